Source: an optimization exercise on an open RTL-to-GDS flow (aim: small area). Production flows keep margins and buffers that such runs may drop. Where RTL was checked, it was by simulation tests only, not by an equivalence proof against the original. The runs stand in the order in which they began. Some may have run side by side, so a run need not build on the results above it, and the first need not be the original design. Not every run is shown, and edits may drop behaviour that the tests do not exercise. For runs 11 and 12, only the layout was checked, not whether the RTL still works. The clock port is modelled as an ideal driver; clocking choices that lean on that would not hold on a real chip.

### run.sh
#!/bin/bash
# synth_recipe.tcl (not shown) runs the flow's synth.tcl, then flattens the netlist and writes it again
# the make line also repeats each setting of config.mk as NAME=value (left out here)
make -C /OpenROAD-flow-scripts/flow DESIGN_CONFIG=/design/flow/config.mk WORK_HOME=/design/flow/orfs CLKGATE_MAP_FILE= SYNTH_SCRIPT=/design/flow/synth_recipe.tcl finish
### config.mk
export PLATFORM = sky130hd
export DESIGN_NAME = rpm_basys2_top
export DESIGN_NICKNAME = rpm_basys2_top
export VERILOG_FILES = /design/flow/design.v
export SDC_FILE = /design/flow/constraint.sdc
export NUM_CORES = 4
export LEC_CHECK = 0
export CAP_MARGIN = 20
export CORE_MARGIN = 2
export CORE_UTILIZATION = 40
export SLEW_MARGIN = 20
### constraint.sdc
create_clock -name core_clock -period 20.0 [get_ports {mclk}]
set_input_delay 4.0000 -clock core_clock [delete_from_list [all_inputs] [get_ports {mclk}]]
set_output_delay 4.0000 -clock core_clock [all_outputs]
set_load 0.01 [all_outputs]
### design.v
module adc(
    input clk,
    input rst,
    output reg adc_clk,
    output reg adc_cs,
    input      adc_data,
    output reg [11:0] adc_value,
    output reg value_change
);
    localparam ADC_CLK_DIV = 13;
    localparam ADC_IDLE    = 0;
    localparam ADC_START   = 1;
    localparam ADC_CONVERT = 2;
    localparam ADC_FINISH  = 4;
    reg [11:0] adc_reg;
    reg [4:0] adc_ctrl_state;
    reg [4:0] adc_bit;
    reg [6:0] adc_delay;
    reg [4:0] adc_clk_div;
    wire adc_tick = (adc_clk_div == ADC_CLK_DIV) && !adc_clk;
    always @(posedge clk) begin
        if(rst) begin
            adc_clk_div <= 0;
            adc_clk     <= 0;
        end else if(adc_clk_div == ADC_CLK_DIV) begin
            adc_clk_div <= 0;
            adc_clk     <= ~adc_clk;
        end else begin
            adc_clk_div <= adc_clk_div + 1;
        end
    end
    always @(posedge clk) begin
        if(rst) begin
            value_change   <= 0;
            adc_cs         <= 1;
            adc_ctrl_state <= ADC_IDLE;
            adc_delay      <= 0;
            adc_reg        <= 0;
            adc_value      <= 0;
        end else if(adc_tick) begin
            case(adc_ctrl_state)
                ADC_IDLE: begin
                    adc_bit <= 15;
                    adc_cs  <= 1;
                    if(adc_delay == 0) begin
                        adc_ctrl_state <= ADC_START;
                    end else begin
                        adc_delay <= adc_delay - 1;
                    end
                end
                ADC_START: begin
                    adc_cs  <= 0;
                    adc_bit <= 14;
                    adc_ctrl_state <= ADC_CONVERT;
                end
                ADC_CONVERT: begin
                    if(adc_bit != 0) begin
                        adc_bit <= adc_bit - 1;
                        if(adc_bit < 12)
                            adc_reg[adc_bit] <= adc_data;
                    end else begin
                        adc_ctrl_state <= ADC_FINISH;
                    end
                end
                ADC_FINISH: begin
                    adc_value      <= adc_reg;
                    value_change   <= ~value_change;
                    adc_delay <= 16;
                    adc_ctrl_state <= ADC_IDLE;
                end
                default: ;
            endcase
        end
    end
endmodule
module threshold(
    input clk,
    input rst,
    input [11:0] adc_value,
    input adc_value_change,
    output reg [15:0] adc_average,
    output reg pulse
);
    localparam ADC_WIDTH    = 12;
    localparam NPOINT_AVG_2 = 4;
    localparam NPOINT_AVG   = 16;
    localparam ADC_AVERAGE_INTERVAL = 5099;
    reg adc_value_changed;
    reg [ADC_WIDTH - 1:0] threshold;
    reg [ADC_WIDTH - 3:0] hysteresis;
    reg [NPOINT_AVG_2 - 1:0] adc_average_index;
    reg [ADC_WIDTH - 1:0] adc_average_buffer[NPOINT_AVG - 1:0];
    reg [ADC_WIDTH - 1:0] adc_min;
    reg [ADC_WIDTH - 1:0] adc_max;
    reg [19:0] adc_average_interval;
    integer i;
    always @(posedge clk) begin
        if(rst) begin
            adc_average_interval <= 0;
            adc_average_index    <= 0;
            for(i = 0; i < NPOINT_AVG; i = i + 1) begin
                adc_average_buffer[i] <= 0;
            end
            adc_min <= 0;
            adc_max <= 0;
            threshold <= (1 << (ADC_WIDTH - 1));
            hysteresis <= (1 << (ADC_WIDTH - 9));
        end else if(adc_average_interval == ADC_AVERAGE_INTERVAL) begin
            adc_average_buffer[adc_average_index] <= adc_value;
            adc_average_index <= adc_average_index + 1;
            adc_average_interval <= 0;
            adc_average = 0;
            for(i = 0; i < NPOINT_AVG; i = i + 1) begin
                adc_average = adc_average + adc_average_buffer[i];
                if(adc_average_buffer[i] > adc_max)
                    adc_max <= adc_average_buffer[i];
                if(adc_average_buffer[i] < adc_max)
                    adc_min <= adc_average_buffer[i];
            end
            adc_average = adc_average/NPOINT_AVG;
            if(adc_max - 8 < adc_min)
                hysteresis <= 8;
            else
                hysteresis <= (adc_max - adc_min)/4;
            threshold <= adc_average[ADC_WIDTH - 1:0];
        end else begin
            adc_average_interval <= adc_average_interval + 1;
        end
    end
    always @(posedge clk) begin
        if(rst) begin
            adc_value_changed <= 0;
            pulse <= 0;
        end else if(adc_value_changed != adc_value_change) begin
            adc_value_changed <= adc_value_change;
            if(pulse) begin
                if(adc_value <= threshold - hysteresis)
                    pulse <= 0;
            end else begin
                if(adc_value >= threshold + hysteresis)
                    pulse <= 1;
            end
        end
    end
endmodule
module pulse_counter(
    input clk,
    input rst,
    input pulse,
    output reg [15:0] pulse_rate,
    output reg pulse_rate_change
);
    localparam CLK_RATE = 32'd500000;
    reg [31:0] second_clk_div;
    reg [15:0] pulse_count;
    reg pulse_active;
    always @(posedge clk) begin
        if(rst) begin
            second_clk_div    <= 0;
            pulse_rate        <= 0;
            pulse_rate_change <= 0;
            pulse_count       <= 0;
            pulse_active      <= 0;
        end else if(second_clk_div == CLK_RATE) begin
            second_clk_div <= 0;
            pulse_rate <= pulse_count;
            pulse_rate_change <= ~pulse_rate_change;
            pulse_count <= 0;
        end else begin
            second_clk_div <= second_clk_div + 1;
            if(pulse & ~pulse_active) begin
                pulse_active <= 1;
                pulse_count <= pulse_count + 1;
            end else if(~pulse) begin
                pulse_active <= 0;
            end
        end
    end
endmodule
module bcd(
    input clk,
    input rst,
    input [15:0] rpm,
    input [4:0] rpm_order,
    input rpm_change,
    output reg [3:0] dec0,
    output reg [3:0] dec1,
    output reg [3:0] dec2,
    output reg [3:0] dec3,
    output reg [3:0] dp,
    output reg [7:0] led
);
    localparam RPM_WIDTH   = 16;
    localparam RPM_WIDTH_2 = 4;
    reg rpm_changed;
    reg [4:0] order;
    reg [RPM_WIDTH_2:0] shift_count;
    reg [15:0] dec;
    reg [RPM_WIDTH - 1:0] p;
    localparam BCD_IDLE = 0;
    localparam BCD_RUN  = 1;
    reg state;
    always @(posedge clk) begin
        if(rst) begin
            shift_count = 0;
            rpm_changed <= 0;
            state <= BCD_IDLE;
            dec = 0;
            dec0 <= 0;
            dec1 <= 0;
            dec2 <= 0;
            dec3 <= 0;
            dp  <= 0;
            led <= 0;
        end else begin
            case(state)
                BCD_IDLE: begin
                    if(rpm_change != rpm_changed) begin
                        rpm_changed <= rpm_change;
                        state <= BCD_RUN;
                        p   = rpm;
                        order <= rpm_order;
                        dec = 0;
                        shift_count = 0;
                    end
                end
                BCD_RUN: begin
                    if(shift_count < RPM_WIDTH) begin
                        shift_count = shift_count + 1;
                        if(dec[3:0] >= 5)
                            dec[3:0] = dec[3:0] + 3;
                        if(dec[7:4] >= 5)
                            dec[7:4] = dec[7:4] + 3;
                        if(dec[11:8] >= 5)
                            dec[11:8] = dec[11:8] + 3;
                        if(dec[15:12] >= 5)
                            dec[15:12] = dec[15:12] + 3;
                        {dec, p} = {dec, p} << 1;
                    end else begin
                        dec0 <= dec[3:0];
                        dec1 <= dec[7:4];
                        dec2 <= dec[11:8];
                        dec3 <= dec[15:12];
                        state <= BCD_IDLE;
                    end
                end
            endcase
        end
    end
endmodule
module decode_seg(
    input clk,
    input [3:0] dec,
    input dp_i,
    output reg dp,
	output reg [6:0] seg  
);
    wire a, b, c, d;
    assign {a,b,c,d} = dec;
    always @(posedge clk) begin
	    seg[0] <=   a |   c | (b & d) | (~b & ~d);
	    seg[1] <=  ~b | (~c & ~d) | (c & d);
	    seg[2] <=   b | ~c  | d;
	    seg[3] <= (~b & ~d) | (c & ~d) | (b & ~c & d) | (~b & c) | a;
	    seg[4] <= (~b & ~d) | (c & ~d);
	    seg[5] <=   a | (~c & ~d) | (b & ~c) | (b & ~d);
	    seg[6] <=   a | ( b & ~c) | (~b & c) | (c & ~d);
        dp <= dp_i;
    end
endmodule
module seg_mux(
    input  clk,
    input  rst,
	input  [7:0] seg_a,
	input  [7:0] seg_b,
	input  [7:0] seg_c,
	input  [7:0] seg_d,
    input  [3:0] dp_k,
    output [3:0] dp,
	output [7:0] seg,
    output [3:0] an
);
    localparam SEG_CLK_DIV = 1166;
    reg [31:0] clk_div;
    reg [3:0] anode;
	reg [7:0] seg_a_r;
	reg [7:0] seg_b_r;
	reg [7:0] seg_c_r;
	reg [7:0] seg_d_r;
    assign an  = ~anode;
    assign dp  = anode[0] ? {3'b0, ~dp_k[0]}
               : anode[1] ? {3'b0, ~dp_k[1]}
               : anode[2] ? {3'b0, ~dp_k[2]}
               : anode[3] ? {3'b0, ~dp_k[3]}
               : 4'b0;
    assign seg = anode[0] ? ~seg_a_r
               : anode[1] ? ~seg_b_r
               : anode[2] ? ~seg_c_r
               : anode[3] ? ~seg_d_r
               : 8'b0;
    always @(posedge clk) begin
        if(rst) begin
            clk_div <= 0;
            anode   <= 0;
        end else if(clk_div == SEG_CLK_DIV) begin
            clk_div <= 0;
            seg_a_r <= seg_a;
            seg_b_r <= seg_b;
            seg_c_r <= seg_c;
            seg_d_r <= seg_d;
            anode <= anode[0] ? 4'b0010
                   : anode[1] ? 4'b0100
                   : anode[2] ? 4'b1000
                   : anode[3] ? 4'b0001
                   : 4'b0001;
        end else begin
            clk_div <= clk_div + 1;
        end
    end
endmodule
module rpm_basys2_top(
    input mclk,
    input rst,
    output [6:0] seg,
    output       dp,
    output [3:0] an,
    input [3:0] btn,
    input  [7:0] sw,
    output [7:0] led,
    output adc_cs,
    input  adc_d0,
    input  adc_d1,
    output adc_clk
);
    wire [11:0] adc_value;
    wire adc_change;
    adc adc_dut(mclk, rst, adc_clk, adc_cs, adc_d0, adc_value, adc_change);
    wire pulse;
    assign led = {7'b0, pulse};
    wire [15:0] avg;
    threshold threshold_dut(mclk, rst, adc_value, adc_change, avg, pulse);
    wire [15:0] pulse_rate;
    wire pulse_rate_change;
    pulse_counter pt(mclk, rst, pulse, pulse_rate, pulse_rate_change);
    wire [4:0] rpm_order = 5'd0;
    wire [3:0] dec0;
    wire [3:0] dec1;
    wire [3:0] dec2;
    wire [3:0] dec3;
    wire [3:0] dp_i;
    wire [7:0] led_i;
    wire [31:0] rpm60 = 60 * pulse_rate;
    bcd bcd_dut(mclk, rst, rpm60[15:0], rpm_order, pulse_rate_change, dec0, dec1, dec2, dec3, dp_i, led_i);
    wire [3:0] dp_j;
    wire [6:0] seg0;
    wire [6:0] seg1;
    wire [6:0] seg2;
    wire [6:0] seg3;
    decode_seg decode_seg0(mclk, dec0, dp_i[0], dp_j[0], seg0);
    decode_seg decode_seg1(mclk, dec1, dp_i[1], dp_j[1], seg1);
    decode_seg decode_seg2(mclk, dec2, dp_i[2], dp_j[2], seg2);
    decode_seg decode_seg3(mclk, dec3, dp_i[3], dp_j[3], seg3);
    wire [3:0] dp_w;
    wire [7:0] seg_w;
    seg_mux sm(mclk, rst,
               {1'b0, seg0}, {1'b0, seg1}, {1'b0, seg2}, {1'b0, seg3},
               dp_j,
               dp_w, seg_w, an);
    assign dp  = dp_w[0];
    assign seg = seg_w[6:0];
endmodule
==> results of run 1 <==
## layout make-up
class	instances	share of cell area [%]
multi-input combinational	2799	53.9
sequential	518	32.4
clock buffer	85	4.51
tap	1165	3.70
inverter	335	3.19
timing repair buffer	69	1.42
clock inverter	25	0.766
antenna	4	0.0254
## worst reg2reg max path: cells and delay by family (launching register included)
family / cells / cell delay, ns
XOR/XNOR: 2 / 0.76
AND/OR/NAND/NOR: 4 / 0.85
buffers and inverters: 5 / 0.32
flip-flops: 1 / 0.42
AO/OA/AOI/OAI: 11 / 1.75
adder cells (fa/ha/maj): 9 / 3.93
## cell usage after synthesis, types with 9 or more instances
master,count
a21boi_0,10
xor2_1,98
a22oi_1,33
nor2_1,322
fa_1,176
nand2b_1,35
inv_1,333
a221oi_1,30
o21a_1,16
o221ai_1,26
nand3_1,87
edfxtp_1,239
nor4_1,22
or3_1,34
a211oi_1,24
dfxtp_1,279
and3_1,38
buf_1,9
o31ai_1,17
o22ai_1,46
xnor2_1,85
ha_1,329
o21bai_1,13
a21oi_1,218
o21ai_0,143
o211ai_1,33
nor3_1,81
or2_2,30
nand2_1,315
a21o_1,44
clkbuf_1,133
a221o_1,15
a211o_1,21
nor2b_1,18
mux2i_1,46
nand4_1,54
and4_1,18
and2_1,191
a31oi_1,13
## worst paths after layout
path	start	endpoint	slack, ns	cells past startpoint
worst max register to register	threshold_dut.adc_average_buffer[1][0]	threshold_dut.threshold[11]	11.87	31
worst min-delay path	decode_seg2.seg[1]	sm.seg_c_r[1]	0.40	0
worst max-delay path	threshold_dut.adc_average_buffer[1][0]	threshold_dut.threshold[11]	11.87	31
worst min register to register	decode_seg2.seg[1]	sm.seg_c_r[1]	0.40	0
## per-layer routing
layer | share of wire (%) | vias up | routed length (um) | global-route usage [%]
li1 | - | 13300 | - | -
met1 | 43 | 13800 | 52300 | 36.1
met2 | 43 | 1198 | 52300 | 40.2
met3 | 9.0 | 295 | 10900 | 5.93
met4 | 4.7 | 4 | 5680 | 11.0
met5 | 0.022 | - | 27 | 0
## cells by family after synthesis
group | after synthesis | share of synthesized area, %
fa+ha+maj | 505 | 21.3
buf+inv | 490 | 5.25
other cells | 1 | 0.0105
compound gates | 774 | 14.3
simple gates | 1276 | 17.6
flops | 518 | 35.6
xor+xnor | 183 | 4.47
mux | 54 | 1.54
## metrics by stage
| step | hold slack [ns] | util [%] | setup WS (ns) | cells | cell area (um2) |
|---|---|---|---|---|---|
| floorplan | 0.386 | - | 13.07 | 3807 | 35900 |
| global placement | 0.386 | 42.0 | 12.07 | 4883 | 37300 |
| detailed placement | 0.389 | 42.0 | 12.07 | 4886 | 37300 |
| CTS | 0.401 | 44.4 | 12.05 | 4996 | 39400 |
| global route | 0.406 | 44.4 | 11.42 | 4996 | 39400 |
| finish | 0.401 | 44.4 | 11.87 | 5000 | 39400 |
==> results.sh, run 1 <==
export IMPL_fin_tns_setup_ns=0
export IMPL_antenna_found_initial=4
export IMPL_grt_overflow=0
export IMPL_clk_pin_slew_ns=0.06
export IMPL_cp_end_kind="flop"
export IMPL_path_delay_family="adder cells"
export IMPL_syn_avg_cell_area_um2=9.43
export IMPL_grt_max_degree=61
export IMPL_synth_edf_count=239
export IMPL_layout_common_cells="inv_1 (332), ha_1 (329), nor2_1 (321)"
export IMPL_post_route_period_util_pct=40.7
export IMPL_setup_viol=0
export IMPL_worstMarginPinSlew_ns=1.19
export IMPL_cp_slowest_stage_delay_ns=0.55
export IMPL_critPathArrivalTime_ns=8.64
export IMPL_largest_reg_flops=192
export IMPL_io_buffers=17
export IMPL_numCtsBuffers=59
export IMPL_path_class="reg2reg"
export IMPL_area_delta_synth_final_pct=9.85
export IMPL_vias=28700
export IMPL_clock_sinks=518
export IMPL_finalMaxSlewViolations=0
export IMPL_max_cap_violations=0
export IMPL_grt_total_usage_pct=26.3
export IMPL_ys_seq_area_share_pct=35.6
export IMPL_crit_path_top_delay_cell="fa_1"
export IMPL_final_layout_size_suffix_gt1_share_pct=5.69
export IMPL_clock_skew_ns=0.0390
export IMPL_wl_per_cell_um=24.2
export IMPL_clock_latency_ns=0.66
export IMPL_slew_limit_headroom_pct=18.8
export IMPL_hpwl_mm=90.3
export IMPL_cts_hold_buf=0
export IMPL_drc=0
export IMPL_crit_fanout=4
export IMPL_grt_pass1_wl_mm=179
export IMPL_max_freq_ghz=0.123
export IMPL_die_w_um=303
export IMPL_reg_largest_list="threshold_dut.adc_average_buffer (192), pt.second_clk_div (32), sm.clk_div (32)"
export IMPL_layout_nets=4303
export IMPL_io_pins=38
export IMPL_register_area_um2=12800
export IMPL_critPathLaunchType="flop"
export IMPL_cts_setup_buffers=0
export IMPL_outcome="finished clean"
export IMPL_hp_class="reg2reg"
export IMPL_grt_pass1_vias=27300
export IMPL_synthCells=3801
export IMPL_route_antenna_remaining_nets=0
export IMPL_place_gp_congestion=1.06
export IMPL_critPathMostFrequentCell="fa_1"
export IMPL_regMostFlops="threshold_dut.adc_average_buffer"
export IMPL_synth_area_leaders="edfxtp_1 (20%), dfxtp_1 (16%), ha_1 (11%)"
export IMPL_synth_area_um2=35800
export IMPL_yosysTopAreaCellShare_pct=20.0
export IMPL_cts_resized=0
export IMPL_fill_cells=8584
export IMPL_drtIter0Drc=2886
export IMPL_yosysWarningCount=6
export IMPL_finalCriticalPeriod_ns=8.13
export IMPL_hold_viol_final=0
export IMPL_core_area_um2=88600
export IMPL_dr_pass1_iters=6
export IMPL_die_area_um2=92000
export IMPL_final_common_cell="inv_1"
export IMPL_critPathBufInv=5
export IMPL_grt_setup_unrepaired="false"
export IMPL_die_h_um=303
export IMPL_synth_cell_types=84
export IMPL_clock_path_buffers=3
export IMPL_synth_async_reset_ratio_pct=0
export IMPL_ys_ff_latch=518
export IMPL_cts_tree="done"
export IMPL_routed_wl_mm=121
export IMPL_h_tree_depth=2
export IMPL_viasPerCell=5.73
export IMPL_num_rows=109
export IMPL_multi_input_area_um2=21200
export IMPL_ys_flop_type="dfxtp_1"
export IMPL_synth_largest_area_cell="edfxtp_1"
export IMPL_initial_core_util_pct=40.4
export IMPL_crit_required_ns=20.51
export IMPL_cts_root_buf="clkbuf_16"
Power of run 1 is not shown: the default activity estimate is doubtful for this run.
==> run 2, diff against run 1 <==
==> design.v (replaced) <==
module rpm_basys2_top(
    input mclk,
    input rst,
    output [6:0] seg,
    output       dp,
    output [3:0] an,
    input [3:0] btn,
    input  [7:0] sw,
    output [7:0] led,
    output adc_cs,
    input  adc_d0,
    input  adc_d1,
    output adc_clk
);
    reg [3:0] c14;           
    reg       aclk;
    reg       sh;            
    reg [4:0] su;            
    wire c13  = c14[3] & c14[2] & c14[0];
    wire tick = c13 & ~aclk;
    always @(posedge mclk) begin
        if (rst) begin
            c14  <= 0;
            aclk <= 0;
        end else if (c13) begin
            c14  <= 0;
            aclk <= ~aclk;
        end else begin
            c14 <= c14 + 4'd1;
        end
    end
    always @(posedge mclk) begin
        if (rst) begin
            sh <= 0;
            su <= 5'd15;
        end else if (tick) begin
            if (su[4]) begin
                su <= 0;
                sh <= ~sh;
            end else begin
                su <= su + 5'd1;
            end
        end
    end
    assign adc_cs  = ~sh;
    assign adc_clk = aclk;
    reg [10:0] sr;           
    reg [10:0] av;           
    wire u14 = su[3:0] == 4'd14;
    wire u15 = su[3:0] == 4'd15;
    always @(posedge mclk) begin
        if (tick & ~u14)
            sr <= {sr[9:0], adc_d0};
        if (tick & sh & u15)
            av <= sr;
    end
    wire ns = (c14 == 4'd0) & aclk & sh & su[4];
    reg  [12:0] ic;          
    wire icw = ic[12] & ic[9] & ic[8] & ic[7] & ic[6] & ic[5] & ic[3] & ic[1] & ic[0];
    always @(posedge mclk) begin
        if (rst)
            ic <= 13'd53;
        else if (icw)
            ic <= 0;
        else
            ic <= ic + 13'd1;
    end
    reg [3:0] ph;            
    always @(posedge mclk) begin
        if (rst)
            ph <= 0;
        else
            ph <= ph + 4'd1;
    end
    wire ph0  = ph == 4'd0;
    wire ph15 = ph == 4'd15;
    reg [10:0] ring [0:15];
    wire [10:0] head = ring[15];
    reg       pulse;
    reg [1:0] st;            
    reg [3:0] nidx;          
    reg       clr;
    reg       done;
    reg [14:0] acc;          
    reg [9:0]  hyst;
    reg [10:0] mx, mn;
    wire wr = (st == 2'd3) & (ph == nidx);
    wire [10:0] rin = wr ? av : (clr ? 11'd0 : head);
    integer i;
    always @(posedge mclk) begin
        ring[0] <= rin;
        for (i = 1; i < 16; i = i + 1)
            ring[i] <= ring[i-1];
    end
    wire hlt = head < mx;
    wire hgt = head > mx;
    wire dn  = ph0 ? 1'b0 : done;
    wire [10:0] dd   = mx - mn;
    wire        hcnd = (dd[10:2] == 0) & (|mx[10:2]);
    wire [9:0]  hn   = hcnd ? 10'd8 : dd[10:1];
    always @(posedge mclk) begin
        if (rst) begin
            st   <= 0;
            nidx <= 4'd15;
            clr  <= 1;
            acc  <= 15'h4000;
            hyst <= 10'd8;
            mx   <= 0;
            mn   <= 0;
        end else begin
            if (ph15)
                clr <= 0;
            if (icw) begin
                st   <= 2'd1;
                hyst <= hn;
            end else if (ph15 & (st != 0)) begin
                st <= st + 2'd1;
                if (st == 2'd3)
                    nidx <= nidx - 4'd1;
            end
            if (st == 2'd2) begin
                acc  <= (ph0 ? 15'd0 : acc) + {4'd0, head};
                if (~dn & hlt)
                    mn <= head;
                done <= dn | hlt;
            end
            if (st == 2'd3) begin
                if (~dn & hgt)
                    mx <= head;
                done <= dn | hgt;
            end
        end
    end
    wire [11:0] thr = acc[14:3];
    wire [11:0] hx  = {2'b0, hyst};
    wire [11:0] ylim = pulse ? thr - hx : thr + hx;
    wire [11:0] smp = {av, 1'b0};
    always @(posedge mclk) begin
        if (rst)
            pulse <= 0;
        else if (ns) begin
            if (pulse) begin
                if (smp <= ylim)
                    pulse <= 0;
            end else begin
                if (smp >= ylim)
                    pulse <= 1;
            end
        end
    end
    assign led = {7'b0, pulse};
    reg  [18:0] wc;          
    wire wwrap = wc[18] & wc[17] & wc[16] & wc[15] & wc[13] & wc[8] & wc[5];
    wire wev   = wc == 19'd499981;
    always @(posedge mclk) begin
        if (rst)
            wc <= 19'd499982;
        else if (wwrap)
            wc <= 0;
        else
            wc <= wc + 19'd1;
    end
    reg  [10:0] mc;
    wire mtick = mc[10] & mc[7] & mc[3] & mc[2] & mc[1];    
    always @(posedge mclk) begin
        if (rst)
            mc <= 0;
        else if (mtick)
            mc <= 0;
        else
            mc <= mc + 11'd1;
    end
    reg pa, frz, rdy, pend;
    reg [2:0] t2;            
    reg [3:0] hh, kk;        
    reg [2:0] m1;
    reg [3:0] m2, m3;
    wire edg = pulse & ~pa & ~wev;
    wire upd = mtick & rdy;
    always @(posedge mclk) begin
        if (rst) begin
            pa   <= 0;
            frz  <= 1;
            rdy  <= 1;
            pend <= 0;
            t2   <= 0;
            hh   <= 0;
            kk   <= 0;
        end else begin
            if (~wev)
                pa <= pulse;
            if (wev)
                frz <= 1;
            if (wwrap)
                rdy <= 1;
            if (upd) begin
                m1   <= t2;
                m2   <= hh;
                m3   <= kk;
                t2   <= (pend | edg) ? 3'd3 : 3'd0;
                hh   <= 0;
                kk   <= 0;
                pend <= 0;
                frz  <= 0;
                rdy  <= 0;
            end else if (edg) begin
                if (frz)
                    pend <= 1;
                else if (t2 >= 3'd2) begin
                    t2 <= t2 - 3'd2;
                    if (hh == 4'd9) begin
                        hh <= 0;
                        kk <= (kk == 4'd9) ? 4'd0 : kk + 4'd1;
                    end else begin
                        hh <= hh + 4'd1;
                    end
                end else begin
                    t2 <= t2 + 3'd3;
                end
            end
        end
    end
    reg [3:0] anode;
    always @(posedge mclk) begin
        if (rst)
            anode <= 0;
        else if (mtick)
            anode <= {anode[2:0], anode[3] | (anode == 4'd0)};
    end
    wire act = |anode;
    wire [3:0] dig = anode[1] ? {m1, 1'b0} : anode[2] ? m2 : anode[3] ? m3 : 4'd0;
    reg  [6:0] pat;          
    always @(*) begin
        case (dig)
            4'd0: pat = 7'b1000000;
            4'd1: pat = 7'b1111001;
            4'd2: pat = 7'b0100100;
            4'd3: pat = 7'b0110000;
            4'd4: pat = 7'b0011001;
            4'd5: pat = 7'b0010010;
            4'd6: pat = 7'b0000010;
            4'd7: pat = 7'b1111000;
            4'd8: pat = 7'b0000000;
            4'd9: pat = 7'b0010000;
            default: pat = 7'bxxxxxxx;
        endcase
    end
    assign an  = ~anode;
    assign seg = act ? pat : 7'd0;
    assign dp  = act;
endmodule
==> run 2 against run 1 <==
Effect of this change: sequential cell count is 176 lower; first-iteration DRC count fell by 88%; cell area decreased by 63%; largest cell class is now flip-flops and latches; clock skew fell by 0.024 ns; maximum frequency up 16%; critical endpoint is now seg[3]; register-to-register slack improved by 4.0 ns.
==> results.sh, run 2 <==
export IMPL_critPathLaunchType="flop"
export IMPL_regMostFlops="ring"
export IMPL_clock_path_buffers=3
export IMPL_synth_async_reset_ratio_pct=0
export IMPL_routed_wl_mm=22.8
export IMPL_die_w_um=182
export IMPL_cts_setup_buffers=0
export IMPL_initial_core_util_pct=40.4
export IMPL_reg_largest_list="ring (176), wc (19), acc (15)"
export IMPL_fin_tns_setup_ns=0
export IMPL_synth_largest_area_cell="dfxtp_1"
export IMPL_syn_avg_cell_area_um2=10.4
export IMPL_clock_skew_ns=0.0152
export IMPL_drc=0
export IMPL_crit_fanout=4
export IMPL_ys_ff_latch=342
export IMPL_finalMaxSlewViolations=0
export IMPL_crit_required_ns=16.00
export IMPL_cp_end_kind="output port"
export IMPL_final_util_pct=46.2
export IMPL_hp_class="reg2reg"
export IMPL_design_area_um2=14500
export IMPL_area_delta_synth_final_pct=14.3
export IMPL_h_tree_depth=2
export IMPL_grt_pass1_wl_mm=38.4
export IMPL_cts_resized=0
export IMPL_ys_seq_area_share_pct=56.7
export IMPL_num_rows=65
export IMPL_die_area_um2=33200
export IMPL_io_pins=38
export IMPL_dr_pass1_iters=7
export IMPL_yosysTopAreaCellShare_pct=48.6
export IMPL_core_area_um2=31400
export IMPL_io_buffers=17
export IMPL_grt_overflow=0
export IMPL_drtIter0Drc=344
export IMPL_clock_sinks=342
export IMPL_synth_area_um2=12700
export IMPL_largest_reg_flops=176
export IMPL_place_gp_congestion=0.811
export IMPL_place_area_um2=13300
export IMPL_hold_viol_final=0
export IMPL_wl_per_cell_um=13.6
export IMPL_post_route_period_util_pct=35.0
export IMPL_synth_edf_count=34
export IMPL_layout_nets=1346
export IMPL_finalCriticalPeriod_ns=7.00
export IMPL_vias=8262
export IMPL_max_freq_ghz=0.143
export IMPL_cts_hold_buf=0
export IMPL_grt_pass1_vias=8002
export IMPL_setup_viol=0
export IMPL_grt_total_usage_pct=14.1
export IMPL_layout_common_cells="dfxtp_1 (308), nor2_1 (132), nand2_1 (92)"
export IMPL_antennaDiodeCount=0
export IMPL_numCtsBuffers=37
export IMPL_path_class="reg2out"
export IMPL_synth_area_leaders="dfxtp_1 (49%), edfxtp_1 (8.0%), ha_1 (7.5%)"
export IMPL_hpwl_mm=15.6
export IMPL_final_common_cell="dfxtp_1"
export IMPL_slew_limit_headroom_pct=35.2
export IMPL_critPathArrivalTime_ns=3.00
export IMPL_grt_setup_unrepaired="false"
export IMPL_cts_tree="done"
export IMPL_clk_pin_slew_ns=0.06
export IMPL_outcome="finished clean"
export IMPL_worstMarginPinSlew_ns=0.970
export IMPL_antenna_found_initial=0
export IMPL_viasPerCell=4.91
export IMPL_ys_flop_type="dfxtp_1"
export IMPL_synth_cell_types=60
export IMPL_grt_max_degree=70
export IMPL_max_cap_violations=0
export IMPL_yosysWarningCount=2
export IMPL_yosysMostFrequentCell="dfxtp_1"
export IMPL_synthCells=1218
export IMPL_synth_top_cells_by_count="dfxtp_1 (308), nor2_1 (132), nand2_1 (92), ha_1 (76), inv_1 (65)"
export IMPL_die_h_um=182
export IMPL_cts_root_buf="clkbuf_16"
export IMPL_route_antenna_remaining_nets=0
export IMPL_clock_latency_ns=0.52
export IMPL_final_layout_size_suffix_gt1_share_pct=6.57
==> run 2: changes by cell type after synthesis, sizes merged, moves of 101 or more <==
| cell | change |
|---|---|
| o21ai | -101 |
| a21oi | -163 |
| ha | -253 |
| edfxtp | -205 |
| nor2 | -191 |
| clkbuf | -108 |
| and2 | -181 |
| inv | -268 |
| fa | -173 |
| nand2 | -223 |
==> run 2: critical path, stage by stage (launching register included) <==
cell and delay (ns):
dfxtp_1 0.38, inv_1 0.07, nor2_1 0.24, a22oi_1 0.10, o21ai_0 0.39, inv_1 0.16
ha_1 0.33, nor2_1 0.10, a21oi_1 0.06, nor2_1 0.11, clkdlybuf4s50_1 0.54
==> run 2: area by class of cell <==
type	instances	area (um2)
clock buffer	49	1040
clock inverter	18	186
fill	2885	16900
inverter	65	244
multi-input combinational	782	5130
sequential	342	7190
tap	402	503
timing repair buffer	23	210
==> run 2: through the flow <==
| step | worst slack (ns) | instances | hold WS [ns] |
|---|---|---|---|
| final | 13.00 | 1681 | 0.321 |
| after global routing | 12.66 | 1681 | 0.327 |
| after CTS | 12.97 | 1681 | 0.321 |
| after detailed placement | 13.53 | 1614 | 0.312 |
| after global placement | 13.55 | 1614 | 0.310 |
| after floorplan | 14.20 | 1224 | 0.310 |
==> run 2: path summary, 6_finish.rpt <==
path	startpoint	to	slack (ns)	depth (start not counted)
max reg2reg	pulse	pulse	15.87	15
min	ring[5][10]	ring[6][10]	0.32	0
min reg2reg	ring[5][10]	ring[6][10]	0.32	0
max	anode[3]	seg[3]	13.00	10
==> run 2: metal layers <==
layer | track usage (%) | up-vias | share of wire, %
met2 | 23.4 | 121 | 45
met3 | 2.43 | 51 | 3.6
met5 | 0 | - | 0
li1 | - | 4225 | -
met4 | 5.68 | 0 | 3.2
met1 | 18.3 | 3865 | 48
==> run 2: cells by family after synthesis <==
group | Yosys count | synth area share (%)
AOI/OAI and AO/OA | 186 | 9.24
adders and majority gates | 79 | 7.97
other | 1 | 0.0296
and+or+nand+nor | 396 | 14.7
DFF | 342 | 56.7
xor gates and xnor gates | 84 | 5.80
muxes | 30 | 2.37
buffers and inverters | 100 | 3.20
Power of run 2 is not shown: the default activity estimate is doubtful for this run.
==> run 3, diff against run 2 <==
==> design.v (replaced) <==
module rpm_basys2_top(
    input mclk,
    input rst,
    output [6:0] seg,
    output       dp,
    output [3:0] an,
    input [3:0] btn,
    input  [7:0] sw,
    output [7:0] led,
    output adc_cs,
    input  adc_d0,
    input  adc_d1,
    output adc_clk
);
    wire [10:0] av;
    wire        ns;
    adc_if u_adc(
        .clk(mclk), .rst(rst), .adc_d0(adc_d0),
        .adc_clk(adc_clk), .adc_cs(adc_cs), .av(av), .ns(ns));
    wire pulse;
    thresh u_thr(.clk(mclk), .rst(rst), .av(av), .ns(ns), .pulse(pulse));
    assign led = {7'b0, pulse};
    wire        mtick;
    wire [2:0]  m1;
    wire [3:0]  m2, m3;
    counter u_cnt(
        .clk(mclk), .rst(rst), .pulse(pulse), .mtick(mtick),
        .m1(m1), .m2(m2), .m3(m3));
    display u_disp(
        .clk(mclk), .rst(rst), .m1(m1), .m2(m2), .m3(m3),
        .mtick(mtick), .seg(seg), .dp(dp), .an(an));
endmodule
module adc_if(
    input             clk,
    input             rst,
    input             adc_d0,
    output reg        adc_clk,
    output            adc_cs,
    output reg [10:0] av,    
    output            ns     
);
    reg [3:0] c14;           
    reg       sh;            
    reg [4:0] su;            
    reg [10:0] sr;
    wire c13  = c14[3] & c14[2] & c14[0];
    wire tick = c13 & ~adc_clk;
    always @(posedge clk) begin
        if (rst) begin
            c14     <= 0;
            adc_clk <= 0;
        end else if (c13) begin
            c14     <= 0;
            adc_clk <= ~adc_clk;
        end else begin
            c14 <= c14 + 4'd1;
        end
    end
    always @(posedge clk) begin
        if (rst) begin
            sh <= 0;
            su <= 5'd15;
        end else if (tick) begin
            if (su[4]) begin
                su <= 0;
                sh <= ~sh;
            end else begin
                su <= su + 5'd1;
            end
        end
    end
    assign adc_cs = ~sh;
    wire u14 = su[3:0] == 4'd14;
    wire u15 = su[3:0] == 4'd15;
    always @(posedge clk) begin
        if (tick & ~u14)
            sr <= {sr[9:0], adc_d0};
        if (tick & sh & u15)
            av <= sr;
    end
    assign ns = (c14 == 4'd0) & adc_clk & sh & su[4];
endmodule
module thresh(
    input        clk,
    input        rst,
    input [10:0] av,
    input        ns,
    output reg   pulse
);
    reg  [12:0] ic;
    wire icw = ic == 13'd7441;                        
    always @(posedge clk) begin
        if (rst)
            ic <= 13'd6755;                           
        else if (icw)
            ic <= 13'd1;                              
        else
            ic <= {ic[11:0], ic[12] ^ ic[3] ^ ic[2] ^ ic[0]};
    end
    reg [3:0] ph;            
    always @(posedge clk)
        ph <= ph + 4'd1;
    wire ph0  = ph == 4'd0;
    wire ph15 = ph == 4'd15;
    reg [175:0] ring;        
    wire [10:0] head = ring[175:165];
    reg [1:0]  st;           
    reg [3:0]  nidx;         
    reg        clr;
    reg        done;
    reg [14:0] acc;          
    reg [9:0]  hyst;
    reg [10:0] mx, mn;
    wire wr = (st == 2'd3) & (ph == nidx);
    wire [10:0] rin = wr ? av : (clr ? 11'd0 : head);
    always @(posedge clk)
        ring <= {ring[164:0], rin};
    genvar g;
    wire [11:0] gc;
    assign gc[0] = 1'b1;
    generate for (g = 0; g < 11; g = g + 1) begin : g_ge
        assign gc[g+1] = (head[g] ^ ~mx[g]) ? gc[g] : head[g];
    end endgenerate
    wire hge = gc[11];
    wire hlt = ~hge;
    wire dn  = ~ph0 & done;
    wire [10:0] dd;
    wire [11:0] dc;
    assign dc[0] = 1'b1;
    generate for (g = 0; g < 11; g = g + 1) begin : g_dd
        wire x = mx[g] ^ ~mn[g];
        assign dd[g]   = x ^ dc[g];
        assign dc[g+1] = x ? dc[g] : mx[g];
    end endgenerate
    wire        hcnd = (dd[10:2] == 0) & (|mx[10:2]);
    wire [9:0]  hn   = hcnd ? 10'd8 : dd[10:1];
    always @(posedge clk) begin
        if (rst) begin
            st   <= 0;
            nidx <= 4'd15;
            clr  <= 1;
            hyst <= 10'd8;
            mx   <= 0;
            mn   <= 0;
        end else begin
            if (icw) begin
                st   <= 2'd1;
                hyst <= hn;
                clr  <= 0;
            end else if (ph15 & (st != 0)) begin
                st <= st + 2'd1;
                if (st == 2'd3)
                    nidx <= nidx - 4'd1;
            end
            if (st == 2'd2) begin
                if (~dn & hlt)
                    mn <= head;
                done <= dn | hlt;
            end
            if ((st == 2'd3) & hge)
                mx <= head;
        end
    end
    wire [14:0] aa = acc & {15{~ph0}};
    wire [14:0] as;
    wire [15:0] ac;
    assign ac[0] = 1'b0;
    generate for (g = 0; g < 15; g = g + 1) begin : g_acc
        if (g < 11) begin : full
            wire x = aa[g] ^ head[g];
            assign as[g]   = x ^ ac[g];
            assign ac[g+1] = x ? ac[g] : aa[g];
        end else begin : half
            assign as[g]   = aa[g] ^ ac[g];
            assign ac[g+1] = aa[g] & ac[g];
        end
    end endgenerate
    always @(posedge clk) begin
        if (rst)
            acc[14:3] <= 12'h800;
        else if (st == 2'd2)
            acc <= as;
    end
    wire [11:0] thr = acc[14:3];
    wire [11:0] hb  = {2'b0, hyst} ^ {12{pulse}};
    wire [11:0] ylim;
    wire [12:0] yc;
    wire [12:0] pc;
    wire [11:0] smp = {av, 1'b0};
    assign yc[0] = pulse;
    assign pc[0] = ~pulse;
    generate for (g = 0; g < 12; g = g + 1) begin : g_lim
        wire x = thr[g] ^ hb[g];
        wire z = smp[g] ^ ~ylim[g];
        assign ylim[g] = x ^ yc[g];
        assign yc[g+1] = x ? yc[g] : thr[g];
        assign pc[g+1] = z ? pc[g] : smp[g];
    end endgenerate
    always @(posedge clk) begin
        if (rst)
            pulse <= 0;
        else if (ns)
            pulse <= pc[12];
    end
endmodule
module counter(
    input            clk,
    input            rst,
    input            pulse,
    input            mtick,
    output reg [2:0] m1,     
    output reg [3:0] m2,     
    output reg [3:0] m3      
);
    reg  [18:0] wc;
    wire wev  = wc == 19'd186189;                     
    wire w18  = wc == 19'd446282;                     
    always @(posedge clk) begin
        if (rst | wev)
            wc <= 19'd1;                              
        else
            wc <= {wc[17:0], wc[18] ^ wc[5] ^ wc[1] ^ wc[0]};
    end
    reg pa, frz, rdy, pend;
    reg [2:0] t2;
    reg [3:0] hh, kk;
    wire edg = pulse & ~pa & ~wev;
    wire upd = mtick & rdy;
    always @(posedge clk)
        if (~wev)
            pa <= pulse;
    always @(posedge clk) begin
        if (rst) begin
            frz  <= 1;
            rdy  <= 1;
            pend <= 0;
            t2   <= 0;
            hh   <= 0;
            kk   <= 0;
        end else begin
            if (wev)
                frz <= 1;
            if (w18)
                rdy <= 1;
            if (upd) begin
                m1   <= t2;
                m2   <= hh;
                m3   <= kk;
                t2   <= (pend | edg) ? 3'd3 : 3'd0;
                hh   <= 0;
                kk   <= 0;
                pend <= 0;
                frz  <= 0;
                rdy  <= 0;
            end else if (edg) begin
                if (frz)
                    pend <= 1;
                else if (t2 >= 3'd2) begin
                    t2 <= t2 - 3'd2;
                    if (hh == 4'd9) begin
                        hh <= 0;
                        kk <= (kk == 4'd9) ? 4'd0 : kk + 4'd1;
                    end else begin
                        hh <= hh + 4'd1;
                    end
                end else begin
                    t2 <= t2 + 3'd3;
                end
            end
        end
    end
endmodule
module display(
    input        clk,
    input        rst,
    input  [2:0] m1,
    input  [3:0] m2,
    input  [3:0] m3,
    output       mtick,
    output [6:0] seg,
    output       dp,
    output [3:0] an
);
    reg  [10:0] mc;
    assign mtick = mc == 11'd1482;                    
    always @(posedge clk) begin
        if (rst | mtick)
            mc <= 11'd1;                              
        else
            mc <= {mc[9:0], mc[10] ^ mc[8]};
    end
    reg [3:0] anode;
    always @(posedge clk) begin
        if (rst)
            anode <= 0;
        else if (mtick)
            anode <= {anode[2:0], anode[3] | (anode == 4'd0)};
    end
    wire act = |anode;
    wire [3:0] dig = anode[1] ? {m1, 1'b0} : anode[2] ? m2 : anode[3] ? m3 : 4'd0;
    reg  [6:0] pat;          
    always @(*) begin
        case (dig)
            4'd0: pat = 7'b1000000;
            4'd1: pat = 7'b1111001;
            4'd2: pat = 7'b0100100;
            4'd3: pat = 7'b0110000;
            4'd4: pat = 7'b0011001;
            4'd5: pat = 7'b0010010;
            4'd6: pat = 7'b0000010;
            4'd7: pat = 7'b1111000;
            4'd8: pat = 7'b0000000;
            4'd9: pat = 7'b0010000;
            default: pat = 7'bxxxxxxx;
        endcase
    end
    assign an  = ~anode;
    assign seg = act ? pat : 7'd0;
    assign dp  = act;
endmodule
==> run 3 against run 2 <==
Effect of this change: setup slack improved by 0.18 ns; synthesized cell count decreased by 2.2%; maximum frequency increased by 2.6%; clock skew increased by 0.0072 ns; die area decreased by 1.7%; global-route usage decreased by 0.18 points; sequential cell count unchanged; critical endpoint is now seg[6].
==> results.sh, run 3 <==
export IMPL_finalMaxSlewViolations=0
export IMPL_slew_limit_headroom_pct=40.8
export IMPL_cp_slowest_stage_delay_ns=0.58
export IMPL_die_w_um=181
export IMPL_grt_pass1_wl_mm=38.0
export IMPL_hp_class="reg2reg"
export IMPL_max_freq_ghz=0.147
export IMPL_finalCriticalPeriod_ns=6.82
export IMPL_synth_xor_area_share_pct=4.92
export IMPL_yosysTopAreaCellShare_pct=48.8
export IMPL_cts_hold_buf=0
export IMPL_synth_top_cells_by_count="dfxtp_1 (304), nor2_1 (92), nand2_1 (90), inv_1 (59), a21oi_1 (47)"
export IMPL_largest_reg_flops=176
export IMPL_place_gp_congestion=0.783
export IMPL_highest_layer="met4"
export IMPL_path_class="reg2out"
export IMPL_routed_wl_mm=22.0
export IMPL_drtIter0Drc=415
export IMPL_syn_avg_cell_area_um2=10.5
export IMPL_wl_met1_mm=11.0
export IMPL_path_delay_family="compound AO/OA/AOI/OAI gates"
export IMPL_wl_per_cell_um=13.5
export IMPL_clock_sinks=342
export IMPL_ys_seq_area_share_pct=58.0
export IMPL_fin_tns_setup_ns=0
export IMPL_grt_pass1_vias=7779
export IMPL_ys_ff_latch=342
export IMPL_grt_total_usage_pct=13.9
export IMPL_layout_common_cells="dfxtp_1 (304), nor2_1 (92), nand2_1 (90)"
export IMPL_met2WireLength_mm=9.77
export IMPL_ys_flop_type="dfxtp_1"
export IMPL_synth_top_family_by_area="simple AND/OR/NAND/NOR gates"
export IMPL_synth_compound_area_share_pct=10.4
export IMPL_reg_largest_list="u_thr.ring (176), u_cnt.wc (19), u_thr.acc (15)"
export IMPL_final_layout_size_suffix_gt1_share_pct=8.21
export IMPL_cts_tree="done"
export IMPL_synth_mux_area_share_pct=3.09
export IMPL_crit_fanout=9
export IMPL_layout_nets=1241
export IMPL_area_delta_synth_final_pct=14.0
export IMPL_die_area_um2=32600
export IMPL_post_route_period_util_pct=34.1
export IMPL_regMostFlops="u_thr.ring"
export IMPL_initial_core_util_pct=40.6
export IMPL_clock_latency_ns=0.51
export IMPL_critPathMostFrequentCell="nor2_1"
export IMPL_critPathBufInv=1
export IMPL_hold_viol_final=0
export IMPL_antennaDiodeCount=0
export IMPL_hpwl_mm=14.5
export IMPL_viasPerCell=4.95
export IMPL_yosys_area_share_simple_pct=16.2
export IMPL_grt_setup_unrepaired="false"
export IMPL_cp_end_kind="output port"
export IMPL_core_area_um2=30700
export IMPL_clk_pin_slew_ns=0.06
export IMPL_final_common_cell="dfxtp_1"
export IMPL_wl_met3_um=865
export IMPL_grt_overflow=0
export IMPL_route_antenna_remaining_nets=0
export IMPL_h_tree_depth=2
export IMPL_crit_path_top_delay_cell="clkdlybuf4s50_1"
export IMPL_max_cap_violations=0
export IMPL_cts_root_buf="clkbuf_16"
export IMPL_synth_largest_area_cell="dfxtp_1"
export IMPL_clock_skew_ns=0.0223
export IMPL_cts_setup_buffers=0
export IMPL_io_buffers=17
export IMPL_crit_chain="nor2_1 -> a22oi_1 -> nor2_1 -> a21oi_1 -> nor2_1 -> a211oi_1 -> clkdlybuf4s50_1"
export IMPL_yosysWarningCount=4
export IMPL_setup_viol=0
export IMPL_vias=8052
export IMPL_die_h_um=181
export IMPL_clock_path_buffers=3
export IMPL_synthCells=1191
export IMPL_num_rows=64
export IMPL_dr_pass1_iters=5
export IMPL_critPathLaunchType="flop"
export IMPL_io_pins=38
export IMPL_synth_area_um2=12500
export IMPL_grt_max_degree=69
export IMPL_yosys_area_share_adder_pct=3.17
export IMPL_numCtsBuffers=36
export IMPL_synth_cell_types=87
export IMPL_yosysMostFrequentCell="dfxtp_1"
export IMPL_antenna_found_initial=0
export IMPL_synth_area_leaders="dfxtp_1 (49%), edfxtp_1 (9.2%), xnor2_1 (3.2%)"
export IMPL_cts_resized=0
export IMPL_crit_required_ns=16.00
export IMPL_synth_edf_count=38
export IMPL_synth_async_reset_ratio_pct=0
export IMPL_critPathArrivalTime_ns=2.82
export IMPL_worstMarginPinSlew_ns=0.885
export IMPL_drc=0
export IMPL_outcome="finished clean"
[run 3: worst register-to-register path, stage by stage, from the launching register on]
cell and delay [ns]:
dfxtp_1 0.38, inv_1 0.07, ha_1 0.20, or3b_1 0.16, buf_4 0.24, and2_1 0.18, ha_1 0.19, a31oi_1 0.19
o211ai_1 0.31, a31oi_1 0.13, a211oi_1 0.66, o21ai_0 0.29, a31oi_1 0.37, o31ai_1 0.14, a21oi_1 0.27, a21oi_1 0.11
nor3_1 0.28, ha_1 0.22, ha_1 0.15, ha_1 0.18, nand3_1 0.07, o21ai_0 0.08, a21o_1 0.13, nand2_1 0.05
[run 3: metal layers]
metal  GRT usage, %  vias to the layer above
met2           22.4                      116
met4           3.97                        0
li1               -                     4115
met1           19.1                     3792
met3           2.59                       29
met5              0                        -
[run 3: logic make-up after synthesis]
| family | Yosys count |
|---|---|
| mux | 38 |
| fa+ha+maj | 33 |
| other cells | 1 |
| buf+inv | 121 |
| compound gates | 196 |
| simple gates | 390 |
| flops | 342 |
| xor+xnor | 70 |
[run 3: area by class of cell]
type | count | area [um2]
multi-input cells | 734 | 4750
clock buffers | 55 | 1110
repair buffers | 28 | 248
fillers | 2844 | 16500
clock inverters | 11 | 149
inverters | 60 | 225
well taps | 396 | 495
flip-flops and latches | 342 | 7230
[run 3: worst paths after layout]
| check | start | to | slack [ns] | depth (start not counted) |
|---|---|---|---|---|
| hold reg to reg | u_thr.ring[21] | u_thr.ring[32] | 0.32 | 0 |
| setup / recovery | u_disp.anode[2] | seg[6] | 13.18 | 7 |
| hold / removal | u_thr.ring[21] | u_thr.ring[32] | 0.32 | 0 |
| setup reg to reg | u_thr.ph[0] | u_thr.acc[14] | 14.83 | 23 |
[run 3: per-stage QoR]
step	hold WS (ns)	setup slack (ns)	instance area, um2	cells	utilization [%]
2_1_floorplan	0.310	14.27	12500	1197	-
3_3_place_gp	0.310	13.74	12900	1560	42.2
3_5_place_dp	0.312	13.69	12900	1560	42.2
4_1_cts	0.322	13.14	14200	1626	46.3
5_1_grt	0.328	12.99	14200	1626	46.3
6_report	0.320	13.18	14200	1626	46.3
Power of run 3 is not shown: the default activity estimate is doubtful for this run.
==> run 4, diff against run 3 <==
--- a/config.mk
+++ b/config.mk
@@ -5,7 +5,11 @@
 export SDC_FILE = /design/flow/constraint.sdc
 export NUM_CORES = 4
 export LEC_CHECK = 0
+export ABC_AREA = 1
 export CAP_MARGIN = 20
 export CORE_MARGIN = 2
 export CORE_UTILIZATION = 40
+export CTS_BUF_LIST = sky130_fd_sc_hd__clkbuf_16
+export CTS_CLUSTER_DIAMETER = 100
+export CTS_CLUSTER_SIZE = 30
 export SLEW_MARGIN = 20
==> run 4 against run 3 <==
Effect of this change: count of clock-buffer cells in the layout decreased by 40; still clean on timing, DRC and antenna; global-route usage decreased by 0.79 points; largest cell class unchanged; wire length decreased by 11%; via count decreased by 7.5%; critical path depth unchanged; synthesized cell count increased by 2.6%.
==> results.sh, run 4 <==
export IMPL_fin_tns_setup_ns=0
export IMPL_io_pins=38
export IMPL_grt_setup_unrepaired="false"
export IMPL_finalCriticalPeriod_ns=6.79
export IMPL_wl_per_cell_um=12.0
export IMPL_core_area_um2=28700
export IMPL_clock_sinks=342
export IMPL_synth_area_um2=11700
export IMPL_ys_ff_latch=342
export IMPL_synth_cell_types=52
export IMPL_clock_path_buffers=3
export IMPL_grt_total_usage_pct=13.1
export IMPL_ys_flop_type="dfxtp_1"
export IMPL_synth_area_leaders="dfxtp_1 (52%), edfxtp_1 (9.8%), nand2_1 (6.3%)"
export IMPL_crit_required_ns=16.00
export IMPL_synth_async_reset_ratio_pct=0
export IMPL_grt_max_degree=46
export IMPL_clock_latency_ns=0.52
export IMPL_dr_pass1_iters=5
export IMPL_cts_hold_buf=0
export IMPL_area_delta_synth_final_pct=8.56
export IMPL_viasPerCell=4.57
export IMPL_hold_viol_final=0
export IMPL_cts_root_buf="clkbuf_16"
export IMPL_place_gp_congestion=0.842
export IMPL_regMostFlops="u_thr.ring"
export IMPL_crit_fanout=7
export IMPL_drc=0
export IMPL_grt_overflow=0
export IMPL_cp_end_kind="output port"
export IMPL_synth_largest_area_cell="dfxtp_1"
export IMPL_largest_reg_flops=176
export IMPL_drtIter0Drc=382
export IMPL_vias=7451
export IMPL_post_route_period_util_pct=34.0
export IMPL_cts_tree="done"
export IMPL_setup_viol=0
export IMPL_grt_pass1_wl_mm=33.6
export IMPL_synth_top_cells_by_count="dfxtp_1 (304), nand2_1 (196), inv_1 (171), nor2_1 (103), o21ai_0 (71)"
export IMPL_outcome="finished clean"
export IMPL_ys_seq_area_share_pct=61.9
export IMPL_yosysWarningCount=4
export IMPL_max_cap_violations=0
export IMPL_hp_class="reg2reg"
export IMPL_critPathArrivalTime_ns=2.79
export IMPL_antennaDiodeCount=0
export IMPL_cts_resized=0
export IMPL_die_area_um2=30600
export IMPL_route_antenna_remaining_nets=0
export IMPL_initial_core_util_pct=40.7
export IMPL_die_h_um=175
export IMPL_io_buffers=17
export IMPL_worstMarginPinSlew_ns=0.913
export IMPL_clock_skew_ns=0.0206
export IMPL_yosysMostFrequentCell="dfxtp_1"
export IMPL_final_common_cell="dfxtp_1"
export IMPL_max_freq_ghz=0.147
export IMPL_hpwl_mm=13.9
export IMPL_numCtsBuffers=15
export IMPL_slew_limit_headroom_pct=38.9
export IMPL_syn_avg_cell_area_um2=9.56
export IMPL_layout_nets=1278
export IMPL_synthCells=1222
export IMPL_final_layout_size_suffix_gt1_share_pct=4.89
export IMPL_cts_setup_buffers=0
export IMPL_die_w_um=175
export IMPL_critPathLaunchType="flop"
export IMPL_reg_largest_list="u_thr.ring (176), u_cnt.wc (19), u_thr.acc (15)"
export IMPL_h_tree_depth=1
export IMPL_layout_common_cells="dfxtp_1 (304), nand2_1 (196), inv_1 (179)"
export IMPL_antenna_found_initial=0
export IMPL_routed_wl_mm=19.6
export IMPL_path_class="reg2out"
export IMPL_synth_edf_count=38
export IMPL_yosysTopAreaCellShare_pct=52.1
export IMPL_clk_pin_slew_ns=0.11
export IMPL_finalMaxSlewViolations=0
export IMPL_num_rows=62
export IMPL_grt_pass1_vias=7021
[run 4: cell count changes in the layout (fill, tap and decap cells not counted), moves of 28 or more]
cell,before,now
inv_1,59,179
nand3_1,20,68
o21ai_0,42,71
nor2b_1,30,0
mux2i_1,34,0
nand2_1,90,196
and2_1,28,0
[run 4: final cells by class]
type | count | area (um2)
flip-flops and latches | 342 | 7230
fillers | 2817 | 16000
repair buffers | 23 | 215
multi-input cells | 676 | 3640
clock buffers | 15 | 375
clock inverters | 10 | 58.8
well taps | 384 | 480
inverters | 181 | 679
[run 4: logic make-up after synthesis]
family | Yosys count | synth area share (%)
AOI/OAI and AO/OA | 165 | 8.00
and+or+nand+nor | 433 | 16.5
other | 1 | 0.0321
adders and majority gates | 24 | 2.56
xor gates and xnor gates | 47 | 3.81
buffers and inverters | 210 | 7.18
DFF | 342 | 61.9
[run 4: layer usage]
metal,GRT usage (%),up-vias,share of wire [%]
met4,3.26,0,2.1
met5,0,-,0
met2,21.2,71,44
met3,1.63,21,2.6
li1,-,3910,-
met1,18.7,3449,51
[run 4: worst paths after layout]
kind / start / to / slack (ns) / cells after the start
worst max-delay path: u_disp.anode[2] / seg[1] / 13.21 / 7
worst min-delay path: u_thr.ring[157] / u_thr.ring[168] / 0.33 / 0
worst max register to register: u_thr.ph[0] / u_thr.acc[13] / 15.92 / 29
worst min register to register: u_thr.ring[157] / u_thr.ring[168] / 0.33 / 0
[run 4: critical path, cell delays in order (launching register included)]
cell             delay [ns]
dfxtp_1                0.38
inv_1                  0.16
nand3_1                0.09
a22oi_1                0.40
inv_1                  0.16
ha_1                   0.33
nor3_1                 0.19
clkdlybuf4s50_1        0.56
[run 4: metrics by stage]
stage          setup slack (ns)  utilization [%]  cell area, um2  cells  hold WS (ns)
5_1_grt                   13.01             44.2           12700   1631         0.339
3_3_place_gp              13.82             42.6           12200   1606         0.310
3_5_place_dp              13.78             42.7           12200   1606         0.312
6_report                  13.21             44.2           12700   1631         0.332
2_1_floorplan             14.36                -           11700   1228         0.310
4_1_cts                   13.19             44.2           12700   1631         0.328
Power of run 4 is not shown: the default activity estimate is doubtful for this run.
==> run 5, diff against run 4 <==
--- a/config.mk
+++ b/config.mk
@@ -9,7 +9,7 @@
 export CAP_MARGIN = 20
 export CORE_MARGIN = 2
 export CORE_UTILIZATION = 40
-export CTS_BUF_LIST = sky130_fd_sc_hd__clkbuf_16
-export CTS_CLUSTER_DIAMETER = 100
-export CTS_CLUSTER_SIZE = 30
+export CTS_BUF_LIST = sky130_fd_sc_hd__clkbuf_8
+export CTS_CLUSTER_DIAMETER = 60
+export CTS_CLUSTER_SIZE = 16
 export SLEW_MARGIN = 20
==> run 5 against run 4 <==
Effect of this change: via count is 1.6% higher; register-to-register slack worse by 0.02 ns; still clean; non-clock buffer count stayed put; worst hold slack worse by 0.010 ns; maximum frequency is 1.1% lower; core utilization is 0.52 points higher.
==> results.sh, run 5 <==
export IMPL_synthCells=1222
export IMPL_num_rows=62
export IMPL_synth_area_um2=11700
export IMPL_synth_top_cells_by_count="dfxtp_1 (304), nand2_1 (196), inv_1 (171), nor2_1 (103), o21ai_0 (71)"
export IMPL_area_delta_synth_final_pct=9.84
export IMPL_synth_largest_area_cell="dfxtp_1"
export IMPL_synth_cell_types=52
export IMPL_drtIter0Drc=377
export IMPL_largest_reg_flops=176
export IMPL_crit_chain="inv_1 -> nand3_1 -> a22oi_1 -> inv_1 -> ha_1 -> nor3_1 -> clkdlybuf4s50_1"
export IMPL_regMostFlops="u_thr.ring"
export IMPL_fin_tns_setup_ns=0
export IMPL_initial_core_util_pct=40.7
export IMPL_crit_fanout=7
export IMPL_path_delay_family="buffers and inverters"
export IMPL_wl_per_cell_um=11.9
export IMPL_critPathLaunchType="flop"
export IMPL_numCtsBuffers=29
export IMPL_clk_pin_slew_ns=0.09
export IMPL_final_util_pct=44.7
export IMPL_yosysWarningCount=4
export IMPL_cts_tree="done"
export IMPL_vias=7569
export IMPL_fill_cells=2809
export IMPL_core_area_um2=28700
export IMPL_max_cap_violations=0
export IMPL_syn_avg_cell_area_um2=9.56
export IMPL_hold_viol_final=0
export IMPL_grt_total_usage_pct=13.2
export IMPL_ys_flop_type="dfxtp_1"
export IMPL_cp_slowest_stage_delay_ns=0.56
export IMPL_route_antenna_remaining_nets=0
export IMPL_grt_pass1_vias=7158
export IMPL_die_area_um2=30600
export IMPL_slew_limit_headroom_pct=37.6
export IMPL_grt_pass1_wl_mm=33.9
export IMPL_drc=0
export IMPL_routed_wl_mm=19.8
export IMPL_post_route_period_util_pct=34.3
export IMPL_crit_required_ns=16.00
export IMPL_die_h_um=175
export IMPL_clock_latency_ns=0.59
export IMPL_cts_setup_buffers=0
export IMPL_critPathBufInv=3
export IMPL_yosysMostFrequentCell="dfxtp_1"
export IMPL_clock_path_buffers=3
export IMPL_final_common_cell="dfxtp_1"
export IMPL_antennaDiodeCount=0
export IMPL_hpwl_mm=13.9
export IMPL_antenna_found_initial=0
export IMPL_path_class="reg2out"
export IMPL_cts_resized=0
export IMPL_synth_async_reset_ratio_pct=0
export IMPL_outcome="finished clean"
export IMPL_yosysTopAreaCellShare_pct=52.1
export IMPL_ys_seq_area_share_pct=61.9
export IMPL_grt_overflow=0
export IMPL_design_area_um2=12800
export IMPL_viasPerCell=4.57
export IMPL_dr_pass1_iters=5
export IMPL_clock_sinks=342
export IMPL_synth_edf_count=38
export IMPL_cp_end_kind="output port"
export IMPL_hold_ws_ns=0.322
export IMPL_crit_path_top_delay_cell="clkdlybuf4s50_1"
export IMPL_clock_skew_ns=0.0298
export IMPL_critPathArrivalTime_ns=2.87
export IMPL_place_area_um2=12200
export IMPL_grt_setup_unrepaired="false"
export IMPL_layout_common_cells="dfxtp_1 (304), nand2_1 (196), inv_1 (177)"
export IMPL_hp_class="reg2reg"
export IMPL_synth_area_leaders="dfxtp_1 (52%), edfxtp_1 (9.8%), nand2_1 (6.3%)"
export IMPL_grt_max_degree=46
export IMPL_finalMaxSlewViolations=0
export IMPL_h_tree_depth=1
export IMPL_io_pins=38
export IMPL_setup_viol=0
export IMPL_layout_nets=1292
export IMPL_cts_hold_buf=0
export IMPL_io_buffers=17
export IMPL_ys_ff_latch=342
export IMPL_cts_root_buf="clkbuf_8"
export IMPL_place_gp_congestion=0.842
export IMPL_worstMarginPinSlew_ns=0.932
export IMPL_final_layout_size_suffix_gt1_share_pct=6.85
export IMPL_reg_largest_list="u_thr.ring (176), u_cnt.wc (19), u_thr.acc (15)"
export IMPL_finalCriticalPeriod_ns=6.87
export IMPL_max_freq_ghz=0.146
export IMPL_die_w_um=175
export IMPL_critPathMostFrequentCell="inv_1"
-- run 5: final cells by class --
cell class              instances  area (um2)  share of cell area, %
clock buffers                  31         427                   3.33
repair buffers                 23         215                   1.68
well taps                     384         480                   3.74
multi-input cells             676        3640                   28.4
inverters                     181         679                   5.29
flip-flops and latches        342        7230                   56.3
clock inverters                18         158                   1.23
-- run 5: final timing paths --
kind | from | end | slack (ns) | depth (start not counted)
max | u_disp.anode[2] | seg[1] | 13.13 | 7
min | u_thr.ring[13] | u_thr.ring[24] | 0.32 | 0
max reg2reg | u_thr.ph[0] | u_thr.acc[13] | 15.90 | 29
min reg2reg | u_thr.ring[13] | u_thr.ring[24] | 0.32 | 0
-- run 5: logic make-up after synthesis --
kind of cell	synth area share, %
xor gates and xnor gates	3.81
adders and majority gates	2.56
and+or+nand+nor	16.5
buffers and inverters	7.18
other	0.0321
DFF	61.9
AOI/OAI and AO/OA	8.00
-- run 5: metrics by stage --
step / cells / worst slack (ns)
after global routing: 1655 / 12.93
final: 1655 / 13.13
after floorplan: 1228 / 14.36
after global placement: 1606 / 13.82
after CTS: 1655 / 13.10
after detailed placement: 1606 / 13.78
-- run 5: per-layer routing --
layer / GRT usage, % / routed length, um / vias up
met5: 0 / 0 / -
met4: 3.78 / 465 / 0
met2: 21.2 / 8610 / 100
met3: 2.09 / 715 / 35
met1: 18.6 / 9980 / 3485
li1: - / - / 3949
Power of run 5 is not shown: the default activity estimate is doubtful for this run.
==> run 6, diff against run 5 <==
--- a/design.v
+++ b/design.v
@@ -140,8 +140,6 @@
             nidx <= 4'd15;
             clr  <= 1;
             hyst <= 10'd8;
-            mx   <= 0;
-            mn   <= 0;
         end else begin
             if (icw) begin
                 st   <= 2'd1;
@@ -152,16 +150,17 @@
                 if (st == 2'd3)
                     nidx <= nidx - 4'd1;
             end
-            if (st == 2'd2) begin
-                if (~dn & hlt)
-                    mn <= head;
+            if (st == 2'd2)
                 done <= dn | hlt;
-            end
-            if ((st == 2'd3) & hge)
-                mx <= head;
         end
     end
-    wire [14:0] aa = acc & {15{~ph0}};
+    always @(posedge clk) begin
+        if (clr | ((st == 2'd2) & ~dn & hlt))
+            mn <= head;
+        if (clr | ((st == 2'd3) & hge))
+            mx <= head;
+    end
+    wire [14:0] aa = acc;
     wire [14:0] as;
     wire [15:0] ac;
     assign ac[0] = 1'b0;
@@ -175,9 +174,12 @@
             assign ac[g+1] = aa[g] & ac[g];
         end
     end endgenerate
+    wire aclr = (st == 2'd1) & ph15;
     always @(posedge clk) begin
         if (rst)
-            acc[14:3] <= 12'h800;
+            acc <= 15'h4000;
+        else if (aclr)
+            acc <= 0;
         else if (st == 2'd2)
             acc <= as;
     end
@@ -298,22 +300,15 @@
     end
     wire act = |anode;
     wire [3:0] dig = anode[1] ? {m1, 1'b0} : anode[2] ? m2 : anode[3] ? m3 : 4'd0;
-    reg  [6:0] pat;          
-    always @(*) begin
-        case (dig)
-            4'd0: pat = 7'b1000000;
-            4'd1: pat = 7'b1111001;
-            4'd2: pat = 7'b0100100;
-            4'd3: pat = 7'b0110000;
-            4'd4: pat = 7'b0011001;
-            4'd5: pat = 7'b0010010;
-            4'd6: pat = 7'b0000010;
-            4'd7: pat = 7'b1111000;
-            4'd8: pat = 7'b0000000;
-            4'd9: pat = 7'b0010000;
-            default: pat = 7'bxxxxxxx;
-        endcase
-    end
+    wire [3:0] d = dig;
+    wire [6:0] pat;
+    assign pat[0] = (~d[3] & ~d[2] & ~d[1] & d[0]) | (d[2] & ~d[1] & ~d[0]);
+    assign pat[1] = (d[2] & ~d[1] & d[0]) | (d[2] & d[1] & ~d[0]);
+    assign pat[2] = ~d[2] & d[1] & ~d[0];
+    assign pat[3] = (~d[3] & ~d[2] & ~d[1] & d[0]) | (d[2] & ~d[1] & ~d[0]) | (d[2] & d[1] & d[0]);
+    assign pat[4] = (d[2] & ~d[1]) | d[0];
+    assign pat[5] = (~d[3] & ~d[2] & d[0]) | (~d[2] & d[1]) | (d[1] & d[0]);
+    assign pat[6] = (~d[3] & ~d[2] & ~d[1]) | (d[2] & d[1] & d[0]);
     assign an  = ~anode;
     assign seg = act ? pat : 7'd0;
     assign dp  = act;
--- a/config.mk
+++ b/config.mk
@@ -9,7 +9,7 @@
 export CAP_MARGIN = 20
 export CORE_MARGIN = 2
 export CORE_UTILIZATION = 40
-export CTS_BUF_LIST = sky130_fd_sc_hd__clkbuf_8
-export CTS_CLUSTER_DIAMETER = 60
-export CTS_CLUSTER_SIZE = 16
+export CTS_BUF_LIST = sky130_fd_sc_hd__clkbuf_16
+export CTS_CLUSTER_DIAMETER = 100
+export CTS_CLUSTER_SIZE = 30
 export SLEW_MARGIN = 20
==> run 6 against run 5 <==
Effect of this change: core utilization fell by 0.10 points; area after synthesis fell by 2.1%; synthesized cell count fell by 7.1%; highest routed layer unchanged; sequential cell count did not move; worst hold slack barely moved; register-to-register slack improved by 0.46 ns; wire length fell by 4.5%; largest cell class unchanged.
==> results.sh, run 6 <==
export IMPL_vias=7052
export IMPL_clock_latency_ns=0.50
export IMPL_ys_flop_type="dfxtp_1"
export IMPL_dp_cells=1518
export IMPL_viasPerCell=4.57
export IMPL_dp_slack_ns=13.68
export IMPL_io_pins=38
export IMPL_cp_slowest_stage_delay_ns=0.53
export IMPL_yosysMostFrequentCell="dfxtp_1"
export IMPL_setup_viol=0
export IMPL_die_area_um2=30000
export IMPL_grt_pass1_wl_mm=31.3
export IMPL_grt_overflow=0
export IMPL_antennaDiodeCount=0
export IMPL_max_cap_violations=0
export IMPL_ys_ff_latch=342
export IMPL_finalCriticalPeriod_ns=6.60
export IMPL_clk_pin_slew_ns=0.12
export IMPL_crit_chain="inv_1 -> o22ai_1 -> inv_1 -> a211oi_1 -> nand2_1 -> nand2_1 -> nand2_1 -> nand2_1 -> clkdlybuf4s50_1"
export IMPL_reg_largest_list="u_thr.ring (176), u_cnt.wc (19), u_thr.acc (15)"
export IMPL_die_h_um=173
export IMPL_wl_per_cell_um=12.2
export IMPL_dr_pass1_iters=7
export IMPL_synth_area_leaders="dfxtp_1 (50%), edfxtp_1 (15%), nand2_1 (6.2%)"
export IMPL_setup_slack_ns=13.40
export IMPL_core_area_um2=27900
export IMPL_h_tree_depth=1
export IMPL_critPathMostFrequentCell="nand2_1"
export IMPL_worstMarginPinSlew_ns=0.929
export IMPL_hpwl_mm=13.3
export IMPL_critPathLaunchType="flop"
export IMPL_synth_top_cells_by_count="dfxtp_1 (285), nand2_1 (190), inv_1 (166), nor2_1 (90), nand3_1 (63)"
export IMPL_design_area_um2=12500
export IMPL_synth_largest_area_cell="dfxtp_1"
export IMPL_num_rows=61
export IMPL_numCtsBuffers=15
export IMPL_path_delay_family="buffers and inverters"
export IMPL_yosysWarningCount=4
export IMPL_die_w_um=173
export IMPL_layout_nets=1190
export IMPL_synth_edf_count=57
export IMPL_place_gp_congestion=0.793
export IMPL_rrSetupSlack_ns=16.36
export IMPL_synth_area_um2=11400
export IMPL_cp_end_kind="output port"
export IMPL_crit_path_top_delay_cell="clkdlybuf4s50_1"
export IMPL_clock_path_buffers=3
export IMPL_grt_pass1_vias=6519
export IMPL_regMostFlops="u_thr.ring"
export IMPL_max_freq_ghz=0.151
export IMPL_yosysTopAreaCellShare_pct=49.9
export IMPL_crit_required_ns=16.00
export IMPL_finalMaxSlewViolations=0
export IMPL_clock_sinks=342
export IMPL_cts_setup_buffers=0
export IMPL_layout_common_cells="dfxtp_1 (285), nand2_1 (190), inv_1 (174)"
export IMPL_hp_class="reg2reg"
export IMPL_antenna_found_initial=0
export IMPL_slew_limit_headroom_pct=37.5
export IMPL_ys_seq_area_share_pct=64.9
export IMPL_clock_skew_ns=0.0247
export IMPL_crit_fanout=7
export IMPL_fin_tns_setup_ns=0
export IMPL_cts_hold_buf=0
export IMPL_hold_viol_final=0
export IMPL_critPathBufInv=3
export IMPL_synth_cell_types=46
export IMPL_cts_tree="done"
export IMPL_final_layout_size_suffix_gt1_share_pct=4.98
export IMPL_syn_avg_cell_area_um2=10.1
export IMPL_grt_setup_unrepaired="false"
export IMPL_final_cells=1543
export IMPL_grt_max_degree=32
export IMPL_post_route_period_util_pct=33.0
export IMPL_place_area_um2=12000
export IMPL_synth_async_reset_ratio_pct=0
export IMPL_initial_core_util_pct=40.9
export IMPL_cts_resized=0
export IMPL_largest_reg_flops=176
export IMPL_path_class="reg2out"
export IMPL_area_delta_synth_final_pct=8.95
export IMPL_route_antenna_remaining_nets=0
export IMPL_io_buffers=17
export IMPL_final_common_cell="dfxtp_1"
export IMPL_routed_wl_mm=18.9
export IMPL_grt_total_usage_pct=12.5
export IMPL_outcome="finished clean"
export IMPL_synthCells=1135
export IMPL_drtIter0Drc=434
export IMPL_cts_root_buf="clkbuf_16"
export IMPL_critPathArrivalTime_ns=2.60
export IMPL_drc=0
[run 6: cell types whose count changed in the layout (fill, tap and decap cells not counted), sizes merged, moves of 7 or more]
| cell | delta |
|---|---|
| a21oi | -16 |
| edfxtp | +19 |
| clkinv | -8 |
| dfxtp | -19 |
| nor2 | -13 |
| nand3 | -7 |
| o21ai | -32 |
| clkbuf | -16 |
| inv | -8 |
[run 6: path summary, 6_finish.rpt]
path	start	end	cells after the start
max reg2reg	u_thr.ring[166]	u_thr.acc[13]	26
min	u_thr.ring[39]	u_thr.ring[50]	0
min reg2reg	u_thr.ring[39]	u_thr.ring[50]	0
max	u_disp.anode[1]	seg[3]	9
[run 6: final cells by class]
class	instances	area, um2
clock buffer	15	375
clock inverter	10	76.3
fill	2659	15500
inverter	171	642
multi-input combinational	605	3270
sequential	342	7420
tap	378	473
timing repair buffer	22	208
[run 6: cells by family after synthesis]
logic type / Yosys count / synth area share (%)
other cells: 1 / 0.0328
compound gates: 127 / 6.75
xor+xnor: 46 / 3.59
simple gates: 407 / 16.0
fa+ha+maj: 18 / 1.95
flops: 342 / 64.9
buf+inv: 194 / 6.84
[run 6: worst reg2reg max path, cell delays in order, from the launching register on]
cell and delay, ns:
dfxtp_1 0.56, nor2_1 0.10, nor2_1 0.11, nand2_1 0.07
o21ai_0 0.10, nand2_1 0.10, o21ai_0 0.13, nand2_1 0.11
o21ai_0 0.13, nand2_1 0.11, nand2_1 0.10, nand3_1 0.09
nand2_1 0.13, nand3_1 0.12, nand2_1 0.10, nand2_1 0.07
nand2_1 0.09, nand3_1 0.10, nand2_1 0.10, nand3_1 0.09
nand2_1 0.13, a21oi_1 0.08, ha_1 0.19, ha_1 0.19
ha_1 0.28, a21oi_1 0.14, nor2_1 0.05
[run 6: stage by stage]
step / hold WS, ns / utilization [%]
floorplan: 0.310 / -
CTS: 0.334 / 44.6
finish: 0.322 / 44.6
detailed placement: 0.312 / 43.0
global placement: 0.309 / 43.0
global route: 0.329 / 44.6
[run 6: metal layers]
metal  vias to the layer above  share of wire, %  global-route usage (%)
li1                       3672                 -                       -
met2                        67                44                    20.4
met5                         -                 0                       0
met1                      3290                51                    17.8
met3                        23               2.6                    1.74
met4                         0               1.8                    2.75
Power of run 6 is not shown: the default activity estimate is doubtful for this run.
==> run 7, diff against run 6 <==
==> flow/run.sh (new file) <==
#!/bin/bash
# Layout flow: the standard flow, with the synthesis step using
# flow/own_synth.tcl (the standard flow's synthesis script with a different ABC script
# and no adder extraction). Each step's output goes to its own log here.
set -euo pipefail
work=$(pwd)
export FLOW_SYNTH_TCL="$work/synth_recipe.tcl"
bash standard.sh SYNTH_SCRIPT="$work/flow/own_synth.tcl" synth > "$work/own_synth.log" 2>&1
bash standard.sh SYNTH_SCRIPT="$work/flow/own_synth.tcl" finish > "$work/own_finish.log" 2>&1
test -f "$work/out/final.def"
==> flow/own_synth.tcl (new file) <==
# Synthesis script for this flow: the standard flow's own synthesis script (which makes
# every synth call skip the fsm and share passes, then flattens and renames),
# with two commands replaced before it runs:
#  - extract_fa does nothing, so adders stay plain logic for ABC;
#  - abc runs Yosys's default area script on the same liberty and don't-use
#    list, without ORFS's speed script, delay target and buffering.
# Neither touches a register.
proc extract_fa {args} { }
proc abc {args} {
  set keep {}
  set skip 0
  foreach a $args {
    if {$skip} { set skip 0; continue }
    if {$a eq "-script" || $a eq "-constr" || $a eq "-D"} { set skip 1; continue }
    lappend keep $a
  }
  yosys abc {*}$keep
}
source $::env(FLOW_SYNTH_TCL)
==> standard.sh (new file) <==
#!/bin/bash
# synth_recipe.tcl (not shown) runs the flow's synth.tcl, then flattens the netlist and writes it again
# the make line also repeats each setting of config.mk as NAME=value (left out here)
make -C /OpenROAD-flow-scripts/flow DESIGN_CONFIG=/design/flow/config.mk WORK_HOME=/design/flow/orfs CLKGATE_MAP_FILE= SYNTH_SCRIPT=/design/flow/synth_recipe.tcl "${@:-finish}"
--- a/config.mk
+++ b/config.mk
@@ -5,7 +5,6 @@
 export SDC_FILE = /design/flow/constraint.sdc
 export NUM_CORES = 4
 export LEC_CHECK = 0
-export ABC_AREA = 1
 export CAP_MARGIN = 20
 export CORE_MARGIN = 2
 export CORE_UTILIZATION = 40
removed: run.sh
==> run 7 against run 6 <==
Effect of this change: area after synthesis down 5.6%; non-clock buffer count up 3; sequential share of layout area up 3.1 points; maximum frequency down 3.2%; wire length down 14%; final cell count down 18%; critical path type unchanged; critical endpoint is now seg[6].
==> results.sh, run 7 <==
export IMPL_final_layout_size_suffix_gt1_share_pct=2.92
export IMPL_dp_slack_ns=13.70
export IMPL_hpwl_mm=11.0
export IMPL_place_gp_congestion=0.735
export IMPL_drc=0
export IMPL_layout_common_cells="dfxtp_1 (285), nor2_1 (79), edfxtp_1 (57)"
export IMPL_yosysMostFrequentCell="dfxtp_1"
export IMPL_grt_total_usage_pct=11.6
export IMPL_critPathLaunchType="flop"
export IMPL_cts_hold_buf=0
export IMPL_finalMaxSlewViolations=0
export IMPL_setup_slack_ns=13.18
export IMPL_cp_end_kind="output port"
export IMPL_area_delta_synth_final_pct=9.67
export IMPL_route_antenna_remaining_nets=0
export IMPL_synth_top_cells_by_count="dfxtp_1 (285), nor2_1 (79), edfxtp_1 (57), xnor2_1 (44), a21oi_1 (39)"
export IMPL_core_area_um2=26700
export IMPL_drtIter0Drc=230
export IMPL_max_freq_ghz=0.147
export IMPL_ys_ff_latch=342
export IMPL_syn_avg_cell_area_um2=12.3
export IMPL_clk_pin_slew_ns=0.11
export IMPL_largest_reg_flops=176
export IMPL_die_area_um2=28300
export IMPL_synth_area_leaders="dfxtp_1 (53%), edfxtp_1 (16%), xnor2_1 (3.6%)"
export IMPL_synth_largest_area_cell="dfxtp_1"
export IMPL_clock_sinks=342
export IMPL_die_w_um=168
export IMPL_ys_seq_area_share_pct=68.7
export IMPL_synth_edf_count=57
export IMPL_slew_limit_headroom_pct=35.0
export IMPL_grt_pass1_vias=5648
export IMPL_max_cap_violations=0
export IMPL_synthCells=877
export IMPL_antennaDiodeCount=0
export IMPL_grt_overflow=0
export IMPL_yosysTopAreaCellShare_pct=52.9
export IMPL_cts_root_buf="clkbuf_16"
export IMPL_critPathArrivalTime_ns=2.82
export IMPL_io_pins=38
export IMPL_fin_tns_setup_ns=0
export IMPL_initial_core_util_pct=40.4
export IMPL_wl_per_cell_um=12.9
export IMPL_die_h_um=168
export IMPL_outcome="finished clean"
export IMPL_viasPerCell=4.68
export IMPL_post_route_period_util_pct=34.1
export IMPL_grt_setup_unrepaired="false"
export IMPL_grt_pass1_wl_mm=27.4
export IMPL_finalCriticalPeriod_ns=6.82
export IMPL_path_class="reg2out"
export IMPL_cts_resized=0
export IMPL_clock_skew_ns=0.0238
export IMPL_final_util_pct=44.3
export IMPL_clock_path_buffers=3
export IMPL_hp_class="reg2reg"
export IMPL_cts_setup_buffers=0
export IMPL_grt_max_degree=48
export IMPL_final_common_cell="dfxtp_1"
export IMPL_synth_area_um2=10800
export IMPL_cts_tree="done"
export IMPL_ys_flop_type="dfxtp_1"
export IMPL_synth_async_reset_ratio_pct=0
export IMPL_yosysWarningCount=4
export IMPL_dr_pass1_iters=4
export IMPL_num_rows=60
export IMPL_io_buffers=17
export IMPL_layout_nets=933
export IMPL_numCtsBuffers=15
export IMPL_setup_viol=0
export IMPL_crit_required_ns=16.00
export IMPL_routed_wl_mm=16.3
export IMPL_synth_cell_types=51
export IMPL_h_tree_depth=1
export IMPL_worstMarginPinSlew_ns=0.971
export IMPL_hold_viol_final=0
export IMPL_vias=5923
export IMPL_crit_fanout=6
export IMPL_reg_largest_list="u_thr.ring (176), u_cnt.wc (19), u_thr.acc (15)"
export IMPL_clock_latency_ns=0.51
export IMPL_antenna_found_initial=0
export IMPL_regMostFlops="u_thr.ring"
run 7: stage by stage:
step	cells	cell area, um2	hold slack, ns
floorplan	883	10800	0.310
global placement	1241	11400	0.310
CTS	1266	11800	0.322
finish	1266	11800	0.317
global route	1266	11800	0.328
detailed placement	1241	11400	0.312
run 7: final timing paths:
check                  start              to  slack [ns]  cells after the start
max          u_disp.anode[3]          seg[6]       13.18                      8
min            u_thr.ring[7]  u_thr.ring[18]        0.32                      0
max reg2reg    u_thr.hyst[0]     u_thr.pulse       14.29                     15
min reg2reg    u_thr.ring[7]  u_thr.ring[18]        0.32                      0
run 7: logic make-up after synthesis:
logic type | share of synthesized area, %
muxes | 0.209
DFF | 68.7
buffers and inverters | 1.57
AOI/OAI and AO/OA | 7.74
xor gates and xnor gates | 6.70
adders and majority gates | 2.97
other | 0.0347
and+or+nand+nor | 12.1
run 7: cell type report:
| type | count | area (um2) |
|---|---|---|
| repair buffers | 25 | 225 |
| clock inverters | 10 | 51.3 |
| multi-input cells | 504 | 3230 |
| clock buffers | 15 | 375 |
| fillers | 2480 | 14900 |
| well taps | 341 | 427 |
| inverters | 29 | 109 |
| flip-flops and latches | 342 | 7420 |
run 7: metal layers:
metal  vias up  GRT usage [%]  part of all wire [%]
met2        59           18.3                    42
met1      2780           16.7                    52
met4         0           2.74                   1.4
met3        18           2.19                   4.3
li1       3066              -                     -
met5         -              0                     0
run 7: critical path: stages, from the launching register on:
cell	delay [ns]
dfxtp_1	0.37
clkinv_1	0.11
nor2_1	0.25
a22oi_1	0.10
o21ai_0	0.46
and2_0	0.27
a21oi_1	0.11
nor2_1	0.11
clkdlybuf4s50_1	0.54
Power of run 7 is not shown: the default activity estimate is doubtful for this run.
==> run 8, diff against run 7 <==
==> flow/run.sh (replaced) <==
#!/bin/bash
# Layout flow: the standard flow (standard.sh), with
#  - synthesis through flow/own_synth.tcl: the standard flow's synthesis script with a
#    different ABC script and no adder extraction;
#  - port buffers of the smallest buffer cell;
#  - clock tree synthesis without dummy loads.
# Each step's output goes to its own log file here.
set -euo pipefail
work=$(pwd)
export FLOW_SYNTH_TCL="$work/synth_recipe.tcl"
args=(
  "SYNTH_SCRIPT=$work/flow/own_synth.tcl"
  "BUFFER_PORTS_ARGS=-buffer_cell sky130_fd_sc_hd__buf_1"
  "CTS_ARGS=-sink_clustering_enable -repair_clock_nets -sink_clustering_size 30 -sink_clustering_max_diameter 100 -buf_list sky130_fd_sc_hd__clkbuf_16 -dont_use_dummy_load"
)
bash standard.sh "${args[@]}" synth > "$work/own_synth.log" 2>&1
bash standard.sh "${args[@]}" finish > "$work/own_finish.log" 2>&1
test -f "$work/out/final.def"
==> run 8 against run 7 <==
Effect of this change: global-route usage grew 0.058 points; via count shrank 0.66%; cell area shrank 1.2%; clock skew grew 0.024 ns; non-clock buffer count grew 1; core utilization shrank 0.53 points; register-to-register slack lost 0.02 ns; sequential cell count is the same; setup slack gained 0.35 ns; wire length grew 1.0%; die area is the same; sequential share of layout area grew 0.76 points; critical endpoint is now seg[3].
==> results.sh, run 8 <==
export IMPL_cp_slowest_stage_delay_ns=0.47
export IMPL_clock_sinks=342
export IMPL_grt_pass1_wl_mm=27.5
export IMPL_path_class="reg2out"
export IMPL_io_buffers=17
export IMPL_max_cap_violations=0
export IMPL_die_h_um=168
export IMPL_yosysTopAreaCellShare_pct=52.9
export IMPL_cts_tree="done"
export IMPL_crit_fanout=6
export IMPL_crit_required_ns=16.00
export IMPL_final_common_cell="dfxtp_1"
export IMPL_h_tree_depth=1
export IMPL_synthCells=877
export IMPL_slew_limit_headroom_pct=35.9
export IMPL_worstMarginPinSlew_ns=0.958
export IMPL_register_area_um2=7420
export IMPL_design_area_um2=11700
export IMPL_worstRegToRegCells=15
export IMPL_place_gp_congestion=0.752
export IMPL_finalMaxSlewViolations=0
export IMPL_rr_startpoint="u_thr.hyst[0]"
export IMPL_vias=5884
export IMPL_ys_ff_latch=342
export IMPL_setup_slack_ns=13.53
export IMPL_clock_skew_ns=0.0478
export IMPL_reg_largest_list="u_thr.ring (176), u_cnt.wc (19), u_thr.acc (15)"
export IMPL_hp_class="reg2reg"
export IMPL_viasPerCell=4.68
export IMPL_worstReg2RegEnd="u_thr.pulse"
export IMPL_ys_seq_area_share_pct=68.7
export IMPL_yosysWarningCount=4
export IMPL_crit_chain="clkinv_1 -> nor2_1 -> a22oi_1 -> o21ai_0 -> nor2b_1 -> o31a_1 -> a21o_1 -> buf_1"
export IMPL_cts_resized=0
export IMPL_finalCriticalPeriod_ns=6.47
export IMPL_dr_pass1_iters=4
export IMPL_crit_path_top_delay_cell="o21ai_0"
export IMPL_layout_common_cells="dfxtp_1 (285), nor2_1 (79), edfxtp_1 (57)"
export IMPL_grt_setup_unrepaired="false"
export IMPL_setup_viol=0
export IMPL_synth_edf_count=57
export IMPL_num_rows=60
export IMPL_min_path_cells=0
export IMPL_largest_reg_flops=176
export IMPL_fill_cells=2467
export IMPL_grt_total_usage_pct=11.7
export IMPL_path_delay_family="compound AO/OA/AOI/OAI gates"
export IMPL_grt_pass1_vias=5527
export IMPL_dp_slack_ns=14.04
export IMPL_cp_end_kind="output port"
export IMPL_yosysMostFrequentCell="dfxtp_1"
export IMPL_outcome="finished clean"
export IMPL_cts_setup_buffers=0
export IMPL_cts_hold_buf=0
export IMPL_routed_wl_mm=16.4
export IMPL_antenna_found_initial=0
export IMPL_final_layout_size_suffix_gt1_share_pct=2.84
export IMPL_place_area_um2=11300
export IMPL_synth_area_leaders="dfxtp_1 (53%), edfxtp_1 (16%), xnor2_1 (3.6%)"
export IMPL_numCtsBuffers=15
export IMPL_clk_pin_slew_ns=0.11
export IMPL_grt_max_degree=48
export IMPL_cts_root_buf="clkbuf_16"
export IMPL_critPathArrivalTime_ns=2.47
export IMPL_area_delta_synth_final_pct=8.36
export IMPL_grt_overflow=0
export IMPL_route_antenna_remaining_nets=0
export IMPL_initial_core_util_pct=40.4
export IMPL_synth_cell_types=51
export IMPL_hold_viol_final=0
export IMPL_hpwl_mm=11.0
export IMPL_synth_area_um2=10800
export IMPL_synth_largest_area_cell="dfxtp_1"
export IMPL_die_area_um2=28300
export IMPL_synth_async_reset_ratio_pct=0
export IMPL_antennaDiodeCount=0
export IMPL_hold_path_end="u_thr.ring[149]"
export IMPL_max_freq_ghz=0.155
export IMPL_rrSetupSlack_ns=14.27
export IMPL_core_area_um2=26700
export IMPL_drc=0
export IMPL_post_route_period_util_pct=32.4
export IMPL_io_pins=38
export IMPL_synth_top_cells_by_count="dfxtp_1 (285), nor2_1 (79), edfxtp_1 (57), xnor2_1 (44), a21oi_1 (39)"
export IMPL_regMostFlops="u_thr.ring"
export IMPL_multi_input_area_um2=3230
export IMPL_die_w_um=168
export IMPL_syn_avg_cell_area_um2=12.3
export IMPL_critPathLaunchType="flop"
export IMPL_drtIter0Drc=193
export IMPL_layout_nets=934
export IMPL_clock_latency_ns=0.51
export IMPL_clock_path_buffers=3
export IMPL_hold_start="u_thr.ring[138]"
export IMPL_fin_tns_setup_ns=0
export IMPL_ys_flop_type="dfxtp_1"
export IMPL_wl_per_cell_um=13.1
export IMPL_critPathBufInv=2
## run 8: per-stage QoR
step                      hold WS, ns  util, %  std cells
after detailed placement        0.312     42.3       1242
final                           0.296     43.8       1257
after global placement          0.310     42.3       1242
after CTS                       0.292     43.7       1257
after global routing            0.303     43.8       1257
after floorplan                 0.310        -        883
## run 8: worst register-to-register path, stage by stage, from the launching register on
cell,delay (ns)
dfxtp_1,0.45
mux2_1,0.38
maj3_1,0.40
maj3_1,0.40
maj3_1,0.40
maj3_1,0.40
maj3_1,0.40
maj3_1,0.41
maj3_1,0.41
maj3_1,0.41
maj3_1,0.42
maj3_1,0.38
xnor2_1,0.22
a21oi_1,0.09
or3_1,0.34
a21oi_1,0.15
## run 8: how the worst max path moves through the flow
| stage | from | endpoint | cells past startpoint | slack (ns) |
|---|---|---|---|---|
| after floorplan | u_disp.anode[3] | seg[3] | 7 | 14.30 |
| after global placement | u_disp.anode[3] | seg[3] | 8 | 14.08 |
| after detailed placement | u_disp.anode[3] | seg[6] | 8 | 14.04 |
| after CTS | u_disp.anode[3] | seg[6] | 8 | 13.48 |
| after global routing | u_disp.anode[3] | seg[6] | 8 | 13.28 |
| final | u_disp.anode[3] | seg[3] | 8 | 13.53 |
## run 8: per-layer routing
metal / up-vias / GRT usage, % / routed length, um
met3: 16 / 2.23 / 594
met5: - / 0 / 0
li1: 3048 / - / -
met4: 0 / 2.51 / 197
met1: 2767 / 17.1 / 8680
met2: 53 / 18.1 / 6980
## run 8: cell families (layout without fill, tap and decap cells)
| group | count (synthesis) | count (layout) | synth area share, % |
|---|---|---|---|
| AND/OR/NAND/NOR | 253 | 253 | 12.1 |
| XOR/XNOR | 81 | 81 | 6.70 |
| multiplexers | 2 | 2 | 0.209 |
| other | 1 | 7 | 0.0347 |
| buffers and inverters | 37 | 70 | 1.57 |
| flip-flops | 342 | 342 | 68.7 |
| adder cells (fa/ha/maj) | 32 | 32 | 2.97 |
| AO/OA/AOI/OAI | 129 | 129 | 7.74 |
## run 8: final cells by class
class	count	share of cell area, %
well taps	341	3.65
repair buffers	26	1.13
multi-input cells	504	27.7
clock buffers	15	3.21
flip-flops and latches	342	63.4
inverters	29	0.931
Power of run 8 is not shown: the default activity estimate is doubtful for this run.
==> run 9, diff against run 8 <==
--- a/design.v
+++ b/design.v
@@ -116,22 +116,18 @@
     always @(posedge clk)
         ring <= {ring[164:0], rin};
     genvar g;
-    wire [11:0] gc;
-    assign gc[0] = 1'b1;
-    generate for (g = 0; g < 11; g = g + 1) begin : g_ge
-        assign gc[g+1] = (head[g] ^ ~mx[g]) ? gc[g] : head[g];
-    end endgenerate
-    wire hge = gc[11];
-    wire hlt = ~hge;
-    wire dn  = ~ph0 & done;
+    wire [10:0] sel = icw ? mn : head;
     wire [10:0] dd;
     wire [11:0] dc;
-    assign dc[0] = 1'b1;
+    assign dc[0] = icw;
     generate for (g = 0; g < 11; g = g + 1) begin : g_dd
-        wire x = mx[g] ^ ~mn[g];
+        wire x = mx[g] ^ ~sel[g];
         assign dd[g]   = x ^ dc[g];
         assign dc[g+1] = x ? dc[g] : mx[g];
     end endgenerate
+    wire hlt = dc[11];       
+    wire hge = ~hlt;
+    wire dn  = ~ph0 & done;
     wire        hcnd = (dd[10:2] == 0) & (|mx[10:2]);
     wire [9:0]  hn   = hcnd ? 10'd8 : dd[10:1];
     always @(posedge clk) begin
@@ -298,8 +294,8 @@
         else if (mtick)
             anode <= {anode[2:0], anode[3] | (anode == 4'd0)};
     end
-    wire act = |anode;
-    wire [3:0] dig = anode[1] ? {m1, 1'b0} : anode[2] ? m2 : anode[3] ? m3 : 4'd0;
+    wire [3:0] dig = anode[1] ? {m1, 1'b0} : anode[2] ? m2 : anode[3] ? m3 :
+                     anode[0] ? 4'd0 : 4'd8;
     wire [3:0] d = dig;
     wire [6:0] pat;
     assign pat[0] = (~d[3] & ~d[2] & ~d[1] & d[0]) | (d[2] & ~d[1] & ~d[0]);
@@ -310,6 +306,6 @@
     assign pat[5] = (~d[3] & ~d[2] & d[0]) | (~d[2] & d[1]) | (d[1] & d[0]);
     assign pat[6] = (~d[3] & ~d[2] & ~d[1]) | (d[2] & d[1] & d[0]);
     assign an  = ~anode;
-    assign seg = act ? pat : 7'd0;
-    assign dp  = act;
+    assign seg = pat;
+    assign dp  = |anode;
 endmodule
--- a/flow/run.sh
+++ b/flow/run.sh
@@ -11,7 +11,7 @@
 args=(
   "SYNTH_SCRIPT=$work/flow/own_synth.tcl"
   "BUFFER_PORTS_ARGS=-buffer_cell sky130_fd_sc_hd__buf_1"
-  "CTS_ARGS=-sink_clustering_enable -repair_clock_nets -sink_clustering_size 30 -sink_clustering_max_diameter 100 -buf_list sky130_fd_sc_hd__clkbuf_16 -dont_use_dummy_load"
+  "CTS_ARGS=-sink_clustering_enable -repair_clock_nets -sink_clustering_size 34 -sink_clustering_max_diameter 80 -buf_list sky130_fd_sc_hd__clkbuf_16 -dont_use_dummy_load"
 )
 bash standard.sh "${args[@]}" synth > "$work/own_synth.log" 2>&1
 bash standard.sh "${args[@]}" finish > "$work/own_finish.log" 2>&1
--- a/config.mk
+++ b/config.mk
@@ -7,8 +7,7 @@
 export LEC_CHECK = 0
 export CAP_MARGIN = 20
 export CORE_MARGIN = 2
-export CORE_UTILIZATION = 40
-export CTS_BUF_LIST = sky130_fd_sc_hd__clkbuf_16
-export CTS_CLUSTER_DIAMETER = 100
-export CTS_CLUSTER_SIZE = 30
+export CORE_UTILIZATION = 50
+export GPL_TIMING_DRIVEN = 0
+export PLACE_DENSITY = 0.7
 export SLEW_MARGIN = 20
==> run 9 against run 8 <==
Effect of this change: maximum frequency rose by 1.8%; via count is 2.9% lower; die area is 20% lower; synthesized cell count down 2.7%; register-to-register slack worse by 0.27 ns; final cell count down 7.2%; first-iteration DRC count up 100%; non-clock buffer count increased by 1; setup slack better by 0.12 ns; critical path type unchanged.
==> results.sh, run 9 <==
export IMPL_outcome="finished clean"
export IMPL_cts_resized=0
export IMPL_routed_wl_mm=15.7
export IMPL_initial_core_util_pct=50.9
export IMPL_grt_setup_unrepaired="false"
export IMPL_finalCriticalPeriod_ns=6.36
export IMPL_synth_async_reset_ratio_pct=0
export IMPL_numCtsBuffers=14
export IMPL_area_delta_synth_final_pct=7.74
export IMPL_io_buffers=17
export IMPL_antenna_found_initial=0
export IMPL_critPathLaunchType="flop"
export IMPL_dr_pass1_iters=5
export IMPL_route_antenna_remaining_nets=0
export IMPL_yosysTopAreaCellShare_pct=53.3
export IMPL_die_area_um2=22600
export IMPL_vias=5714
export IMPL_layout_common_cells="dfxtp_1 (285), nor2_1 (60), edfxtp_1 (57)"
export IMPL_ys_seq_area_share_pct=69.3
export IMPL_final_common_cell="dfxtp_1"
export IMPL_finalMaxSlewViolations=0
export IMPL_crit_fanout=9
export IMPL_clock_skew_ns=0.0346
export IMPL_slew_limit_headroom_pct=26.2
export IMPL_path_class="reg2out"
export IMPL_clock_latency_ns=0.50
export IMPL_max_freq_ghz=0.157
export IMPL_synthCells=853
export IMPL_synth_largest_area_cell="dfxtp_1"
export IMPL_wl_per_cell_um=13.5
export IMPL_cp_end_kind="output port"
export IMPL_cts_root_buf="clkbuf_16"
export IMPL_clock_path_buffers=3
export IMPL_grt_pass1_wl_mm=25.8
export IMPL_final_layout_size_suffix_gt1_share_pct=3.14
export IMPL_antennaDiodeCount=0
export IMPL_hp_class="reg2reg"
export IMPL_setup_viol=0
export IMPL_crit_required_ns=16.00
export IMPL_hpwl_mm=10.5
export IMPL_num_rows=53
export IMPL_yosysMostFrequentCell="dfxtp_1"
export IMPL_grt_max_degree=35
export IMPL_drtIter0Drc=392
export IMPL_cts_tree="done"
export IMPL_synth_area_um2=10700
export IMPL_die_h_um=150
export IMPL_reg_largest_list="u_thr.ring (176), u_cnt.wc (19), u_thr.acc (15)"
export IMPL_syn_avg_cell_area_um2=12.5
export IMPL_clock_sinks=342
export IMPL_ys_ff_latch=342
export IMPL_h_tree_depth=1
export IMPL_clk_pin_slew_ns=0.12
export IMPL_cts_hold_buf=0
export IMPL_yosysWarningCount=4
export IMPL_worstMarginPinSlew_ns=1.09
export IMPL_layout_nets=910
export IMPL_largest_reg_flops=176
export IMPL_synth_edf_count=57
export IMPL_ys_flop_type="dfxtp_1"
export IMPL_drc=0
export IMPL_fill_cells=1771
export IMPL_synth_cell_types=49
export IMPL_io_pins=38
export IMPL_regMostFlops="u_thr.ring"
export IMPL_place_gp_congestion=0.780
export IMPL_die_w_um=150
export IMPL_hold_viol_final=0
export IMPL_synth_area_leaders="dfxtp_1 (53%), edfxtp_1 (16%), xnor2_1 (3.6%)"
export IMPL_grt_overflow=0
export IMPL_post_route_period_util_pct=31.8
export IMPL_core_area_um2=21000
export IMPL_grt_pass1_vias=5182
export IMPL_fin_tns_setup_ns=0
export IMPL_synth_top_cells_by_count="dfxtp_1 (285), nor2_1 (60), edfxtp_1 (57), a21oi_1 (48), xnor2_1 (44)"
export IMPL_grt_total_usage_pct=14.1
export IMPL_critPathArrivalTime_ns=2.36
export IMPL_cts_setup_buffers=0
export IMPL_viasPerCell=4.90
export IMPL_max_cap_violations=0
-- run 9: cell families (layout without fill, tap and decap cells) --
group | after synthesis | in the layout | synth area share (%)
buffers and inverters | 25 | 58 | 1.16
AOI/OAI and AO/OA | 118 | 118 | 6.56
muxes | 11 | 11 | 1.04
other | 1 | 7 | 0.0350
and+or+nand+nor | 235 | 235 | 11.5
xor gates and xnor gates | 87 | 87 | 7.25
DFF | 342 | 342 | 69.3
adders and majority gates | 34 | 34 | 3.18
-- run 9: final timing paths --
| kind | from | endpoint | slack [ns] | cells after the start |
|---|---|---|---|---|
| worst max-delay path | u_disp.anode[1] | seg[3] | 13.64 | 7 |
| worst min-delay path | u_thr.ring[31] | u_thr.ring[42] | 0.32 | 0 |
| worst max register to register | u_thr.pulse | u_thr.pulse | 14.00 | 15 |
| worst min register to register | u_thr.ring[31] | u_thr.ring[42] | 0.32 | 0 |
-- run 9: layout make-up --
cell class	instances	area [um2]	share of cell area [%]
Buffer	8	60.1	0.521
Clock buffer	14	350	3.04
Inverter	17	63.8	0.553
Multi-Input combinational cell	492	3190	27.7
Sequential cell	342	7420	64.3
Tap cell	275	344	2.98
Timing Repair Buffer	19	100	0.868
-- run 9: through the flow --
| stage | std cells | worst slack (ns) | instance area [um2] | util [%] | hold WS [ns] |
|---|---|---|---|---|---|
| 5_1_grt | 1167 | 13.43 | 11500 | 54.8 | 0.332 |
| 3_3_place_gp | 1151 | 12.70 | 11100 | 53.0 | 0.310 |
| 3_5_place_dp | 1153 | 14.03 | 11200 | 53.2 | 0.312 |
| 4_1_cts | 1167 | 13.62 | 11500 | 54.8 | 0.326 |
| 2_1_floorplan | 859 | 14.20 | 10700 | - | 0.310 |
| 6_report | 1167 | 13.64 | 11500 | 54.8 | 0.317 |
-- run 9: critical path, stage by stage, from the launching register on --
cell and delay, ns:
dfxtp_1 0.52, clkinv_1 0.19, o21ai_0 0.38, and3_1 0.24
nand2_1 0.07, a21boi_0 0.21, nand2b_1 0.13, buf_1 0.15
-- run 9: metal layers --
metal	vias up	track usage, %	part of all wire (%)
li1	2971	-	-
met1	2643	21.6	52
met2	84	21.0	42
met3	16	2.03	4.8
met4	0	3.58	1.4
met5	-	0	0
Power of run 9 is not shown: the default activity estimate is doubtful for this run.
==> run 10, diff against run 9 <==
--- a/flow/run.sh
+++ b/flow/run.sh
@@ -11,7 +11,7 @@
 args=(
   "SYNTH_SCRIPT=$work/flow/own_synth.tcl"
   "BUFFER_PORTS_ARGS=-buffer_cell sky130_fd_sc_hd__buf_1"
-  "CTS_ARGS=-sink_clustering_enable -repair_clock_nets -sink_clustering_size 34 -sink_clustering_max_diameter 80 -buf_list sky130_fd_sc_hd__clkbuf_16 -dont_use_dummy_load"
+  "CTS_ARGS=-sink_clustering_enable -repair_clock_nets -sink_clustering_size 30 -sink_clustering_max_diameter 100 -buf_list sky130_fd_sc_hd__clkbuf_16 -dont_use_dummy_load"
 )
 bash standard.sh "${args[@]}" synth > "$work/own_synth.log" 2>&1
 bash standard.sh "${args[@]}" finish > "$work/own_finish.log" 2>&1
--- a/config.mk
+++ b/config.mk
@@ -7,7 +7,5 @@
 export LEC_CHECK = 0
 export CAP_MARGIN = 20
 export CORE_MARGIN = 2
-export CORE_UTILIZATION = 50
-export GPL_TIMING_DRIVEN = 0
-export PLACE_DENSITY = 0.7
+export CORE_UTILIZATION = 40
 export SLEW_MARGIN = 20
==> run 10 against run 9 <==
Effect of this change: sequential cell count unchanged; critical path depth stayed put; cell area increased by 0.38%; core utilization shrank 11 points; wire length up 3.8%; still clean on timing, DRC and antenna; worst hold slack worse by 0.028 ns; count of clock-buffer cells in the layout up 1; non-clock buffer count is 4 lower.
==> results.sh, run 10 <==
export IMPL_outcome="finished clean"
export IMPL_hp_class="reg2reg"
export IMPL_layout_nets=907
export IMPL_clock_sinks=342
export IMPL_synth_largest_area_cell="dfxtp_1"
export IMPL_synth_top_cells_by_count="dfxtp_1 (285), nor2_1 (60), edfxtp_1 (57), a21oi_1 (48), xnor2_1 (44)"
export IMPL_path_class="reg2out"
export IMPL_ys_ff_latch=342
export IMPL_fill_cells=2447
export IMPL_clock_path_buffers=3
export IMPL_final_util_pct=44.3
export IMPL_die_h_um=168
export IMPL_cts_resized=0
export IMPL_cts_root_buf="clkbuf_16"
export IMPL_yosysTopAreaCellShare_pct=53.3
export IMPL_max_cap_violations=0
export IMPL_crit_chain="clkinv_1 -> o21ai_0 -> and3_1 -> nand2_1 -> a21boi_0 -> nand2b_1 -> buf_1"
export IMPL_io_buffers=17
export IMPL_ys_flop_type="dfxtp_1"
export IMPL_grt_overflow=0
export IMPL_synthCells=853
export IMPL_regMostFlops="u_thr.ring"
export IMPL_ys_seq_area_share_pct=69.3
export IMPL_clock_skew_ns=0.0823
export IMPL_synth_area_leaders="dfxtp_1 (53%), edfxtp_1 (16%), xnor2_1 (3.6%)"
export IMPL_clock_latency_ns=0.52
export IMPL_die_w_um=168
export IMPL_setup_viol=0
export IMPL_fin_tns_setup_ns=0
export IMPL_final_cells=1224
export IMPL_worstMarginPinSlew_ns=0.975
export IMPL_cts_setup_buffers=0
export IMPL_hold_path_end="u_thr.ring[155]"
export IMPL_io_pins=38
export IMPL_antennaDiodeCount=0
export IMPL_synth_edf_count=57
export IMPL_yosysMostFrequentCell="dfxtp_1"
export IMPL_worstRegToRegCells=15
export IMPL_h_tree_depth=1
export IMPL_max_freq_ghz=0.156
export IMPL_wl_per_cell_um=13.3
export IMPL_post_route_period_util_pct=32.0
export IMPL_yosysWarningCount=4
export IMPL_syn_avg_cell_area_um2=12.5
export IMPL_routed_wl_mm=16.3
export IMPL_dr_pass1_iters=4
export IMPL_numCtsBuffers=15
export IMPL_area_delta_synth_final_pct=8.15
export IMPL_place_gp_congestion=0.760
export IMPL_initial_core_util_pct=41.0
export IMPL_hold_viol_final=0
export IMPL_drc=0
export IMPL_grt_max_degree=50
export IMPL_rrSetupSlack_ns=14.33
export IMPL_min_path_cells=0
export IMPL_clk_pin_slew_ns=0.11
export IMPL_critPathArrivalTime_ns=2.40
export IMPL_synth_async_reset_ratio_pct=0
export IMPL_final_common_cell="dfxtp_1"
export IMPL_vias=5723
export IMPL_core_area_um2=26100
export IMPL_grt_pass1_wl_mm=27.7
export IMPL_finalCriticalPeriod_ns=6.40
export IMPL_slew_limit_headroom_pct=34.8
export IMPL_reg_largest_list="u_thr.ring (176), u_cnt.wc (19), u_thr.acc (15)"
export IMPL_grt_pass1_vias=5555
export IMPL_drtIter0Drc=233
export IMPL_cts_hold_buf=0
export IMPL_hpwl_mm=10.9
export IMPL_largest_reg_flops=176
export IMPL_grt_total_usage_pct=11.9
export IMPL_dp_cells=1209
export IMPL_crit_fanout=9
export IMPL_cp_end_kind="output port"
export IMPL_num_rows=59
export IMPL_grt_setup_unrepaired="false"
export IMPL_hold_start="u_thr.ring[144]"
export IMPL_cts_tree="done"
export IMPL_cp_slowest_stage_delay_ns=0.50
export IMPL_path_delay_family="compound AO/OA/AOI/OAI gates"
export IMPL_finalMaxSlewViolations=0
export IMPL_crit_required_ns=16.00
export IMPL_layout_common_cells="dfxtp_1 (285), nor2_1 (60), edfxtp_1 (57)"
export IMPL_synth_area_um2=10700
export IMPL_synth_cell_types=49
export IMPL_antenna_found_initial=0
export IMPL_viasPerCell=4.68
export IMPL_critPathLaunchType="flop"
export IMPL_rr_startpoint="u_thr.hyst[0]"
export IMPL_final_layout_size_suffix_gt1_share_pct=2.59
export IMPL_worstReg2RegEnd="u_thr.pulse"
export IMPL_crit_path_top_delay_cell="dfxtp_1"
export IMPL_critPathBufInv=2
export IMPL_die_area_um2=28100
export IMPL_route_antenna_remaining_nets=0
[run 10: cell counts after synthesis]
No cell type changed its count.
[run 10: routing by layer]
layer  wire length (um)  vias up  global-route usage [%]
li1                   -     2958                       -
met3                387       18                    1.82
met1               8140     2706                    16.3
met2               7460       41                    20.1
met5                  0        -                       0
met4                344        0                    2.87
[run 10: layout make-up]
| type | instances | area [um2] | area share (%) |
|---|---|---|---|
| Sequential cell | 342 | 7420 | 64.1 |
| Multi-Input combinational cell | 492 | 3190 | 27.5 |
| Tap cell | 335 | 419 | 3.62 |
| Clock buffer | 15 | 375 | 3.24 |
| Timing Repair Buffer | 23 | 110 | 0.951 |
| Inverter | 17 | 63.8 | 0.551 |
[run 10: cell families (layout without fill, tap and decap cells)]
logic type / count (synthesis) / in the layout / share of synthesized area (%)
mux: 11 / 11 / 1.04
simple gates: 235 / 235 / 11.5
flops: 342 / 342 / 69.3
other cells: 1 / 7 / 0.0350
xor+xnor: 87 / 87 / 7.25
buf+inv: 25 / 55 / 1.16
compound gates: 118 / 118 / 6.56
fa+ha+maj: 34 / 34 / 3.18
[run 10: metrics by stage]
step                      setup slack (ns)  hold slack [ns]  instance area (um2)
after floorplan                      14.20            0.310                10700
after global placement               14.15            0.310                11200
after detailed placement             14.12            0.312                11200
after CTS                            13.60            0.298                11600
after global routing                 13.37            0.299                11600
final                                13.60            0.289                11600
[run 10: how the worst max path moves through the flow]
stage,from,to,cells after the start
2_1_floorplan,u_disp.anode[3],seg[3],8
3_3_place_gp,rst,u_cnt.kk[1],7
3_5_place_dp,u_disp.anode[2],seg[3],8
4_1_cts,u_disp.anode[1],seg[3],7
5_1_grt,u_disp.anode[1],seg[3],7
6_report,u_disp.anode[1],seg[3],7
[run 10: worst register-to-register path, cell delays in order, from the launching register on]
cell	delay (ns)
dfxtp_1	0.40
mux2_1	0.37
maj3_1	0.40
maj3_1	0.41
maj3_1	0.41
maj3_1	0.40
maj3_1	0.40
maj3_1	0.40
maj3_1	0.40
maj3_1	0.43
maj3_1	0.42
maj3_1	0.38
xnor2_1	0.21
a21oi_1	0.09
or3_1	0.35
a21oi_1	0.14
Power of run 10 is not shown: the default activity estimate is doubtful for this run.
==> run 11, diff against run 10 <==
--- a/design.v
+++ b/design.v
@@ -121,9 +121,9 @@
     wire [11:0] dc;
     assign dc[0] = icw;
     generate for (g = 0; g < 11; g = g + 1) begin : g_dd
-        wire x = mx[g] ^ ~sel[g];
-        assign dd[g]   = x ^ dc[g];
-        assign dc[g+1] = x ? dc[g] : mx[g];
+        wire y = ~sel[g];
+        assign dd[g]   = mx[g] ^ y ^ dc[g];
+        assign dc[g+1] = (mx[g] & y) | (mx[g] & dc[g]) | (y & dc[g]);
     end endgenerate
     wire hlt = dc[11];       
     wire hge = ~hlt;
@@ -162,9 +162,8 @@
     assign ac[0] = 1'b0;
     generate for (g = 0; g < 15; g = g + 1) begin : g_acc
         if (g < 11) begin : full
-            wire x = aa[g] ^ head[g];
-            assign as[g]   = x ^ ac[g];
-            assign ac[g+1] = x ? ac[g] : aa[g];
+            assign as[g]   = aa[g] ^ head[g] ^ ac[g];
+            assign ac[g+1] = (aa[g] & head[g]) | (aa[g] & ac[g]) | (head[g] & ac[g]);
         end else begin : half
             assign as[g]   = aa[g] ^ ac[g];
             assign ac[g+1] = aa[g] & ac[g];
@@ -188,11 +187,10 @@
     assign yc[0] = pulse;
     assign pc[0] = ~pulse;
     generate for (g = 0; g < 12; g = g + 1) begin : g_lim
-        wire x = thr[g] ^ hb[g];
-        wire z = smp[g] ^ ~ylim[g];
-        assign ylim[g] = x ^ yc[g];
-        assign yc[g+1] = x ? yc[g] : thr[g];
-        assign pc[g+1] = z ? pc[g] : smp[g];
+        wire ny = ~ylim[g];
+        assign ylim[g] = thr[g] ^ hb[g] ^ yc[g];
+        assign yc[g+1] = (thr[g] & hb[g]) | (thr[g] & yc[g]) | (hb[g] & yc[g]);
+        assign pc[g+1] = (smp[g] & ny) | (smp[g] & pc[g]) | (ny & pc[g]);
     end endgenerate
     always @(posedge clk) begin
         if (rst)
--- a/flow/own_synth.tcl
+++ b/flow/own_synth.tcl
@@ -1,11 +1,11 @@
 # Synthesis script for this flow: the standard flow's own synthesis script (which makes
 # every synth call skip the fsm and share passes, then flattens and renames),
 # with two commands replaced before it runs:
-#  - extract_fa does nothing, so adders stay plain logic for ABC;
+#  - extract_fa extracts full adders only (no half adders);
 #  - abc runs Yosys's default area script on the same liberty and don't-use
 #    list, without ORFS's speed script, delay target and buffering.
 # Neither touches a register.
-proc extract_fa {args} { }
+proc extract_fa {args} { yosys extract_fa -fa }
 proc abc {args} {
   set keep {}
   set skip 0
==> run 11 against run 10 <==
Effect of this change: synthesized cell count shrank 4.3%; cell area down 1.5%; count of clock-buffer cells in the layout did not move; first-iteration DRC count rose by 3.0%; clock skew down 0.035 ns; worst hold slack lost 0.0087 ns; area after synthesis decreased by 1.6%; via count is 4.8% lower; critical path type unchanged.
==> results.sh, run 11 <==
export IMPL_outcome="finished clean"
export IMPL_finalMaxSlewViolations=0
export IMPL_design_area_um2=11400
export IMPL_synth_mux_area_share_pct=1.06
export IMPL_routed_wl_mm=15.2
export IMPL_hold_viol_final=0
export IMPL_dp_slack_ns=13.53
export IMPL_die_area_um2=27600
export IMPL_crit_required_ns=16.00
export IMPL_synth_cell_types=52
export IMPL_worstReg2RegEnd="u_thr.hyst[0]"
export IMPL_num_rows=59
export IMPL_die_h_um=166
export IMPL_numCtsBuffers=15
export IMPL_grt_busiest_layer="met1"
export IMPL_grt_total_usage_pct=11.1
export IMPL_drc=0
export IMPL_final_layout_size_suffix_gt1_share_pct=2.70
export IMPL_post_route_period_util_pct=33.0
export IMPL_viasPerCell=4.59
export IMPL_synth_edf_count=57
export IMPL_cts_resized=0
export IMPL_clock_skew_ns=0.0476
export IMPL_cp_slowest_stage_delay_ns=0.50
export IMPL_cts_hold_buf=0
export IMPL_initial_core_util_pct=40.6
export IMPL_max_cap_violations=0
export IMPL_antenna_found_initial=0
export IMPL_synth_compound_area_share_pct=6.11
export IMPL_synth_xor_area_share_pct=2.50
export IMPL_yosysMostFrequentCell="dfxtp_1"
export IMPL_reg_largest_list="u_thr.ring (176), u_cnt.wc (19), u_thr.acc (15)"
export IMPL_ys_ff_latch=342
export IMPL_synth_largest_area_cell="dfxtp_1"
export IMPL_core_area_um2=25900
export IMPL_synthCells=816
export IMPL_synth_async_reset_ratio_pct=0
export IMPL_cts_root_buf="clkbuf_16"
export IMPL_yosysWarningCount=4
export IMPL_yosys_area_share_simple_pct=12.3
export IMPL_grt_setup_unrepaired="false"
export IMPL_rrSetupSlack_ns=13.53
export IMPL_clock_sinks=342
export IMPL_grt_pass1_wl_mm=25.8
export IMPL_fin_tns_setup_ns=0
export IMPL_grt_overflow=0
export IMPL_final_common_cell="dfxtp_1"
export IMPL_crit_fanout=8
export IMPL_wl_per_cell_um=12.8
export IMPL_max_freq_ghz=0.152
export IMPL_critPathArrivalTime_ns=2.60
export IMPL_path_class="reg2out"
export IMPL_crit_path_top_delay_cell="dfxtp_1"
export IMPL_critPathMostFrequentCell="nand2b_1"
export IMPL_route_antenna_remaining_nets=0
export IMPL_drtIter0Drc=240
export IMPL_worstRegToRegCells=20
export IMPL_antennaDiodeCount=0
export IMPL_grt_max_degree=43
export IMPL_slew_limit_headroom_pct=34.8
export IMPL_finalCriticalPeriod_ns=6.60
export IMPL_place_gp_congestion=0.766
export IMPL_met2_usage_pct=16.7
export IMPL_layout_common_cells="dfxtp_1 (285), nand2_1 (69), edfxtp_1 (57)"
export IMPL_largest_reg_flops=176
export IMPL_min_path_cells=0
export IMPL_yosys_area_share_adder_pct=5.71
export IMPL_crit_path_end="seg[3]"
export IMPL_synth_area_leaders="dfxtp_1 (54%), edfxtp_1 (16%), fa_1 (5.7%)"
export IMPL_ys_seq_area_share_pct=70.5
export IMPL_h_tree_depth=1
export IMPL_ys_flop_type="dfxtp_1"
export IMPL_cts_setup_buffers=0
export IMPL_hold_ws_ns=0.281
export IMPL_vias=5447
export IMPL_yosysTopAreaCellShare_pct=54.2
export IMPL_setup_viol=0
export IMPL_io_buffers=17
export IMPL_synth_top_cells_by_count="dfxtp_1 (285), nand2_1 (69), edfxtp_1 (57), nor2_1 (54), a21oi_1 (40)"
export IMPL_rr_startpoint="u_thr.ic[2]"
export IMPL_global_route_usage_met3_pct=2.19
export IMPL_clock_path_buffers=3
export IMPL_setup_slack_ns=13.40
export IMPL_cp_end_kind="output port"
export IMPL_synth_top_family_by_area="simple AND/OR/NAND/NOR gates"
export IMPL_die_w_um=166
export IMPL_clock_latency_ns=0.50
export IMPL_syn_avg_cell_area_um2=12.9
export IMPL_regMostFlops="u_thr.ring"
export IMPL_critPathLaunchType="flop"
export IMPL_layout_nets=900
export IMPL_hp_class="reg2reg"
export IMPL_startpoint="u_disp.anode[2]"
export IMPL_io_pins=38
export IMPL_area_delta_synth_final_pct=8.27
export IMPL_dr_pass1_iters=4
export IMPL_use_met1_pct=16.8
export IMPL_cts_tree="done"
export IMPL_clk_pin_slew_ns=0.11
export IMPL_worstMarginPinSlew_ns=0.975
export IMPL_place_area_um2=11000
export IMPL_crit_chain="nor2_1 -> a22oi_1 -> o21ai_0 -> a2111oi_0 -> nand2b_1 -> a21oi_1 -> nand2b_1 -> buf_1"
export IMPL_hpwl_mm=10.1
export IMPL_synth_area_um2=10500
export IMPL_grt_pass1_vias=5193
run 11: worst min path at each step:
| stage | to | from |
|---|---|---|
| 6_report | u_thr.ring[32] | u_thr.ring[21] |
| 5_1_grt | u_thr.ring[32] | u_thr.ring[21] |
| 4_1_cts | u_thr.ring[32] | u_thr.ring[21] |
| 3_5_place_dp | u_thr.ring[52] | u_thr.ring[41] |
| 3_3_place_gp | u_thr.ring[25] | u_thr.ring[14] |
| 2_1_floorplan | u_thr.ring[100] | u_thr.ring[89] |
run 11: through the flow:
step           std cells  util (%)
4_1_cts             1186      43.9
3_5_place_dp        1171      42.5
2_1_floorplan        822         -
5_1_grt             1187      44.0
3_3_place_gp        1171      42.5
6_report            1187      44.0
run 11: cell type report:
| class | count | area, um2 |
|---|---|---|
| Fill cell | 2365 | 14500 |
| Timing Repair Buffer | 23 | 110 |
| Multi-Input combinational cell | 437 | 2940 |
| Inverter | 35 | 131 |
| Clock buffer | 15 | 375 |
| Sequential cell | 342 | 7420 |
| Tap cell | 335 | 419 |
run 11: cells by family (layout without fill, tap and decap cells):
logic type	count (synthesis)	in the layout
flip-flops	342	342
AND/OR/NAND/NOR	255	255
AO/OA/AOI/OAI	105	105
buffers and inverters	43	73
adder cells (fa/ha/maj)	30	30
XOR/XNOR	30	30
multiplexers	10	10
other	1	7
run 11: critical path, delay by kind of cell, from the launching register on:
family / cells / cell delay [ns]
flops: 1 / 0.50
simple gates: 3 / 0.41
compound gates: 4 / 1.05
buf+inv: 1 / 0.15
run 11: layer usage:
metal  vias up  share of wire [%]
met3        15                4.5
li1       2794                  -
met5         -                  0
met4         0                1.3
met1      2586                 52
met2        52                 42
Power of run 11 is not shown: the default activity estimate is doubtful for this run.
==> run 12, diff against run 11 <==
==> flow/run.sh (replaced) <==
#!/bin/bash
# Layout flow: the standard flow (standard.sh), with
#  - synthesis through flow/own_synth.tcl: the standard flow's synthesis script with a
#    different ABC script and full adders only;
#  - port buffers of the smallest buffer cell;
#  - clock tree synthesis without dummy loads.
# Each step's output goes to its own log file here.
set -euo pipefail
work=$(pwd)
export FLOW_SYNTH_TCL="$work/synth_recipe.tcl"
args=(
  "SYNTH_SCRIPT=$work/flow/own_synth.tcl"
  "BUFFER_PORTS_ARGS=-buffer_cell sky130_fd_sc_hd__buf_1"
  "CTS_ARGS=-sink_clustering_enable -repair_clock_nets -sink_clustering_size 30 -sink_clustering_max_diameter 100 -buf_list sky130_fd_sc_hd__clkbuf_4 -root_buf sky130_fd_sc_hd__clkbuf_4 -sink_clustering_buffer sky130_fd_sc_hd__clkbuf_16 -dont_use_dummy_load"
)
bash standard.sh "${args[@]}" synth > "$work/own_synth.log" 2>&1
bash standard.sh "${args[@]}" finish > "$work/own_finish.log" 2>&1
test -f "$work/out/final.def"
==> run 12 against run 11 <==
Effect of this change: still clean on timing, DRC and antenna; clock skew increased by 0.0040 ns; sequential share of layout area increased by 0.29 points; synthesized cell count unchanged; critical path depth unchanged; non-clock buffer count unchanged; critical endpoint unchanged; largest cell class unchanged; highest routed layer unchanged.
==> results.sh, run 12 <==
export IMPL_route_antenna_remaining_nets=0
export IMPL_wl_per_cell_um=12.7
export IMPL_yosysTopAreaCellShare_pct=54.2
export IMPL_clock_path_buffers=3
export IMPL_outcome="finished clean"
export IMPL_synth_async_reset_ratio_pct=0
export IMPL_crit_fanout=8
export IMPL_reg_largest_list="u_thr.ring (176), u_cnt.wc (19), u_thr.acc (15)"
export IMPL_vias=5459
export IMPL_cp_end_kind="output port"
export IMPL_antenna_found_initial=1
export IMPL_synth_largest_area_cell="dfxtp_1"
export IMPL_die_h_um=166
export IMPL_synth_top_cells_by_count="dfxtp_1 (285), nand2_1 (69), edfxtp_1 (57), nor2_1 (54), a21oi_1 (40)"
export IMPL_cts_tree="done"
export IMPL_final_common_cell="dfxtp_1"
export IMPL_rr_startpoint="u_thr.ic[2]"
export IMPL_grt_total_usage_pct=11.1
export IMPL_crit_required_ns=16.00
export IMPL_synth_edf_count=57
export IMPL_critPathLaunchType="flop"
export IMPL_cts_root_buf="clkbuf_4"
export IMPL_clock_latency_ns=0.66
export IMPL_cts_resized=0
export IMPL_viasPerCell=4.60
export IMPL_clk_pin_slew_ns=0.11
export IMPL_routed_wl_mm=15.1
export IMPL_dr_pass1_iters=4
export IMPL_die_area_um2=27600
export IMPL_io_buffers=17
export IMPL_io_pins=38
export IMPL_hold_viol_final=0
export IMPL_post_route_period_util_pct=33.8
export IMPL_startpoint="u_disp.anode[2]"
export IMPL_num_rows=59
export IMPL_syn_avg_cell_area_um2=12.9
export IMPL_clock_sinks=342
export IMPL_place_gp_congestion=0.766
export IMPL_core_area_um2=25900
export IMPL_max_freq_ghz=0.148
export IMPL_max_cap_violations=0
export IMPL_hpwl_mm=10.1
export IMPL_synth_cell_types=52
export IMPL_initial_core_util_pct=40.6
export IMPL_setup_viol=0
export IMPL_drc=0
export IMPL_layout_nets=900
export IMPL_largest_reg_flops=176
export IMPL_synthCells=816
export IMPL_critPathArrivalTime_ns=2.76
export IMPL_fin_tns_setup_ns=0
export IMPL_regMostFlops="u_thr.ring"
export IMPL_die_w_um=166
export IMPL_worstMarginPinSlew_ns=0.978
export IMPL_synth_area_um2=10500
export IMPL_finalMaxSlewViolations=0
export IMPL_clock_skew_ns=0.0517
export IMPL_ys_ff_latch=342
export IMPL_layout_common_cells="dfxtp_1 (285), nand2_1 (69), edfxtp_1 (57)"
export IMPL_ys_flop_type="dfxtp_1"
export IMPL_finalCriticalPeriod_ns=6.76
export IMPL_final_layout_size_suffix_gt1_share_pct=2.70
export IMPL_synth_area_leaders="dfxtp_1 (54%), edfxtp_1 (16%), fa_1 (5.7%)"
export IMPL_grt_setup_unrepaired="false"
export IMPL_grt_pass1_vias=5195
export IMPL_grt_pass1_wl_mm=25.8
export IMPL_final_cells=1188
export IMPL_slew_limit_headroom_pct=34.6
export IMPL_h_tree_depth=1
export IMPL_cts_hold_buf=0
export IMPL_ys_seq_area_share_pct=70.5
export IMPL_area_delta_synth_final_pct=7.80
export IMPL_cts_setup_buffers=0
export IMPL_yosysMostFrequentCell="dfxtp_1"
export IMPL_path_class="reg2out"
export IMPL_dp_cells=1171
export IMPL_final_util_pct=43.8
export IMPL_yosysWarningCount=4
export IMPL_numCtsBuffers=15
export IMPL_grt_max_degree=43
export IMPL_hp_class="reg2reg"
export IMPL_grt_overflow=0
export IMPL_drtIter0Drc=217
export IMPL_hold_start="u_thr.ring[21]"
==> run 12: kinds of logic after synthesis <==
kind of cell	after synthesis	share of synthesized area [%]
other	1	0.0356
AND/OR/NAND/NOR	255	12.3
XOR/XNOR	30	2.50
multiplexers	10	1.06
AO/OA/AOI/OAI	105	6.11
adder cells (fa/ha/maj)	30	5.71
buffers and inverters	43	1.82
flip-flops	342	70.5
==> run 12: per-layer routing <==
metal / part of all wire, % / up-vias / track usage (%)
met5: 0 / - / 0
met4: 1.4 / 0 / 2.59
met3: 4.2 / 18 / 1.98
met2: 43 / 56 / 16.7
met1: 52 / 2587 / 16.8
li1: - / 2798 / -
==> run 12: final timing paths <==
path	slack, ns	endpoint	cells past startpoint
worst max-delay path	13.24	seg[3]	8
worst min-delay path	0.28	u_thr.ring[32]	0
worst max register to register	13.53	u_thr.hyst[0]	20
worst min register to register	0.28	u_thr.ring[32]	0
==> run 12: final cells by class <==
cell class	count	area (um2)
fillers	2370	14600
flip-flops and latches	342	7420
multi-input cells	437	2940
well taps	335	419
clock buffers	15	323
inverters	35	131
repair buffers	23	110
diodes	1	2.50
==> run 12: stage by stage <==
step                      hold slack (ns)  setup slack (ns)  cell area, um2
after floorplan                     0.310             13.51           10500
after global placement              0.310             13.53           11000
after detailed placement            0.312             13.53           11000
after CTS                           0.286             13.20           11300
after global routing                0.279             12.84           11300
final                               0.283             13.24           11300
==> run 12: critical path, cell delays in order (launching register included) <==
cell and delay [ns]:
dfxtp_1 0.50, nor2_1 0.15, a22oi_1 0.17, o21ai_0 0.19, a2111oi_0 0.51, nand2b_1 0.14
a21oi_1 0.19, nand2b_1 0.12, buf_1 0.15
Power of run 12 is not shown: the default activity estimate is doubtful for this run.
==> run 13, diff against run 12 <==
--- a/design.v
+++ b/design.v
@@ -129,7 +129,7 @@
     wire hge = ~hlt;
     wire dn  = ~ph0 & done;
     wire        hcnd = (dd[10:2] == 0) & (|mx[10:2]);
-    wire [9:0]  hn   = hcnd ? 10'd8 : dd[10:1];
+    wire [9:0]  hn   = {dd[10:5], dd[4] | hcnd, dd[3:2], dd[1] & ~hcnd};
     always @(posedge clk) begin
         if (rst) begin
             st   <= 0;
--- a/flow/run.sh
+++ b/flow/run.sh
@@ -11,7 +11,7 @@
 args=(
   "SYNTH_SCRIPT=$work/flow/own_synth.tcl"
   "BUFFER_PORTS_ARGS=-buffer_cell sky130_fd_sc_hd__buf_1"
-  "CTS_ARGS=-sink_clustering_enable -repair_clock_nets -sink_clustering_size 30 -sink_clustering_max_diameter 100 -buf_list sky130_fd_sc_hd__clkbuf_4 -root_buf sky130_fd_sc_hd__clkbuf_4 -sink_clustering_buffer sky130_fd_sc_hd__clkbuf_16 -dont_use_dummy_load"
+  "CTS_ARGS=-sink_clustering_enable -repair_clock_nets -sink_clustering_size 32 -sink_clustering_max_diameter 100 -buf_list sky130_fd_sc_hd__clkbuf_4 -root_buf sky130_fd_sc_hd__clkbuf_4 -sink_clustering_buffer sky130_fd_sc_hd__clkbuf_16 -dont_use_dummy_load"
 )
 bash standard.sh "${args[@]}" synth > "$work/own_synth.log" 2>&1
 bash standard.sh "${args[@]}" finish > "$work/own_finish.log" 2>&1
==> run 13 against run 12 <==
Effect of this change: still clean; global-route usage rose by 0.49 points; final cell count fell by 0.25%; sequential cell count did not move; critical path depth fell by 1; first-iteration DRC count rose by 34%; clock skew fell by 0.010 ns; via count fell by 0.16%; highest routed layer unchanged.
==> results.sh, run 13 <==
export IMPL_synth_area_leaders="dfxtp_1 (54%), edfxtp_1 (16%), fa_1 (5.7%)"
export IMPL_ys_seq_area_share_pct=70.6
export IMPL_grt_overflow=0
export IMPL_crit_required_ns=16.00
export IMPL_numCtsBuffers=14
export IMPL_cts_root_buf="clkbuf_4"
export IMPL_max_freq_ghz=0.151
export IMPL_io_buffers=17
export IMPL_layout_nets=897
export IMPL_synth_largest_area_cell="dfxtp_1"
export IMPL_num_rows=59
export IMPL_ys_flop_type="dfxtp_1"
export IMPL_path_class="reg2out"
export IMPL_dr_pass1_iters=4
export IMPL_clock_sinks=342
export IMPL_route_antenna_remaining_nets=0
export IMPL_die_h_um=166
export IMPL_syn_avg_cell_area_um2=12.9
export IMPL_fill_cells=2329
export IMPL_cp_end_kind="output port"
export IMPL_routed_wl_mm=15.7
export IMPL_synth_top_cells_by_count="dfxtp_1 (285), nand2_1 (66), nor2_1 (58), edfxtp_1 (57), clkinv_1 (37)"
export IMPL_cts_setup_buffers=0
export IMPL_clock_latency_ns=0.66
export IMPL_reg_largest_list="u_thr.ring (176), u_cnt.wc (19), u_thr.acc (15)"
export IMPL_met2_usage_pct=17.4
export IMPL_clock_skew_ns=0.0416
export IMPL_core_area_um2=25900
export IMPL_critPathArrivalTime_ns=2.61
export IMPL_place_gp_congestion=0.807
export IMPL_grt_setup_unrepaired="false"
export IMPL_crit_fanout=9
export IMPL_synth_cell_types=48
export IMPL_layout_common_cells="dfxtp_1 (285), nand2_1 (66), nor2_1 (58)"
export IMPL_cts_resized=0
export IMPL_h_tree_depth=1
export IMPL_final_common_cell="dfxtp_1"
export IMPL_global_route_usage_met3_pct=2.12
export IMPL_io_pins=38
export IMPL_largest_reg_flops=176
export IMPL_clk_pin_slew_ns=0.11
export IMPL_yosysMostFrequentCell="dfxtp_1"
export IMPL_grt_total_usage_pct=11.6
export IMPL_cts_hold_buf=0
export IMPL_cts_tree="done"
export IMPL_max_cap_violations=0
export IMPL_crit_chain="nor2_1 -> a22oi_1 -> o21ai_0 -> nor4_1 -> o21a_1 -> nand2b_1 -> buf_1"
export IMPL_slew_limit_headroom_pct=32.4
export IMPL_outcome="finished clean"
export IMPL_multi_input_area_um2=2920
export IMPL_finalMaxSlewViolations=0
export IMPL_initial_core_util_pct=40.6
export IMPL_ys_ff_latch=342
export IMPL_setup_viol=0
export IMPL_hpwl_mm=10.3
export IMPL_regMostFlops="u_thr.ring"
export IMPL_yosysWarningCount=4
export IMPL_area_delta_synth_final_pct=7.59
export IMPL_antenna_found_initial=1
export IMPL_grt_pass1_wl_mm=26.5
export IMPL_synthCells=814
export IMPL_drtIter0Drc=291
export IMPL_viasPerCell=4.60
export IMPL_finalCriticalPeriod_ns=6.61
export IMPL_die_area_um2=27600
export IMPL_crit_path_top_delay_cell="dfxtp_1"
export IMPL_wl_per_cell_um=13.3
export IMPL_worstMarginPinSlew_ns=1.01
export IMPL_post_route_period_util_pct=33.1
export IMPL_grt_busiest_layer="met2"
export IMPL_synth_async_reset_ratio_pct=0
export IMPL_critPathLaunchType="flop"
export IMPL_final_layout_size_suffix_gt1_share_pct=2.71
export IMPL_drc=0
export IMPL_synth_edf_count=57
export IMPL_synth_area_um2=10500
export IMPL_yosysTopAreaCellShare_pct=54.3
export IMPL_cp_slowest_stage_delay_ns=0.51
export IMPL_grt_pass1_vias=5105
export IMPL_fin_tns_setup_ns=0
export IMPL_use_met1_pct=17.3
export IMPL_die_w_um=166
export IMPL_vias=5450
export IMPL_clock_path_buffers=3
export IMPL_register_area_um2=7420
export IMPL_grt_max_degree=46
export IMPL_hp_class="reg2reg"
export IMPL_hold_viol_final=0
[run 13: metrics by stage]
step                      setup slack, ns  std cells  hold WS [ns]  utilization [%]  cell area, um2
after floorplan                     13.58        820         0.310                -           10500
after global placement              13.56       1169         0.310             42.4           11000
after detailed placement            13.45       1169         0.312             42.4           11000
after CTS                           13.38       1183         0.292             43.6           11300
after global routing                13.15       1185         0.318             43.6           11300
final                               13.39       1185         0.311             43.6           11300
[run 13: final cells by class]
| cell class | instances | share of cell area (%) |
|---|---|---|
| Antenna cell | 1 | 0.0221 |
| Clock buffer | 14 | 2.63 |
| Inverter | 37 | 1.23 |
| Multi-Input combinational cell | 433 | 25.9 |
| Sequential cell | 342 | 65.6 |
| Tap cell | 335 | 3.71 |
| Timing Repair Buffer | 23 | 0.974 |
[run 13: worst max-delay path, delay by kind of cell (launching register included)]
kind                   cells  cell delay (ns)
AOI/OAI and AO/OA          3             0.57
buffers and inverters      1             0.15
DFF                        1             0.51
and+or+nand+nor            3             0.75
[run 13: worst paths after layout]
path	startpoint	to	slack, ns	cells past startpoint
max	u_disp.anode[2]	seg[3]	13.39	7
min	u_thr.ring[87]	u_thr.ring[98]	0.31	0
max reg2reg	u_thr.ic[3]	u_thr.hyst[0]	13.53	23
min reg2reg	u_thr.ring[87]	u_thr.ring[98]	0.31	0
[run 13: cell families (layout without fill, tap and decap cells)]
logic type | Yosys count | after routing | share of synthesized area, %
adders and majority gates | 30 | 30 | 5.71
xor gates and xnor gates | 29 | 29 | 2.42
other | 1 | 8 | 0.0357
buffers and inverters | 45 | 74 | 1.89
and+or+nand+nor | 254 | 254 | 12.3
DFF | 342 | 342 | 70.6
AOI/OAI and AO/OA | 100 | 100 | 5.78
muxes | 13 | 13 | 1.33
[run 13: layer usage]
metal,share of wire (%),up-vias
li1,-,2786
met1,52,2580
met2,42,60
met3,3.9,24
met4,2.1,0
met5,0,-
Power of run 13 is not shown: the default activity estimate is doubtful for this run.
==> run 14, diff against run 13 <==
--- a/flow/run.sh
+++ b/flow/run.sh
@@ -11,7 +11,7 @@
 args=(
   "SYNTH_SCRIPT=$work/flow/own_synth.tcl"
   "BUFFER_PORTS_ARGS=-buffer_cell sky130_fd_sc_hd__buf_1"
-  "CTS_ARGS=-sink_clustering_enable -repair_clock_nets -sink_clustering_size 32 -sink_clustering_max_diameter 100 -buf_list sky130_fd_sc_hd__clkbuf_4 -root_buf sky130_fd_sc_hd__clkbuf_4 -sink_clustering_buffer sky130_fd_sc_hd__clkbuf_16 -dont_use_dummy_load"
+  "CTS_ARGS=-sink_clustering_enable -repair_clock_nets -sink_clustering_size 38 -sink_clustering_max_diameter 60 -buf_list sky130_fd_sc_hd__clkbuf_4 -root_buf sky130_fd_sc_hd__clkbuf_4 -sink_clustering_buffer sky130_fd_sc_hd__clkbuf_16 -dont_use_dummy_load"
 )
 bash standard.sh "${args[@]}" synth > "$work/own_synth.log" 2>&1
 bash standard.sh "${args[@]}" finish > "$work/own_finish.log" 2>&1
--- a/config.mk
+++ b/config.mk
@@ -8,4 +8,5 @@
 export CAP_MARGIN = 20
 export CORE_MARGIN = 2
 export CORE_UTILIZATION = 40
+export PLACE_DENSITY = 0.8
 export SLEW_MARGIN = 20
==> run 14 against run 13 <==
Effect of this change: register-to-register slack worse by 0.03 ns; clock skew rose by 0.11 ns; worst hold slack lost 0.099 ns; largest cell class unchanged; highest routed layer unchanged.
==> results.sh, run 14 <==
export IMPL_synth_area_um2=10500
export IMPL_met2WireLength_mm=7.67
export IMPL_cts_tree="done"
export IMPL_grt_overflow=0
export IMPL_yosys_area_share_simple_pct=12.3
export IMPL_clock_skew_ns=0.154
export IMPL_ys_flop_type="dfxtp_1"
export IMPL_rrSetupSlack_ns=13.50
export IMPL_crit_fanout=6
export IMPL_yosysWarningCount=4
export IMPL_regMostFlops="u_thr.ring"
export IMPL_synth_top_family_by_area="simple AND/OR/NAND/NOR gates"
export IMPL_highest_layer="met4"
export IMPL_finalCriticalPeriod_ns=6.55
export IMPL_layout_common_cells="dfxtp_1 (285), nand2_1 (66), nor2_1 (58)"
export IMPL_die_area_um2=27600
export IMPL_reg_largest_list="u_thr.ring (176), u_cnt.wc (19), u_thr.acc (15)"
export IMPL_clock_path_buffers=3
export IMPL_clock_latency_ns=0.76
export IMPL_die_w_um=166
export IMPL_final_layout_size_suffix_gt1_share_pct=3.06
export IMPL_max_cap_violations=0
export IMPL_grt_setup_unrepaired="false"
export IMPL_wl_per_cell_um=13.5
export IMPL_fin_tns_setup_ns=0
export IMPL_clk_pin_slew_ns=0.12
export IMPL_finalMaxSlewViolations=0
export IMPL_synth_area_leaders="dfxtp_1 (54%), edfxtp_1 (16%), fa_1 (5.7%)"
export IMPL_critPathArrivalTime_ns=2.55
export IMPL_synth_edf_count=57
export IMPL_area_delta_synth_final_pct=8.46
export IMPL_layout_nets=899
export IMPL_outcome="finished clean"
export IMPL_critPathLaunchType="flop"
export IMPL_worstMarginPinSlew_ns=0.961
export IMPL_final_common_cell="dfxtp_1"
export IMPL_vias=5633
export IMPL_crit_path_end="seg[3]"
export IMPL_final_cells=1188
export IMPL_path_class="reg2out"
export IMPL_grt_max_degree=46
export IMPL_synth_cell_types=48
export IMPL_synth_compound_area_share_pct=5.79
export IMPL_cts_setup_buffers=0
export IMPL_synth_mux_area_share_pct=1.33
export IMPL_clock_sinks=342
export IMPL_initial_core_util_pct=40.6
export IMPL_yosysMostFrequentCell="dfxtp_1"
export IMPL_io_buffers=17
export IMPL_startpoint="u_disp.anode[3]"
export IMPL_route_antenna_remaining_nets=0
export IMPL_crit_required_ns=16.00
export IMPL_viasPerCell=4.74
export IMPL_wl_met1_mm=7.26
export IMPL_synth_top_cells_by_count="dfxtp_1 (285), nand2_1 (66), nor2_1 (58), edfxtp_1 (57), clkinv_1 (37)"
export IMPL_max_freq_ghz=0.153
export IMPL_numCtsBuffers=18
export IMPL_largest_reg_flops=176
export IMPL_hpwl_mm=10.7
export IMPL_drc=0
export IMPL_routed_wl_mm=16.1
export IMPL_cts_hold_buf=0
export IMPL_yosys_area_share_adder_pct=5.71
export IMPL_antenna_found_initial=1
export IMPL_grt_total_usage_pct=11.8
export IMPL_grt_pass1_vias=5699
export IMPL_post_route_period_util_pct=32.7
export IMPL_synth_largest_area_cell="dfxtp_1"
export IMPL_die_h_um=166
export IMPL_dp_cells=1168
export IMPL_num_rows=59
export IMPL_hold_ws_ns=0.212
export IMPL_core_area_um2=25900
export IMPL_grt_pass1_wl_mm=27.4
export IMPL_worstReg2RegEnd="u_thr.hyst[0]"
export IMPL_syn_avg_cell_area_um2=12.9
export IMPL_synthCells=814
export IMPL_fill_cells=2264
export IMPL_setup_viol=0
export IMPL_synth_async_reset_ratio_pct=0
export IMPL_h_tree_depth=1
export IMPL_slew_limit_headroom_pct=35.7
export IMPL_synth_xor_area_share_pct=2.42
export IMPL_rr_startpoint="u_thr.ic[3]"
export IMPL_ys_ff_latch=342
export IMPL_place_gp_congestion=0.877
export IMPL_cts_resized=0
export IMPL_yosysTopAreaCellShare_pct=54.3
export IMPL_cts_root_buf="clkbuf_4"
export IMPL_hold_viol_final=0
export IMPL_hp_class="reg2reg"
export IMPL_io_pins=38
export IMPL_cp_end_kind="output port"
export IMPL_wl_met3_um=702
export IMPL_drtIter0Drc=317
export IMPL_worstRegToRegCells=23
export IMPL_ys_seq_area_share_pct=70.6
export IMPL_dr_pass1_iters=6
[run 14: final cells by class]
class	count	area, um2	area share, %
sequential	342	7420	65.1
multi-input combinational	433	2930	25.7
tap	335	419	3.68
clock buffer	18	398	3.49
inverter	37	139	1.22
timing repair buffer	21	95.1	0.834
antenna	2	5.00	0.0439
[run 14: critical path: stages, from the launching register on]
cell and delay, ns:
dfxtp_1 0.36, clkinv_1 0.10, nor2_1 0.21, a22oi_1 0.09
o21ai_0 0.55, nand2b_1 0.16, nand2_1 0.12, o21a_1 0.14
nand2b_1 0.10, buf_1 0.15
[run 14: cells by family after synthesis]
logic type	Yosys count
mux	13
fa+ha+maj	30
compound gates	100
buf+inv	45
xor+xnor	29
other cells	1
flops	342
simple gates	254
[run 14: how the worst min path moves through the flow]
| stage | end | slack, ns | depth (start not counted) | startpoint |
|---|---|---|---|---|
| 2_1_floorplan | u_thr.ring[100] | 0.31 | 0 | u_thr.ring[89] |
| 3_3_place_gp | u_thr.ring[34] | 0.31 | 0 | u_thr.ring[23] |
| 3_5_place_dp | u_thr.ring[31] | 0.31 | 0 | u_thr.ring[20] |
| 4_1_cts | u_thr.ring[20] | 0.23 | 0 | u_thr.ring[9] |
| 5_1_grt | u_thr.ring[20] | 0.22 | 0 | u_thr.ring[9] |
| 6_report | u_thr.ring[20] | 0.21 | 0 | u_thr.ring[9] |
[run 14: metal layers]
layer,GRT usage (%),vias up
met2,19.8,99
met5,0,-
met3,1.88,36
met4,4.31,0
li1,-,2792
met1,15.5,2706
[run 14: stage by stage]
step	utilization [%]	instance area [um2]	worst slack, ns
floorplan	-	10500	13.58
global placement	42.4	11000	13.62
detailed placement	42.4	11000	13.49
CTS	43.9	11400	13.41
global route	44.0	11400	13.11
finish	44.0	11400	13.45
Power of run 14 is not shown: the default activity estimate is doubtful for this run.
==> run 15, diff against run 14 <==
--- a/design.v
+++ b/design.v
@@ -209,14 +209,11 @@
     output reg [3:0] m3      
 );
     reg  [18:0] wc;
-    wire wev  = wc == 19'd186189;                     
-    wire w18  = wc == 19'd446282;                     
-    always @(posedge clk) begin
-        if (rst | wev)
-            wc <= 19'd1;                              
-        else
-            wc <= {wc[17:0], wc[18] ^ wc[5] ^ wc[1] ^ wc[0]};
-    end
+    wire wev  = wc == 19'd486979;                     
+    wire w18  = wc == 19'd115479;                     
+    wire wld  = rst | wev;
+    always @(posedge clk)
+        wc <= ~({19{wld}} | {wc[17:0], wc[18] ^ wc[5] ^ wc[1] ^ wc[0]});
     reg pa, frz, rdy, pend;
     reg [2:0] t2;
     reg [3:0] hh, kk;
@@ -278,13 +275,10 @@
     output [3:0] an
 );
     reg  [10:0] mc;
-    assign mtick = mc == 11'd1482;                    
-    always @(posedge clk) begin
-        if (rst | mtick)
-            mc <= 11'd1;                              
-        else
-            mc <= {mc[9:0], mc[10] ^ mc[8]};
-    end
+    assign mtick = mc == 11'd317;                     
+    wire mld = rst | mtick;
+    always @(posedge clk)
+        mc <= ~({11{mld}} | {mc[9:0], mc[10] ^ mc[8]});
     reg [3:0] anode;
     always @(posedge clk) begin
         if (rst)
--- a/flow/run.sh
+++ b/flow/run.sh
@@ -11,7 +11,7 @@
 args=(
   "SYNTH_SCRIPT=$work/flow/own_synth.tcl"
   "BUFFER_PORTS_ARGS=-buffer_cell sky130_fd_sc_hd__buf_1"
-  "CTS_ARGS=-sink_clustering_enable -repair_clock_nets -sink_clustering_size 38 -sink_clustering_max_diameter 60 -buf_list sky130_fd_sc_hd__clkbuf_4 -root_buf sky130_fd_sc_hd__clkbuf_4 -sink_clustering_buffer sky130_fd_sc_hd__clkbuf_16 -dont_use_dummy_load"
+  "CTS_ARGS=-sink_clustering_enable -repair_clock_nets -sink_clustering_size 32 -sink_clustering_max_diameter 100 -buf_list sky130_fd_sc_hd__clkbuf_4 -root_buf sky130_fd_sc_hd__clkbuf_4 -sink_clustering_buffer sky130_fd_sc_hd__clkbuf_16 -dont_use_dummy_load"
 )
 bash standard.sh "${args[@]}" synth > "$work/own_synth.log" 2>&1
 bash standard.sh "${args[@]}" finish > "$work/own_finish.log" 2>&1
--- a/config.mk
+++ b/config.mk
@@ -8,5 +8,5 @@
 export CAP_MARGIN = 20
 export CORE_MARGIN = 2
 export CORE_UTILIZATION = 40
-export PLACE_DENSITY = 0.8
+export GPL_TIMING_DRIVEN = 0
 export SLEW_MARGIN = 20
==> run 15 against run 14 <==
Effect of this change: setup slack got worse by 0.71 ns; synthesized cell count fell by 0.98%; cell area fell by 0.78%; die area fell by 0.55%; first-iteration DRC count fell by 29%; global-route usage fell by 0.75 points; largest cell class unchanged; highest routed layer unchanged.
==> results.sh, run 15 <==
export IMPL_min_path_cells=0
export IMPL_synth_largest_area_cell="dfxtp_1"
export IMPL_clock_sinks=342
export IMPL_grt_pass1_wl_mm=25.4
export IMPL_clock_path_buffers=3
export IMPL_setup_viol=0
export IMPL_vias=5413
export IMPL_max_cap_violations=0
export IMPL_final_common_cell="dfxtp_1"
export IMPL_grt_total_usage_pct=11.0
export IMPL_worstRegToRegCells=21
export IMPL_rrSetupSlack_ns=12.74
export IMPL_setup_slack_ns=12.74
export IMPL_layout_common_cells="dfxtp_1 (285), nor2_1 (84), edfxtp_1 (57)"
export IMPL_crit_fanout=17
export IMPL_path_class="reg2reg"
export IMPL_antenna_found_initial=1
export IMPL_largest_reg_flops=176
export IMPL_grt_setup_unrepaired="false"
export IMPL_routed_wl_mm=14.9
export IMPL_route_antenna_remaining_nets=0
export IMPL_place_gp_congestion=0.771
export IMPL_slew_limit_headroom_pct=30.9
export IMPL_syn_avg_cell_area_um2=13.0
export IMPL_rr_startpoint="u_thr.ic[3]"
export IMPL_outcome="finished clean"
export IMPL_die_h_um=166
export IMPL_io_pins=38
export IMPL_synth_cell_types=52
export IMPL_hpwl_mm=10.2
export IMPL_cts_tree="done"
export IMPL_dp_slack_ns=12.61
export IMPL_layout_nets=894
export IMPL_post_route_period_util_pct=36.3
export IMPL_initial_core_util_pct=40.5
export IMPL_drc=0
export IMPL_worstMarginPinSlew_ns=1.03
export IMPL_wl_per_cell_um=12.6
export IMPL_hold_start="u_thr.ring[96]"
export IMPL_yosysTopAreaCellShare_pct=54.6
export IMPL_worstReg2RegEnd="u_thr.hyst[0]"
export IMPL_clock_latency_ns=0.64
export IMPL_fin_tns_setup_ns=0
export IMPL_die_area_um2=27400
export IMPL_core_area_um2=25800
export IMPL_num_rows=59
export IMPL_grt_overflow=0
export IMPL_drtIter0Drc=226
export IMPL_critPathLaunchType="flop"
export IMPL_cts_hold_buf=0
export IMPL_h_tree_depth=1
export IMPL_ys_flop_type="dfxtp_1"
export IMPL_synthCells=806
export IMPL_io_buffers=17
export IMPL_reg_largest_list="u_thr.ring (176), u_cnt.wc (19), u_thr.acc (15)"
export IMPL_grt_max_degree=33
export IMPL_die_w_um=166
export IMPL_final_layout_size_suffix_gt1_share_pct=3.55
export IMPL_clk_pin_slew_ns=0.11
export IMPL_synth_top_cells_by_count="dfxtp_1 (285), nor2_1 (84), edfxtp_1 (57), nand2_1 (55), a21oi_1 (37)"
export IMPL_grt_pass1_vias=5135
export IMPL_ys_seq_area_share_pct=71.0
export IMPL_yosysMostFrequentCell="dfxtp_1"
export IMPL_yosysWarningCount=4
export IMPL_critPathArrivalTime_ns=7.81
export IMPL_synth_area_leaders="dfxtp_1 (55%), edfxtp_1 (16%), fa_1 (5.7%)"
export IMPL_numCtsBuffers=14
export IMPL_crit_required_ns=20.55
export IMPL_cts_setup_buffers=0
export IMPL_ys_ff_latch=342
export IMPL_hp_class="reg2reg"
export IMPL_finalCriticalPeriod_ns=7.26
export IMPL_synth_area_um2=10500
export IMPL_viasPerCell=4.58
export IMPL_max_freq_ghz=0.138
export IMPL_clock_skew_ns=0.0369
export IMPL_cp_end_kind="flop"
export IMPL_hold_path_end="u_thr.ring[107]"
export IMPL_dr_pass1_iters=4
export IMPL_hold_viol_final=0
export IMPL_regMostFlops="u_thr.ring"
export IMPL_area_delta_synth_final_pct=8.22
export IMPL_cts_resized=0
export IMPL_synth_async_reset_ratio_pct=0
export IMPL_finalMaxSlewViolations=0
export IMPL_synth_edf_count=57
export IMPL_cts_root_buf="clkbuf_4"
-- run 15: changes by cell type after synthesis, moves of 3 or more --
cell | previous run | this run
nor2_1 | 58 | 84
a211oi_1 | 0 | 7
nand2_1 | 66 | 55
a21oi_1 | 34 | 37
nand2b_1 | 17 | 21
o21ai_0 | 28 | 24
a31oi_1 | 3 | 6
clkinv_1 | 37 | 30
nor3_1 | 11 | 15
nand3_1 | 9 | 6
mux2i_1 | 5 | 2
and2_0 | 35 | 9
-- run 15: critical path, cell delays in order, from the launching register on --
cell,delay [ns]
dfxtp_1,0.35
nor4_1,0.26
and4b_1,0.23
nand4_1,0.75
mux2i_1,0.52
fa_1,0.24
clkinv_1,0.08
fa_1,0.42
fa_1,0.43
fa_1,0.43
fa_1,0.43
fa_1,0.43
fa_1,0.43
fa_1,0.43
fa_1,0.40
clkinv_1,0.07
fa_1,0.44
and4b_1,0.26
nand4_1,0.11
a31oi_1,0.15
a31oi_1,0.12
a22o_1,0.19
-- run 15: how the worst max path moves through the flow --
stage                           start       endpoint  slack (ns)
after global routing      u_thr.ic[3]  u_thr.hyst[0]       12.27
after global placement    u_thr.ic[3]  u_thr.hyst[0]       12.65
after detailed placement  u_thr.ic[3]  u_thr.hyst[0]       12.61
after floorplan           u_thr.ic[3]  u_thr.hyst[0]       13.45
after CTS                 u_thr.ic[3]  u_thr.hyst[0]       12.58
final                     u_thr.ic[3]  u_thr.hyst[0]       12.74
-- run 15: cells by family after synthesis --
group                      count (synthesis)  share of synthesized area (%)
DFF                                      342                           71.0
and+or+nand+nor                          247                           11.6
AOI/OAI and AO/OA                        107                           6.31
buffers and inverters                     38                           1.65
xor gates and xnor gates                  31                           2.60
adders and majority gates                 30                           5.75
muxes                                     10                           1.05
other                                      1                         0.0359
-- run 15: through the flow --
| stage | util (%) | instance area [um2] | hold WS, ns | std cells |
|---|---|---|---|---|
| 4_1_cts | 43.7 | 11300 | 0.318 | 1181 |
| 3_5_place_dp | 42.6 | 11000 | 0.312 | 1167 |
| 5_1_grt | 43.8 | 11300 | 0.326 | 1182 |
| 2_1_floorplan | - | 10500 | 0.310 | 812 |
| 3_3_place_gp | 42.4 | 11000 | 0.310 | 1164 |
| 6_report | 43.8 | 11300 | 0.312 | 1182 |
-- run 15: final cells by class --
type | count | area [um2]
Timing Repair Buffer | 20 | 100
Fill cell | 2408 | 14500
Inverter | 30 | 113
Tap cell | 335 | 419
Clock buffer | 14 | 298
Sequential cell | 342 | 7420
Buffer | 8 | 60.1
Multi-Input combinational cell | 432 | 2900
Antenna cell | 1 | 2.50
-- run 15: routing by layer --
layer / GRT usage, % / routed length (um) / up-vias / part of all wire [%]
li1: - / - / 2793 / -
met1: 16.1 / 7670 / 2541 / 51
met2: 17.1 / 6450 / 60 / 43
met3: 1.72 / 504 / 19 / 3.4
met4: 3.21 / 279 / 0 / 1.9
met5: 0 / 0 / - / 0
Power of run 15 is not shown: the default activity estimate is doubtful for this run.
==> run 16, diff against run 15 <==
--- a/flow/run.sh
+++ b/flow/run.sh
@@ -11,7 +11,7 @@
 args=(
   "SYNTH_SCRIPT=$work/flow/own_synth.tcl"
   "BUFFER_PORTS_ARGS=-buffer_cell sky130_fd_sc_hd__buf_1"
-  "CTS_ARGS=-sink_clustering_enable -repair_clock_nets -sink_clustering_size 32 -sink_clustering_max_diameter 100 -buf_list sky130_fd_sc_hd__clkbuf_4 -root_buf sky130_fd_sc_hd__clkbuf_4 -sink_clustering_buffer sky130_fd_sc_hd__clkbuf_16 -dont_use_dummy_load"
+  "CTS_ARGS=-sink_clustering_enable -repair_clock_nets -sink_clustering_size 35 -sink_clustering_max_diameter 150 -buf_list sky130_fd_sc_hd__clkbuf_4 -root_buf sky130_fd_sc_hd__clkbuf_4 -sink_clustering_buffer sky130_fd_sc_hd__clkbuf_16 -dont_use_dummy_load"
 )
 bash standard.sh "${args[@]}" synth > "$work/own_synth.log" 2>&1
 bash standard.sh "${args[@]}" finish > "$work/own_finish.log" 2>&1
--- a/config.mk
+++ b/config.mk
@@ -8,5 +8,4 @@
 export CAP_MARGIN = 20
 export CORE_MARGIN = 2
 export CORE_UTILIZATION = 40
-export GPL_TIMING_DRIVEN = 0
 export SLEW_MARGIN = 20
==> run 16 against run 15 <==
Effect of this change: sequential share of layout area is 0.47 points higher; via count up 0.78%; clock skew grew 0.0025 ns; worst hold slack lost 0.010 ns; count of clock-buffer cells in the layout decreased by 1; final cell count shrank 0.42%; sequential cell count stayed put; synthesized cell count stayed put; die area unchanged; maximum frequency grew 6.2%; largest cell class unchanged.
==> results.sh, run 16 <==
export IMPL_finalCriticalPeriod_ns=6.83
export IMPL_outcome="finished clean"
export IMPL_clock_latency_ns=0.66
export IMPL_wl_met1_mm=7.79
export IMPL_synth_compound_area_share_pct=6.31
export IMPL_syn_avg_cell_area_um2=13.0
export IMPL_cp_slowest_stage_delay_ns=0.55
export IMPL_synthCells=806
export IMPL_worstMarginPinSlew_ns=0.962
export IMPL_hold_path_end="u_thr.ring[145]"
export IMPL_io_pins=38
export IMPL_synth_top_cells_by_count="dfxtp_1 (285), nor2_1 (84), edfxtp_1 (57), nand2_1 (55), a21oi_1 (37)"
export IMPL_rrSetupSlack_ns=13.47
export IMPL_highest_layer="met4"
export IMPL_dp_slack_ns=13.43
export IMPL_num_rows=59
export IMPL_numCtsBuffers=13
export IMPL_reg_largest_list="u_thr.ring (176), u_cnt.wc (19), u_thr.acc (15)"
export IMPL_setup_viol=0
export IMPL_ys_seq_area_share_pct=71.0
export IMPL_yosysMostFrequentCell="dfxtp_1"
export IMPL_hold_viol_final=0
export IMPL_crit_required_ns=16.00
export IMPL_synth_top_family_by_area="simple AND/OR/NAND/NOR gates"
export IMPL_final_common_cell="dfxtp_1"
export IMPL_clock_path_buffers=3
export IMPL_cts_hold_buf=0
export IMPL_synth_cell_types=52
export IMPL_die_w_um=166
export IMPL_cts_root_buf="clkbuf_4"
export IMPL_grt_pass1_vias=5082
export IMPL_antenna_found_initial=1
export IMPL_hp_class="reg2reg"
export IMPL_h_tree_depth=1
export IMPL_drc=0
export IMPL_cts_resized=0
export IMPL_viasPerCell=4.63
export IMPL_dr_pass1_iters=4
export IMPL_yosys_area_share_adder_pct=5.75
export IMPL_setup_slack_ns=13.17
export IMPL_final_layout_size_suffix_gt1_share_pct=2.62
export IMPL_clk_pin_slew_ns=0.12
export IMPL_rr_startpoint="u_thr.ic[3]"
export IMPL_critPathLaunchType="flop"
export IMPL_cp_end_kind="output port"
export IMPL_synth_edf_count=57
export IMPL_largest_reg_flops=176
export IMPL_max_cap_violations=0
export IMPL_finalMaxSlewViolations=0
export IMPL_initial_core_util_pct=40.5
export IMPL_hold_start="u_thr.ring[134]"
export IMPL_path_delay_family="compound AO/OA/AOI/OAI gates"
export IMPL_worstReg2RegEnd="u_thr.hyst[0]"
export IMPL_route_antenna_remaining_nets=0
export IMPL_cts_setup_buffers=0
export IMPL_fill_cells=2427
export IMPL_min_path_cells=0
export IMPL_critPathArrivalTime_ns=2.83
export IMPL_synth_mux_area_share_pct=1.05
export IMPL_ys_ff_latch=342
export IMPL_layout_nets=889
export IMPL_place_gp_congestion=0.767
export IMPL_grt_setup_unrepaired="false"
export IMPL_die_h_um=166
export IMPL_slew_limit_headroom_pct=35.8
export IMPL_grt_pass1_wl_mm=25.2
export IMPL_wl_per_cell_um=12.7
export IMPL_io_buffers=17
export IMPL_vias=5455
export IMPL_wl_met3_um=593
export IMPL_max_freq_ghz=0.146
export IMPL_synth_area_leaders="dfxtp_1 (55%), edfxtp_1 (16%), fa_1 (5.7%)"
export IMPL_routed_wl_mm=14.9
export IMPL_grt_total_usage_pct=10.9
export IMPL_clock_sinks=342
export IMPL_drtIter0Drc=228
export IMPL_synth_async_reset_ratio_pct=0
export IMPL_layout_common_cells="dfxtp_1 (285), nor2_1 (84), edfxtp_1 (57)"
export IMPL_synth_largest_area_cell="dfxtp_1"
export IMPL_synth_xor_area_share_pct=2.60
export IMPL_regMostFlops="u_thr.ring"
export IMPL_yosysWarningCount=4
export IMPL_crit_chain="nor2_1 -> a22oi_1 -> o21ai_0 -> a2111oi_0 -> nand2b_1 -> a21oi_1 -> nand2b_1 -> buf_1"
export IMPL_critPathBufInv=1
export IMPL_core_area_um2=25800
export IMPL_grt_max_degree=48
export IMPL_worstRegToRegCells=22
export IMPL_crit_path_top_delay_cell="a2111oi_0"
export IMPL_yosys_area_share_simple_pct=11.6
export IMPL_clock_skew_ns=0.0394
export IMPL_synth_area_um2=10500
export IMPL_cts_tree="done"
export IMPL_yosysTopAreaCellShare_pct=54.6
export IMPL_critPathMostFrequentCell="nand2b_1"
export IMPL_met2WireLength_mm=6.37
export IMPL_area_delta_synth_final_pct=7.45
export IMPL_path_class="reg2out"
export IMPL_ys_flop_type="dfxtp_1"
export IMPL_grt_overflow=0
export IMPL_crit_fanout=8
export IMPL_path_depth=8
export IMPL_hpwl_mm=10.1
export IMPL_fin_tns_setup_ns=0
export IMPL_post_route_period_util_pct=34.2
export IMPL_die_area_um2=27400
run 16: cell families (layout without fill, tap and decap cells):
group | count (synthesis) | count (layout)
multiplexers | 10 | 10
XOR/XNOR | 31 | 31
flip-flops | 342 | 342
AND/OR/NAND/NOR | 247 | 247
AO/OA/AOI/OAI | 107 | 107
buffers and inverters | 38 | 67
other | 1 | 8
adder cells (fa/ha/maj) | 30 | 30
run 16: per-layer routing:
metal,GRT usage [%],vias to the layer above
met2,16.6,70
met1,16.3,2595
li1,-,2777
met4,2.80,0
met5,0,-
met3,2.03,13
run 16: through the flow:
stage | area [um2] | hold WS [ns] | utilization [%] | instances
final | 11200 | 0.302 | 43.5 | 1177
after detailed placement | 10900 | 0.312 | 42.4 | 1162
after floorplan | 10500 | 0.310 | - | 812
after global routing | 11200 | 0.288 | 43.5 | 1177
after global placement | 10900 | 0.310 | 42.4 | 1162
after CTS | 11200 | 0.297 | 43.4 | 1175
run 16: layout make-up:
cell class	instances	area (um2)	area share (%)
Tap cell	335	419	3.73
Inverter	30	113	1.00
Multi-Input combinational cell	432	2890	25.7
Timing Repair Buffer	24	118	1.05
Sequential cell	342	7420	66.0
Antenna cell	1	2.50	0.0223
Clock buffer	13	273	2.43
run 16: worst register-to-register path: cells and delay by family (launching register included):
family                   cells  cell delay, ns
multiplexers                 1            0.26
AND/OR/NAND/NOR              5            0.93
flip-flops                   1            0.36
adder cells (fa/ha/maj)     10            4.06
AO/OA/AOI/OAI                3            0.46
buffers and inverters        3            0.38
run 16: worst max path at each step:
stage | slack [ns] | from | to
floorplan | 13.45 | u_thr.ic[3] | u_thr.hyst[0]
global placement | 13.40 | u_thr.ic[3] | u_thr.hyst[0]
detailed placement | 13.43 | u_thr.ic[3] | u_thr.hyst[0]
CTS | 13.11 | u_disp.anode[2] | seg[3]
global route | 12.83 | u_disp.anode[2] | seg[3]
finish | 13.17 | u_disp.anode[2] | seg[3]
Power of run 16 is not shown: the default activity estimate is doubtful for this run.
==> run 17, diff against run 16 <==
--- a/flow/run.sh
+++ b/flow/run.sh
@@ -11,7 +11,7 @@
 args=(
   "SYNTH_SCRIPT=$work/flow/own_synth.tcl"
   "BUFFER_PORTS_ARGS=-buffer_cell sky130_fd_sc_hd__buf_1"
-  "CTS_ARGS=-sink_clustering_enable -repair_clock_nets -sink_clustering_size 35 -sink_clustering_max_diameter 150 -buf_list sky130_fd_sc_hd__clkbuf_4 -root_buf sky130_fd_sc_hd__clkbuf_4 -sink_clustering_buffer sky130_fd_sc_hd__clkbuf_16 -dont_use_dummy_load"
+  "CTS_ARGS=-sink_clustering_enable -repair_clock_nets -sink_clustering_size 32 -sink_clustering_max_diameter 100 -buf_list sky130_fd_sc_hd__clkbuf_4 -root_buf sky130_fd_sc_hd__clkbuf_4 -sink_clustering_buffer sky130_fd_sc_hd__clkbuf_16 -dont_use_dummy_load"
 )
 bash standard.sh "${args[@]}" synth > "$work/own_synth.log" 2>&1
 bash standard.sh "${args[@]}" finish > "$work/own_finish.log" 2>&1
==> run 17 against run 16 <==
Effect of this change: setup slack better by 0.055 ns; register-to-register slack about the same; count of clock-buffer cells in the layout up 1; critical path depth unchanged; via count about the same; maximum frequency up 0.82%; largest cell class unchanged; clock skew up 0.013 ns; die area unchanged; area after synthesis unchanged.
==> results.sh, run 17 <==
export IMPL_clock_sinks=342
export IMPL_synthCells=806
export IMPL_critPathBufInv=1
export IMPL_critPathLaunchType="flop"
export IMPL_regMostFlops="u_thr.ring"
export IMPL_clock_path_buffers=3
export IMPL_drc=0
export IMPL_yosysMostFrequentCell="dfxtp_1"
export IMPL_yosysTopAreaCellShare_pct=54.6
export IMPL_grt_pass1_vias=5077
export IMPL_core_area_um2=25800
export IMPL_max_cap_violations=0
export IMPL_final_cells=1178
export IMPL_place_gp_congestion=0.767
export IMPL_die_w_um=166
export IMPL_clock_latency_ns=0.66
export IMPL_worstMarginPinSlew_ns=0.974
export IMPL_cts_tree="done"
export IMPL_synth_area_um2=10500
export IMPL_die_area_um2=27400
export IMPL_synth_async_reset_ratio_pct=0
export IMPL_post_route_period_util_pct=33.9
export IMPL_outcome="finished clean"
export IMPL_crit_required_ns=16.00
export IMPL_crit_fanout=8
export IMPL_hold_viol_final=0
export IMPL_highest_layer="met4"
export IMPL_io_pins=38
export IMPL_area_delta_synth_final_pct=7.68
export IMPL_cts_hold_buf=0
export IMPL_crit_path_top_delay_cell="a2111oi_0"
export IMPL_num_rows=59
export IMPL_synth_cell_types=52
export IMPL_cp_end_kind="output port"
export IMPL_ys_seq_area_share_pct=71.0
export IMPL_fill_cells=2435
export IMPL_grt_pass1_wl_mm=25.1
export IMPL_slew_limit_headroom_pct=34.9
export IMPL_reg_largest_list="u_thr.ring (176), u_cnt.wc (19), u_thr.acc (15)"
export IMPL_layout_common_cells="dfxtp_1 (285), nor2_1 (84), edfxtp_1 (57)"
export IMPL_path_delay_family="compound AO/OA/AOI/OAI gates"
export IMPL_largest_reg_flops=176
export IMPL_antenna_found_initial=1
export IMPL_viasPerCell=4.63
export IMPL_synth_top_cells_by_count="dfxtp_1 (285), nor2_1 (84), edfxtp_1 (57), nand2_1 (55), a21oi_1 (37)"
export IMPL_finalCriticalPeriod_ns=6.78
export IMPL_numCtsBuffers=14
export IMPL_route_antenna_remaining_nets=0
export IMPL_routed_wl_mm=14.9
export IMPL_met2WireLength_mm=6.36
export IMPL_grt_overflow=0
export IMPL_setup_viol=0
export IMPL_synth_largest_area_cell="dfxtp_1"
export IMPL_hpwl_mm=10.1
export IMPL_h_tree_depth=1
export IMPL_ys_ff_latch=342
export IMPL_dp_cells=1162
export IMPL_multi_input_area_um2=2890
export IMPL_finalMaxSlewViolations=0
export IMPL_grt_setup_unrepaired="false"
export IMPL_max_freq_ghz=0.148
export IMPL_cts_setup_buffers=0
export IMPL_cts_root_buf="clkbuf_4"
export IMPL_initial_core_util_pct=40.5
export IMPL_yosysWarningCount=4
export IMPL_io_buffers=17
export IMPL_cp_slowest_stage_delay_ns=0.54
export IMPL_register_area_um2=7420
export IMPL_path_class="reg2out"
export IMPL_layout_nets=890
export IMPL_hold_ws_ns=0.306
export IMPL_clock_skew_ns=0.0528
export IMPL_grt_max_degree=48
export IMPL_wl_met3_um=439
export IMPL_clk_pin_slew_ns=0.11
export IMPL_final_util_pct=43.6
export IMPL_final_layout_size_suffix_gt1_share_pct=2.73
export IMPL_synth_edf_count=57
export IMPL_critPathArrivalTime_ns=2.78
export IMPL_grt_total_usage_pct=10.9
export IMPL_drtIter0Drc=235
export IMPL_hp_class="reg2reg"
export IMPL_dr_pass1_iters=4
export IMPL_die_h_um=166
export IMPL_ys_flop_type="dfxtp_1"
export IMPL_critPathMostFrequentCell="nand2b_1"
export IMPL_syn_avg_cell_area_um2=13.0
export IMPL_wl_per_cell_um=12.7
export IMPL_synth_area_leaders="dfxtp_1 (55%), edfxtp_1 (16%), fa_1 (5.7%)"
export IMPL_vias=5450
export IMPL_final_common_cell="dfxtp_1"
export IMPL_crit_chain="nor2_1 -> a22oi_1 -> o21ai_0 -> a2111oi_0 -> nand2b_1 -> a21oi_1 -> nand2b_1 -> buf_1"
export IMPL_wl_met1_mm=7.81
export IMPL_cts_resized=0
export IMPL_fin_tns_setup_ns=0
==> run 17: cell counts after synthesis <==
Identical to the previous run, type by type.
==> run 17: cell type report <==
class,instances,share of cell area (%)
inverter,30,1.00
multi-input combinational,432,25.7
tap,335,3.72
sequential,342,65.9
clock buffer,14,2.65
timing repair buffer,24,1.04
antenna,1,0.0222
==> run 17: stage by stage <==
stage | cell area (um2) | setup slack (ns)
after floorplan | 10500 | 13.45
after detailed placement | 10900 | 13.43
after global routing | 11300 | 12.89
after global placement | 10900 | 13.40
final | 11300 | 13.22
after CTS | 11200 | 13.17
==> run 17: final timing paths <==
path,startpoint,end,slack [ns],cells after the start
max,u_disp.anode[2],seg[3],13.22,8
min,u_thr.ring[2],u_thr.ring[13],0.31,0
max reg2reg,u_thr.ic[3],u_thr.hyst[0],13.46,22
min reg2reg,u_thr.ring[2],u_thr.ring[13],0.31,0
==> run 17: logic make-up (layout without fill, tap and decap cells) <==
| family | after synthesis | after routing | synth area share, % |
|---|---|---|---|
| other cells | 1 | 8 | 0.0359 |
| flops | 342 | 342 | 71.0 |
| xor+xnor | 31 | 31 | 2.60 |
| buf+inv | 38 | 68 | 1.65 |
| fa+ha+maj | 30 | 30 | 5.75 |
| compound gates | 107 | 107 | 6.31 |
| simple gates | 247 | 247 | 11.6 |
| mux | 10 | 10 | 1.05 |
==> run 17: metal layers <==
| metal | global-route usage (%) | vias up |
|---|---|---|
| met1 | 16.2 | 2601 |
| met2 | 16.6 | 49 |
| met5 | 0 | - |
| met3 | 2.03 | 16 |
| li1 | - | 2784 |
| met4 | 2.68 | 0 |
Power of run 17 is not shown: the default activity estimate is doubtful for this run.
==> run 18, diff against run 17 <==
--- a/config.mk
+++ b/config.mk
@@ -5,7 +5,7 @@
 export SDC_FILE = /design/flow/constraint.sdc
 export NUM_CORES = 4
 export LEC_CHECK = 0
-export CAP_MARGIN = 20
+export CAP_MARGIN = 0
 export CORE_MARGIN = 2
 export CORE_UTILIZATION = 40
-export SLEW_MARGIN = 20
+export SLEW_MARGIN = 0
==> run 18 against run 17 <==
Effect of this change: cell area fell by 0.10%; critical path type unchanged; final cell count barely moved; die area did not move; via count barely moved; still clean on timing, DRC and antenna; area after synthesis did not move; global-route usage did not move; sequential cell count did not move; worst hold slack got worse by 0.0049 ns; highest routed layer unchanged; core utilization barely moved.
==> results.sh, run 18 <==
export IMPL_max_cap_violations=0
export IMPL_synth_async_reset_ratio_pct=0
export IMPL_worstRegToRegCells=22
export IMPL_post_route_period_util_pct=33.9
export IMPL_clock_sinks=342
export IMPL_ys_ff_latch=342
export IMPL_min_path_cells=0
export IMPL_highest_layer="met4"
export IMPL_final_util_pct=43.5
export IMPL_rr_startpoint="u_thr.ic[3]"
export IMPL_place_gp_congestion=0.767
export IMPL_outcome="finished clean"
export IMPL_grt_total_usage_pct=10.9
export IMPL_cts_tree="done"
export IMPL_synthCells=806
export IMPL_initial_core_util_pct=40.5
export IMPL_setup_viol=0
export IMPL_layout_common_cells="dfxtp_1 (285), nor2_1 (84), edfxtp_1 (57)"
export IMPL_crit_chain="nor2_1 -> a22oi_1 -> o21ai_0 -> a2111oi_0 -> nand2b_1 -> a21oi_1 -> nand2b_1 -> buf_1"
export IMPL_met2WireLength_mm=6.39
export IMPL_worstReg2RegEnd="u_thr.hyst[0]"
export IMPL_numCtsBuffers=14
export IMPL_worstMarginPinSlew_ns=1.15
export IMPL_finalCriticalPeriod_ns=6.77
export IMPL_fill_cells=2437
export IMPL_num_rows=59
export IMPL_synth_cell_types=52
export IMPL_ys_flop_type="dfxtp_1"
export IMPL_register_area_um2=7420
export IMPL_hold_path_end="u_thr.ring[13]"
export IMPL_die_area_um2=27400
export IMPL_grt_setup_unrepaired="false"
export IMPL_ys_seq_area_share_pct=71.0
export IMPL_reg_largest_list="u_thr.ring (176), u_cnt.wc (19), u_thr.acc (15)"
export IMPL_multi_input_area_um2=2890
export IMPL_rrSetupSlack_ns=13.47
export IMPL_grt_overflow=0
export IMPL_wl_per_cell_um=12.7
export IMPL_area_delta_synth_final_pct=7.58
export IMPL_grt_pass1_vias=5077
export IMPL_wl_met1_mm=7.79
export IMPL_cts_setup_buffers=0
export IMPL_slew_limit_headroom_pct=22.9
export IMPL_max_freq_ghz=0.148
export IMPL_final_layout_size_suffix_gt1_share_pct=2.50
export IMPL_hp_class="reg2reg"
export IMPL_h_tree_depth=1
export IMPL_synth_largest_area_cell="dfxtp_1"
export IMPL_die_h_um=166
export IMPL_synth_area_um2=10500
export IMPL_grt_max_degree=48
export IMPL_critPathMostFrequentCell="nand2b_1"
export IMPL_cts_root_buf="clkbuf_4"
export IMPL_finalMaxSlewViolations=0
export IMPL_clk_pin_slew_ns=0.11
export IMPL_cp_slowest_stage_delay_ns=0.54
export IMPL_grt_pass1_wl_mm=25.1
export IMPL_core_area_um2=25800
export IMPL_critPathArrivalTime_ns=2.77
export IMPL_yosysMostFrequentCell="dfxtp_1"
export IMPL_dr_pass1_iters=4
export IMPL_io_buffers=17
export IMPL_viasPerCell=4.63
export IMPL_crit_required_ns=16.00
export IMPL_cp_end_kind="output port"
export IMPL_syn_avg_cell_area_um2=13.0
export IMPL_clock_skew_ns=0.0562
export IMPL_synth_top_cells_by_count="dfxtp_1 (285), nor2_1 (84), edfxtp_1 (57), nand2_1 (55), a21oi_1 (37)"
export IMPL_die_w_um=166
export IMPL_hold_viol_final=0
export IMPL_drtIter0Drc=230
export IMPL_largest_reg_flops=176
export IMPL_layout_nets=889
export IMPL_cts_resized=0
export IMPL_crit_path_top_delay_cell="a2111oi_0"
export IMPL_fin_tns_setup_ns=0
export IMPL_cts_hold_buf=0
export IMPL_io_pins=38
export IMPL_clock_path_buffers=3
export IMPL_yosysWarningCount=4
export IMPL_hold_start="u_thr.ring[2]"
export IMPL_synth_edf_count=57
export IMPL_path_class="reg2out"
export IMPL_regMostFlops="u_thr.ring"
export IMPL_crit_fanout=8
export IMPL_critPathLaunchType="flop"
export IMPL_drc=0
export IMPL_yosysTopAreaCellShare_pct=54.6
export IMPL_route_antenna_remaining_nets=0
export IMPL_routed_wl_mm=14.9
export IMPL_hpwl_mm=10.1
export IMPL_clock_latency_ns=0.67
export IMPL_synth_area_leaders="dfxtp_1 (55%), edfxtp_1 (16%), fa_1 (5.7%)"
export IMPL_final_common_cell="dfxtp_1"
export IMPL_wl_met3_um=442
export IMPL_vias=5447
export IMPL_antenna_found_initial=1
run 18: cell counts after synthesis:
Identical to the previous run, type by type.
run 18: critical path: cells and delay by family (launching register included):
| family | cells | cell delay, ns |
|---|---|---|
| compound gates | 4 | 1.07 |
| buf+inv | 1 | 0.15 |
| flops | 1 | 0.50 |
| simple gates | 3 | 0.43 |
run 18: kinds of logic (layout without fill, tap and decap cells):
group,Yosys count,after routing,share of synthesized area (%)
buffers and inverters,38,67,1.65
DFF,342,342,71.0
AOI/OAI and AO/OA,107,107,6.31
and+or+nand+nor,247,247,11.6
muxes,10,10,1.05
adders and majority gates,30,30,5.75
other,1,8,0.0359
xor gates and xnor gates,31,31,2.60
run 18: stage by stage:
step	worst slack (ns)	instances	area, um2	hold slack (ns)
finish	13.23	1177	11200	0.301
global route	12.89	1177	11200	0.318
CTS	13.17	1176	11200	0.295
detailed placement	13.43	1162	10900	0.312
global placement	13.40	1162	10900	0.310
floorplan	13.45	812	10500	0.310
run 18: worst max path at each step:
stage,start,end,cells past startpoint
after detailed placement,u_thr.ic[3],u_thr.hyst[0],22
after CTS,u_disp.anode[2],seg[3],8
after global placement,u_thr.ic[3],u_thr.hyst[0],22
final,u_disp.anode[2],seg[3],8
after floorplan,u_thr.ic[3],u_thr.hyst[0],21
after global routing,u_disp.anode[2],seg[3],8
run 18: layout make-up:
| type | count | share of cell area (%) |
|---|---|---|
| Clock buffer | 14 | 2.65 |
| Multi-Input combinational cell | 432 | 25.7 |
| Sequential cell | 342 | 66.0 |
| Tap cell | 335 | 3.73 |
| Timing Repair Buffer | 23 | 0.979 |
| Antenna cell | 1 | 0.0223 |
| Inverter | 30 | 1.00 |
run 18: per-layer routing:
layer / GRT usage (%) / up-vias
met5: 0 / -
met4: 2.68 / 0
met3: 2.03 / 16
met2: 16.6 / 50
met1: 16.2 / 2597
li1: - / 2784
Power of run 18 is not shown: the default activity estimate is doubtful for this run.
==> run 19, diff against run 18 <==
--- a/design.v
+++ b/design.v
@@ -98,8 +98,12 @@
             ic <= {ic[11:0], ic[12] ^ ic[3] ^ ic[2] ^ ic[0]};
     end
     reg [3:0] ph;            
-    always @(posedge clk)
-        ph <= ph + 4'd1;
+    always @(posedge clk) begin
+        if (rst)
+            ph <= 0;
+        else
+            ph <= ph + 4'd1;
+    end
     wire ph0  = ph == 4'd0;
     wire ph15 = ph == 4'd15;
     reg [175:0] ring;        
--- a/config.mk
+++ b/config.mk
@@ -5,7 +5,7 @@
 export SDC_FILE = /design/flow/constraint.sdc
 export NUM_CORES = 4
 export LEC_CHECK = 0
-export CAP_MARGIN = 0
+export CAP_MARGIN = 20
 export CORE_MARGIN = 2
 export CORE_UTILIZATION = 40
-export SLEW_MARGIN = 0
+export SLEW_MARGIN = 20
==> run 19 against run 18 <==
Effect of this change: still clean; final cell count is 0.59% higher; setup slack gained 0.023 ns; register-to-register slack about the same; synthesized cell count grew 0.99%; area after synthesis rose by 0.14%; sequential share of layout area fell by 0.081 points; die area is 0.14% higher; first-iteration DRC count is 5.7% higher; sequential cell count stayed put.
==> results.sh, run 19 <==
export IMPL_outcome="finished clean"
export IMPL_synthCells=814
export IMPL_fin_tns_setup_ns=0
export IMPL_drc=0
export IMPL_grt_total_usage_pct=11.1
export IMPL_max_freq_ghz=0.148
export IMPL_dr_pass1_iters=5
export IMPL_synth_area_leaders="dfxtp_1 (55%), edfxtp_1 (16%), fa_1 (5.7%)"
export IMPL_h_tree_depth=1
export IMPL_final_common_cell="dfxtp_1"
export IMPL_critPathLaunchType="flop"
export IMPL_synth_edf_count=57
export IMPL_ys_ff_latch=342
export IMPL_viasPerCell=4.63
export IMPL_clock_skew_ns=0.0596
export IMPL_grt_pass1_vias=5200
export IMPL_grt_setup_unrepaired="false"
export IMPL_die_h_um=166
export IMPL_synth_compound_area_share_pct=6.14
export IMPL_yosys_area_share_simple_pct=12.2
export IMPL_cts_root_buf="clkbuf_4"
export IMPL_grt_max_degree=51
export IMPL_place_gp_congestion=0.752
export IMPL_largest_reg_flops=176
export IMPL_path_class="reg2out"
export IMPL_slew_limit_headroom_pct=29.7
export IMPL_wl_per_cell_um=12.8
export IMPL_die_w_um=166
export IMPL_yosysMostFrequentCell="dfxtp_1"
export IMPL_clock_path_buffers=3
export IMPL_cts_setup_buffers=0
export IMPL_hold_viol_final=0
export IMPL_regMostFlops="u_thr.ring"
export IMPL_rr_startpoint="u_thr.ic[3]"
export IMPL_yosys_area_share_adder_pct=5.74
export IMPL_routed_wl_mm=15.1
export IMPL_core_area_um2=25900
export IMPL_rrSetupSlack_ns=13.48
export IMPL_clock_sinks=342
export IMPL_ys_seq_area_share_pct=70.9
export IMPL_numCtsBuffers=14
export IMPL_max_cap_violations=0
export IMPL_worstMarginPinSlew_ns=1.05
export IMPL_synth_mux_area_share_pct=1.05
export IMPL_grt_overflow=0
export IMPL_cts_tree="done"
export IMPL_crit_required_ns=16.00
export IMPL_yosysWarningCount=4
export IMPL_hold_path_end="u_thr.ring[159]"
export IMPL_vias=5485
export IMPL_clk_pin_slew_ns=0.11
export IMPL_synth_xor_area_share_pct=2.34
export IMPL_clock_latency_ns=0.66
export IMPL_synth_largest_area_cell="dfxtp_1"
export IMPL_hpwl_mm=10.2
export IMPL_num_rows=59
export IMPL_worstReg2RegEnd="u_thr.hyst[0]"
export IMPL_die_area_um2=27500
export IMPL_syn_avg_cell_area_um2=12.9
export IMPL_synth_cell_types=51
export IMPL_finalMaxSlewViolations=0
export IMPL_synth_top_family_by_area="simple AND/OR/NAND/NOR gates"
export IMPL_worstRegToRegCells=25
export IMPL_yosysTopAreaCellShare_pct=54.5
export IMPL_reg_largest_list="u_thr.ring (176), u_cnt.wc (19), u_thr.acc (15)"
export IMPL_crit_fanout=8
export IMPL_synth_top_cells_by_count="dfxtp_1 (285), nor2_1 (87), edfxtp_1 (57), nand2_1 (56), a21oi_1 (41)"
export IMPL_io_pins=38
export IMPL_io_buffers=17
export IMPL_area_delta_synth_final_pct=7.55
export IMPL_cp_end_kind="output port"
export IMPL_layout_nets=896
export IMPL_finalCriticalPeriod_ns=6.75
export IMPL_drtIter0Drc=243
export IMPL_initial_core_util_pct=40.4
export IMPL_hold_start="u_thr.ring[148]"
export IMPL_grt_pass1_wl_mm=25.8
export IMPL_critPathArrivalTime_ns=2.75
export IMPL_route_antenna_remaining_nets=0
export IMPL_cts_hold_buf=0
export IMPL_layout_common_cells="dfxtp_1 (285), nor2_1 (87), edfxtp_1 (57)"
export IMPL_setup_viol=0
export IMPL_ys_flop_type="dfxtp_1"
export IMPL_hp_class="reg2reg"
export IMPL_post_route_period_util_pct=33.7
export IMPL_final_layout_size_suffix_gt1_share_pct=2.59
export IMPL_synth_async_reset_ratio_pct=0
export IMPL_antenna_found_initial=1
export IMPL_cts_resized=0
export IMPL_fill_cells=2387
export IMPL_synth_area_um2=10500
export IMPL_min_path_cells=0
[run 19: cell types whose count changed after synthesis, sizes merged, moves of 3 or more]
cell	previous run	this run
a21oi	37	41
and2	9	12
nor2	84	87
o21ai	24	27
xnor2	15	12
[run 19: final cells by class]
class	count	area (um2)	share of cell area [%]
diodes	1	2.50	0.0222
clock buffers	14	298	2.65
inverters	30	113	1.00
multi-input cells	440	2910	25.8
flip-flops and latches	342	7420	65.9
well taps	335	419	3.72
repair buffers	22	103	0.911
[run 19: logic make-up after synthesis]
| family | Yosys count |
|---|---|
| other | 1 |
| AOI/OAI and AO/OA | 107 |
| xor gates and xnor gates | 28 |
| adders and majority gates | 30 |
| buffers and inverters | 38 |
| muxes | 10 |
| and+or+nand+nor | 258 |
| DFF | 342 |
[run 19: worst max path at each step]
stage	from	endpoint	slack, ns	cells past startpoint
finish	u_disp.anode[2]	seg[3]	13.25	8
global route	u_disp.anode[2]	seg[3]	12.86	8
CTS	u_disp.anode[2]	seg[3]	13.19	8
detailed placement	u_thr.ic[3]	u_thr.hyst[0]	13.49	25
global placement	u_thr.ic[3]	u_thr.hyst[0]	13.52	23
floorplan	u_thr.ic[3]	u_thr.hyst[0]	13.52	22
[run 19: per-stage QoR]
step / util, % / cell area, um2 / hold WS (ns) / cells / worst slack (ns)
floorplan: - / 10500 / 0.310 / 820 / 13.52
global placement: 42.3 / 11000 / 0.310 / 1169 / 13.52
detailed placement: 42.3 / 11000 / 0.312 / 1169 / 13.49
CTS: 43.4 / 11300 / 0.285 / 1183 / 13.19
global route: 43.4 / 11300 / 0.286 / 1184 / 12.86
finish: 43.4 / 11300 / 0.292 / 1184 / 13.25
[run 19: layer usage]
metal  GRT usage [%]  routed length [um]
met1            16.6                7930
met4            3.18                 312
met5               0                   0
met2            16.9                6450
met3            1.60                 410
[run 19: worst max-delay path, cell delays in order, from the launching register on]
cell and delay [ns]:
dfxtp_1 0.49, nor2_1 0.14, a22oi_1 0.16, o21ai_0 0.19, a2111oi_0 0.52, nand2b_1 0.14
a21oi_1 0.19, nand2b_1 0.12, buf_1 0.15
Power of run 19 is not shown: the default activity estimate is doubtful for this run.
==> run 20, diff against run 19 <==
--- a/design.v
+++ b/design.v
@@ -110,11 +110,11 @@
     wire [10:0] head = ring[175:165];
     reg [1:0]  st;           
     reg [3:0]  nidx;         
-    reg        clr;
-    reg        done;
+    reg        done;         
     reg [14:0] acc;          
     reg [9:0]  hyst;
     reg [10:0] mx, mn;
+    wire clr = done & ~st[1];
     wire wr = (st == 2'd3) & (ph == nidx);
     wire [10:0] rin = wr ? av : (clr ? 11'd0 : head);
     always @(posedge clk)
@@ -138,13 +138,12 @@
         if (rst) begin
             st   <= 0;
             nidx <= 4'd15;
-            clr  <= 1;
+            done <= 1;
             hyst <= 10'd8;
         end else begin
             if (icw) begin
                 st   <= 2'd1;
                 hyst <= hn;
-                clr  <= 0;
             end else if (ph15 & (st != 0)) begin
                 st <= st + 2'd1;
                 if (st == 2'd3)
@@ -152,6 +151,8 @@
             end
             if (st == 2'd2)
                 done <= dn | hlt;
+            if (st == 2'd3)
+                done <= 0;
         end
     end
     always @(posedge clk) begin
==> run 20 against run 19 <==
Effect of this change: still clean; sequential share of layout area is essentially flat; maximum frequency shrank 1.4%; sequential cell count is 1 lower; highest routed layer unchanged.
==> results.sh, run 20 <==
export IMPL_critPathLaunchType="flop"
export IMPL_crit_fanout=8
export IMPL_cts_tree="done"
export IMPL_largest_reg_flops=176
export IMPL_critPathArrivalTime_ns=2.84
export IMPL_layout_common_cells="dfxtp_1 (285), nor2_1 (84), nand2_1 (62)"
export IMPL_yosysTopAreaCellShare_pct=54.9
export IMPL_hp_class="reg2reg"
export IMPL_rrSetupSlack_ns=13.55
export IMPL_cts_root_buf="clkbuf_4"
export IMPL_final_layout_size_suffix_gt1_share_pct=2.82
export IMPL_die_h_um=165
export IMPL_path_class="reg2out"
export IMPL_worstMarginPinSlew_ns=0.946
export IMPL_hold_viol_final=0
export IMPL_cp_slowest_stage_delay_ns=0.61
export IMPL_clk_pin_slew_ns=0.11
export IMPL_clock_skew_ns=0.0672
export IMPL_post_route_period_util_pct=34.2
export IMPL_critPathMostFrequentCell="nand2b_1"
export IMPL_reg_largest_list="u_thr.ring (176), u_cnt.wc (19), u_thr.acc (15)"
export IMPL_syn_avg_cell_area_um2=12.8
export IMPL_antenna_found_initial=1
export IMPL_numCtsBuffers=14
export IMPL_yosysMostFrequentCell="dfxtp_1"
export IMPL_grt_overflow=0
export IMPL_io_pins=38
export IMPL_viasPerCell=4.64
export IMPL_die_w_um=165
export IMPL_wl_per_cell_um=13.1
export IMPL_critPathBufInv=1
export IMPL_synth_area_um2=10400
export IMPL_die_area_um2=27300
export IMPL_synthCells=814
export IMPL_slew_limit_headroom_pct=36.7
export IMPL_io_buffers=17
export IMPL_crit_path_top_delay_cell="a2111oi_0"
export IMPL_grt_max_degree=50
export IMPL_cts_resized=0
export IMPL_ys_flop_type="dfxtp_1"
export IMPL_h_tree_depth=1
export IMPL_vias=5508
export IMPL_final_common_cell="dfxtp_1"
export IMPL_yosysWarningCount=4
export IMPL_clock_latency_ns=0.68
export IMPL_dr_pass1_iters=5
export IMPL_finalCriticalPeriod_ns=6.84
export IMPL_ys_ff_latch=341
export IMPL_synth_area_leaders="dfxtp_1 (55%), edfxtp_1 (16%), fa_1 (5.8%)"
export IMPL_route_antenna_remaining_nets=0
export IMPL_fill_cells=2313
export IMPL_initial_core_util_pct=40.4
export IMPL_hpwl_mm=10.4
export IMPL_synth_cell_types=49
export IMPL_ys_seq_area_share_pct=71.0
export IMPL_outcome="finished clean"
export IMPL_grt_total_usage_pct=11.8
export IMPL_synth_top_cells_by_count="dfxtp_1 (285), nor2_1 (84), nand2_1 (62), edfxtp_1 (56), a21oi_1 (38)"
export IMPL_grt_setup_unrepaired="false"
export IMPL_synth_largest_area_cell="dfxtp_1"
export IMPL_clock_path_buffers=3
export IMPL_cts_setup_buffers=0
export IMPL_clock_sinks=341
export IMPL_finalMaxSlewViolations=0
export IMPL_synth_async_reset_ratio_pct=0
export IMPL_setup_viol=0
export IMPL_routed_wl_mm=15.5
export IMPL_max_freq_ghz=0.146
export IMPL_grt_pass1_wl_mm=26.0
export IMPL_regMostFlops="u_thr.ring"
export IMPL_drtIter0Drc=283
export IMPL_num_rows=59
export IMPL_core_area_um2=25800
export IMPL_layout_nets=898
export IMPL_cts_hold_buf=0
export IMPL_multi_input_area_um2=2860
export IMPL_max_cap_violations=0
export IMPL_synth_edf_count=56
export IMPL_fin_tns_setup_ns=0
export IMPL_crit_required_ns=16.00
export IMPL_grt_pass1_vias=5136
export IMPL_cp_end_kind="output port"
export IMPL_register_area_um2=7390
export IMPL_path_delay_family="compound AO/OA/AOI/OAI gates"
export IMPL_drc=0
export IMPL_place_gp_congestion=0.757
export IMPL_area_delta_synth_final_pct=7.75
export IMPL_crit_chain="nor2_1 -> a22oi_1 -> o21ai_0 -> a2111oi_0 -> nand2b_1 -> a21oi_1 -> nand2b_1 -> buf_1"
-- run 20: kinds of logic after synthesis --
group	after synthesis	share of synthesized area (%)
AOI/OAI and AO/OA	113	6.54
xor gates and xnor gates	26	2.19
adders and majority gates	30	5.77
buffers and inverters	40	1.73
DFF	341	71.0
muxes	10	1.06
other	1	0.0361
and+or+nand+nor	253	11.6
-- run 20: path summary, 6_finish.rpt --
path              startpoint        endpoint  cells past startpoint
max reg2reg      u_thr.ic[3]   u_thr.hyst[0]                     23
max          u_disp.anode[2]          seg[3]                      8
min reg2reg   u_thr.ring[24]  u_thr.ring[35]                      0
min           u_thr.ring[24]  u_thr.ring[35]                      0
-- run 20: layout make-up --
| class | instances | share of cell area [%] |
|---|---|---|
| sequential | 341 | 65.9 |
| antenna | 1 | 0.0223 |
| tap | 335 | 3.74 |
| clock buffer | 14 | 2.66 |
| timing repair buffer | 24 | 1.05 |
| inverter | 32 | 1.07 |
| multi-input combinational | 439 | 25.5 |
-- run 20: through the flow --
| step | setup WS [ns] | hold slack [ns] | instances | area, um2 | utilization (%) |
|---|---|---|---|---|---|
| finish | 13.16 | 0.291 | 1186 | 11200 | 43.5 |
| global route | 12.80 | 0.279 | 1186 | 11200 | 43.5 |
| CTS | 13.11 | 0.300 | 1185 | 11200 | 43.5 |
| detailed placement | 13.42 | 0.312 | 1171 | 10900 | 42.3 |
| global placement | 13.51 | 0.310 | 1171 | 10900 | 42.3 |
| floorplan | 13.58 | 0.310 | 820 | 10400 | - |
-- run 20: routing by layer --
metal	wire (um)	part of all wire, %	track usage (%)	up-vias
met5	0	0	0	-
met4	279	1.8	2.96	0
met3	675	4.4	2.17	16
met2	6690	43	17.7	77
met1	7880	51	17.6	2606
li1	-	-	-	2809
Power of run 20 is not shown: the default activity estimate is doubtful for this run.
==> run 21, diff against run 20 <==
--- a/config.mk
+++ b/config.mk
@@ -5,7 +5,7 @@
 export SDC_FILE = /design/flow/constraint.sdc
 export NUM_CORES = 4
 export LEC_CHECK = 0
-export CAP_MARGIN = 20
+export CAP_MARGIN = 0
 export CORE_MARGIN = 2
 export CORE_UTILIZATION = 40
-export SLEW_MARGIN = 20
+export SLEW_MARGIN = 0
==> run 21 against run 20 <==
Effect of this change: via count is 0.36% higher; synthesized cell count stayed put; setup slack worse by 0.0037 ns; core utilization hardly changed; final cell count stayed put; highest routed layer unchanged.
==> results.sh, run 21 <==
export IMPL_outcome="finished clean"
export IMPL_layout_common_cells="dfxtp_1 (285), nor2_1 (84), nand2_1 (62)"
export IMPL_yosysMostFrequentCell="dfxtp_1"
export IMPL_crit_chain="nor2_1 -> a22oi_1 -> o21ai_0 -> a2111oi_0 -> nand2b_1 -> a21oi_1 -> nand2b_1 -> buf_1"
export IMPL_synth_area_um2=10400
export IMPL_clk_pin_slew_ns=0.11
export IMPL_max_cap_violations=0
export IMPL_critPathLaunchType="flop"
export IMPL_vias=5528
export IMPL_antenna_found_initial=1
export IMPL_cts_hold_buf=0
export IMPL_cp_end_kind="output port"
export IMPL_synth_top_cells_by_count="dfxtp_1 (285), nor2_1 (84), nand2_1 (62), edfxtp_1 (56), a21oi_1 (38)"
export IMPL_path_class="reg2out"
export IMPL_synth_largest_area_cell="dfxtp_1"
export IMPL_cts_resized=0
export IMPL_reg_largest_list="u_thr.ring (176), u_cnt.wc (19), u_thr.acc (15)"
export IMPL_cp_slowest_stage_delay_ns=0.61
export IMPL_io_pins=38
export IMPL_clock_sinks=341
export IMPL_grt_total_usage_pct=11.8
export IMPL_numCtsBuffers=14
export IMPL_wl_per_cell_um=13.1
export IMPL_grt_pass1_vias=5136
export IMPL_grt_overflow=0
export IMPL_crit_fanout=8
export IMPL_clock_path_buffers=3
export IMPL_worstMarginPinSlew_ns=1.09
export IMPL_fill_cells=2314
export IMPL_yosysTopAreaCellShare_pct=54.9
export IMPL_h_tree_depth=1
export IMPL_die_h_um=165
export IMPL_cts_setup_buffers=0
export IMPL_worstRegToRegCells=23
export IMPL_design_area_um2=11200
export IMPL_hp_class="reg2reg"
export IMPL_cts_tree="done"
export IMPL_min_path_cells=0
export IMPL_hpwl_mm=10.4
export IMPL_synth_async_reset_ratio_pct=0
export IMPL_hold_viol_final=0
export IMPL_ys_flop_type="dfxtp_1"
export IMPL_regMostFlops="u_thr.ring"
export IMPL_max_freq_ghz=0.146
export IMPL_fin_tns_setup_ns=0
export IMPL_viasPerCell=4.66
export IMPL_finalMaxSlewViolations=0
export IMPL_ys_seq_area_share_pct=71.0
export IMPL_syn_avg_cell_area_um2=12.8
export IMPL_place_area_um2=10900
export IMPL_slew_limit_headroom_pct=26.9
export IMPL_drc=0
export IMPL_path_delay_family="compound AO/OA/AOI/OAI gates"
export IMPL_ys_ff_latch=341
export IMPL_final_layout_size_suffix_gt1_share_pct=2.59
export IMPL_critPathArrivalTime_ns=2.85
export IMPL_routed_wl_mm=15.5
export IMPL_yosysWarningCount=4
export IMPL_hold_start="u_thr.ring[24]"
export IMPL_critPathBufInv=1
export IMPL_rrSetupSlack_ns=13.58
export IMPL_worstReg2RegEnd="u_thr.hyst[0]"
export IMPL_crit_path_top_delay_cell="a2111oi_0"
export IMPL_clock_skew_ns=0.0684
export IMPL_synth_edf_count=56
export IMPL_die_area_um2=27300
export IMPL_post_route_period_util_pct=34.2
export IMPL_clock_latency_ns=0.68
export IMPL_route_antenna_remaining_nets=0
export IMPL_synth_cell_types=49
export IMPL_critPathMostFrequentCell="nand2b_1"
export IMPL_core_area_um2=25800
export IMPL_crit_required_ns=16.00
export IMPL_layout_nets=898
export IMPL_initial_core_util_pct=40.4
export IMPL_synthCells=814
export IMPL_dr_pass1_iters=4
export IMPL_die_w_um=165
export IMPL_finalCriticalPeriod_ns=6.85
export IMPL_setup_viol=0
export IMPL_grt_max_degree=50
export IMPL_num_rows=59
export IMPL_area_delta_synth_final_pct=7.69
export IMPL_hold_path_end="u_thr.ring[35]"
export IMPL_io_buffers=17
export IMPL_synth_area_leaders="dfxtp_1 (55%), edfxtp_1 (16%), fa_1 (5.8%)"
export IMPL_grt_pass1_wl_mm=26.0
export IMPL_cts_root_buf="clkbuf_4"
export IMPL_rr_startpoint="u_thr.ic[3]"
export IMPL_drtIter0Drc=295
export IMPL_final_common_cell="dfxtp_1"
export IMPL_grt_setup_unrepaired="false"
export IMPL_largest_reg_flops=176
export IMPL_place_gp_congestion=0.757
==> run 21: kinds of logic (layout without fill, tap and decap cells) <==
logic type               Yosys count  after routing  share of synthesized area [%]
other                              1              8                         0.0361
multiplexers                      10             10                           1.06
AO/OA/AOI/OAI                    113            113                           6.54
adder cells (fa/ha/maj)           30             30                           5.77
AND/OR/NAND/NOR                  253            253                           11.6
XOR/XNOR                          26             26                           2.19
flip-flops                       341            341                           71.0
buffers and inverters             40             70                           1.73
==> run 21: routing by layer <==
| metal | vias up | track usage [%] | wire length (um) |
|---|---|---|---|
| li1 | 2809 | - | - |
| met1 | 2640 | 17.6 | 7940 |
| met2 | 63 | 17.7 | 6710 |
| met3 | 16 | 2.17 | 579 |
| met4 | 0 | 2.96 | 279 |
| met5 | - | 0 | 0 |
==> run 21: metrics by stage <==
step | hold WS [ns] | setup slack, ns | std cells | util [%]
2_1_floorplan | 0.310 | 13.58 | 820 | -
3_3_place_gp | 0.310 | 13.51 | 1171 | 42.3
3_5_place_dp | 0.312 | 13.42 | 1171 | 42.3
4_1_cts | 0.300 | 13.11 | 1185 | 43.5
5_1_grt | 0.279 | 12.80 | 1186 | 43.5
6_report | 0.287 | 13.15 | 1186 | 43.5
==> run 21: layout make-up <==
type	count	area (um2)	area share (%)
inverter	32	120	1.07
timing repair buffer	24	118	1.05
antenna	1	2.50	0.0223
multi-input combinational	439	2860	25.5
tap	335	419	3.74
clock buffer	14	298	2.66
sequential	341	7390	66.0
==> run 21: how the worst max path moves through the flow <==
stage	startpoint	endpoint	slack [ns]	cells after the start
final	u_disp.anode[2]	seg[3]	13.15	8
after global routing	u_disp.anode[2]	seg[3]	12.80	8
after CTS	u_disp.anode[2]	seg[3]	13.11	8
after detailed placement	u_thr.ic[3]	u_thr.hyst[0]	13.42	23
after global placement	u_thr.ic[3]	u_thr.hyst[0]	13.51	23
after floorplan	u_thr.ic[3]	u_thr.hyst[0]	13.58	22
Power of run 21 is not shown: the default activity estimate is doubtful for this run.
==> run 22, diff against run 21 <==
--- a/design.v
+++ b/design.v
@@ -16,7 +16,7 @@
     wire        ns;
     adc_if u_adc(
         .clk(mclk), .rst(rst), .adc_d0(adc_d0),
-        .adc_clk(adc_clk), .adc_cs(adc_cs), .av(av), .ns(ns));
+        .adc_clk(adc_clk), .adc_cs(adc_cs), .sr(av), .ns(ns));
     wire pulse;
     thresh u_thr(.clk(mclk), .rst(rst), .av(av), .ns(ns), .pulse(pulse));
     assign led = {7'b0, pulse};
@@ -36,13 +36,12 @@
     input             adc_d0,
     output reg        adc_clk,
     output            adc_cs,
-    output reg [10:0] av,    
+    output reg [10:0] sr,    
     output            ns     
 );
     reg [3:0] c14;           
     reg       sh;            
     reg [4:0] su;            
-    reg [10:0] sr;
     wire c13  = c14[3] & c14[2] & c14[0];
     wire tick = c13 & ~adc_clk;
     always @(posedge clk) begin
@@ -70,14 +69,10 @@
         end
     end
     assign adc_cs = ~sh;
-    wire u14 = su[3:0] == 4'd14;
-    wire u15 = su[3:0] == 4'd15;
-    always @(posedge clk) begin
-        if (tick & ~u14)
+    wire u1416 = su[4] | (su[3:1] == 3'b111);
+    always @(posedge clk)
+        if (tick & sh & ~u1416)
             sr <= {sr[9:0], adc_d0};
-        if (tick & sh & u15)
-            av <= sr;
-    end
     assign ns = (c14 == 4'd0) & adc_clk & sh & su[4];
 endmodule
 module thresh(
@@ -91,7 +86,7 @@
     wire icw = ic == 13'd7441;                        
     always @(posedge clk) begin
         if (rst)
-            ic <= 13'd6755;                           
+            ic <= 13'd3017;                           
         else if (icw)
             ic <= 13'd1;                              
         else
@@ -111,6 +106,8 @@
     reg [1:0]  st;           
     reg [3:0]  nidx;         
     reg        done;         
+    reg        armed;
+    wire       start = armed & ns;
     reg [14:0] acc;          
     reg [9:0]  hyst;
     reg [10:0] mx, mn;
@@ -120,10 +117,10 @@
     always @(posedge clk)
         ring <= {ring[164:0], rin};
     genvar g;
-    wire [10:0] sel = icw ? mn : head;
+    wire [10:0] sel = start ? mn : head;
     wire [10:0] dd;
     wire [11:0] dc;
-    assign dc[0] = icw;
+    assign dc[0] = start;
     generate for (g = 0; g < 11; g = g + 1) begin : g_dd
         wire y = ~sel[g];
         assign dd[g]   = mx[g] ^ y ^ dc[g];
@@ -139,9 +136,13 @@
             st   <= 0;
             nidx <= 4'd15;
             done <= 1;
+            armed <= 0;
             hyst <= 10'd8;
         end else begin
-            if (icw) begin
+            if (icw)
+                armed <= 1;
+            if (start) begin
+                armed <= 0;
                 st   <= 2'd1;
                 hyst <= hn;
             end else if (ph15 & (st != 0)) begin
==> run 22 against run 21 <==
Effect of this change: still clean; core utilization increased by 0.14 points; sequential cell count decreased by 10; global-route usage increased by 0.083 points; final cell count decreased by 0.76%; first-iteration DRC count increased by 9.2%; area after synthesis decreased by 2.4%; maximum frequency decreased by 1.3%; die area decreased by 2.4%.
==> results.sh, run 22 <==
export IMPL_die_area_um2=26700
export IMPL_clock_latency_ns=0.67
export IMPL_max_freq_ghz=0.144
export IMPL_numCtsBuffers=14
export IMPL_dp_cells=1162
export IMPL_outcome="finished clean"
export IMPL_synth_area_leaders="dfxtp_1 (56%), edfxtp_1 (13%), fa_1 (5.9%)"
export IMPL_synth_cell_types=49
export IMPL_post_route_period_util_pct=34.7
export IMPL_drc=0
export IMPL_crit_chain="nor4bb_1 -> and3_1 -> nand2_1 -> o21ai_0 -> fa_1 -> clkinv_1 -> fa_1 -> fa_1 -> fa_1 -> fa_1 -> fa_1 -> fa_1 -> fa_1 -> fa_1 -> clkinv_1 -> fa_1 -> nor3b_1 -> nand4_1 -> a31oi_1 -> nor2_1 -> a22o_1"
export IMPL_layout_common_cells="dfxtp_1 (286), nor2_1 (77), nand2_1 (64)"
export IMPL_critPathLaunchType="flop"
export IMPL_crit_path_top_delay_cell="fa_1"
export IMPL_setup_viol=0
export IMPL_ys_flop_type="dfxtp_1"
export IMPL_die_w_um=163
export IMPL_cts_root_buf="clkbuf_4"
export IMPL_layout_nets=894
export IMPL_grt_overflow=0
export IMPL_final_common_cell="dfxtp_1"
export IMPL_clock_sinks=331
export IMPL_cts_setup_buffers=0
export IMPL_largest_reg_flops=176
export IMPL_vias=5479
export IMPL_synthCells=813
export IMPL_grt_setup_unrepaired="false"
export IMPL_final_cells=1177
export IMPL_routed_wl_mm=15.3
export IMPL_path_class="reg2reg"
export IMPL_place_gp_congestion=0.726
export IMPL_finalCriticalPeriod_ns=6.94
export IMPL_cp_slowest_stage_delay_ns=0.49
export IMPL_yosysWarningCount=4
export IMPL_clock_path_buffers=3
export IMPL_grt_total_usage_pct=11.9
export IMPL_crit_required_ns=20.58
export IMPL_hp_class="reg2reg"
export IMPL_critPathArrivalTime_ns=7.52
export IMPL_yosysMostFrequentCell="dfxtp_1"
export IMPL_regMostFlops="u_thr.ring"
export IMPL_num_rows=58
export IMPL_fin_tns_setup_ns=0
export IMPL_crit_fanout=14
export IMPL_initial_core_util_pct=40.5
export IMPL_cts_hold_buf=0
export IMPL_clk_pin_slew_ns=0.12
export IMPL_yosysTopAreaCellShare_pct=56.4
export IMPL_h_tree_depth=1
export IMPL_dr_pass1_iters=4
export IMPL_ys_ff_latch=331
export IMPL_viasPerCell=4.66
export IMPL_cts_tree="done"
export IMPL_ys_seq_area_share_pct=69.7
export IMPL_io_buffers=17
export IMPL_cts_resized=0
export IMPL_hold_viol_final=0
export IMPL_synth_area_um2=10100
export IMPL_cp_end_kind="flop"
export IMPL_grt_pass1_wl_mm=25.8
export IMPL_grt_max_degree=50
export IMPL_antenna_found_initial=1
export IMPL_synth_top_cells_by_count="dfxtp_1 (286), nor2_1 (77), nand2_1 (64), edfxtp_1 (45), clkinv_1 (39)"
export IMPL_io_pins=38
export IMPL_wl_per_cell_um=13.0
export IMPL_synth_async_reset_ratio_pct=0
export IMPL_synth_largest_area_cell="dfxtp_1"
export IMPL_critPathBufInv=2
export IMPL_slew_limit_headroom_pct=20.8
export IMPL_hpwl_mm=10.1
export IMPL_synth_edf_count=45
export IMPL_clock_skew_ns=0.0886
export IMPL_core_area_um2=25000
export IMPL_drtIter0Drc=322
export IMPL_reg_largest_list="u_thr.ring (176), u_cnt.wc (19), u_thr.acc (15)"
export IMPL_route_antenna_remaining_nets=0
export IMPL_final_layout_size_suffix_gt1_share_pct=2.25
export IMPL_die_h_um=163
export IMPL_finalMaxSlewViolations=0
export IMPL_worstMarginPinSlew_ns=1.18
export IMPL_grt_pass1_vias=5168
export IMPL_max_cap_violations=0
export IMPL_area_delta_synth_final_pct=7.59
export IMPL_syn_avg_cell_area_um2=12.5
export IMPL_path_delay_family="adder cells"
export IMPL_critPathMostFrequentCell="fa_1"
-- run 22: cell count changes in the layout (fill, tap and decap cells not counted), sizes merged, moves of 3 or more --
cell / change
a21o: +3
clkinv: +7
nor2: -7
or4b: -3
buf: -3
nor3b: +3
or2: +3
edfxtp: -11
-- run 22: kinds of logic (layout without fill, tap and decap cells) --
logic type	count (synthesis)	after routing	synth area share, %
multiplexers	11	11	1.18
buffers and inverters	47	74	2.03
AO/OA/AOI/OAI	110	110	6.45
other	1	8	0.0369
AND/OR/NAND/NOR	256	256	12.3
XOR/XNOR	27	27	2.33
adder cells (fa/ha/maj)	30	30	5.92
flip-flops	331	331	69.7
-- run 22: final cells by class --
cell class,instances,area (um2)
Tap cell,330,413
Inverter,39,146
Clock buffer,14,298
Antenna cell,1,2.50
Multi-Input combinational cell,441,2890
Sequential cell,331,7080
Fill cell,2329,14100
Timing Repair Buffer,21,95.1
-- run 22: worst paths after layout --
| kind | slack (ns) | from | cells after the start | endpoint |
|---|---|---|---|---|
| setup reg to reg | 13.06 | u_adc.su[4] | 21 | u_thr.hyst[0] |
| hold / removal | 0.30 | u_thr.ring[110] | 0 | u_thr.ring[121] |
| hold reg to reg | 0.30 | u_thr.ring[110] | 0 | u_thr.ring[121] |
| setup / recovery | 13.06 | u_adc.su[4] | 21 | u_thr.hyst[0] |
-- run 22: per-layer routing --
metal	GRT usage [%]	share of wire [%]	vias up	routed length, um
met5	0	0	-	0
met4	2.90	1.8	0	274
met3	2.03	3.8	18	577
met2	18.4	43	65	6610
met1	17.3	51	2614	7870
li1	-	-	2782	-
-- run 22: stage by stage --
step                worst slack, ns  cell area [um2]  util [%]  hold slack [ns]
finish                        13.06            10900      43.6            0.297
global route                  12.48            10900      43.6            0.305
CTS                           12.95            10900      43.6            0.314
detailed placement            12.83            10600      42.4            0.312
global placement              12.89            10600      42.4            0.310
floorplan                     13.75            10200         -            0.310
Power of run 22 is not shown: the default activity estimate is doubtful for this run.
==> run 23, diff against run 22 <==
--- a/design.v
+++ b/design.v
@@ -82,15 +82,22 @@
     input        ns,
     output reg   pulse
 );
-    reg  [12:0] ic;
-    wire icw = ic == 13'd7441;                        
+    reg  [2:0] nc;
+    reg  [3:0] kc;
+    wire gap6  = (kc == 4'd1) | (kc == 4'd4) | (kc == 4'd7) | (kc == 4'd9) | (kc == 4'd12);
+    wire start = ns & (nc == (gap6 ? 3'd5 : 3'd4));
     always @(posedge clk) begin
-        if (rst)
-            ic <= 13'd3017;                           
-        else if (icw)
-            ic <= 13'd1;                              
-        else
-            ic <= {ic[11:0], ic[12] ^ ic[3] ^ ic[2] ^ ic[0]};
+        if (rst) begin
+            nc <= 0;
+            kc <= 0;
+        end else if (ns) begin
+            if (start) begin
+                nc <= 0;
+                kc <= (kc == 4'd13) ? 4'd0 : kc + 4'd1;
+            end else begin
+                nc <= nc + 3'd1;
+            end
+        end
     end
     reg [3:0] ph;            
     always @(posedge clk) begin
@@ -106,8 +113,6 @@
     reg [1:0]  st;           
     reg [3:0]  nidx;         
     reg        done;         
-    reg        armed;
-    wire       start = armed & ns;
     reg [14:0] acc;          
     reg [9:0]  hyst;
     reg [10:0] mx, mn;
@@ -136,13 +141,9 @@
             st   <= 0;
             nidx <= 4'd15;
             done <= 1;
-            armed <= 0;
             hyst <= 10'd8;
         end else begin
-            if (icw)
-                armed <= 1;
             if (start) begin
-                armed <= 0;
                 st   <= 2'd1;
                 hyst <= hn;
             end else if (ph15 & (st != 0)) begin
==> run 23 against run 22 <==
Effect of this change: critical path depth is 1 lower; first-iteration DRC count is 0.31% higher; sequential cell count is 7 lower; global-route usage is 0.15 points higher; cell area is 1.5% lower; sequential share of layout area is 0.32 points lower; via count is 0.11% higher; area after synthesis is 1.8% lower; register-to-register slack worse by 0.27 ns.
==> results.sh, run 23 <==
export IMPL_regMostFlops="u_thr.ring"
export IMPL_layout_common_cells="dfxtp_1 (279), nand2_1 (98), nor2_1 (79)"
export IMPL_final_cells=1183
export IMPL_clock_path_buffers=3
export IMPL_vias=5485
export IMPL_h_tree_depth=1
export IMPL_synth_cell_types=48
export IMPL_ys_seq_area_share_pct=69.6
export IMPL_final_layout_size_suffix_gt1_share_pct=2.56
export IMPL_final_common_cell="dfxtp_1"
export IMPL_crit_required_ns=20.26
export IMPL_area_delta_synth_final_pct=7.95
export IMPL_synth_largest_area_cell="dfxtp_1"
export IMPL_finalCriticalPeriod_ns=7.21
export IMPL_fin_tns_setup_ns=0
export IMPL_io_buffers=17
export IMPL_fill_cells=2269
export IMPL_crit_path_top_delay_cell="and4b_1"
export IMPL_drc=0
export IMPL_cts_hold_buf=0
export IMPL_synth_area_leaders="dfxtp_1 (56%), edfxtp_1 (14%), fa_1 (6.0%)"
export IMPL_io_pins=38
export IMPL_synth_area_um2=9970
export IMPL_dp_cells=1168
export IMPL_clock_latency_ns=0.66
export IMPL_grt_total_usage_pct=12.0
export IMPL_antenna_found_initial=1
export IMPL_grt_max_degree=33
export IMPL_cp_slowest_stage_delay_ns=0.61
export IMPL_post_route_period_util_pct=36.1
export IMPL_synth_edf_count=45
export IMPL_outcome="finished clean"
export IMPL_grt_pass1_vias=5287
export IMPL_drtIter0Drc=323
export IMPL_routed_wl_mm=15.2
export IMPL_yosysMostFrequentCell="dfxtp_1"
export IMPL_grt_setup_unrepaired="false"
export IMPL_hold_viol_final=0
export IMPL_viasPerCell=4.64
export IMPL_dr_pass1_iters=4
export IMPL_crit_fanout=14
export IMPL_critPathArrivalTime_ns=7.48
export IMPL_hp_class="reg2reg"
export IMPL_cp_end_kind="flop"
export IMPL_numCtsBuffers=14
export IMPL_num_rows=57
export IMPL_synthCells=821
export IMPL_clock_sinks=324
export IMPL_clock_skew_ns=0.0662
export IMPL_cts_tree="done"
export IMPL_syn_avg_cell_area_um2=12.1
export IMPL_yosysTopAreaCellShare_pct=56.0
export IMPL_critPathBufInv=2
export IMPL_path_class="reg2reg"
export IMPL_slew_limit_headroom_pct=29.0
export IMPL_setup_viol=0
export IMPL_worstMarginPinSlew_ns=1.06
export IMPL_clk_pin_slew_ns=0.12
export IMPL_die_w_um=162
export IMPL_critPathLaunchType="flop"
export IMPL_ys_flop_type="dfxtp_1"
export IMPL_path_delay_family="adder cells"
export IMPL_ys_ff_latch=324
export IMPL_hpwl_mm=10.2
export IMPL_grt_overflow=0
export IMPL_largest_reg_flops=176
export IMPL_layout_nets=906
export IMPL_cts_resized=0
export IMPL_reg_largest_list="u_thr.ring (176), u_cnt.wc (19), u_thr.acc (15)"
export IMPL_finalMaxSlewViolations=0
export IMPL_synth_top_cells_by_count="dfxtp_1 (279), nand2_1 (98), nor2_1 (79), a21oi_1 (47), edfxtp_1 (45)"
export IMPL_critPathMostFrequentCell="fa_1"
export IMPL_hold_ws_ns=0.272
export IMPL_cts_setup_buffers=0
export IMPL_grt_pass1_wl_mm=26.0
export IMPL_crit_chain="nor2_1 -> nand3_1 -> nor4b_1 -> buf_4 -> and4b_1 -> mux2i_1 -> fa_1 -> clkinv_1 -> fa_1 -> fa_1 -> fa_1 -> fa_1 -> fa_1 -> fa_1 -> fa_1 -> fa_1 -> fa_1 -> nor2_1 -> nand2_1 -> nand2_1"
export IMPL_wl_per_cell_um=12.9
export IMPL_synth_async_reset_ratio_pct=0
export IMPL_max_freq_ghz=0.139
export IMPL_core_area_um2=24400
export IMPL_die_h_um=162
export IMPL_final_util_pct=44.1
export IMPL_yosysWarningCount=4
export IMPL_place_gp_congestion=0.800
export IMPL_initial_core_util_pct=40.9
export IMPL_max_cap_violations=0
export IMPL_cts_root_buf="clkbuf_4"
export IMPL_route_antenna_remaining_nets=0
export IMPL_die_area_um2=26200
run 23: cell types whose count changed in the layout (fill, tap and decap cells not counted), sizes merged, moves of 7 or more:
cell,before,now
o21ai,32,40
mux2,8,0
dfxtp,286,279
and2,11,4
nand2,64,98
a21oi,38,47
run 23: per-layer routing:
layer | up-vias | wire (um) | GRT usage (%)
met2 | 53 | 6450 | 18.7
met3 | 13 | 507 | 1.97
met5 | - | 0 | 0
met1 | 2585 | 8120 | 17.9
li1 | 2834 | - | -
met4 | 0 | 156 | 2.41
run 23: final timing paths:
path,slack (ns),cells after the start,from,end
setup / recovery,12.79,20,u_adc.c14[0],u_thr.mn[9]
hold / removal,0.27,0,u_thr.ring[75],u_thr.ring[86]
setup reg to reg,12.79,20,u_adc.c14[0],u_thr.mn[9]
hold reg to reg,0.27,0,u_thr.ring[75],u_thr.ring[86]
run 23: logic make-up (layout without fill, tap and decap cells):
| group | after synthesis | in the layout | synth area share, % |
|---|---|---|---|
| fa+ha+maj | 30 | 30 | 6.03 |
| compound gates | 126 | 126 | 7.37 |
| simple gates | 267 | 267 | 12.3 |
| xor+xnor | 29 | 29 | 2.55 |
| buf+inv | 42 | 73 | 1.88 |
| mux | 2 | 2 | 0.201 |
| other cells | 1 | 8 | 0.0376 |
| flops | 324 | 324 | 69.6 |
run 23: final cells by class:
type | count | area (um2) | share of cell area [%]
flip-flops and latches | 324 | 6940 | 64.5
multi-input cells | 461 | 2860 | 26.6
well taps | 324 | 405 | 3.77
clock buffers | 14 | 298 | 2.77
inverters | 34 | 128 | 1.19
repair buffers | 25 | 124 | 1.15
diodes | 1 | 2.50 | 0.0233
run 23: metrics by stage:
| step | setup WS [ns] | area (um2) |
|---|---|---|
| after floorplan | 13.03 | 9990 |
| after global placement | 12.71 | 10500 |
| after detailed placement | 12.71 | 10500 |
| after CTS | 12.67 | 10800 |
| after global routing | 12.22 | 10800 |
| final | 12.79 | 10800 |
Power of run 23 is not shown: the default activity estimate is doubtful for this run.
==> run 24, diff against run 23 <==
--- a/flow/run.sh
+++ b/flow/run.sh
@@ -11,7 +11,7 @@
 args=(
   "SYNTH_SCRIPT=$work/flow/own_synth.tcl"
   "BUFFER_PORTS_ARGS=-buffer_cell sky130_fd_sc_hd__buf_1"
-  "CTS_ARGS=-sink_clustering_enable -repair_clock_nets -sink_clustering_size 32 -sink_clustering_max_diameter 100 -buf_list sky130_fd_sc_hd__clkbuf_4 -root_buf sky130_fd_sc_hd__clkbuf_4 -sink_clustering_buffer sky130_fd_sc_hd__clkbuf_16 -dont_use_dummy_load"
+  "CTS_ARGS=-sink_clustering_enable -repair_clock_nets -sink_clustering_size 33 -sink_clustering_max_diameter 100 -buf_list sky130_fd_sc_hd__clkbuf_4 -root_buf sky130_fd_sc_hd__clkbuf_4 -sink_clustering_buffer sky130_fd_sc_hd__clkbuf_16 -dont_use_dummy_load"
 )
 bash standard.sh "${args[@]}" synth > "$work/own_synth.log" 2>&1
 bash standard.sh "${args[@]}" finish > "$work/own_finish.log" 2>&1
==> run 24 against run 23 <==
Effect of this change: worst hold slack improved by 0.044 ns; maximum frequency is 0.60% lower; critical endpoint is now u_thr.mn[0]; global-route usage down 0.065 points; wire length decreased by 0.57%; via count decreased by 0.40%; core utilization shrank 0.10 points; sequential share of layout area up 0.15 points; largest cell class unchanged.
==> results.sh, run 24 <==
export IMPL_vias=5463
export IMPL_io_pins=38
export IMPL_synth_top_cells_by_count="dfxtp_1 (279), nand2_1 (98), nor2_1 (79), a21oi_1 (47), edfxtp_1 (45)"
export IMPL_route_antenna_remaining_nets=0
export IMPL_grt_overflow=0
export IMPL_ys_seq_area_share_pct=69.6
export IMPL_area_delta_synth_final_pct=7.70
export IMPL_grt_total_usage_pct=12.0
export IMPL_max_cap_violations=0
export IMPL_largest_reg_flops=176
export IMPL_post_route_period_util_pct=36.3
export IMPL_rr_startpoint="u_adc.c14[0]"
export IMPL_drc=0
export IMPL_routed_wl_mm=15.1
export IMPL_initial_core_util_pct=40.9
export IMPL_worstRegToRegCells=20
export IMPL_hold_start="u_thr.ring[65]"
export IMPL_hold_path_end="u_thr.ring[76]"
export IMPL_critPathLaunchType="flop"
export IMPL_drtIter0Drc=346
export IMPL_fill_cells=2270
export IMPL_ys_ff_latch=324
export IMPL_cts_hold_buf=0
export IMPL_clock_path_buffers=3
export IMPL_cts_root_buf="clkbuf_4"
export IMPL_synth_async_reset_ratio_pct=0
export IMPL_viasPerCell=4.62
export IMPL_finalMaxSlewViolations=0
export IMPL_place_gp_congestion=0.800
export IMPL_cts_tree="done"
export IMPL_h_tree_depth=1
export IMPL_grt_setup_unrepaired="false"
export IMPL_dr_pass1_iters=4
export IMPL_critPathArrivalTime_ns=7.53
export IMPL_layout_nets=905
export IMPL_hp_class="reg2reg"
export IMPL_min_path_cells=0
export IMPL_clock_latency_ns=0.64
export IMPL_die_h_um=162
export IMPL_fin_tns_setup_ns=0
export IMPL_crit_fanout=14
export IMPL_numCtsBuffers=13
export IMPL_final_common_cell="dfxtp_1"
export IMPL_syn_avg_cell_area_um2=12.1
export IMPL_clock_sinks=324
export IMPL_grt_pass1_vias=5244
export IMPL_yosysWarningCount=4
export IMPL_slew_limit_headroom_pct=32.5
export IMPL_rrSetupSlack_ns=12.74
export IMPL_synth_cell_types=48
export IMPL_reg_largest_list="u_thr.ring (176), u_cnt.wc (19), u_thr.acc (15)"
export IMPL_synth_largest_area_cell="dfxtp_1"
export IMPL_wl_per_cell_um=12.8
export IMPL_synth_edf_count=45
export IMPL_outcome="finished clean"
export IMPL_multi_input_area_um2=2860
export IMPL_io_buffers=17
export IMPL_register_area_um2=6940
export IMPL_clk_pin_slew_ns=0.12
export IMPL_die_w_um=162
export IMPL_path_class="reg2reg"
export IMPL_regMostFlops="u_thr.ring"
export IMPL_hold_viol_final=0
export IMPL_grt_pass1_wl_mm=25.8
export IMPL_antenna_found_initial=1
export IMPL_ys_flop_type="dfxtp_1"
export IMPL_worstReg2RegEnd="u_thr.mn[0]"
export IMPL_layout_common_cells="dfxtp_1 (279), nand2_1 (98), nor2_1 (79)"
export IMPL_crit_required_ns=20.27
export IMPL_core_area_um2=24400
export IMPL_clock_skew_ns=0.0289
export IMPL_synthCells=821
export IMPL_grt_max_degree=34
export IMPL_finalCriticalPeriod_ns=7.26
export IMPL_synth_area_um2=9970
export IMPL_hpwl_mm=10.2
export IMPL_die_area_um2=26200
export IMPL_yosysMostFrequentCell="dfxtp_1"
export IMPL_cts_setup_buffers=0
export IMPL_final_layout_size_suffix_gt1_share_pct=2.45
export IMPL_yosysTopAreaCellShare_pct=56.0
export IMPL_cts_resized=0
export IMPL_max_freq_ghz=0.138
export IMPL_cp_end_kind="flop"
export IMPL_worstMarginPinSlew_ns=1.01
export IMPL_synth_area_leaders="dfxtp_1 (56%), edfxtp_1 (14%), fa_1 (6.0%)"
export IMPL_setup_viol=0
export IMPL_num_rows=57
[run 24: stage by stage]
stage               instances  worst slack [ns]  hold slack [ns]  instance area [um2]  util (%)
floorplan                 827             13.03            0.310                 9990         -
global placement         1168             12.71            0.310                10500      42.9
detailed placement       1168             12.71            0.312                10500      42.9
CTS                      1181             12.65            0.318                10700      44.0
global route             1182             12.21            0.325                10700      44.0
finish                   1182             12.74            0.316                10700      44.0
[run 24: area by class of cell]
cell class	instances	area share [%]
Antenna cell	1	0.0233
Sequential cell	324	64.6
Inverter	34	1.19
Multi-Input combinational cell	461	26.7
Tap cell	324	3.78
Timing Repair Buffer	25	1.15
Clock buffer	13	2.54
[run 24: critical path, cell delays in order (launching register included)]
cell and delay [ns]:
dfxtp_1 0.36, nor2_1 0.15, nand3_1 0.09, nor4b_1 0.30, buf_4 0.23, and4b_1 0.62, mux2i_1 0.32, fa_1 0.23
clkinv_1 0.08, fa_1 0.41, fa_1 0.42, fa_1 0.42, fa_1 0.43, fa_1 0.44, fa_1 0.43, fa_1 0.43
fa_1 0.43, fa_1 0.43, nor2_1 0.16, nand2_1 0.07, nand2_1 0.42
[run 24: cell families after synthesis]
group                      Yosys count  share of synthesized area [%]
DFF                                324                           69.6
and+or+nand+nor                    267                           12.3
AOI/OAI and AO/OA                  126                           7.37
buffers and inverters               42                           1.88
adders and majority gates           30                           6.03
xor gates and xnor gates            29                           2.55
muxes                                2                          0.201
other                                1                         0.0376
[run 24: per-layer routing]
layer	track usage, %	part of all wire (%)	wire [um]
met2	18.6	42	6370
met4	2.65	1.3	195
met3	1.92	3.4	510
met1	17.7	53	8070
met5	0	0	0
[run 24: how the worst max path moves through the flow]
stage | slack, ns | start | endpoint | depth (start not counted)
floorplan | 13.03 | u_adc.c14[0] | u_thr.mn[0] | 20
global placement | 12.71 | u_adc.c14[0] | u_thr.mn[2] | 20
detailed placement | 12.71 | u_adc.c14[0] | u_thr.mn[2] | 20
CTS | 12.65 | u_adc.c14[0] | u_thr.mn[2] | 20
global route | 12.21 | u_adc.c14[0] | u_thr.mn[0] | 20
finish | 12.74 | u_adc.c14[0] | u_thr.mn[0] | 20
Power of run 24 is not shown: the default activity estimate is doubtful for this run.

static timing again, ports no longer ideal:
The flow's constraints put no driver on any port. The routed layouts listed below were extracted and timed again, unchanged, in two steps. Step 1 sets driving cells, clkbuf_16 on the clock port and buf_2 on the other inputs (assumed; they add their load-dependent delay and slew). Step 2 adds t to the input delays and takes it off the output delays; t is the mean of the earliest and latest rising clock arrival at the registers after step 1. Input paths then give back, and output paths get back, about the clock's delay inside the block. a / b / c = ideal ports / drivers / drivers and shift; a / b = the first two.
run | shift t [ns] | setup slack, ns | pins driven straight from the clock port
run 1 | 0.716 | 11.866 / 11.866 / 11.866 | 1
run 2 | 0.567 | 12.999 / 12.948 / 13.514 | 1
run 3 | 0.554 | 13.175 / 13.124 / 13.679 | 1
run 4 | 0.550 | 13.209 / 13.162 / 13.712 | 1
run 5 | 0.618 | 13.134 / 13.092 / 13.710 | 1
run 6 | 0.539 | 13.398 / 13.350 / 13.733 | 1
run 7 | 0.536 | 13.179 / 13.136 / 13.672 | 1
run 8 | 0.526 | 13.529 / 13.486 / 14.012 | 1
run 9 | 0.520 | 13.645 / 13.602 / 13.996 | 1
run 10 | 0.523 | 13.596 / 13.550 / 14.073 | 1
run 11 | 0.516 | 13.401 / 13.357 / 13.528 | 1
run 12 | 0.670 | 13.237 / 13.198 / 13.528 | 1
run 13 | 0.680 | 13.386 / 13.348 / 13.528 | 1
run 14 | 0.714 | 13.451 / 13.410 / 13.497 | 1
run 15 | 0.667 | 12.740 / 12.740 / 12.740 | 1
run 16 | 0.677 | 13.166 / 13.127 / 13.469 | 1
run 17 | 0.679 | 13.221 / 13.181 / 13.461 | 1
run 18 | 0.679 | 13.227 / 13.187 / 13.467 | 1
run 19 | 0.669 | 13.250 / 13.213 / 13.484 | 1
run 20 | 0.696 | 13.155 / 13.113 / 13.554 | 1
run 21 | 0.694 | 13.152 / 13.110 / 13.580 | 1
run 22 | 0.670 | 13.061 / 13.061 / 13.061 | 1
run 23 | 0.642 | 12.787 / 12.787 / 12.787 | 1
run 24 | 0.663 | 12.744 / 12.744 / 12.744 | 1
After both steps every run listed still meets setup and hold.
